From an optimization exercise on the open Yosys and OpenROAD flow, aimed at small area; shortcuts taken in it are not production practice. Only simulation tests tie the RTL to the original design; equivalence was not proved. Runs are listed by start time; runs that overlapped did not see each other's results, and the first one shown may already differ from the original design. Some runs may be left out. An edit can pass the tests and still lose a function that they never use. No activity file was given, so power comes from the tool's default toggle rates.

### flow/run.sh
#!/bin/bash
# synth_recipe.tcl (not shown) runs the flow's synth.tcl, then flattens the netlist and writes it again
# the make line also repeats each setting of config.mk as NAME=value (left out here)
make -C /OpenROAD-flow-scripts/flow DESIGN_CONFIG=/design/flow/config.mk WORK_HOME=/design/flow/orfs CLKGATE_MAP_FILE= SYNTH_SCRIPT=/design/flow/synth_recipe.tcl finish
### flow/config.mk
export PLATFORM = sky130hd
export DESIGN_NAME = speck_uart_top_v3
export DESIGN_NICKNAME = speck_uart_top_v3
export VERILOG_FILES = /design/flow/design.v
export SDC_FILE = /design/flow/constraint.sdc
export NUM_CORES = 4
export LEC_CHECK = 0
export CAP_MARGIN = 20
export CORE_MARGIN = 2
export CORE_UTILIZATION = 40
export SLEW_MARGIN = 20
### flow/constraint.sdc
create_clock -name core_clock -period 10.0 [get_ports {clk}]
set_input_delay 2.0000 -clock core_clock [delete_from_list [all_inputs] [get_ports {clk}]]
set_output_delay 2.0000 -clock core_clock [all_outputs]
set_load 0.01 [all_outputs]
### flow/design.v
module speck_uart_top_v3 (
    input  wire clk,
    input  wire rst,
    input  wire uart_rxd,
    output wire uart_txd
);
    localparam [3:0] S_CMD   = 4'd0,    
                     S_KEY   = 4'd1,    
                     S_BLK   = 4'd2,    
                     S_FWDW  = 4'd3,    
                     S_FWD   = 4'd4,    
                     S_PREPW = 4'd5,    
                     S_INVA  = 4'd6,    
                     S_INVB  = 4'd7,    
                     S_TX    = 4'd8;    
    reg  [3:0]  st;
    reg  [4:0]  ph;
    reg  [1:0]  sg;
    reg  [4:0]  cnt;       
    reg  [3:0]  bn;        
    reg         rx_busy;
    reg         sp;        
    reg         rb;        
    reg         c0, c1, match;    
    reg         key_ok;
    reg         tx_out;
    reg  [31:0] X, Y, K;
    reg  [95:0] L;
    reg  [7:0]  XS, LS;    
    reg  [3:0]  YS, KS;    
    reg         cd, ck;    
    assign uart_txd = tx_out;
    wire slot_end = (ph == 5'd31);
    wire fwd     = (st == S_FWD);
    wire inva    = (st == S_INVA);
    wire invb    = (st == S_INVB);
    wire invmode = (st == S_PREPW) | inva | invb;
    wire cnt_m1  = (cnt == 5'd31);
    wire cnt_26  = (cnt == 5'd26);
    wire en_df   = fwd & c0;                        
    wire en_kf   = fwd;                             
    wire en_di   = inva & ~c0 & ~cnt_26;            
    wire en_ki   = inva & ~cnt_m1;                  
    wire lo8     = (ph[4:3] == 2'b00);              
    wire late_d  = invb & ~c0 & ~cnt_26 & lo8;
    wire late_k  = invb & ~cnt_m1 & lo8;
    wire ph_hi3  = (ph >= 5'd29);
    wire prep    = ((st == S_PREPW) & (sg == 2'd1) | invb) & ph_hi3;
    wire ph_lt24 = ~(ph[4] & ph[3]);
    reg ib;
    always @(*) begin
        case (ph)
            5'd0:    ib = cnt[0];
            5'd1:    ib = cnt[1];
            5'd2:    ib = cnt[2];
            5'd3:    ib = cnt[3];
            5'd4:    ib = cnt[4];
            default: ib = 1'b0;
        endcase
    end
    wire ynew_i = ph_hi3 ? YS[0] : (Y[3] ^ X[3]);
    wire da     = fwd ? (ph_lt24 ? X[8] : XS[0]) : (X[0] ^ K[0]);
    wire db     = fwd ? Y[0] : ~ynew_i;
    wire dci    = (ph == 5'd0) ? ~fwd : cd;
    wire dsum   = da ^ db ^ dci;
    wire xnew_f = dsum ^ K[0];
    wire ynew_f = YS[1] ^ xnew_f;
    wire knew_i = ph_hi3 ? KS[0] : (K[3] ^ L[3]);
    wire ka     = fwd ? (ph_lt24 ? L[8] : LS[0]) : (L[0] ^ ib);
    wire kb     = fwd ? K[0] : ~knew_i;
    wire kci    = (ph == 5'd0) ? ~fwd : ck;
    wire ksum   = ka ^ kb ^ kci;
    wire lnew_f = ksum ^ ib;
    wire knew_f = KS[1] ^ lnew_f;
    wire rx_win = rx_busy & ~bn[3] & (ph == {cnt[1:0], bn[2:0]});
    wire [1:0] seg  = cnt[3:2] - 2'd1;             
    wire [1:0] dseg = (seg >= sg) ? (seg - sg) : (seg - sg - 2'd1);  
    wire wr_key = rx_win & (st == S_KEY);
    wire wr_blk = rx_win & (st == S_BLK);
    wire wr_K   = wr_key & (cnt[3:2] == 2'd0);
    wire wr_L0  = wr_key & (cnt[3:2] != 2'd0) & (dseg == 2'd0);
    wire wr_L1  = wr_key & (cnt[3:2] != 2'd0) & (dseg == 2'd1);
    wire wr_L2  = wr_key & (cnt[3:2] != 2'd0) & (dseg == 2'd2);
    wire wr_X   = wr_blk & cnt[2];
    wire wr_Y   = wr_blk & ~cnt[2];
    wire xfb = wr_X ? rb :
               en_df ? xnew_f :
               ((en_di & ~lo8) | late_d) ? XS[0] : X[0];
    wire yfb = wr_Y ? rb :
               en_df ? ynew_f :
               en_di ? ynew_i : Y[0];
    wire kfb = wr_K ? rb :
               en_kf ? knew_f :
               en_ki ? knew_i : K[0];
    wire lfb = wr_L0 ? rb :
               en_kf ? lnew_f :
               (en_ki & ~lo8) ? LS[0] : L[0];
    wire l31 = wr_L1 ? rb : L[32];
    wire l63 = wr_L2 ? rb : late_k ? LS[0] : L[64];
    wire xs_in = fwd ? (lo8 ? X[0] : XS[0]) : dsum;
    wire ls_in = fwd ? (lo8 ? L[0] : LS[0]) : ksum;
    wire ys_in = prep ? (Y[3] ^ X[3]) : invmode ? YS[0] : ph_hi3 ? yfb : Y[0];
    wire ks_in = prep ? (K[3] ^ L[3]) : invmode ? KS[0] : ph_hi3 ? kfb : K[0];
    always @(posedge clk) begin
        X  <= {xfb, X[31:1]};
        Y  <= {yfb, Y[31:1]};
        K  <= {kfb, K[31:1]};
        L  <= {lfb, L[95:65], l63, L[63:33], l31, L[31:1]};
        XS <= {xs_in, XS[7:1]};
        LS <= {ls_in, LS[7:1]};
        YS <= {ys_in, YS[3:1]};
        KS <= {ks_in, KS[3:1]};
        cd <= (da & db) | (da & dci) | (db & dci);
        ck <= (ka & kb) | (ka & kci) | (kb & kci);
    end
    wire tapv = cnt[2] ? X[0] : Y[0];
    wire cap  = (st == S_TX) & (ph == {cnt[1:0], bn[2:0]});
    wire rx_open  = (st == S_CMD) | (st == S_KEY) | (st == S_BLK);
    wire rx_start = rx_open & ~rx_busy & ~uart_rxd;
    wire smp      = rx_busy & (ph[3:0] == 4'd0) & (ph[4] == sp);
    wire smp_stop = smp & (bn == 4'd7);
    reg exp_bit;
    always @(*) begin
        case (bn[2:0])
            3'd1:    exp_bit = ~c1;
            3'd2:    exp_bit = c0 & c1;
            3'd3:    exp_bit = ~c0 & c1;
            3'd5:    exp_bit = 1'b1;
            default: exp_bit = 1'b0;
        endcase
    end
    wire tx_last = (st == S_TX) & slot_end & (bn == 4'd9) & (cnt[2:0] == 3'd7);
    wire inv_end = invb & slot_end & cnt_m1;
    always @(posedge clk or posedge rst) begin
        if (rst) begin
            st      <= S_CMD;
            ph      <= 5'd0;
            sg      <= 2'd0;
            rx_busy <= 1'b0;
            key_ok  <= 1'b0;
            tx_out  <= 1'b1;
        end else begin
            ph <= ph + 5'd1;
            if (slot_end)
                sg <= (sg == 2'd2) ? 2'd0 : sg + 2'd1;
            if (rx_start) rx_busy <= 1'b1;
            if (smp_stop) rx_busy <= 1'b0;
            if (smp_stop) begin
                case (st)
                    S_CMD: if (match) begin
                        if (c0 & c1)
                            st <= S_KEY;
                        else if (~c1 & key_ok)
                            st <= S_BLK;
                        else if (~c0 & c1)
                            key_ok <= 1'b0;
                    end
                    S_KEY: if (cnt[3:0] == 4'd15) begin
                        st     <= S_CMD;
                        key_ok <= 1'b1;
                    end
                    default: if (cnt[2:0] == 3'd7) st <= S_FWDW;
                endcase
            end
            if (slot_end) begin
                case (st)
                    S_FWDW:  if (sg == 2'd2) st <= S_FWD;
                    S_FWD:   if (cnt_26) st <= S_PREPW;
                    S_PREPW: if (sg == 2'd1) st <= S_INVA;
                    S_INVA:  st <= S_INVB;
                    S_INVB:  st <= cnt_m1 ? S_TX : S_INVA;
                    S_TX:    if (tx_last) st <= S_CMD;
                    default: ;
                endcase
            end
            if (inv_end)
                tx_out <= 1'b0;
            else if ((st == S_TX) & slot_end)
                tx_out <= (bn == 4'd9) ? tx_last : (bn == 4'd8) ? 1'b1 : (cap ? tapv : rb);
        end
    end
    always @(posedge clk) begin
        if (rx_start) begin
            sp <= ~(ph[4] ^ ph[3]);
            bn <= 4'd14;
        end else if (smp) begin
            bn <= bn + 4'd1;
        end else if (inv_end) begin
            bn <= 4'd0;
        end else if ((st == S_TX) & slot_end) begin
            bn <= (bn == 4'd9) ? 4'd0 : bn + 4'd1;
        end
        if (smp)
            rb <= uart_rxd;
        else if (cap)
            rb <= tapv;
        if (smp & (st == S_CMD)) begin
            if (bn == 4'd15) begin
                c0    <= uart_rxd;
                match <= 1'b1;
            end else if (bn == 4'd0) begin
                c1    <= uart_rxd;
            end else if (~bn[3] & (bn[2:0] != 3'd7)) begin
                if (uart_rxd != exp_bit) match <= 1'b0;
            end
        end
        if (smp_stop)
            cnt <= (st == S_CMD) ? 5'd0 : cnt + 5'd1;
        else if (slot_end) begin
            if ((st == S_FWDW) | inv_end)
                cnt <= 5'd0;
            else if (fwd & ~cnt_26)
                cnt <= cnt + 5'd1;
            else if (invb & ~cnt_m1)
                cnt <= cnt - 5'd1;
            else if ((st == S_TX) & (bn == 4'd9))
                cnt <= cnt + 5'd1;
        end
    end
endmodule
==> flow_metrics.env, run 1 <==
export IMPL_crit_type="reg -> out"
export IMPL_slowest_delay_ns=0.54
export IMPL_worstRegToRegCells=12
export IMPL_clkPwrFrac=0.441
export IMPL_start_util=0.4046
export IMPL_cts_buffer_depth=3
export IMPL_dr_pass1_iters=4
export IMPL_pre_cts_ws_ns=6.167
export IMPL_crit_path_end="uart_txd"
export IMPL_avgSynthCellArea_um2=12.71
export IMPL_tritoncts="built"
export IMPL_leakagePower_nw=3.319
export IMPL_place_area_um2=7445
export IMPL_slowest_stage="dfstp_2"
export IMPL_n_antenna_cell=0
export IMPL_setup_viol=0
export IMPL_crit_cells=1
export IMPL_dp_hpwl_um=7648
export IMPL_crit_family="flip-flops"
export IMPL_yosysTopAreaCell="dfxtp_1"
export IMPL_rrSetupSlack_ns=6.55
export IMPL_relSlewSlack=0.2505
export IMPL_grt_overflow_total=0
export IMPL_cts_max_level=1
export IMPL_nets=606
export IMPL_placement_rows=49
export IMPL_crit_start="tx_out"
export IMPL_critPathBufInv=1
export IMPL_viasPerCell=4.803
export IMPL_fillCellCount=1553
export IMPL_synth_area_leaders="dfxtp_1 62%, dfrtp_1 4.5%, ha_1 4.0%"
export IMPL_synth_area_um2=7218
export IMPL_ys_seq_area_frac=0.7046
export IMPL_synth_seq_cells=246
export IMPL_area_growth_syn_to_layout_pct=14.18
export IMPL_post_cts_resized=0
export IMPL_ios=4
export IMPL_synth_main_ff_cell="dfxtp_1"
export IMPL_cap_violations=0
export IMPL_r2r_start="ph[0]"
export IMPL_rsz0062_at_grt="no"
export IMPL_worst_pin_slew_ns=1.109
export IMPL_detail_route_antenna_nets=0
export IMPL_required_ns=8.00
export IMPL_gp_congestion=0.8655
export IMPL_grt_total_usage=0.1269
export IMPL_clkLatencyLatePin_ns=0.52
export IMPL_share_comb_of_total_power=0.040
export IMPL_end_kind="primary output"
export IMPL_p_sw_frac=0.2161
export IMPL_grt_max_degree=25
export IMPL_grt_pass1_wl_um=20070
export IMPL_critPathArrivalTime_ns=1.59
export IMPL_cts_buffers=23
export IMPL_clock_tree_root_cell="clkbuf_16"
export IMPL_yosys_warnings=1
export IMPL_vias=3943
export IMPL_drive_gt1_frac=0.09459
export IMPL_stdcell_count=821
export IMPL_run_status="timing/DRC/antenna clean"
export IMPL_synth_edf_count=9
export IMPL_layout_min_cycle_time_ns=3.585
export IMPL_chipHeight_um=138.3
export IMPL_io_buffers=3
export IMPL_fin_area_um2=8242
export IMPL_postSynthCellCount=568
export IMPL_drv_slew=0
export IMPL_synth_fp_nets=597
export IMPL_worstHoldPathType="reg -> reg"
export IMPL_dieArea_um2=19140
export IMPL_switching_power_mw=0.4284
export IMPL_placeableCoreArea_um2=17840
export IMPL_synth_top_cell_area_share=0.6185
export IMPL_setup_tns_ns=0
export IMPL_cts_sinks=246
export IMPL_r2r_end="KS[3]"
export IMPL_hold_viol=0
export IMPL_grt_pass1_vias=3935
export IMPL_crit_fanout=2
export IMPL_cts_hold_buf=0
export IMPL_final_setup_worst_slack_ns=6.415
export IMPL_startpoint_type="register"
export IMPL_p_int_mw=1.554
export IMPL_drt_total_wl_um=11840
export IMPL_whs_ns=0.3206
export IMPL_dp_cells=781
export IMPL_p_total_mw=1.983
export IMPL_crit_chain="clkdlybuf4s50_1"
export IMPL_synthArstFlopShare=0.05691
export IMPL_dieWidth_um=138.3
export IMPL_max_freq_mhz=278.9
export IMPL_antenna_found_initial=0
export IMPL_wire_per_inst_um=14.43
export IMPL_cts_reportedPaths_clkPinSlew_ns=0.06
export IMPL_drc=0
export IMPL_p_per_area_nw_per_um2=240.6
export IMPL_skew_ns=0.009302
export IMPL_post_route_util=0.4620
export IMPL_vdd_drop_max_v=0.0001360
export IMPL_pwr_share_seq=0.519
export IMPL_cts_post_setup_buffers_inserted=0
export IMPL_drt_iter0_drc=275
export IMPL_post_route_period_util=0.3585
export IMPL_ys_types=59
==> area by class of cell <==
cell class                      instances  area (um^2)  area share
Sequential cell                       246         5086      0.6171
Clock inverter                          7        83.83     0.01017
Multi-Input combinational cell        282         1972      0.2393
Clock buffer                           33        704.4     0.08547
Timing Repair Buffer                    3        30.03    0.003644
Tap cell                              229        286.5     0.03477
Inverter                               21        78.83    0.009564
==> logic make-up after synthesis <==
logic type	Yosys count	share of synthesized area
simple gates	137	0.1007
mux	19	0.02774
compound gates	80	0.07107
xor+xnor	20	0.02427
buf+inv	40	0.02340
fa+ha+maj	26	0.04819
flops	246	0.7046
==> cells in the final DEF (no fill, tap or decap), types with 3 or more instances in the layout <==
cell,n
edfxtp_1,9
dfxtp_1,223
nand3_1,8
nand2b_1,8
or3_1,3
and2_1,4
nor2_1,39
clkdlybuf4s50_1,3
clkbuf_16,24
o21ai_0,27
nor3_1,12
nor4_1,5
xnor2_1,9
ha_1,23
inv_1,21
mux2i_1,11
mux2_2,8
nand2_1,26
nand4_1,3
clkbuf_8,7
and3_1,6
nor2b_1,5
a21oi_1,19
nor3b_1,3
o211ai_1,5
dfrtp_1,13
fa_1,3
o41ai_1,3
and3b_1,3
a211oi_1,3
xor2_1,11
==> power by group through the flow <==
| stage | clock [mW] | sequential, mW | combinational (mW) |
|---|---|---|---|
| after floorplan | 0 | 1.03 | 0.0706 |
| after global placement | 0 | 1.05 | 0.0726 |
| after detailed placement | 0 | 1.05 | 0.0784 |
| after CTS | 0.900 | 1.03 | 0.0791 |
| after global routing | 0.939 | 1.03 | 0.0913 |
| final | 0.874 | 1.03 | 0.0796 |
==> routing by layer <==
metal,share of wire,track usage,up-vias,routed length (um)
li1,-,-,1942,-
met1,0.49,0.1779,1900,5826
met2,0.44,0.1933,73,5211
met3,0.039,0.02771,28,466
met4,0.029,0.04834,0,340
met5,0,0,-,0
==> sequential cells by signal (all words and copies together) (netlist names), 2 cells and up <==
| signal | cells |
|---|---|
| Y | 32 |
| L | 96 |
| cnt | 5 |
| st | 4 |
| LS | 8 |
| bn | 4 |
| sg | 2 |
| K | 32 |
| KS | 4 |
| XS | 8 |
| YS | 4 |
| X | 32 |
| ph | 5 |
==> worst register-to-register path: cells and delay by family (launching register included) <==
family	cells	cell delay (ns)
and+or+nand+nor	1	0.12
AOI/OAI and AO/OA	5	1.28
DFF	1	0.47
xor gates and xnor gates	3	0.57
buffers and inverters	1	0.14
adders and majority gates	2	0.76
==> synth_stat cells, types with 2 or more instances <==
cell type / n
dfrtp_1: 13
ha_1: 23
nor2_1: 39
o21ai_1: 2
nand2b_1: 8
a21oi_1: 19
and2_1: 4
xor2_1: 11
fa_1: 3
mux2_2: 8
nor4b_1: 2
edfxtp_1: 9
a21o_1: 2
nand3_1: 8
nor3_1: 12
a41oi_1: 2
nand4_1: 3
xnor2_1: 9
a221oi_1: 2
o21ai_0: 27
o211ai_1: 5
nor4b_2: 2
and3b_1: 3
clkbuf_1: 8
o41ai_1: 3
or3_1: 3
nor4_1: 5
o22ai_1: 2
and3_1: 6
nand3b_1: 2
nor3b_1: 3
mux2i_1: 11
nor3b_2: 2
nor2b_1: 5
nand2_1: 26
dfxtp_1: 223
inv_1: 21
a211oi_1: 3
buf_2: 9
==> worst min-delay path by stage <==
stage | start | to | slack, ns | cells past startpoint
floorplan | KS[2] | KS[1] | 0.31 | 0
global placement | XS[7] | XS[6] | 0.31 | 0
detailed placement | L[36] | L[35] | 0.31 | 0
CTS | L[43] | L[42] | 0.32 | 0
global route | X[5] | X[4] | 0.33 | 0
finish | L[43] | L[42] | 0.32 | 0
==> run 2: changes to the inputs <==
--- a/flow/config.mk
+++ b/flow/config.mk
@@ -9,3 +9,6 @@
 export CORE_MARGIN = 2
-export CORE_UTILIZATION = 40
+export CORE_UTILIZATION = 60
+export CTS_BUF_LIST = sky130_fd_sc_hd__clkbuf_16
+export CTS_CLUSTER_DIAMETER = 60
+export CTS_CLUSTER_SIZE = 36
 export SLEW_MARGIN = 20
==> flow_metrics.env, run 2 <==
export IMPL_layout_min_cycle_time_ns=3.526
export IMPL_p_int_mw=1.338
export IMPL_start_util=0.6085
export IMPL_grt_total_usage=0.1857
export IMPL_dieWidth_um=113.7
export IMPL_grt_max_degree=37
export IMPL_max_freq_mhz=283.6
export IMPL_slowest_delay_ns=0.54
export IMPL_crit_family="flip-flops"
export IMPL_r2r_end="KS[3]"
export IMPL_relSlewSlack=0.3388
export IMPL_cts_reportedPaths_clkPinSlew_ns=0.11
export IMPL_run_status="timing/DRC/antenna clean"
export IMPL_post_route_util=0.6645
export IMPL_cap_violations=0
export IMPL_cts_sinks=246
export IMPL_placement_rows=40
export IMPL_dieArea_um2=12920
export IMPL_io_buffers=3
export IMPL_rsz0062_at_grt="no"
export IMPL_drc=0
export IMPL_ys_seq_area_frac=0.7046
export IMPL_leakagePower_nw=3.188
export IMPL_cts_hold_buf=0
export IMPL_worst_pin_slew_ns=0.9781
export IMPL_p_per_area_nw_per_um2=223.4
export IMPL_synth_fp_nets=597
export IMPL_nets=598
export IMPL_dp_hpwl_um=7560
export IMPL_drt_iter0_drc=239
export IMPL_p_sw_frac=0.2402
export IMPL_crit_chain="clkdlybuf4s50_1"
export IMPL_critPathBufInv=1
export IMPL_yosys_warnings=1
export IMPL_post_route_period_util=0.3526
export IMPL_synthArstFlopShare=0.05691
export IMPL_wire_per_inst_um=15.85
export IMPL_synth_seq_cells=246
export IMPL_dr_pass1_iters=4
export IMPL_end_kind="primary output"
export IMPL_r2r_start="ph[0]"
export IMPL_grt_overflow_total=0
export IMPL_largest_reg_flops=96
export IMPL_drt_total_wl_um=11440
export IMPL_critPathArrivalTime_ns=1.53
export IMPL_hold_depth=0
export IMPL_synth_main_ff_cell="dfxtp_1"
export IMPL_rrSetupSlack_ns=6.78
export IMPL_grt_pass1_wl_um=19060
export IMPL_chipHeight_um=113.7
export IMPL_gp_congestion=0.8947
export IMPL_startpoint_type="register"
export IMPL_synth_area_leaders="dfxtp_1 62%, dfrtp_1 4.5%, ha_1 4.0%"
export IMPL_drive_gt1_frac=0.07130
export IMPL_synth_top_cell_area_share=0.6185
export IMPL_whs_ns=0.3135
export IMPL_skew_ns=0.04031
export IMPL_hold_viol=0
export IMPL_crit_type="reg -> out"
export IMPL_avgSynthCellArea_um2=12.71
export IMPL_grt_pass1_vias=3808
export IMPL_hold_path_end="XS[5]"
export IMPL_cts_buffer_depth=3
export IMPL_yosysMostFrequentCell="dfxtp_1"
export IMPL_placeableCoreArea_um2=11860
export IMPL_setup_tns_ns=0
export IMPL_drv_slew=0
export IMPL_worstHoldPathType="reg -> reg"
export IMPL_hp_start="XS[6]"
export IMPL_pwr_share_seq=0.586
export IMPL_fin_area_um2=7881
export IMPL_synth_area_um2=7218
export IMPL_postSynthCellCount=568
export IMPL_antenna_found_initial=0
export IMPL_clock_tree_root_cell="clkbuf_16"
export IMPL_mostFrequentLayoutCells="223 x dfxtp_1, 39 x nor2_1, 27 x o21ai_0, 26 x nand2_1, 23 x ha_1"
export IMPL_setup_viol=0
export IMPL_synth_commonest_cells="223 x dfxtp_1, 39 x nor2_1, 27 x o21ai_0, 26 x nand2_1, 23 x ha_1"
export IMPL_synth_edf_count=9
export IMPL_top_register="L"
export IMPL_yosysTopAreaCell="dfxtp_1"
export IMPL_crit_fanout=2
export IMPL_cts_post_setup_buffers_inserted=0
export IMPL_worstRegToRegCells=12
export IMPL_switching_power_mw=0.4229
export IMPL_area_growth_syn_to_layout_pct=9.187
export IMPL_tritoncts="built"
export IMPL_layout_commonest_cell="dfxtp_1"
export IMPL_ios=4
export IMPL_vdd_drop_max_v=0.0002444
export IMPL_detail_route_antenna_nets=0
export IMPL_clkLatencyLatePin_ns=0.49
export IMPL_place_area_um2=7350
export IMPL_share_comb_of_total_power=0.044
export IMPL_viasPerCell=5.307
export IMPL_vias=3832
export IMPL_n_antenna_cell=0
export IMPL_clkPwrFrac=0.370
export IMPL_fillCellCount=877
export IMPL_stdcell_count=722
export IMPL_required_ns=8.00
export IMPL_slowest_stage="dfstp_2"
export IMPL_post_cts_resized=0
export IMPL_dp_cells=700
export IMPL_ys_types=59
export IMPL_cts_max_level=1
export IMPL_cts_buffers=14
## run 2: changes by cell type in the layout (fill, tap and decap cells not counted), moves of 2 or more
cell and delta:
clkbuf_16 -9, clkbuf_8 -7, clkinv_16 +4, clkbuf_1 -2, clkinv_2 -2, clkinvlp_4 -2
## run 2: layer usage
layer | part of all wire | global-route usage
met2 | 0.43 | 0.2882
met5 | 0 | 0
met4 | 0.015 | 0.05285
met1 | 0.51 | 0.2681
met3 | 0.046 | 0.03719
## run 2: area by class of cell
cell class / count / area (um^2) / share of cell area
clock buffers: 15 / 375.4 / 0.04763
clock inverters: 7 / 156.4 / 0.01984
inverters: 21 / 78.83 / 0.01000
multi-input cells: 282 / 1963 / 0.2491
flip-flops and latches: 246 / 5086 / 0.6453
well taps: 147 / 183.9 / 0.02334
repair buffers: 4 / 37.54 / 0.004763
## run 2: stage by stage
step,worst slack [ns],total power [mW]
after floorplan,6.974,1.104
after global placement,6.321,1.125
after detailed placement,6.226,1.129
after CTS,6.465,1.774
after global routing,6.445,1.823
final,6.474,1.761
## run 2: power by group through the flow
stage               Sequential, mW  Combinational [mW]  Clock [mW]
floorplan                     1.03              0.0706           0
global placement              1.05              0.0729           0
detailed placement            1.05              0.0764           0
CTS                           1.03              0.0771       0.667
global route                  1.03              0.0884       0.701
finish                        1.03              0.0771       0.652
## run 2: worst max path at each step
stage / slack [ns] / startpoint / cells past startpoint / to
after floorplan: 6.97 / uart_rxd / 1 / sp
after global placement: 6.32 / uart_rxd / 2 / sp
after detailed placement: 6.23 / uart_rxd / 2 / sp
after CTS: 6.46 / tx_out / 1 / uart_txd
after global routing: 6.45 / tx_out / 1 / uart_txd
final: 6.47 / tx_out / 1 / uart_txd
## run 2: cell families after synthesis
kind of cell	share of synthesized area
xor+xnor	0.02427
fa+ha+maj	0.04819
buf+inv	0.02340
compound gates	0.07107
mux	0.02774
flops	0.7046
simple gates	0.1007
## run 2: worst register-to-register path: stages (launching register included)
cell and delay (ns):
dfrtp_1 0.48, inv_1 0.15, ha_1 0.22, o21ai_2 0.07, a2111oi_2 0.56, xor2_1 0.13
nand2_1 0.09, o21ai_0 0.12, fa_1 0.53, xnor2_1 0.24, xnor2_1 0.09, a211oi_1 0.34
o41ai_2 0.11
==> run 3: changes to the inputs <==
--- a/flow/config.mk
+++ b/flow/config.mk
@@ -9,6 +9,6 @@
 export CORE_MARGIN = 2
-export CORE_UTILIZATION = 60
-export CTS_BUF_LIST = sky130_fd_sc_hd__clkbuf_16
-export CTS_CLUSTER_DIAMETER = 60
-export CTS_CLUSTER_SIZE = 36
+export CORE_UTILIZATION = 40
+export CTS_BUF_LIST = sky130_fd_sc_hd__clkbuf_8
+export CTS_CLUSTER_DIAMETER = 50
+export CTS_CLUSTER_SIZE = 20
 export SLEW_MARGIN = 20
==> flow_metrics.env, run 3 <==
export IMPL_cts_reportedPaths_clkPinSlew_ns=0.11
export IMPL_largest_reg_flops=96
export IMPL_drc=0
export IMPL_leakagePower_nw=3.131
export IMPL_skew_ns=0.01815
export IMPL_crit_fanout=2
export IMPL_hp_start="Y[4]"
export IMPL_rrSetupSlack_ns=6.54
export IMPL_setup_tns_ns=0
export IMPL_synth_area_um2=7218
export IMPL_grt_overflow_total=0
export IMPL_dieWidth_um=138.3
export IMPL_ys_seq_area_frac=0.7046
export IMPL_top_register="L"
export IMPL_cts_hold_buf=0
export IMPL_end_kind="primary output"
export IMPL_vias=3885
export IMPL_dr_pass1_iters=5
export IMPL_post_route_period_util=0.3600
export IMPL_postSynthCellCount=568
export IMPL_cap_violations=0
export IMPL_stdcell_count=812
export IMPL_viasPerCell=4.784
export IMPL_p_total_mw=1.639
export IMPL_hold_depth=0
export IMPL_yosysTopAreaCell="dfxtp_1"
export IMPL_max_freq_mhz=277.8
export IMPL_gp_congestion=0.8655
export IMPL_wire_per_inst_um=14.33
export IMPL_ios=4
export IMPL_cts_buffer_depth=3
export IMPL_dp_cells=781
export IMPL_n_antenna_cell=0
export IMPL_whs_ns=0.3176
export IMPL_tritoncts="built"
export IMPL_clock_tree_root_cell="clkbuf_8"
export IMPL_drt_total_wl_um=11640
export IMPL_synth_edf_count=9
export IMPL_slowest_delay_ns=0.55
export IMPL_avgSynthCellArea_um2=12.71
export IMPL_slowest_stage="dfstp_2"
export IMPL_startpoint_type="register"
export IMPL_grt_pass1_wl_um=19600
export IMPL_worst_pin_slew_ns=1.152
export IMPL_area_growth_syn_to_layout_pct=8.546
export IMPL_fin_area_um2=7835
export IMPL_drv_slew=0
export IMPL_layout_min_cycle_time_ns=3.600
export IMPL_synth_top_cell_area_share=0.6185
export IMPL_crit_family="flip-flops"
export IMPL_detail_route_antenna_nets=0
export IMPL_cts_sinks=246
export IMPL_dp_hpwl_um=7648
export IMPL_synthArstFlopShare=0.05691
export IMPL_post_route_util=0.4392
export IMPL_drive_gt1_frac=0.08062
export IMPL_place_area_um2=7445
export IMPL_crit_chain="clkdlybuf4s50_1"
export IMPL_chipHeight_um=138.3
export IMPL_p_per_area_nw_per_um2=209.2
export IMPL_grt_max_degree=25
export IMPL_ys_types=59
export IMPL_post_cts_resized=0
export IMPL_rsz0062_at_grt="no"
export IMPL_yosys_warnings=1
export IMPL_required_ns=8.00
export IMPL_placeableCoreArea_um2=17840
export IMPL_cts_post_setup_buffers_inserted=0
export IMPL_io_buffers=3
export IMPL_clkLatencyLatePin_ns=0.53
export IMPL_hold_viol=0
export IMPL_critPathBufInv=1
export IMPL_critPathArrivalTime_ns=1.60
export IMPL_r2r_start="ph[0]"
export IMPL_start_util=0.4046
export IMPL_dieArea_um2=19140
export IMPL_nets=602
export IMPL_final_setup_worst_slack_ns=6.400
export IMPL_cts_buffers=19
export IMPL_synth_area_leaders="dfxtp_1 62%, dfrtp_1 4.5%, ha_1 4.0%"
export IMPL_worstHoldPathType="reg -> reg"
export IMPL_mostFrequentLayoutCells="223 x dfxtp_1, 39 x nor2_1, 27 x o21ai_0, 26 x nand2_1"
export IMPL_layout_commonest_cell="dfxtp_1"
export IMPL_antenna_found_initial=0
export IMPL_cts_max_level=1
export IMPL_r2r_end="KS[3]"
export IMPL_run_status="timing/DRC/antenna clean"
export IMPL_worstRegToRegCells=12
export IMPL_pre_cts_ws_ns=6.167
export IMPL_yosysMostFrequentCell="dfxtp_1"
export IMPL_placement_rows=49
export IMPL_crit_type="reg -> out"
export IMPL_drt_iter0_drc=279
export IMPL_grt_pass1_vias=3806
export IMPL_synth_commonest_cells="223 x dfxtp_1, 39 x nor2_1, 27 x o21ai_0, 26 x nand2_1, 23 x ha_1"
export IMPL_synth_fp_nets=597
export IMPL_synth_main_ff_cell="dfxtp_1"
export IMPL_hold_path_end="Y[3]"
export IMPL_relSlewSlack=0.2212
export IMPL_grt_total_usage=0.1237
export IMPL_setup_viol=0
export IMPL_vdd_drop_max_v=0.0001472
export IMPL_synth_seq_cells=246
-- run 3: cell types whose count changed in the layout (fill, tap and decap cells not counted), moves of 2 or more --
cell | before | now
clkbuf_16 | 15 | 0
clkinv_16 | 4 | 0
inv_1 | 21 | 23
inv_8 | 1 | 3
clkinvlp_4 | 0 | 2
clkbuf_8 | 0 | 20
-- run 3: where the power goes --
part / switching (mW) / internal (mW)
combinational: 0.0447 / 0.0351
clock: 0.326 / 0.204
sequential: 0.0294 / 0.999
total: 0.400 / 1.24
-- run 3: how the worst max path moves through the flow --
stage	startpoint	end	slack, ns	depth (start not counted)
finish	tx_out	uart_txd	6.40	1
global route	ph[0]	KS[3]	6.32	12
CTS	tx_out	uart_txd	6.38	1
detailed placement	uart_rxd	sp	6.17	2
global placement	uart_rxd	sp	6.29	2
floorplan	uart_rxd	sp	6.97	1
-- run 3: layout make-up --
cell class              instances  area [um^2]
flip-flops and latches        246         5086
clock buffers                  20        275.3
well taps                     229        286.5
fillers                      1593        10010
clock inverters                11        106.4
repair buffers                  3        30.03
inverters                      21        78.83
multi-input cells             282         1972
-- run 3: kinds of logic (layout without fill, tap and decap cells) --
family	after synthesis	count (layout)	synth area share
xor+xnor	20	20	0.02427
mux	19	19	0.02774
fa+ha+maj	26	26	0.04819
flops	246	246	0.7046
compound gates	80	80	0.07107
simple gates	137	137	0.1007
buf+inv	40	55	0.02340
-- run 3: layer usage --
layer	vias to the layer above	share of wire	track usage
li1	1928	-	-
met1	1844	0.50	0.1785
met2	92	0.43	0.1868
met3	21	0.049	0.02598
met4	0	0.023	0.03974
met5	-	0	0
==> run 4: changes to the inputs <==
==> flow/flow/run.sh (new file) <==
#!/bin/bash
set -euo pipefail
export CTS_ARGS="-sink_clustering_enable -repair_clock_nets -dont_use_dummy_load -buf_list sky130_fd_sc_hd__clkbuf_4 -sink_clustering_size 10 -sink_clustering_max_diameter 40"
bash standard.sh > flow.log 2>&1
==> flow/standard.sh (new file) <==
#!/bin/bash
# synth_recipe.tcl (not shown) runs the flow's synth.tcl, then flattens the netlist and writes it again
# the make line also repeats each setting of config.mk as NAME=value (left out here)
make -C /OpenROAD-flow-scripts/flow DESIGN_CONFIG=/design/flow/config.mk WORK_HOME=/design/flow/orfs CLKGATE_MAP_FILE= SYNTH_SCRIPT=/design/flow/synth_recipe.tcl "${@:-finish}"
--- a/flow/config.mk
+++ b/flow/config.mk
@@ -10,5 +10,2 @@
 export CORE_UTILIZATION = 40
-export CTS_BUF_LIST = sky130_fd_sc_hd__clkbuf_8
-export CTS_CLUSTER_DIAMETER = 50
-export CTS_CLUSTER_SIZE = 20
 export SLEW_MARGIN = 20
removed: flow/run.sh
==> flow_metrics.env, run 4 <==
export IMPL_run_status="timing/DRC/antenna clean"
export IMPL_cts_max_level=1
export IMPL_p_per_area_nw_per_um2=198.1
export IMPL_post_cts_resized=0
export IMPL_synth_top_cell_area_share=0.6185
export IMPL_slowest_stage="dfstp_2"
export IMPL_drt_total_wl_um=11530
export IMPL_drt_iter0_drc=232
export IMPL_post_route_period_util=0.3687
export IMPL_crit_chain="clkdlybuf4s50_1"
export IMPL_hold_viol=0
export IMPL_drv_slew=0
export IMPL_ios=4
export IMPL_busiest_layer="met2"
export IMPL_antenna_found_initial=0
export IMPL_synth_main_ff_cell="dfxtp_1"
export IMPL_setup_tns_ns=0
export IMPL_synth_seq_cells=246
export IMPL_largest_reg_flops=96
export IMPL_start_util=0.4046
export IMPL_crit_fanout=2
export IMPL_clock_tree_root_cell="clkbuf_4"
export IMPL_grt_max_degree=25
export IMPL_crit_family="flip-flops"
export IMPL_cts_post_setup_buffers_inserted=0
export IMPL_relSlewSlack=0.2289
export IMPL_worstHoldPathType="reg -> reg"
export IMPL_vias=3909
export IMPL_max_freq_mhz=271.2
export IMPL_setup_viol=0
export IMPL_synth_area_um2=7218
export IMPL_grt_total_usage=0.1247
export IMPL_end_kind="primary output"
export IMPL_avgSynthCellArea_um2=12.71
export IMPL_n_antenna_cell=0
export IMPL_chipHeight_um=138.3
export IMPL_drc=0
export IMPL_placeableCoreArea_um2=17840
export IMPL_critPathArrivalTime_ns=1.69
export IMPL_p_total_mw=1.523
export IMPL_synth_commonest_cells="223 x dfxtp_1, 39 x nor2_1, 27 x o21ai_0, 26 x nand2_1, 23 x ha_1"
export IMPL_use_met3=0.02910
export IMPL_grt_pass1_vias=3918
export IMPL_cap_violations=0
export IMPL_critPathBufInv=1
export IMPL_viasPerCell=4.814
export IMPL_layout_min_cycle_time_ns=3.687
export IMPL_grt_pass1_wl_um=19860
export IMPL_crit_type="reg -> out"
export IMPL_worst_pin_slew_ns=1.141
export IMPL_cts_sinks=246
export IMPL_tritoncts="built"
export IMPL_leakagePower_nw=3.077
export IMPL_io_buffers=3
export IMPL_nets=614
export IMPL_post_route_util=0.4308
export IMPL_ys_seq_area_frac=0.7046
export IMPL_postSynthCellCount=568
export IMPL_vdd_drop_max_v=0.0001108
export IMPL_yosysTopAreaCell="dfxtp_1"
export IMPL_synthArstFlopShare=0.05691
export IMPL_cts_buffers=31
export IMPL_top_register="L"
export IMPL_dieArea_um2=19140
export IMPL_grt_overflow_total=0
export IMPL_yosysMostFrequentCell="dfxtp_1"
export IMPL_placement_rows=49
export IMPL_drive_gt1_frac=0.08405
export IMPL_wire_per_inst_um=14.20
export IMPL_skew_ns=0.06694
export IMPL_dieWidth_um=138.3
export IMPL_slowest_delay_ns=0.55
export IMPL_gp_congestion=0.8655
export IMPL_dr_pass1_iters=5
export IMPL_clkLatencyLatePin_ns=0.65
export IMPL_area_growth_syn_to_layout_pct=6.483
export IMPL_fin_area_um2=7686
export IMPL_grtUsageMet2=0.1915
export IMPL_rsz0062_at_grt="no"
export IMPL_grt_use_met1=0.1756
export IMPL_cts_hold_buf=0
export IMPL_cts_buffer_depth=3
export IMPL_place_area_um2=7445
export IMPL_ys_types=59
export IMPL_detail_route_antenna_nets=0
export IMPL_synth_edf_count=9
export IMPL_cts_reportedPaths_clkPinSlew_ns=0.09
export IMPL_layout_commonest_cell="dfxtp_1"
export IMPL_mostFrequentLayoutCells="223 x dfxtp_1, 39 x nor2_1, 31 x clkbuf_4, 27 x o21ai_0, 26 x nand2_1"
export IMPL_yosys_warnings=1
export IMPL_dp_hpwl_um=7648
export IMPL_startpoint_type="register"
export IMPL_required_ns=8.00
export IMPL_synth_area_leaders="dfxtp_1 62%, dfrtp_1 4.5%, ha_1 4.0%"
export IMPL_synth_fp_nets=597
==> run 4: cell types whose count changed in the layout (fill, tap and decap cells not counted) <==
| cell | before | now |
|---|---|---|
| inv_6 | 1 | 0 |
| clkbuf_4 | 0 | 31 |
| clkbuf_8 | 20 | 0 |
| inv_8 | 3 | 0 |
| inv_1 | 23 | 21 |
| clkinvlp_4 | 2 | 0 |
| inv_12 | 1 | 0 |
| clkinv_8 | 1 | 0 |
| clkinv_4 | 1 | 0 |
==> run 4: kinds of logic (layout without fill, tap and decap cells) <==
group,Yosys count,count (layout),share of synthesized area
AOI/OAI and AO/OA,80,80,0.07107
xor gates and xnor gates,20,20,0.02427
adders and majority gates,26,26,0.04819
buffers and inverters,40,55,0.02340
DFF,246,246,0.7046
muxes,19,19,0.02774
and+or+nand+nor,137,137,0.1007
==> run 4: per-layer routing <==
layer,vias to the layer above,routed length (um)
li1,1940,-
met4,0,308
met2,83,5065
met1,1864,5656
met5,-,0
met3,22,498
==> run 4: worst paths after layout <==
path                         from       end  slack (ns)  cells past startpoint
max                        tx_out  uart_txd        6.31                      1
min                         L[53]     L[52]        0.27                      0
max reg2reg                 ph[0]     KS[3]        6.56                     12
min reg2reg                 L[53]     L[52]        0.27                      0
max in group asynchronous     rst     sg[1]        7.80                      2
min in group asynchronous     rst     ph[2]        1.72                      2
==> run 4: metrics by stage <==
step	setup slack (ns)	hold WS, ns	std cells
2_1_floorplan	6.974	0.3096	568
3_3_place_gp	6.291	0.3099	781
3_5_place_dp	6.167	0.3121	781
4_1_cts	6.252	0.2672	812
5_1_grt	6.231	0.2616	812
6_report	6.313	0.2709	812
==> run 4: final cells by class <==
| class | count | area, um^2 |
|---|---|---|
| tap | 229 | 286.5 |
| sequential | 246 | 5086 |
| inverter | 21 | 78.83 |
| fill | 1630 | 10150 |
| clock buffer | 31 | 232.7 |
| multi-input combinational | 282 | 1972 |
| timing repair buffer | 3 | 30.03 |
==> run 4: where the power goes <==
part	internal (mW)	switching, mW
Clock	0.141	0.274
Combinational	0.0349	0.0443
Sequential	0.999	0.0289
Total	1.18	0.347
==> run 5: changes to the inputs <==
==> flow/flow/run.sh (replaced) <==
#!/bin/bash
set -euo pipefail
export CTS_ARGS="-sink_clustering_enable -repair_clock_nets -dont_use_dummy_load -buf_list sky130_fd_sc_hd__clkbuf_8 -sink_clustering_size 20 -sink_clustering_max_diameter 50"
bash standard.sh > flow.log 2>&1
==> flow_metrics.env, run 5 <==
export IMPL_synthArstFlopShare=0.05691
export IMPL_grt_max_degree=25
export IMPL_ys_seq_area_frac=0.7046
export IMPL_crit_type="reg -> out"
export IMPL_synth_main_ff_cell="dfxtp_1"
export IMPL_worst_pin_slew_ns=1.106
export IMPL_cts_reportedPaths_clkPinSlew_ns=0.11
export IMPL_clock_tree_root_cell="clkbuf_8"
export IMPL_crit_chain="clkdlybuf4s50_1"
export IMPL_relSlewSlack=0.2520
export IMPL_dp_hpwl_um=7648
export IMPL_start_util=0.4046
export IMPL_critPathArrivalTime_ns=1.53
export IMPL_cap_violations=0
export IMPL_wire_per_inst_um=14.51
export IMPL_grt_total_usage=0.1241
export IMPL_n_antenna_cell=0
export IMPL_p_total_mw=1.552
export IMPL_dieArea_um2=19140
export IMPL_crit_family="flip-flops"
export IMPL_vias=3867
export IMPL_cts_buffers=19
export IMPL_antenna_found_initial=0
export IMPL_dieWidth_um=138.3
export IMPL_nets=602
export IMPL_postSynthCellCount=568
export IMPL_leakagePower_nw=3.071
export IMPL_synth_area_leaders="dfxtp_1 62%, dfrtp_1 4.5%, ha_1 4.0%"
export IMPL_vdd_drop_max_v=0.0001462
export IMPL_drt_total_wl_um=11610
export IMPL_mostFrequentLayoutCells="223 x dfxtp_1, 39 x nor2_1, 27 x o21ai_0, 26 x nand2_1, 23 x ha_1"
export IMPL_fin_area_um2=7715
export IMPL_required_ns=8.00
export IMPL_drive_gt1_frac=0.06480
export IMPL_io_buffers=3
export IMPL_slowest_stage="dfstp_2"
export IMPL_startpoint_type="register"
export IMPL_cts_buffer_depth=3
export IMPL_synth_fp_nets=597
export IMPL_worstHoldPathType="reg -> reg"
export IMPL_hold_viol=0
export IMPL_slowest_delay_ns=0.54
export IMPL_largest_reg_flops=96
export IMPL_detail_route_antenna_nets=0
export IMPL_post_route_period_util=0.3529
export IMPL_grt_pass1_wl_um=19660
export IMPL_grt_pass1_vias=3835
export IMPL_crit_fanout=2
export IMPL_drc=0
export IMPL_rsz0062_at_grt="no"
export IMPL_placement_rows=49
export IMPL_run_status="timing/DRC/antenna clean"
export IMPL_cts_sinks=246
export IMPL_layout_commonest_cell="dfxtp_1"
export IMPL_end_kind="primary output"
export IMPL_setup_tns_ns=0
export IMPL_cts_post_setup_buffers_inserted=0
export IMPL_grt_overflow_total=0
export IMPL_yosys_warnings=1
export IMPL_drt_iter0_drc=284
export IMPL_tritoncts="built"
export IMPL_max_freq_mhz=283.4
export IMPL_cts_hold_buf=0
export IMPL_viasPerCell=4.834
export IMPL_layout_min_cycle_time_ns=3.529
export IMPL_post_route_util=0.4324
export IMPL_ios=4
export IMPL_setup_viol=0
export IMPL_ys_types=59
export IMPL_placeableCoreArea_um2=17840
export IMPL_clkLatencyLatePin_ns=0.52
export IMPL_dr_pass1_iters=5
export IMPL_chipHeight_um=138.3
export IMPL_synth_area_um2=7218
export IMPL_fillCellCount=1603
export IMPL_synth_top_cell_area_share=0.6185
export IMPL_synth_commonest_cells="223 x dfxtp_1, 39 x nor2_1, 27 x o21ai_0, 26 x nand2_1, 23 x ha_1"
export IMPL_synth_seq_cells=246
export IMPL_gp_congestion=0.8655
export IMPL_place_area_um2=7445
export IMPL_avgSynthCellArea_um2=12.71
export IMPL_synth_edf_count=9
export IMPL_area_growth_syn_to_layout_pct=6.882
export IMPL_yosysTopAreaCell="dfxtp_1"
export IMPL_drv_slew=0
export IMPL_post_cts_resized=0
export IMPL_p_per_area_nw_per_um2=201.2
export IMPL_top_register="L"
export IMPL_yosysMostFrequentCell="dfxtp_1"
export IMPL_critPathBufInv=1
export IMPL_skew_ns=0.05352
export IMPL_cts_max_level=1
==> run 5: logic make-up after synthesis <==
group / share of synthesized area
flip-flops: 0.7046
AND/OR/NAND/NOR: 0.1007
AO/OA/AOI/OAI: 0.07107
buffers and inverters: 0.02340
adder cells (fa/ha/maj): 0.04819
XOR/XNOR: 0.02427
multiplexers: 0.02774
==> run 5: cell type report <==
type	count	area, um^2	area share
Multi-Input combinational cell	282	1972	0.2556
Clock buffer	19	261.5	0.03390
Inverter	21	78.83	0.01022
Timing Repair Buffer	3	30.03	0.003892
Tap cell	229	286.5	0.03714
Sequential cell	246	5086	0.6593
==> run 5: worst paths after layout <==
kind,startpoint,to,slack (ns),depth (start not counted)
max in group asynchronous,rst,key_ok,7.65,2
min in group asynchronous,rst,ph[2],1.87,2
worst max register to register,ph[0],KS[3],6.52,12
worst min register to register,Y[4],Y[3],0.28,0
worst max-delay path,tx_out,uart_txd,6.47,1
worst min-delay path,Y[4],Y[3],0.28,0
==> run 5: power by group <==
part	leakage, nW	total (mW)	switching [mW]	internal [mW]
combinational	0.884	0.0791	0.0443	0.0348
clock	0.137	0.444	0.273	0.171
sequential	2.05	1.03	0.0289	1.00
total	3.07	1.55	0.346	1.21
==> run 5: per-layer routing <==
layer | wire [um] | share of wire | track usage | vias up
li1 | - | - | - | 1911
met1 | 5827 | 0.50 | 0.1780 | 1861
met2 | 5066 | 0.44 | 0.1884 | 76
met3 | 453 | 0.039 | 0.02425 | 19
met4 | 263 | 0.023 | 0.04350 | 0
met5 | 0 | 0 | 0 | -
==> run 5: metrics by stage <==
step	cells	hold slack [ns]	worst slack [ns]
final	800	0.2827	6.471
after global routing	800	0.2800	6.296
after CTS	800	0.2814	6.442
after detailed placement	781	0.3121	6.167
after global placement	781	0.3099	6.291
after floorplan	568	0.3096	6.974
==> run 6: changes to the inputs <==
==> flow/design.v (replaced) <==
module speck_uart_top_v3 (
    input  wire clk,
    input  wire rst,
    input  wire uart_rxd,
    output wire uart_txd
);
    localparam [2:0] S_CMD  = 3'd0,    
                     S_KEY  = 3'd1,    
                     S_BLK  = 3'd2,    
                     S_WAIT = 3'd3,    
                     S_RUN  = 3'd4,    
                     S_TX   = 3'd5;    
    reg  [2:0]  st;
    reg         fwd;       
    reg         dk;        
    reg         pk, pd;    
    reg  [4:0]  ph;
    reg  [4:0]  cnt;       
    reg  [3:0]  bn;        
    reg         rx_busy;
    reg         sp;        
    reg         rb;        
    reg         c0, c1, match;    
    reg         key_ok;
    reg         tx_out;
    reg  [31:0] X, Y, K, L0, L1, L2;
    reg  [7:0]  S8;        
    reg  [3:0]  S4;        
    reg         cy;        
    assign uart_txd = tx_out;
    wire slot_end = (ph == 5'd31);
    wire ph_0     = (ph == 5'd0);
    wire lo8      = (ph[4:3] == 2'b00);                        
    wire lo3      = lo8 & ~(ph[2] | (ph[1] & ph[0]));          
    wire hi3      = (ph[4:2] == 3'b111) & (ph[1] | ph[0]);     
    wire lt24     = ~(ph[4] & ph[3]);
    wire run  = (st == S_RUN);
    wire f_d  = run & fwd & ~dk;
    wire f_k  = run & fwd & dk;
    wire i_d  = run & ~fwd & ~dk;
    wire i_k  = run & ~fwd & dk;
    reg cb;
    always @(*) begin
        case (ph[2:0])
            3'd0:    cb = cnt[0];
            3'd1:    cb = cnt[1];
            3'd2:    cb = cnt[2];
            3'd3:    cb = cnt[3];
            default: cb = cnt[4];
        endcase
    end
    wire ib = lo8 & ~(ph[2] & (ph[1] | ph[0])) & (cb ^ ~fwd);
    wire p0  = ~dk ? X[0] : (fwd ? L0[0] : L2[0]);
    wire p8  = ~dk ? X[8] : L0[8];
    wire p3  = ~dk ? X[3] : L2[3];
    wire q0  = ~dk ? Y[0] : K[0];
    wire q3  = ~dk ? Y[3] : K[3];
    wire q29 = ~dk ? Y[29] : K[29];
    wire r   = ~dk ? K[0] : ib;
    wire qnew_i = hi3 ? S4[3] : (q3 ^ p3);
    wire ea     = fwd ? (lt24 ? p8 : S8[0]) : (p0 ^ r);
    wire eb     = fwd ? q0 : ~qnew_i;
    wire eci    = ph_0 ? ~fwd : cy;
    wire esum   = ea ^ eb ^ eci;
    wire pnew_f = esum ^ r;
    wire qnew_f = (lo3 ? q29 : S4[1]) ^ pnew_f;
    wire s8_in = fwd ? (lo8 ? p0 : S8[0]) : esum;
    wire s4_in = fwd ? q0 : (lo3 ? (q0 ^ p0) : S4[0]);
    wire hit    = (ph == {cnt[1:0], bn[2:0]});
    wire rx_win = rx_busy & ~bn[3] & hit;
    wire wr_key = rx_win & (st == S_KEY);
    wire wr_blk = rx_win & (st == S_BLK);
    wire wr_K   = wr_key & (cnt[3:2] == 2'd0);
    wire wr_L0  = wr_key & (cnt[3:2] == 2'd1);
    wire wr_L1  = wr_key & (cnt[3:2] == 2'd2);
    wire wr_L2  = wr_key & (cnt[3:2] == 2'd3);
    wire wr_X   = wr_blk & cnt[2];
    wire wr_Y   = wr_blk & ~cnt[2];
    wire late_x = (i_d & ~lo8) | (pd & lo8);
    wire xfb  = wr_X ? rb : f_d ? pnew_f : late_x ? S8[0] : X[0];
    wire yfb  = wr_Y ? rb : f_d ? qnew_f : i_d ? qnew_i : Y[0];
    wire kfb  = wr_K ? rb : f_k ? qnew_f : i_k ? qnew_i : K[0];
    wire l0fb = wr_L0 ? rb : f_k ? L1[0] : (i_k | (pk & lo8)) ? S8[0] : L0[0];
    wire l1fb = wr_L1 ? rb : f_k ? L2[0] : i_k ? ((pk & lo8) ? S8[0] : L0[0]) : L1[0];
    wire l2fb = wr_L2 ? rb : f_k ? pnew_f : i_k ? L1[0] : L2[0];
    always @(posedge clk) begin
        X  <= {xfb,  X[31:1]};
        Y  <= {yfb,  Y[31:1]};
        K  <= {kfb,  K[31:1]};
        L0 <= {l0fb, L0[31:1]};
        L1 <= {l1fb, L1[31:1]};
        L2 <= {l2fb, L2[31:1]};
        S8 <= {s8_in, S8[7:1]};
        S4 <= {s4_in, S4[3:1]};
        cy <= (ea & eb) | (ea & eci) | (eb & eci);
    end
    wire tapv = cnt[2] ? X[0] : Y[0];
    wire s_tx = (st == S_TX);
    wire cap  = s_tx & hit;
    wire rx_start = ~rx_busy & ~uart_rxd;
    wire smp      = rx_busy & (ph[3:0] == 4'd0) & (ph[4] == sp);
    wire smp_stop = smp & (bn == 4'd7);
    reg exp_bit;
    always @(*) begin
        case (bn[2:0])
            3'd1:    exp_bit = ~c1;
            3'd2:    exp_bit = c0 & c1;
            3'd3:    exp_bit = ~c0 & c1;
            3'd5:    exp_bit = 1'b1;
            default: exp_bit = 1'b0;
        endcase
    end
    wire cnt_26   = (cnt == 5'd26);
    wire cnt_31   = (cnt == 5'd31);
    wire pair_end = ~fwd & (~dk | c0);               
    wire run_end  = run & slot_end & pair_end & cnt_31;
    wire tx_last  = (bn == 4'd9) & (cnt[2:0] == 3'd7);
    always @(posedge clk or posedge rst) begin
        if (rst) begin
            st      <= S_CMD;
            rx_busy <= 1'b0;
            key_ok  <= 1'b0;
            tx_out  <= 1'b1;
        end else begin
            if (rx_start) rx_busy <= 1'b1;
            if (smp_stop) rx_busy <= 1'b0;
            if (smp_stop) begin
                case (st)
                    S_CMD: if (match) begin
                        if (c0 & c1)
                            st <= S_KEY;
                        else if (~c1 & key_ok)
                            st <= S_BLK;
                        else if (~c0 & c1)
                            key_ok <= 1'b0;
                    end
                    S_KEY: if (cnt[3:0] == 4'd15) begin
                        st     <= S_CMD;
                        key_ok <= 1'b1;
                    end
                    default: if (cnt[2:0] == 3'd7) st <= S_WAIT;
                endcase
            end
            if (slot_end) begin
                if (st == S_WAIT) st <= S_RUN;
                if (run_end)      st <= S_TX;
                if (s_tx & tx_last) st <= S_CMD;
            end
            if (run_end)
                tx_out <= 1'b0;
            else if (s_tx & slot_end)
                tx_out <= (bn == 4'd9) ? tx_last : (bn == 4'd8) ? 1'b1 : (cap ? tapv : rb);
        end
    end
    always @(posedge clk) begin
        ph <= ph + 5'd1;
        if (slot_end) begin
            pk <= i_k;
            pd <= i_d;
            if (st == S_WAIT) begin
                fwd <= 1'b1;
                dk  <= ~c0;
            end else if (run) begin
                if (fwd) begin
                    if (dk & cnt_26) fwd <= 1'b0;
                    dk <= ~dk | ~c0 | cnt_26;
                end else begin
                    dk <= pair_end;
                end
            end
        end
        if (rx_start) begin
            sp <= ~(ph[4] ^ ph[3]);
            bn <= 4'd14;
        end else if (smp) begin
            bn <= bn + 4'd1;
        end else if (run_end) begin
            bn <= 4'd0;
        end else if (s_tx & slot_end) begin
            bn <= (bn == 4'd9) ? 4'd0 : bn + 4'd1;
        end
        if (smp)
            rb <= uart_rxd;
        else if (cap)
            rb <= tapv;
        if (smp & (st == S_CMD)) begin
            if (bn == 4'd15) begin
                c0    <= uart_rxd;
                match <= 1'b1;
            end else if (bn == 4'd0) begin
                c1    <= uart_rxd;
            end else if (~bn[3] & (bn[2:0] != 3'd7)) begin
                if (uart_rxd != exp_bit) match <= 1'b0;
            end
        end
        if (smp_stop)
            cnt <= (st == S_CMD) ? {~c1, ~c1, 3'b000} : cnt + 5'd1;
        else if (slot_end) begin
            if (run & fwd & dk & cnt_26)
                cnt <= ~cnt;
            else if ((run & (fwd ? dk : pair_end)) | (s_tx & (bn == 4'd9)))
                cnt <= cnt + 5'd1;
        end
    end
endmodule
==> flow/flow/run.sh (replaced) <==
#!/bin/bash
set -euo pipefail
export CTS_ARGS="-sink_clustering_enable -repair_clock_nets -dont_use_dummy_load -buf_list sky130_fd_sc_hd__clkbuf_4 -sink_clustering_size 10 -sink_clustering_max_diameter 40"
bash standard.sh > flow.log 2>&1
==> flow_metrics.env, run 6 <==
export IMPL_placement_rows=46
export IMPL_wire_per_inst_um=13.56
export IMPL_mostFrequentLayoutCells="215 x dfxtp_1, 34 x nand2_1, 29 x clkbuf_4, 25 x nor2_1"
export IMPL_ios=4
export IMPL_setup_viol=0
export IMPL_leakagePower_nw=2.802
export IMPL_cap_violations=0
export IMPL_cts_reportedPaths_clkPinSlew_ns=0.10
export IMPL_crit_fanout=2
export IMPL_grt_max_degree=24
export IMPL_cts_sinks=234
export IMPL_grt_overflow_total=0
export IMPL_r2r_start="ph[2]"
export IMPL_hold_path_end="L2[14]"
export IMPL_grt_pass1_vias=3446
export IMPL_crit_start="tx_out"
export IMPL_yosysMostFrequentCell="dfxtp_1"
export IMPL_area_growth_syn_to_layout_pct=7.118
export IMPL_use_met3=0.03114
export IMPL_cts_post_setup_buffers_inserted=0
export IMPL_slowest_stage="dfstp_2"
export IMPL_vias=3481
export IMPL_r2r_end="K[31]"
export IMPL_synth_top_cell_area_share=0.6547
export IMPL_io_buffers=3
export IMPL_synth_fp_nets=526
export IMPL_drt_total_wl_um=10050
export IMPL_synth_area_leaders="dfxtp_1 65%, edfxtp_1 5.9%, ha_1 3.6%"
export IMPL_final_setup_worst_slack_ns=6.331
export IMPL_start_util=0.4109
export IMPL_drc=0
export IMPL_synth_main_ff_cell="dfxtp_1"
export IMPL_dp_hpwl_um=6535
export IMPL_clkLatencyLatePin_ns=0.63
export IMPL_cts_hold_buf=0
export IMPL_yosysTopAreaCell="dfxtp_1"
export IMPL_synthArstFlopShare=0.02564
export IMPL_hp_start="L2[15]"
export IMPL_chipHeight_um=132.2
export IMPL_max_freq_mhz=272.5
export IMPL_placeableCoreArea_um2=16000
export IMPL_clock_tree_root_cell="clkbuf_4"
export IMPL_rrSetupSlack_ns=6.68
export IMPL_dr_pass1_iters=5
export IMPL_synth_area_um2=6574
export IMPL_drt_iter0_drc=223
export IMPL_drv_slew=0
export IMPL_yosys_warnings=1
export IMPL_detail_route_antenna_nets=0
export IMPL_postSynthCellCount=503
export IMPL_worstHoldPathType="reg -> reg"
export IMPL_relSlewSlack=0.4817
export IMPL_stdcell_count=741
export IMPL_gp_congestion=0.8482
export IMPL_cts_max_level=1
export IMPL_tritoncts="built"
export IMPL_skew_ns=0.03970
export IMPL_grt_use_met1=0.1705
export IMPL_dieArea_um2=17480
export IMPL_dp_cells=711
export IMPL_ys_types=59
export IMPL_ys_seq_area_frac=0.7372
export IMPL_grt_pass1_wl_um=17040
export IMPL_post_route_period_util=0.3669
export IMPL_startpoint_type="register"
export IMPL_synth_edf_count=13
export IMPL_hold_depth=0
export IMPL_grt_total_usage=0.1193
export IMPL_setup_tns_ns=0
export IMPL_worstRegToRegCells=12
export IMPL_required_ns=8.00
export IMPL_worst_pin_slew_ns=0.7775
export IMPL_crit_family="flip-flops"
export IMPL_layout_min_cycle_time_ns=3.669
export IMPL_vdd_drop_max_v=0.0001054
export IMPL_cts_buffers=29
export IMPL_end_kind="primary output"
export IMPL_critPathArrivalTime_ns=1.67
export IMPL_layout_commonest_cell="dfxtp_1"
export IMPL_pre_cts_ws_ns=6.523
export IMPL_p_per_area_nw_per_um2=209.3
export IMPL_crit_type="reg -> out"
export IMPL_antenna_found_initial=1
export IMPL_crit_chain="clkdlybuf4s50_1"
export IMPL_critPathBufInv=1
export IMPL_viasPerCell=4.698
export IMPL_slowest_delay_ns=0.53
export IMPL_run_status="timing/DRC/antenna clean"
export IMPL_hold_viol=0
export IMPL_nets=549
export IMPL_grtUsageMet2=0.1722
export IMPL_busiest_layer="met2"
export IMPL_synth_seq_cells=234
export IMPL_avgSynthCellArea_um2=13.07
export IMPL_dieWidth_um=132.2
export IMPL_synth_commonest_cells="215 x dfxtp_1, 34 x nand2_1, 25 x nor2_1, 22 x a21oi_1, 22 x inv_1"
export IMPL_rsz0062_at_grt="no"
export IMPL_drive_gt1_frac=0.08015
export IMPL_post_cts_resized=0
export IMPL_cts_buffer_depth=3
==> run 6: stage by stage <==
step	power (mW)	utilization	cell area (um^2)	hold slack (ns)
CTS	1.499	0.4399	7039	0.3312
detailed placement	1.101	0.4263	6822	0.3121
global placement	1.098	0.4263	6822	0.3110
global route	1.549	0.4401	7042	0.3334
finish	1.474	0.4401	7042	0.3200
floorplan	1.073	-	6574	0.3096
==> run 6: report_power, final <==
part | leakage [nW] | internal [mW] | switching, mW
Clock | 0.133 | 0.133 | 0.260
Sequential | 1.93 | 0.956 | 0.0288
Combinational | 0.742 | 0.0426 | 0.0540
==> run 6: worst max path at each step <==
stage	end	slack [ns]	depth (start not counted)
global placement	match	6.56	5
finish	uart_txd	6.33	1
global route	uart_txd	6.25	1
CTS	uart_txd	6.27	1
floorplan	K[31]	6.96	13
detailed placement	match	6.52	5
==> run 6: area by class of cell <==
cell class	count	area (um^2)
Antenna cell	1	2.502
Sequential cell	234	4846
Clock buffer	29	217.7
Fill cell	1503	8959
Inverter	23	86.33
Tap cell	216	270.3
Timing Repair Buffer	3	30.03
Multi-Input combinational cell	235	1589
==> run 6: cells by family after synthesis <==
family,synth area share
flops,0.7372
simple gates,0.08965
compound gates,0.06852
buf+inv,0.02112
fa+ha+maj,0.03921
xor+xnor,0.02113
mux,0.02322
==> run 6: routing by layer <==
metal,vias to the layer above,share of wire
li1,1734,-
met3,25,0.060
met4,0,0.026
met1,1618,0.50
met2,104,0.41
met5,-,0
==> run 7: changes to the inputs <==
==> flow/flow/run.sh (replaced) <==
#!/bin/bash
set -euo pipefail
export CTS_ARGS="-sink_clustering_enable -repair_clock_nets -dont_use_dummy_load -buf_list sky130_fd_sc_hd__clkbuf_4 -sink_clustering_size 10 -sink_clustering_max_diameter 40"

bash standard.sh synth > synth.log 2>&1

R=orfs/results/${FLOW_PLATFORM}/speck_uart_top_v3/base
LIB=${FLOW_HOME}/platforms/${FLOW_PLATFORM}/lib/sky130_fd_sc_hd__tt_025C_1v80.lib
YOSYS=${FLOW_HOME}/../tools/install/yosys/bin/yosys
[ -x "$YOSYS" ] || YOSYS=yosys

cp $R/1_2_yosys.v std_netlist.v
SEQ=$(grep -o "sky130_fd_sc_hd__[a-z]*df[a-z0-9_]*" std_netlist.v | sort -u | tr '\n' ' ')

cat > reopt.ys <<EOY
read_liberty -ignore_miss_func $LIB
blackbox $SEQ
read_verilog std_netlist.v
hierarchy -top ${FLOW_TOP}
flatten
opt -purge
abc -liberty $LIB -dont_use *probe* -dont_use *lpflow*
opt_clean -purge
hilomap -singleton -hicell sky130_fd_sc_hd__conb_1 HI -locell sky130_fd_sc_hd__conb_1 LO
splitnets
opt_clean -purge
insbuf -buf sky130_fd_sc_hd__buf_4 A X
stat -liberty $LIB
write_verilog -noattr -noexpr -nohex -nodec reopt_netlist.v
EOY

cat > equiv.ys <<EOY
read_liberty -ignore_miss_func $LIB
blackbox $SEQ
read_verilog std_netlist.v
rename ${FLOW_TOP} gold
read_verilog reopt_netlist.v
rename ${FLOW_TOP} gate
flatten gold gate
rename -hide w:_*
rename -hide w:*.*
opt_clean
equiv_make gold gate equiv
hierarchy -top equiv
equiv_simple -seq 0
equiv_status -assert
EOY

if "$YOSYS" -l reopt.log -s reopt.ys > /dev/null 2>&1 && \
   "$YOSYS" -l equiv.log -s equiv.ys > /dev/null 2>&1; then
    cp reopt_netlist.v $R/1_2_yosys.v
    touch $R/1_2_yosys.v
    echo "re-mapped netlist in use" > reopt_status.txt
else
    echo "re-mapping failed or not proven; standard netlist in use" > reopt_status.txt
fi

bash standard.sh > flow.log 2>&1
==> flow_metrics.env, run 7 <==
export IMPL_critPathArrivalTime_ns=1.65
export IMPL_placement_rows=45
export IMPL_skew_ns=0.04314
export IMPL_worst_pin_slew_ns=0.6874
export IMPL_drt_iter0_drc=180
export IMPL_viasPerCell=4.797
export IMPL_cts_sinks=234
export IMPL_slowest_stage="dfstp_2"
export IMPL_fin_area_um2=6654
export IMPL_cts_reportedPaths_clkPinSlew_ns=0.09
export IMPL_area_growth_syn_to_layout_pct=7.870
export IMPL_startpoint_type="register"
export IMPL_layout_min_cycle_time_ns=3.645
export IMPL_clock_tree_root_cell="clkbuf_4"
export IMPL_drc=0
export IMPL_layout_commonest_cell="dfxtp_1"
export IMPL_cts_max_level=1
export IMPL_synth_fp_nets=472
export IMPL_postSynthCellCount=469
export IMPL_hold_depth=0
export IMPL_grt_max_degree=15
export IMPL_dr_pass1_iters=4
export IMPL_start_util=0.4073
export IMPL_dp_hpwl_um=5995
export IMPL_mostFrequentLayoutCells="215 x dfxtp_1, 38 x nand2_1, 32 x nor2_1, 29 x clkbuf_4, 22 x o21ai_0"
export IMPL_cts_buffers=29
export IMPL_chipHeight_um=128.2
export IMPL_critPathBufInv=1
export IMPL_final_setup_worst_slack_ns=6.355
export IMPL_avgSynthCellArea_um2=13.15
export IMPL_drv_slew=0
export IMPL_dieArea_um2=16430
export IMPL_rsz0062_at_grt="no"
export IMPL_crit_chain="clkdlybuf4s50_1"
export IMPL_crit_family="flip-flops"
export IMPL_grt_pass1_wl_um=15570
export IMPL_tritoncts="built"
export IMPL_nets=506
export IMPL_worstRegToRegCells=11
export IMPL_drt_total_wl_um=9359
export IMPL_vias=3310
export IMPL_crit_type="reg -> out"
export IMPL_post_route_period_util=0.3645
export IMPL_setup_viol=0
export IMPL_synth_area_um2=6168
export IMPL_wire_per_inst_um=13.56
export IMPL_cts_post_setup_buffers_inserted=0
export IMPL_detail_route_antenna_nets=0
export IMPL_dieWidth_um=128.2
export IMPL_crit_fanout=2
export IMPL_hold_viol=0
export IMPL_grt_total_usage=0.1179
export IMPL_grt_overflow_total=0
export IMPL_rrSetupSlack_ns=6.82
export IMPL_max_freq_mhz=274.3
export IMPL_required_ns=8.00
export IMPL_post_cts_resized=0
export IMPL_gp_congestion=0.8870
export IMPL_cts_hold_buf=0
export IMPL_crit_cells=1
export IMPL_relSlewSlack=0.5375
export IMPL_grt_pass1_vias=3228
export IMPL_run_status="timing/DRC/antenna clean"
export IMPL_setup_tns_ns=0
export IMPL_end_kind="primary output"
export IMPL_clkLatencyLatePin_ns=0.62
export IMPL_pre_cts_ws_ns=6.731
export IMPL_worstHoldPathType="reg -> reg"
export IMPL_cap_violations=0
export IMPL_ios=4
export IMPL_place_area_um2=6434
export IMPL_placeableCoreArea_um2=15150
export IMPL_drive_gt1_frac=0.06188
export IMPL_antenna_found_initial=1
export IMPL_slowest_delay_ns=0.53
export IMPL_yosys_warnings=1
export IMPL_io_buffers=3
export IMPL_cts_buffer_depth=3
## run 7: per-layer routing
layer / track usage / share of wire / vias to the layer above
li1: - / - / 1669
met5: 0 / 0 / -
met3: 0.03381 / 0.060 / 19
met1: 0.1689 / 0.49 / 1541
met4: 0.04590 / 0.018 / 0
met2: 0.1680 / 0.43 / 81
## run 7: final cells by class
cell class / count / area, um^2
flip-flops and latches: 234 / 4846
well taps: 188 / 235.2
fillers: 1358 / 8492
clock buffers: 29 / 217.7
repair buffers: 3 / 30.03
inverters: 11 / 41.29
multi-input cells: 224 / 1281
diodes: 1 / 2.502
## run 7: metrics by stage
stage,hold WS [ns],cells,util
2_1_floorplan,0.3096,469,-
3_3_place_gp,0.3099,660,0.4248
3_5_place_dp,0.3121,660,0.4248
4_1_cts,0.2889,689,0.4392
5_1_grt,0.2990,690,0.4393
6_report,0.2907,690,0.4393
## run 7: worst paths after layout
path	to	from
hold reg to reg	L1[9]	L1[10]
hold / removal	L1[9]	L1[10]
max in group asynchronous	tx_out	rst
min in group asynchronous	st[0]	rst
setup / recovery	uart_txd	tx_out
setup reg to reg	K[31]	ph[0]
## run 7: worst register-to-register path: stages, from the launching register on
cell and delay (ns):
dfxtp_1 0.54, mux4_2 0.56, a21oi_1 0.14, o21ai_0 0.09
a211o_1 0.37, xnor2_1 0.13, o21ai_0 0.27, xor2_1 0.29
xnor2_1 0.23, xnor2_1 0.15, a211oi_1 0.26, a21oi_1 0.07
Power of run 7 is not shown: the default activity estimate is doubtful for this run.
==> run 8: changes to the inputs <==
--- a/flow/flow/run.sh
+++ b/flow/flow/run.sh
@@ -2,3 +2,3 @@
 set -euo pipefail
-export CTS_ARGS="-sink_clustering_enable -repair_clock_nets -dont_use_dummy_load -buf_list sky130_fd_sc_hd__clkbuf_4 -sink_clustering_size 10 -sink_clustering_max_diameter 40"
+export CTS_ARGS="-sink_clustering_enable -repair_clock_nets -dont_use_dummy_load -buf_list {sky130_fd_sc_hd__clkbuf_2 sky130_fd_sc_hd__clkbuf_4 sky130_fd_sc_hd__clkbuf_8} -sink_clustering_size 14 -sink_clustering_max_diameter 35"
 
--- a/flow/config.mk
+++ b/flow/config.mk
@@ -9,3 +9,3 @@
 export CORE_MARGIN = 2
-export CORE_UTILIZATION = 40
+export CORE_UTILIZATION = 60
 export SLEW_MARGIN = 20
==> flow_metrics.env, run 8 <==
export IMPL_crit_chain="clkdlybuf4s50_1"
export IMPL_vias=3263
export IMPL_avgSynthCellArea_um2=13.15
export IMPL_end_kind="primary output"
export IMPL_post_cts_resized=0
export IMPL_critPathBufInv=1
export IMPL_n_antenna_cell=0
export IMPL_synth_area_um2=6168
export IMPL_layout_min_cycle_time_ns=3.522
export IMPL_dieArea_um2=11110
export IMPL_layout_commonest_cell="dfxtp_1"
export IMPL_worst_pin_slew_ns=0.6561
export IMPL_ios=4
export IMPL_drt_total_wl_um=9126
export IMPL_wire_per_inst_um=14.35
export IMPL_rsz0062_at_grt="no"
export IMPL_drc=0
export IMPL_drt_iter0_drc=228
export IMPL_cts_buffer_depth=3
export IMPL_relSlewSlack=0.5610
export IMPL_placement_rows=37
export IMPL_antenna_found_initial=0
export IMPL_grt_max_degree=15
export IMPL_drive_gt1_frac=0.06000
export IMPL_grt_pass1_vias=3115
export IMPL_tritoncts="built"
export IMPL_startpoint_type="register"
export IMPL_yosys_warnings=1
export IMPL_cap_violations=0
export IMPL_required_ns=8.00
export IMPL_hold_viol=0
export IMPL_cts_max_level=1
export IMPL_slowest_delay_ns=0.53
export IMPL_post_route_util=0.6662
export IMPL_final_setup_worst_slack_ns=6.478
export IMPL_cts_buffers=28
export IMPL_crit_fanout=2
export IMPL_dp_hpwl_um=5766
export IMPL_io_buffers=3
export IMPL_start_util=0.6084
export IMPL_dr_pass1_iters=4
export IMPL_rrSetupSlack_ns=6.84
export IMPL_cts_post_setup_buffers_inserted=0
export IMPL_critPathArrivalTime_ns=1.52
export IMPL_cts_reportedPaths_clkPinSlew_ns=0.07
export IMPL_max_freq_mhz=283.9
export IMPL_pre_cts_ws_ns=6.745
export IMPL_clock_tree_root_cell="clkbuf_8"
export IMPL_grt_total_usage=0.1728
export IMPL_cts_hold_buf=0
export IMPL_setup_tns_ns=0
export IMPL_area_growth_syn_to_layout_pct=9.493
export IMPL_post_route_period_util=0.3522
export IMPL_cts_sinks=234
export IMPL_worstHoldPathType="reg -> reg"
export IMPL_grt_pass1_wl_um=15350
export IMPL_synth_fp_nets=472
export IMPL_viasPerCell=5.131
export IMPL_drv_slew=0
export IMPL_placeableCoreArea_um2=10140
export IMPL_chipHeight_um=105.4
export IMPL_skew_ns=0.04932
export IMPL_place_area_um2=6369
export IMPL_slowest_stage="clkdlybuf4s50_1"
export IMPL_crit_type="reg -> out"
export IMPL_crit_family="buffers and inverters"
export IMPL_dieWidth_um=105.4
export IMPL_fin_area_um2=6754
export IMPL_clkLatencyLatePin_ns=0.52
export IMPL_gp_congestion=0.8981
export IMPL_detail_route_antenna_nets=0
export IMPL_postSynthCellCount=469
export IMPL_run_status="timing/DRC/antenna clean"
export IMPL_nets=505
export IMPL_setup_viol=0
export IMPL_mostFrequentLayoutCells="215 x dfxtp_1, 38 x nand2_1, 32 x nor2_1, 28 x clkbuf_8, 22 x o21ai_0"
export IMPL_grt_overflow_total=0
run 8: cell count changes in the layout (fill, tap and decap cells not counted):
cell      change
clkbuf_4     -29
clkbuf_8     +28
diode_2       -1
run 8: worst paths after layout:
kind | to | cells after the start | start
setup / recovery | uart_txd | 1 | tx_out
hold reg to reg | L2[14] | 0 | L2[15]
max in group asynchronous | tx_out | 2 | rst
min in group asynchronous | st[2] | 2 | rst
hold / removal | L2[14] | 0 | L2[15]
setup reg to reg | K[31] | 11 | cnt[2]
run 8: stage by stage:
| stage | hold WS (ns) | cells |
|---|---|---|
| floorplan | 0.3096 | 469 |
| global placement | 0.3099 | 608 |
| detailed placement | 0.3121 | 608 |
| CTS | 0.3044 | 636 |
| global route | 0.3059 | 636 |
| finish | 0.3024 | 636 |
run 8: metal layers:
metal	vias to the layer above	GRT usage	share of wire
li1	1655	-	-
met1	1529	0.2669	0.52
met2	65	0.2401	0.42
met3	14	0.03772	0.041
met4	0	0.06000	0.021
met5	-	0	0
run 8: final cells by class:
| type | instances | area [um^2] |
|---|---|---|
| flip-flops and latches | 234 | 4846 |
| fillers | 743 | 3385 |
| multi-input cells | 224 | 1281 |
| clock buffers | 28 | 385.4 |
| well taps | 136 | 170.2 |
| inverters | 11 | 41.29 |
| repair buffers | 3 | 30.03 |
Power of run 8 is not shown: the default activity estimate is doubtful for this run.
==> run 9: changes to the inputs <==
--- a/flow/flow/run.sh
+++ b/flow/flow/run.sh
@@ -2,3 +2,3 @@
 set -euo pipefail
-export CTS_ARGS="-sink_clustering_enable -repair_clock_nets -dont_use_dummy_load -buf_list {sky130_fd_sc_hd__clkbuf_2 sky130_fd_sc_hd__clkbuf_4 sky130_fd_sc_hd__clkbuf_8} -sink_clustering_size 14 -sink_clustering_max_diameter 35"
+export CTS_ARGS="-sink_clustering_enable -repair_clock_nets -dont_use_dummy_load -buf_list sky130_fd_sc_hd__clkbuf_4 -sink_clustering_size 13 -sink_clustering_max_diameter 30"
 
--- a/flow/config.mk
+++ b/flow/config.mk
@@ -9,3 +9,3 @@
 export CORE_MARGIN = 2
-export CORE_UTILIZATION = 60
+export CORE_UTILIZATION = 55
 export SLEW_MARGIN = 20
==> flow_metrics.env, run 9 <==
export IMPL_grt_pass1_wl_um=15210
export IMPL_startpoint_type="register"
export IMPL_layout_min_cycle_time_ns=3.571
export IMPL_whs_ns=0.2675
export IMPL_drt_total_wl_um=9200
export IMPL_crit_type="reg -> out"
export IMPL_clock_tree_root_cell="clkbuf_4"
export IMPL_drive_gt1_frac=0.07115
export IMPL_vias=3341
export IMPL_grt_total_usage=0.1624
export IMPL_setup_tns_ns=0
export IMPL_chipHeight_um=109.9
export IMPL_synth_area_um2=6168
export IMPL_cts_post_setup_buffers_inserted=0
export IMPL_crit_family="flip-flops"
export IMPL_skew_ns=0.06956
export IMPL_dp_cells=612
export IMPL_antenna_found_initial=0
export IMPL_cts_buffers=34
export IMPL_hold_viol=0
export IMPL_ios=4
export IMPL_max_freq_mhz=280.0
export IMPL_wire_per_inst_um=14.24
export IMPL_crit_fanout=2
export IMPL_placement_rows=38
export IMPL_r2r_start="cnt[2]"
export IMPL_avgSynthCellArea_um2=13.15
export IMPL_crit_chain="clkdlybuf4s50_1"
export IMPL_worstHoldPathType="reg -> reg"
export IMPL_layout_commonest_cell="dfxtp_1"
export IMPL_drv_slew=0
export IMPL_gp_congestion=0.8289
export IMPL_cts_max_level=2
export IMPL_mostFrequentLayoutCells="215 x dfxtp_1, 38 x nand2_1, 34 x clkbuf_4, 32 x nor2_1, 22 x o21ai_0"
export IMPL_grt_max_degree=15
export IMPL_yosys_warnings=1
export IMPL_slowest_stage="dfstp_2"
export IMPL_critPathArrivalTime_ns=1.57
export IMPL_detail_route_antenna_nets=0
export IMPL_tritoncts="built"
export IMPL_worst_pin_slew_ns=0.7311
export IMPL_hold_path_end="S8[6]"
export IMPL_required_ns=8.00
export IMPL_area_growth_syn_to_layout_pct=7.465
export IMPL_grt_pass1_vias=3163
export IMPL_start_util=0.5665
export IMPL_dp_hpwl_um=5840
export IMPL_run_status="timing/DRC/antenna clean"
export IMPL_cap_violations=0
export IMPL_io_buffers=3
export IMPL_post_cts_resized=0
export IMPL_drt_iter0_drc=227
export IMPL_dieArea_um2=12080
export IMPL_rrSetupSlack_ns=6.79
export IMPL_clkLatencyLatePin_ns=0.56
export IMPL_dr_pass1_iters=4
export IMPL_placeableCoreArea_um2=10890
export IMPL_hold_depth=0
export IMPL_worstRegToRegCells=11
export IMPL_grt_overflow_total=0
export IMPL_relSlewSlack=0.5081
export IMPL_viasPerCell=5.172
export IMPL_postSynthCellCount=469
export IMPL_post_route_util=0.6088
export IMPL_end_kind="primary output"
export IMPL_hp_start="S8[7]"
export IMPL_cts_hold_buf=0
export IMPL_setup_viol=0
export IMPL_cts_sinks=234
export IMPL_cts_reportedPaths_clkPinSlew_ns=0.11
export IMPL_stdcell_count=646
export IMPL_critPathBufInv=1
export IMPL_nets=511
export IMPL_cts_buffer_depth=3
export IMPL_r2r_end="K[31]"
export IMPL_dieWidth_um=109.9
export IMPL_post_route_period_util=0.3571
export IMPL_slowest_delay_ns=0.53
export IMPL_synth_fp_nets=472
export IMPL_rsz0062_at_grt="no"
export IMPL_drc=0
export IMPL_n_antenna_cell=0
-- run 9: per-layer routing --
metal / routed length [um] / global-route usage / up-vias / share of wire
met1: 4703 / 0.2369 / 1572 / 0.51
met2: 3829 / 0.2235 / 64 / 0.42
met3: 447 / 0.04386 / 23 / 0.049
li1: - / - / 1682 / -
met5: 0 / 0 / - / 0
met4: 220 / 0.07685 / 0 / 0.024
-- run 9: through the flow --
step	instance area, um^2	setup WS, ns
CTS	6629	6.391
detailed placement	6374	6.723
global placement	6374	6.770
global route	6629	6.373
floorplan	6168	7.133
finish	6629	6.429
-- run 9: worst max path at each step --
stage / startpoint / cells past startpoint / end
6_report: tx_out / 1 / uart_txd
5_1_grt: tx_out / 1 / uart_txd
4_1_cts: tx_out / 1 / uart_txd
3_5_place_dp: uart_rxd / 5 / bn[1]
3_3_place_gp: uart_rxd / 5 / bn[1]
2_1_floorplan: ph[0] / 11 / K[31]
-- run 9: layout make-up --
| cell class | count | area, um^2 |
|---|---|---|
| multi-input combinational | 224 | 1281 |
| timing repair buffer | 3 | 30.03 |
| fill | 886 | 4259 |
| sequential | 234 | 4846 |
| inverter | 11 | 41.29 |
| tap | 140 | 175.2 |
| clock buffer | 34 | 255.2 |
Power of run 9 is not shown: the default activity estimate is doubtful for this run.
==> run 10: changes to the inputs <==
--- a/flow/design.v
+++ b/flow/design.v
@@ -15,3 +15,2 @@
     reg         dk;        
-    reg         pk, pd;    
     reg  [4:0]  ph;
@@ -78,14 +77,16 @@
     wire wr_Y   = wr_blk & ~cnt[2];
-    wire late_x = (i_d & ~lo8) | (pd & lo8);
-    wire xfb  = wr_X ? rb : f_d ? pnew_f : late_x ? S8[0] : X[0];
+    wire hi8  = ph[4] & ph[3];                                  
+    wire xfb  = wr_X ? rb : f_d ? pnew_f : (i_d & ~lo8) ? S8[0] : X[0];
+    wire x7   = (i_d & hi8) ? esum : X[8];
     wire yfb  = wr_Y ? rb : f_d ? qnew_f : i_d ? qnew_i : Y[0];
     wire kfb  = wr_K ? rb : f_k ? qnew_f : i_k ? qnew_i : K[0];
-    wire l0fb = wr_L0 ? rb : f_k ? L1[0] : (i_k | (pk & lo8)) ? S8[0] : L0[0];
-    wire l1fb = wr_L1 ? rb : f_k ? L2[0] : i_k ? ((pk & lo8) ? S8[0] : L0[0]) : L1[0];
+    wire l0fb = wr_L0 ? rb : f_k ? L1[0] : i_k ? S8[0] : L0[0];
+    wire l07  = (i_k & hi8) ? esum : L0[8];
+    wire l1fb = wr_L1 ? rb : f_k ? L2[0] : i_k ? L0[0] : L1[0];
     wire l2fb = wr_L2 ? rb : f_k ? pnew_f : i_k ? L1[0] : L2[0];
     always @(posedge clk) begin
-        X  <= {xfb,  X[31:1]};
+        X  <= {xfb,  X[31:9], x7, X[7:1]};
         Y  <= {yfb,  Y[31:1]};
         K  <= {kfb,  K[31:1]};
-        L0 <= {l0fb, L0[31:1]};
+        L0 <= {l0fb, L0[31:9], l07, L0[7:1]};
         L1 <= {l1fb, L1[31:1]};
@@ -136,3 +137,3 @@
                     end
-                    S_KEY: if (cnt[3:0] == 4'd15) begin
+                    S_KEY: if (cnt_31) begin
                         st     <= S_CMD;
@@ -140,3 +141,3 @@
                     end
-                    default: if (cnt[2:0] == 3'd7) st <= S_WAIT;
+                    default: if (cnt_31) st <= S_WAIT;
                 endcase
@@ -157,4 +158,2 @@
         if (slot_end) begin
-            pk <= i_k;
-            pd <= i_d;
             if (st == S_WAIT) begin
@@ -196,3 +195,3 @@
         if (smp_stop)
-            cnt <= (st == S_CMD) ? {~c1, ~c1, 3'b000} : cnt + 5'd1;
+            cnt <= (st == S_CMD) ? {1'b1, ~c1, 3'b000} : cnt + 5'd1;
         else if (slot_end) begin
--- a/flow/flow/run.sh
+++ b/flow/flow/run.sh
@@ -2,3 +2,3 @@
 set -euo pipefail
-export CTS_ARGS="-sink_clustering_enable -repair_clock_nets -dont_use_dummy_load -buf_list sky130_fd_sc_hd__clkbuf_4 -sink_clustering_size 13 -sink_clustering_max_diameter 30"
+export CTS_ARGS="-sink_clustering_enable -repair_clock_nets -dont_use_dummy_load -buf_list sky130_fd_sc_hd__clkbuf_4 -sink_clustering_size 10 -sink_clustering_max_diameter 40"
 
--- a/flow/config.mk
+++ b/flow/config.mk
@@ -9,3 +9,3 @@
 export CORE_MARGIN = 2
-export CORE_UTILIZATION = 55
+export CORE_UTILIZATION = 40
 export SLEW_MARGIN = 20
==> flow_metrics.env, run 10 <==
export IMPL_crit_family="flip-flops"
export IMPL_dp_hpwl_um=6547
export IMPL_post_cts_resized=0
export IMPL_busiest_layer="met1"
export IMPL_layout_min_cycle_time_ns=3.662
export IMPL_antenna_found_initial=0
export IMPL_grtUsageMet2=0.1840
export IMPL_use_met3=0.03451
export IMPL_end_kind="primary output"
export IMPL_worstHoldPathType="reg -> reg"
export IMPL_detail_route_antenna_nets=0
export IMPL_drive_gt1_frac=0.06102
export IMPL_cts_sinks=232
export IMPL_dr_pass1_iters=5
export IMPL_grt_total_usage=0.1284
export IMPL_dieWidth_um=128.4
export IMPL_wire_per_inst_um=14.48
export IMPL_worst_pin_slew_ns=0.6772
export IMPL_setup_tns_ns=0
export IMPL_crit_type="reg -> out"
export IMPL_avgSynthCellArea_um2=13.00
export IMPL_synth_fp_nets=479
export IMPL_worstRegToRegCells=10
export IMPL_post_route_period_util=0.3662
export IMPL_nets=513
export IMPL_area_growth_syn_to_layout_pct=7.806
export IMPL_skew_ns=0.04166
export IMPL_setup_viol=0
export IMPL_placeableCoreArea_um2=15150
export IMPL_yosys_warnings=1
export IMPL_cts_buffer_depth=3
export IMPL_cts_buffers=29
export IMPL_hold_viol=0
export IMPL_startpoint_type="register"
export IMPL_max_freq_mhz=273.1
export IMPL_io_buffers=3
export IMPL_placement_rows=45
export IMPL_required_ns=8.00
export IMPL_grt_use_met1=0.1855
export IMPL_dieArea_um2=16480
export IMPL_run_status="timing/DRC/antenna clean"
export IMPL_hold_depth=0
export IMPL_layout_commonest_cell="dfxtp_1"
export IMPL_r2r_start="fwd"
export IMPL_clock_tree_root_cell="clkbuf_4"
export IMPL_drv_slew=0
export IMPL_grt_pass1_vias=3354
export IMPL_start_util=0.4085
export IMPL_vias=3404
export IMPL_chipHeight_um=128.4
export IMPL_crit_fanout=2
export IMPL_drt_iter0_drc=240
export IMPL_grt_overflow_total=0
export IMPL_synth_area_um2=6187
export IMPL_gp_congestion=0.8245
export IMPL_postSynthCellCount=476
export IMPL_mostFrequentLayoutCells="215 x dfxtp_1, 38 x nor2_1, 31 x nand2_1, 29 x clkbuf_4, 26 x a21oi_1"
export IMPL_grt_pass1_wl_um=16990
export IMPL_slowest_delay_ns=0.54
export IMPL_clkLatencyLatePin_ns=0.62
export IMPL_critPathBufInv=1
export IMPL_drc=0
export IMPL_drt_total_wl_um=10080
export IMPL_critPathArrivalTime_ns=1.66
export IMPL_crit_chain="clkdlybuf4s50_1"
export IMPL_cap_violations=0
export IMPL_tritoncts="built"
export IMPL_rsz0062_at_grt="no"
export IMPL_cts_max_level=1
export IMPL_grt_max_degree=18
export IMPL_ios=4
export IMPL_viasPerCell=4.891
export IMPL_n_antenna_cell=0
export IMPL_cts_hold_buf=0
export IMPL_slowest_stage="dfstp_2"
export IMPL_cts_reportedPaths_clkPinSlew_ns=0.10
export IMPL_rrSetupSlack_ns=6.67
export IMPL_cts_post_setup_buffers_inserted=0
export IMPL_r2r_end="Y[31]"
export IMPL_relSlewSlack=0.5450
export IMPL_whs_ns=0.3096
export IMPL_hp_start="Y[28]"
export IMPL_hold_path_end="Y[27]"
==> run 10: layer usage <==
layer	vias up	share of wire
met1	1596	0.50
met2	92	0.41
met4	0	0.029
met5	-	0
li1	1692	-
met3	24	0.059
==> run 10: worst max path at each step <==
stage	startpoint	endpoint	slack (ns)	cells after the start
2_1_floorplan	ph[0]	Y[31]	7.16	10
3_3_place_gp	uart_rxd	match	6.73	3
3_5_place_dp	uart_rxd	match	6.70	3
4_1_cts	tx_out	uart_txd	6.27	1
5_1_grt	tx_out	uart_txd	6.25	1
6_report	tx_out	uart_txd	6.34	1
==> run 10: layout make-up <==
type                       count  area [um^2]
clock buffer                  29        217.7
multi-input combinational    232         1356
fill                        1423         8476
sequential                   232         4786
tap                          188        235.2
inverter                      12        45.04
timing repair buffer           3        30.03
==> run 10: through the flow <==
stage	setup slack [ns]	std cells	area [um^2]	util
2_1_floorplan	7.163	476	6187	-
4_1_cts	6.268	696	6670	0.4404
6_report	6.338	696	6670	0.4404
3_5_place_dp	6.698	667	6452	0.4260
3_3_place_gp	6.732	667	6452	0.4260
5_1_grt	6.253	696	6670	0.4404
Power of run 10 is not shown: the default activity estimate is doubtful for this run.
==> run 11: changes to the inputs <==
--- a/flow/design.v
+++ b/flow/design.v
@@ -11,3 +11,4 @@
                      S_RUN  = 3'd4,    
-                     S_TX   = 3'd5;    
+                     S_TX   = 3'd5,    
+                     S_DEC  = 3'd6;    
     reg  [2:0]  st;
@@ -21,3 +22,3 @@
     reg         rb;        
-    reg         c0, c1, match;    
+    reg         c0;        
     reg         key_ok;
@@ -26,3 +27,3 @@
     reg  [7:0]  S8;        
-    reg  [3:0]  S4;        
+    reg  [2:0]  S3;        
     reg         cy;        
@@ -58,3 +59,3 @@
     wire r   = ~dk ? K[0] : ib;
-    wire qnew_i = hi3 ? S4[3] : (q3 ^ p3);
+    wire qnew_i = hi3 ? S3[1] : (q3 ^ p3);
     wire ea     = fwd ? (lt24 ? p8 : S8[0]) : (p0 ^ r);
@@ -64,6 +65,7 @@
     wire pnew_f = esum ^ r;
-    wire qnew_f = (lo3 ? q29 : S4[1]) ^ pnew_f;
+    wire qnew_f = (lo3 ? q29 : S3[0]) ^ pnew_f;
     wire s8_in = fwd ? (lo8 ? p0 : S8[0]) : esum;
-    wire s4_in = fwd ? q0 : (lo3 ? (q0 ^ p0) : S4[0]);
-    wire hit    = (ph == {cnt[1:0], bn[2:0]});
+    wire s3_in = fwd ? q0 : (lo3 ? (q0 ^ p0) : S3[0]);
+    wire s_cmd  = (st == S_CMD);
+    wire hit    = (ph == {cnt[1:0] & {2{~s_cmd}}, bn[2:0]});
     wire rx_win = rx_busy & ~bn[3] & hit;
@@ -75,3 +77,3 @@
     wire wr_L2  = wr_key & (cnt[3:2] == 2'd3);
-    wire wr_X   = wr_blk & cnt[2];
+    wire wr_X   = (wr_blk & cnt[2]) | (rx_win & s_cmd);
     wire wr_Y   = wr_blk & ~cnt[2];
@@ -94,3 +96,3 @@
         S8 <= {s8_in, S8[7:1]};
-        S4 <= {s4_in, S4[3:1]};
+        S3 <= {s3_in, S3[2:1]};
         cy <= (ea & eb) | (ea & eci) | (eb & eci);
@@ -103,12 +105,7 @@
     wire smp_stop = smp & (bn == 4'd7);
-    reg exp_bit;
-    always @(*) begin
-        case (bn[2:0])
-            3'd1:    exp_bit = ~c1;
-            3'd2:    exp_bit = c0 & c1;
-            3'd3:    exp_bit = ~c0 & c1;
-            3'd5:    exp_bit = 1'b1;
-            default: exp_bit = 1'b0;
-        endcase
-    end
+    wire [7:0] cmd   = X[8:1];
+    wire       is_k  = (cmd == 8'h4B);
+    wire       is_ed = (cmd[7:1] == 7'b0100_010);   
+    wire       is_r  = (cmd == 8'h52);
+    wire       dec   = (st == S_DEC) & slot_end;
     wire cnt_26   = (cnt == 5'd26);
@@ -127,12 +124,15 @@
             if (smp_stop) rx_busy <= 1'b0;
+            if (dec) begin
+                if (is_k)
+                    st <= S_KEY;
+                else if (is_ed & key_ok)
+                    st <= S_BLK;
+                else
+                    st <= S_CMD;
+                if (is_r)
+                    key_ok <= 1'b0;
+            end
             if (smp_stop) begin
                 case (st)
-                    S_CMD: if (match) begin
-                        if (c0 & c1)
-                            st <= S_KEY;
-                        else if (~c1 & key_ok)
-                            st <= S_BLK;
-                        else if (~c0 & c1)
-                            key_ok <= 1'b0;
-                    end
+                    S_CMD: st <= S_DEC;
                     S_KEY: if (cnt_31) begin
@@ -184,14 +184,8 @@
             rb <= tapv;
-        if (smp & (st == S_CMD)) begin
-            if (bn == 4'd15) begin
-                c0    <= uart_rxd;
-                match <= 1'b1;
-            end else if (bn == 4'd0) begin
-                c1    <= uart_rxd;
-            end else if (~bn[3] & (bn[2:0] != 3'd7)) begin
-                if (uart_rxd != exp_bit) match <= 1'b0;
-            end
-        end
-        if (smp_stop)
-            cnt <= (st == S_CMD) ? {1'b1, ~c1, 3'b000} : cnt + 5'd1;
+        if (dec)
+            c0 <= cmd[0];
+        if (dec)
+            cnt <= {1'b1, ~cmd[1], 3'b000};
+        else if (smp_stop)
+            cnt <= cnt + 5'd1;
         else if (slot_end) begin
==> flow_metrics.env, run 11 <==
export IMPL_cts_hold_buf=0
export IMPL_nets=505
export IMPL_start_util=0.4053
export IMPL_hold_viol=0
export IMPL_whs_ns=0.2963
export IMPL_placement_rows=45
export IMPL_critPathBufInv=1
export IMPL_synth_fp_nets=470
export IMPL_detail_route_antenna_nets=0
export IMPL_max_freq_mhz=272.2
export IMPL_slowest_stage="dfstp_2"
export IMPL_avgSynthCellArea_um2=13.05
export IMPL_worstHoldPathType="reg -> reg"
export IMPL_drt_total_wl_um=9664
export IMPL_chipHeight_um=127.4
export IMPL_hold_depth=0
export IMPL_post_route_period_util=0.3674
export IMPL_fillCellCount=1393
export IMPL_grtUsageMet2=0.1828
export IMPL_critPathArrivalTime_ns=1.67
export IMPL_tritoncts="built"
export IMPL_cts_reportedPaths_clkPinSlew_ns=0.10
export IMPL_startpoint_type="register"
export IMPL_worstRegToRegCells=9
export IMPL_skew_ns=0.04284
export IMPL_setup_tns_ns=0
export IMPL_n_antenna_cell=0
export IMPL_dieArea_um2=16240
export IMPL_drv_slew=0
export IMPL_drc=0
export IMPL_crit_fanout=2
export IMPL_vias=3357
export IMPL_gp_congestion=0.9211
export IMPL_postSynthCellCount=467
export IMPL_synth_area_um2=6093
export IMPL_grt_pass1_wl_um=16190
export IMPL_dp_hpwl_um=6235
export IMPL_ios=4
export IMPL_crit_chain="clkdlybuf4s50_1"
export IMPL_cap_violations=0
export IMPL_setup_viol=0
export IMPL_grt_total_usage=0.1235
export IMPL_layout_min_cycle_time_ns=3.674
export IMPL_drive_gt1_frac=0.06400
export IMPL_use_met3=0.03559
export IMPL_crit_type="reg -> out"
export IMPL_grt_use_met1=0.1713
export IMPL_stdcell_count=688
export IMPL_viasPerCell=4.879
export IMPL_crit_cells=1
export IMPL_drt_iter0_drc=188
export IMPL_cts_buffers=30
export IMPL_mostFrequentLayoutCells="218 x dfxtp_1, 33 x nand2_1, 30 x nor2_1, 30 x clkbuf_4, 23 x a21oi_1"
export IMPL_cts_max_level=1
export IMPL_grt_max_degree=29
export IMPL_cts_sinks=229
export IMPL_grt_overflow_total=0
export IMPL_area_growth_syn_to_layout_pct=8.049
export IMPL_dr_pass1_iters=4
export IMPL_post_cts_resized=0
export IMPL_wire_per_inst_um=14.05
export IMPL_busiest_layer="met2"
export IMPL_dieWidth_um=127.4
export IMPL_clkLatencyLatePin_ns=0.61
export IMPL_crit_family="flip-flops"
export IMPL_post_route_util=0.4380
export IMPL_io_buffers=3
export IMPL_worst_pin_slew_ns=0.8899
export IMPL_rsz0062_at_grt="no"
export IMPL_placeableCoreArea_um2=15030
export IMPL_clock_tree_root_cell="clkbuf_4"
export IMPL_yosys_warnings=1
export IMPL_cts_buffer_depth=3
export IMPL_layout_commonest_cell="dfxtp_1"
export IMPL_grt_pass1_vias=3317
export IMPL_cts_post_setup_buffers_inserted=0
export IMPL_relSlewSlack=0.4067
export IMPL_dp_cells=658
export IMPL_required_ns=8.00
export IMPL_end_kind="primary output"
export IMPL_run_status="timing/DRC/antenna clean"
export IMPL_slowest_delay_ns=0.54
export IMPL_antenna_found_initial=0
-- run 11: through the flow --
step	cell area (um^2)	setup slack, ns
floorplan	6093	7.085
global placement	6359	6.876
detailed placement	6359	6.767
CTS	6584	6.267
global route	6584	6.218
finish	6584	6.326
-- run 11: layout make-up --
class,count,area (um^2),share of cell area
Clock buffer,30,225.2,0.03421
Inverter,14,52.55,0.007982
Multi-Input combinational cell,224,1375,0.2089
Sequential cell,229,4666,0.7087
Tap cell,188,235.2,0.03573
Timing Repair Buffer,3,30.03,0.004561
-- run 11: path summary, 6_finish.rpt --
| kind | startpoint | end | slack (ns) |
|---|---|---|---|
| min in group asynchronous | rst | st[0] | 1.56 |
| worst min register to register | Y[4] | Y[3] | 0.30 |
| worst min-delay path | Y[4] | Y[3] | 0.30 |
| worst max register to register | ph[1] | Y[31] | 6.72 |
| worst max-delay path | tx_out | uart_txd | 6.33 |
| max in group asynchronous | rst | tx_out | 8.21 |
-- run 11: metal layers --
metal,wire (um),vias up,part of all wire
li1,-,1670,-
met1,4785,1608,0.50
met2,4203,59,0.43
met3,416,20,0.043
met4,259,0,0.027
met5,0,-,0
Power of run 11 is not shown: the default activity estimate is doubtful for this run.
==> run 12: changes to the inputs <==
--- a/flow/config.mk
+++ b/flow/config.mk
@@ -9,3 +9,4 @@
 export CORE_MARGIN = 2
-export CORE_UTILIZATION = 40
+export CORE_UTILIZATION = 65
+export PLACE_DENSITY = 0.8
 export SLEW_MARGIN = 20
==> flow_metrics.env, run 12 <==
export IMPL_rsz0062_at_grt="no"
export IMPL_drc=0
export IMPL_critPathArrivalTime_ns=1.59
export IMPL_vias=3409
export IMPL_viasPerCell=5.598
export IMPL_io_buffers=3
export IMPL_cap_violations=0
export IMPL_layout_commonest_cell="dfxtp_1"
export IMPL_pre_cts_ws_ns=6.692
export IMPL_n_antenna_cell=0
export IMPL_area_growth_syn_to_layout_pct=6.222
export IMPL_dieWidth_um=100.8
export IMPL_nets=503
export IMPL_dieArea_um2=10160
export IMPL_run_status="timing/DRC/antenna clean"
export IMPL_crit_type="reg -> out"
export IMPL_drt_total_wl_um=9803
export IMPL_postSynthCellCount=467
export IMPL_startpoint_type="register"
export IMPL_mostFrequentLayoutCells="218 x dfxtp_1, 33 x nand2_1, 30 x nor2_1, 28 x clkbuf_4, 23 x a21oi_1"
export IMPL_crit_family="flip-flops"
export IMPL_grt_pass1_wl_um=16530
export IMPL_detail_route_antenna_nets=0
export IMPL_worstHoldPathType="reg -> reg"
export IMPL_clkLatencyLatePin_ns=0.60
export IMPL_placeableCoreArea_um2=9153
export IMPL_gp_congestion=0.9654
export IMPL_cts_hold_buf=0
export IMPL_dp_cells=581
export IMPL_chipHeight_um=100.8
export IMPL_clock_tree_root_cell="clkbuf_4"
export IMPL_hold_viol=0
export IMPL_setup_viol=0
export IMPL_cts_post_setup_buffers_inserted=0
export IMPL_dp_hpwl_um=6505
export IMPL_fin_area_um2=6472
export IMPL_synth_area_um2=6093
export IMPL_setup_tns_ns=0
export IMPL_yosys_warnings=1
export IMPL_fillCellCount=643
export IMPL_worst_pin_slew_ns=0.9129
export IMPL_post_route_period_util=0.3593
export IMPL_max_freq_mhz=278.3
export IMPL_cts_reportedPaths_clkPinSlew_ns=0.10
export IMPL_layout_min_cycle_time_ns=3.593
export IMPL_cts_max_level=1
export IMPL_grt_max_degree=29
export IMPL_cts_buffer_depth=3
export IMPL_place_area_um2=6262
export IMPL_cts_sinks=229
export IMPL_ios=4
export IMPL_placement_rows=35
export IMPL_skew_ns=0.07996
export IMPL_slowest_stage="dfstp_2"
export IMPL_antenna_found_initial=0
export IMPL_required_ns=8.00
export IMPL_critPathBufInv=1
export IMPL_crit_chain="clkdlybuf4s50_1"
export IMPL_drt_iter0_drc=144
export IMPL_relSlewSlack=0.3914
export IMPL_dr_pass1_iters=4
export IMPL_grt_pass1_vias=3345
export IMPL_avgSynthCellArea_um2=13.05
export IMPL_post_cts_resized=0
export IMPL_start_util=0.6658
export IMPL_grt_overflow_total=0
export IMPL_crit_fanout=2
export IMPL_drv_slew=0
export IMPL_drive_gt1_frac=0.06024
export IMPL_wire_per_inst_um=16.10
export IMPL_final_setup_worst_slack_ns=6.407
export IMPL_tritoncts="built"
export IMPL_slowest_delay_ns=0.53
export IMPL_synth_fp_nets=470
export IMPL_end_kind="primary output"
export IMPL_grt_total_usage=0.2066
export IMPL_cts_buffers=28
export IMPL_stdcell_count=609
-- run 12: changes by cell type in the layout (fill, tap and decap cells not counted) --
cell | before | now
clkbuf_4 | 30 | 28
-- run 12: final cells by class --
type                            count  area, um^2  share of cell area
Timing Repair Buffer                3       30.03            0.004639
Inverter                           14       52.55            0.008119
Sequential cell                   229        4666              0.7209
Multi-Input combinational cell    224        1375              0.2124
Clock buffer                       28       210.2             0.03248
Tap cell                          111       138.9             0.02146
-- run 12: worst paths after layout --
check,startpoint,end,slack [ns],cells after the start
worst max-delay path,tx_out,uart_txd,6.41,1
worst min-delay path,L1[6],L1[5],0.30,0
worst max register to register,cnt[3],Y[31],6.60,9
worst min register to register,L1[6],L1[5],0.30,0
max in group asynchronous,rst,tx_out,8.12,2
min in group asynchronous,rst,key_ok,1.59,2
-- run 12: through the flow --
step,util,hold slack (ns)
floorplan,-,0.3096
global placement,0.6842,0.3111
detailed placement,0.6842,0.3121
CTS,0.7072,0.2865
global route,0.7072,0.2819
finish,0.7072,0.3022
-- run 12: layer usage --
| layer | vias to the layer above | global-route usage | part of all wire |
|---|---|---|---|
| met5 | - | 0 | 0 |
| met4 | 0 | 0.06744 | 0.016 |
| met3 | 15 | 0.04716 | 0.057 |
| li1 | 1662 | - | - |
| met1 | 1627 | 0.2961 | 0.46 |
| met2 | 105 | 0.3133 | 0.46 |
Power of run 12 is not shown: the default activity estimate is doubtful for this run.
==> run 13: changes to the inputs <==
--- a/flow/flow/run.sh
+++ b/flow/flow/run.sh
@@ -14,3 +14,13 @@
 
-cat > reopt.ys <<EOY
+SCRIPTS=(
+  ""
+  "-script +&get,-n;&st;&dch,-f;&nf,-R,1000;&put"
+  "-script +&get,-n;&st;&dch,-f;&nf,-a,-R,1000,-F,5;&put"
+  "-script +&get,-n;&st;&syn2;&dch,-f;&nf,-R,1000;&put"
+)
+
+best=""
+best_area=""
+for n in "${!SCRIPTS[@]}"; do
+  cat > reopt_$n.ys <<EOY
 read_liberty -ignore_miss_func $LIB
@@ -21,3 +31,3 @@
 opt -purge
-abc -liberty $LIB -dont_use *probe* -dont_use *lpflow*
+abc -liberty $LIB -dont_use *probe* -dont_use *lpflow* ${SCRIPTS[$n]}
 opt_clean -purge
@@ -27,7 +37,6 @@
 insbuf -buf sky130_fd_sc_hd__buf_4 A X
-stat -liberty $LIB
-write_verilog -noattr -noexpr -nohex -nodec reopt_netlist.v
+tee -o reopt_$n.stat stat -liberty $LIB
+write_verilog -noattr -noexpr -nohex -nodec reopt_$n.v
 EOY
-
-cat > equiv.ys <<EOY
+  cat > equiv_$n.ys <<EOY
 read_liberty -ignore_miss_func $LIB
@@ -36,3 +45,3 @@
 rename ${FLOW_TOP} gold
-read_verilog reopt_netlist.v
+read_verilog reopt_$n.v
 rename ${FLOW_TOP} gate
@@ -47,10 +56,21 @@
 EOY
+  if "$YOSYS" -l reopt_$n.log -s reopt_$n.ys > /dev/null 2>&1 && \
+     "$YOSYS" -l equiv_$n.log -s equiv_$n.ys > /dev/null 2>&1; then
+    area=$(awk '/Chip area for module/ {print $NF}' reopt_$n.stat | tail -1)
+    echo "script $n: area $area, proven" >> reopt_status.txt
+    if [ -z "$best" ] || awk -v a="$area" -v b="$best_area" 'BEGIN {exit !(a < b)}'; then
+      best=$n
+      best_area=$area
+    fi
+  else
+    echo "script $n: failed or not proven" >> reopt_status.txt
+  fi
+done
 
-if "$YOSYS" -l reopt.log -s reopt.ys > /dev/null 2>&1 && \
-   "$YOSYS" -l equiv.log -s equiv.ys > /dev/null 2>&1; then
-    cp reopt_netlist.v $R/1_2_yosys.v
-    touch $R/1_2_yosys.v
-    echo "re-mapped netlist in use" > reopt_status.txt
+if [ -n "$best" ]; then
+  cp reopt_$best.v $R/1_2_yosys.v
+  touch $R/1_2_yosys.v
+  echo "re-mapped netlist $best in use (area $best_area)" >> reopt_status.txt
 else
-    echo "re-mapping failed or not proven; standard netlist in use" > reopt_status.txt
+  echo "standard netlist in use" >> reopt_status.txt
 fi
==> flow_metrics.env, run 13 <==
export IMPL_layout_min_cycle_time_ns=3.604
export IMPL_nets=510
export IMPL_crit_family="flip-flops"
export IMPL_drt_total_wl_um=9306
export IMPL_worstHoldPathType="reg -> reg"
export IMPL_dr_pass1_iters=5
export IMPL_relSlewSlack=0.3693
export IMPL_crit_fanout=2
export IMPL_run_status="timing/DRC/antenna clean"
export IMPL_viasPerCell=5.519
export IMPL_required_ns=8.00
export IMPL_cts_buffers=27
export IMPL_cts_buffer_depth=3
export IMPL_hold_viol=0
export IMPL_drt_iter0_drc=173
export IMPL_drive_gt1_frac=0.05743
export IMPL_wire_per_inst_um=15.11
export IMPL_setup_viol=0
export IMPL_synth_area_um2=6038
export IMPL_r2r_end="Y[31]"
export IMPL_cap_violations=0
export IMPL_hold_path_end="L1[0]"
export IMPL_start_util=0.6629
export IMPL_drc=0
export IMPL_io_buffers=3
export IMPL_grt_pass1_vias=3220
export IMPL_grt_max_degree=29
export IMPL_setup_tns_ns=0
export IMPL_cts_post_setup_buffers_inserted=0
export IMPL_hp_start="L1[1]"
export IMPL_dieArea_um2=10080
export IMPL_crit_type="reg -> out"
export IMPL_avgSynthCellArea_um2=12.71
export IMPL_post_route_period_util=0.3604
export IMPL_r2r_start="ph[1]"
export IMPL_post_cts_resized=0
export IMPL_gp_congestion=0.9083
export IMPL_slowest_delay_ns=0.54
export IMPL_critPathBufInv=1
export IMPL_grt_pass1_wl_um=15610
export IMPL_dp_hpwl_um=6113
export IMPL_worstRegToRegCells=10
export IMPL_crit_chain="clkdlybuf4s50_1"
export IMPL_antenna_found_initial=0
export IMPL_ios=4
export IMPL_grt_overflow_total=0
export IMPL_n_antenna_cell=0
export IMPL_postSynthCellCount=475
export IMPL_clkLatencyLatePin_ns=0.60
export IMPL_chipHeight_um=100.4
export IMPL_area_growth_syn_to_layout_pct=6.154
export IMPL_clock_tree_root_cell="clkbuf_4"
export IMPL_hold_depth=0
export IMPL_skew_ns=0.07564
export IMPL_drv_slew=0
export IMPL_cts_sinks=229
export IMPL_synth_fp_nets=478
export IMPL_vias=3400
export IMPL_placement_rows=35
export IMPL_yosys_warnings=1
export IMPL_detail_route_antenna_nets=0
export IMPL_grt_total_usage=0.1946
export IMPL_end_kind="primary output"
export IMPL_rsz0062_at_grt="no"
export IMPL_dieWidth_um=100.4
export IMPL_critPathArrivalTime_ns=1.60
export IMPL_mostFrequentLayoutCells="218 x dfxtp_1, 40 x nor2_1, 39 x nand2_1, 27 x clkbuf_4, 23 x o21ai_0"
export IMPL_cts_max_level=1
export IMPL_worst_pin_slew_ns=0.9461
export IMPL_placeableCoreArea_um2=9109
export IMPL_tritoncts="built"
export IMPL_rrSetupSlack_ns=6.79
export IMPL_cts_hold_buf=0
export IMPL_cts_reportedPaths_clkPinSlew_ns=0.10
export IMPL_startpoint_type="register"
export IMPL_layout_commonest_cell="dfxtp_1"
export IMPL_slowest_stage="dfstp_2"
export IMPL_max_freq_mhz=277.5
[run 13: cell type report]
type	instances	area [um^2]
Sequential cell	229	4666
Fill cell	663	2699
Multi-Input combinational cell	233	1324
Clock buffer	27	202.7
Tap cell	111	138.9
Inverter	13	48.80
Timing Repair Buffer	3	30.03
[run 13: worst max path at each step]
| stage | from | end | slack (ns) | cells past startpoint |
|---|---|---|---|---|
| floorplan | ph[1] | K[31] | 7.22 | 10 |
| global placement | cnt[3] | K[31] | 6.94 | 10 |
| detailed placement | cnt[3] | Y[31] | 6.83 | 10 |
| CTS | tx_out | uart_txd | 6.34 | 1 |
| global route | tx_out | uart_txd | 6.31 | 1 |
| finish | tx_out | uart_txd | 6.40 | 1 |
[run 13: metal layers]
layer,part of all wire,track usage,up-vias
met5,0,0,-
met2,0.44,0.2907,113
li1,-,-,1682
met3,0.065,0.04666,22
met1,0.48,0.2809,1583
met4,0.022,0.06639,0
[run 13: worst register-to-register path, delay by kind of cell (launching register included)]
family | cells | cell delay (ns)
AND/OR/NAND/NOR | 1 | 0.16
multiplexers | 1 | 0.54
AO/OA/AOI/OAI | 3 | 0.91
flip-flops | 1 | 0.49
XOR/XNOR | 5 | 0.99
[run 13: stage by stage]
| step | setup WS (ns) | hold WS [ns] | instances | area (um^2) | utilization |
|---|---|---|---|---|---|
| global route | 6.307 | 0.2945 | 616 | 6410 | 0.7037 |
| floorplan | 7.221 | 0.3096 | 475 | 6038 | - |
| global placement | 6.938 | 0.3102 | 589 | 6207 | 0.6815 |
| finish | 6.396 | 0.2904 | 616 | 6410 | 0.7037 |
| CTS | 6.344 | 0.2896 | 616 | 6410 | 0.7037 |
| detailed placement | 6.830 | 0.3121 | 589 | 6207 | 0.6815 |
Power of run 13 is not shown: the default activity estimate is doubtful for this run.
==> run 14: changes to the inputs <==
--- a/flow/flow/run.sh
+++ b/flow/flow/run.sh
@@ -2,2 +2,3 @@
 set -euo pipefail
+export BUFFER_PORTS_ARGS="-buffer_cell sky130_fd_sc_hd__buf_1"
 export CTS_ARGS="-sink_clustering_enable -repair_clock_nets -dont_use_dummy_load -buf_list sky130_fd_sc_hd__clkbuf_4 -sink_clustering_size 10 -sink_clustering_max_diameter 40"
==> flow_metrics.env, run 14 <==
export IMPL_run_status="timing/DRC/antenna clean"
export IMPL_viasPerCell=5.549
export IMPL_startpoint_type="register"
export IMPL_placement_rows=35
export IMPL_grt_use_met1=0.2651
export IMPL_crit_fanout=7
export IMPL_ios=4
export IMPL_drt_iter0_drc=228
export IMPL_end_kind="register"
export IMPL_crit_chain="mux4_2, nor2b_1, o31ai_1, xor2_1, o21ai_0, xnor2_1, xnor2_1, xnor2_1, xnor2_1, a31oi_1"
export IMPL_setup_tns_ns=0
export IMPL_dp_hpwl_um=6203
export IMPL_relSlewSlack=0.3943
export IMPL_cts_buffers=27
export IMPL_wire_per_inst_um=15.14
export IMPL_mostFrequentLayoutCells="218 x dfxtp_1, 40 x nor2_1, 39 x nand2_1, 27 x clkbuf_4, 23 x o21ai_0"
export IMPL_chipHeight_um=100.4
export IMPL_cts_sinks=229
export IMPL_placeableCoreArea_um2=9109
export IMPL_cts_post_setup_buffers_inserted=0
export IMPL_synth_area_um2=6038
export IMPL_required_ns=10.43
export IMPL_detail_route_antenna_nets=0
export IMPL_grt_overflow_total=0
export IMPL_setup_viol=0
export IMPL_hold_viol=0
export IMPL_crit_type="reg -> reg"
export IMPL_layout_min_cycle_time_ns=3.367
export IMPL_slowest_delay_ns=0.54
export IMPL_worstHoldPathType="reg -> reg"
export IMPL_skew_ns=0.02601
export IMPL_grt_total_usage=0.1920
export IMPL_dr_pass1_iters=4
export IMPL_drc=0
export IMPL_cts_reportedPaths_clkPinSlew_ns=0.10
export IMPL_clock_tree_root_cell="clkbuf_4"
export IMPL_grt_pass1_wl_um=15470
export IMPL_dieWidth_um=100.4
export IMPL_cap_violations=0
export IMPL_post_route_period_util=0.3367
export IMPL_worst_pin_slew_ns=0.9086
export IMPL_rsz0062_at_grt="no"
export IMPL_cts_hold_buf=0
export IMPL_drive_gt1_frac=0.05743
export IMPL_grtUsageMet2=0.3010
export IMPL_yosys_warnings=1
export IMPL_antenna_found_initial=0
export IMPL_grt_max_degree=29
export IMPL_gp_congestion=0.9487
export IMPL_slowest_stage="mux4_2"
export IMPL_max_freq_mhz=297.0
export IMPL_n_antenna_cell=0
export IMPL_busiest_layer="met2"
export IMPL_post_cts_resized=0
export IMPL_clkLatencyLatePin_ns=0.59
export IMPL_area_growth_syn_to_layout_pct=5.843
export IMPL_use_met3=0.04178
export IMPL_drt_total_wl_um=9324
export IMPL_synth_fp_nets=478
export IMPL_critPathArrivalTime_ns=3.79
export IMPL_postSynthCellCount=475
export IMPL_io_buffers=3
export IMPL_nets=510
export IMPL_start_util=0.6629
export IMPL_cts_max_level=1
export IMPL_vias=3418
export IMPL_cts_buffer_depth=3
export IMPL_crit_top_cell="xnor2_1"
export IMPL_avgSynthCellArea_um2=12.71
export IMPL_layout_commonest_cell="dfxtp_1"
export IMPL_dieArea_um2=10080
export IMPL_drv_slew=0
export IMPL_tritoncts="built"
export IMPL_grt_pass1_vias=3336
[run 14: cell count changes in the layout (fill, tap and decap cells not counted), sizes merged]
cell           before  now
clkdlybuf4s50       3    0
buf                 0    3
[run 14: path summary, 6_finish.rpt]
path,slack [ns],to,startpoint,cells past startpoint
setup / recovery,6.63,K[31],ph[1],10
max in group asynchronous,8.51,tx_out,rst,2
min in group asynchronous,1.27,st[0],rst,2
setup reg to reg,6.63,K[31],ph[1],10
hold / removal,0.31,X[10],X[11],0
hold reg to reg,0.31,X[10],X[11],0
[run 14: final cells by class]
class | instances | area (um^2)
multi-input combinational | 233 | 1324
inverter | 13 | 48.80
timing repair buffer | 3 | 11.26
tap | 111 | 138.9
sequential | 229 | 4666
clock buffer | 27 | 202.7
fill | 655 | 2718
[run 14: per-layer routing]
layer / routed length (um) / vias to the layer above
met2: 4206 / 119
met1: 4365 / 1597
met3: 532 / 25
li1: - / 1677
met5: 0 / -
met4: 220 / 0
[run 14: critical path, delay by kind of cell, from the launching register on]
kind	cells	cell delay [ns]
compound gates	3	0.97
xor+xnor	5	1.05
mux	1	0.54
flops	1	0.50
simple gates	1	0.15
[run 14: per-stage QoR]
stage	hold slack [ns]	setup WS (ns)	utilization	cells	cell area [um^2]
after floorplan	0.3096	7.221	-	475	6038
after global placement	0.3100	6.959	0.6794	589	6188
after detailed placement	0.3121	6.729	0.6794	589	6188
after CTS	0.3034	6.715	0.7016	616	6391
after global routing	0.3216	6.484	0.7016	616	6391
final	0.3082	6.633	0.7016	616	6391
Power of run 14 is not shown: the default activity estimate is doubtful for this run.
==> run 15: changes to the inputs <==
--- a/flow/flow/run.sh
+++ b/flow/flow/run.sh
@@ -18,4 +18,8 @@
   "-script +&get,-n;&st;&dch,-f;&nf,-R,1000;&put"
-  "-script +&get,-n;&st;&dch,-f;&nf,-a,-R,1000,-F,5;&put"
+  "-script +&get,-n;&st;&dch,-f;&nf,-R,1000;&put;&get,-n;&st;&dch,-f;&nf,-R,1000;&put"
   "-script +&get,-n;&st;&syn2;&dch,-f;&nf,-R,1000;&put"
+  "-script +&get,-n;&st;&if,-K,4,-a;&mfs;&st;&dch,-f;&nf,-R,1000;&put"
+  "-script +&get,-n;&st;&if,-K,6,-a;&mfs;&st;&dch,-f;&nf,-R,1000;&put"
+  "-script +&get,-n;&st;&dch,-f;&if,-K,3,-a;&mfs;&st;&dch,-f;&nf,-R,1000;&put"
+  "-script +&get,-n;&st;&dch,-f;&if,-K,6,-a;&mfs;&st;&dch,-f;&nf,-R,1000;&put;&get,-n;&st;&dch,-f;&nf,-R,1000;&put"
 )
==> flow_metrics.env, run 15 <==
export IMPL_gp_congestion=0.8943
export IMPL_cts_buffer_depth=3
export IMPL_drive_gt1_frac=0.05870
export IMPL_drt_iter0_drc=156
export IMPL_dieArea_um2=10010
export IMPL_synth_fp_nets=467
export IMPL_detail_route_antenna_nets=0
export IMPL_crit_family="flip-flops"
export IMPL_crit_fanout=2
export IMPL_max_freq_mhz=305.4
export IMPL_relSlewSlack=0.4342
export IMPL_clkLatencyLatePin_ns=0.60
export IMPL_postSynthCellCount=464
export IMPL_layout_min_cycle_time_ns=3.275
export IMPL_cts_post_setup_buffers_inserted=0
export IMPL_grt_overflow_total=0
export IMPL_post_cts_resized=0
export IMPL_end_kind="primary output"
export IMPL_skew_ns=0.05877
export IMPL_cts_sinks=229
export IMPL_fillCellCount=664
export IMPL_n_antenna_cell=0
export IMPL_wire_per_inst_um=15.12
export IMPL_fin_area_um2=6347
export IMPL_startpoint_type="register"
export IMPL_place_area_um2=6145
export IMPL_dr_pass1_iters=6
export IMPL_slowest_delay_ns=0.54
export IMPL_grt_pass1_wl_um=15460
export IMPL_synth_area_um2=5994
export IMPL_chipHeight_um=100.0
export IMPL_antenna_found_initial=0
export IMPL_nets=499
export IMPL_rrSetupSlack_ns=6.82
export IMPL_worst_pin_slew_ns=0.8422
export IMPL_hold_viol=0
export IMPL_cap_violations=0
export IMPL_grt_max_degree=27
export IMPL_grt_total_usage=0.1940
export IMPL_cts_max_level=1
export IMPL_drc=0
export IMPL_area_growth_syn_to_layout_pct=5.886
export IMPL_crit_chain="buf_1"
export IMPL_cts_reportedPaths_clkPinSlew_ns=0.11
export IMPL_grt_pass1_vias=3356
export IMPL_cts_hold_buf=0
export IMPL_setup_tns_ns=0
export IMPL_drv_slew=0
export IMPL_placeableCoreArea_um2=9109
export IMPL_cts_buffers=27
export IMPL_mostFrequentLayoutCells="218 x dfxtp_1, 35 x nor2_1, 34 x nand2_1, 27 x clkbuf_4, 24 x o21ai_0"
export IMPL_placement_rows=35
export IMPL_tritoncts="built"
export IMPL_crit_type="reg -> out"
export IMPL_worstHoldPathType="reg -> reg"
export IMPL_slowest_stage="dfstp_2"
export IMPL_viasPerCell=5.567
export IMPL_run_status="timing/DRC/antenna clean"
export IMPL_dieWidth_um=100.0
export IMPL_setup_viol=0
export IMPL_post_route_period_util=0.3275
export IMPL_critPathArrivalTime_ns=1.27
export IMPL_clock_tree_root_cell="clkbuf_4"
export IMPL_io_buffers=3
export IMPL_vias=3368
export IMPL_start_util=0.6581
export IMPL_avgSynthCellArea_um2=12.92
export IMPL_ios=4
export IMPL_drt_total_wl_um=9150
export IMPL_layout_commonest_cell="dfxtp_1"
export IMPL_dp_hpwl_um=5911
export IMPL_yosys_warnings=1
export IMPL_required_ns=8.00
export IMPL_rsz0062_at_grt="no"
export IMPL_critPathBufInv=1
run 15: worst paths after layout:
path                       cells after the start        to  startpoint
max in group asynchronous                      2    tx_out         rst
hold / removal                                 0      Y[6]        Y[7]
min in group asynchronous                      2   rx_busy         rst
setup reg to reg                              11     Y[31]      cnt[3]
hold reg to reg                                0      Y[6]        Y[7]
setup / recovery                               1  uart_txd      tx_out
run 15: cell type report:
type                    instances  area [um^2]  area share
clock buffers                  27        202.7     0.03193
flip-flops and latches        229         4666      0.7351
multi-input cells             226         1295      0.2040
repair buffers                  3        11.26    0.001774
inverters                       9        33.78    0.005322
well taps                     111        138.9     0.02188
run 15: routing by layer:
layer  GRT usage  up-vias  routed length, um
met4     0.08008        0                278
met2      0.3025      124               4046
met1      0.2660     1568               4275
met5           0        -                  0
li1            -     1653                  -
met3     0.04248       23                549
run 15: per-stage QoR:
step	std cells	utilization	hold WS (ns)	worst slack (ns)
floorplan	464	-	0.3096	7.256
global placement	578	0.6746	0.3101	6.962
detailed placement	578	0.6746	0.3121	6.886
CTS	605	0.6968	0.3031	6.700
global route	605	0.6968	0.3129	6.554
finish	605	0.6968	0.3188	6.725
Power of run 15 is not shown: the default activity estimate is doubtful for this run.
==> run 16: changes to the inputs <==
--- a/flow/design.v
+++ b/flow/design.v
@@ -6,12 +6,16 @@
 );
-    localparam [2:0] S_CMD  = 3'd0,    
-                     S_KEY  = 3'd1,    
-                     S_BLK  = 3'd2,    
-                     S_WAIT = 3'd3,    
-                     S_RUN  = 3'd4,    
-                     S_TX   = 3'd5,    
-                     S_DEC  = 3'd6;    
-    reg  [2:0]  st;
-    reg         fwd;       
-    reg         dk;        
+    localparam [3:0] S_CMD  = 4'b0000,    
+                     S_KEY  = 4'b0001,    
+                     S_BLK  = 4'b0010,    
+                     S_WAIT = 4'b0011,    
+                     S_DEC  = 4'b0100,    
+                     S_TX   = 4'b0101,    
+                     S_FD   = 4'b1100,    
+                     S_FK   = 4'b1101,    
+                     S_ID   = 4'b1000,    
+                     S_IK   = 4'b1001;    
+    reg  [3:0]  st;
+    wire        run = st[3];
+    wire        fwd = st[2];
+    wire        dk  = st[0];
     reg  [4:0]  ph;
@@ -36,3 +40,2 @@
     wire lt24     = ~(ph[4] & ph[3]);
-    wire run  = (st == S_RUN);
     wire f_d  = run & fwd & ~dk;
@@ -145,5 +148,21 @@
             if (slot_end) begin
-                if (st == S_WAIT) st <= S_RUN;
-                if (run_end)      st <= S_TX;
+                if (st == S_WAIT) st <= c0 ? S_FD : S_FK;
                 if (s_tx & tx_last) st <= S_CMD;
+                if (run) begin
+                    if (fwd) begin
+                        if (~dk)
+                            st <= S_FK;
+                        else if (cnt_26)
+                            st <= S_IK;
+                        else
+                            st <= c0 ? S_FD : S_FK;
+                    end else begin
+                        if (~pair_end)
+                            st <= S_ID;
+                        else if (cnt_31)
+                            st <= S_TX;
+                        else
+                            st <= S_IK;
+                    end
+                end
             end
@@ -157,15 +176,2 @@
         ph <= ph + 5'd1;
-        if (slot_end) begin
-            if (st == S_WAIT) begin
-                fwd <= 1'b1;
-                dk  <= ~c0;
-            end else if (run) begin
-                if (fwd) begin
-                    if (dk & cnt_26) fwd <= 1'b0;
-                    dk <= ~dk | ~c0 | cnt_26;
-                end else begin
-                    dk <= pair_end;
-                end
-            end
-        end
         if (rx_start) begin
==> flow_metrics.env, run 16 <==
export IMPL_worstRegToRegCells=11
export IMPL_r2r_start="ph[0]"
export IMPL_cap_violations=0
export IMPL_grt_total_usage=0.2007
export IMPL_rsz0062_at_grt="no"
export IMPL_vdd_drop_max_v=0.0001498
export IMPL_crit_start="ph[0]"
export IMPL_placeableCoreArea_um2=9065
export IMPL_max_freq_mhz=285.2
export IMPL_dieArea_um2=9984
export IMPL_ios=4
export IMPL_dieWidth_um=99.92
export IMPL_p_sw_frac=0.2481
export IMPL_pwr_share_seq=0.668
export IMPL_layout_min_cycle_time_ns=3.507
export IMPL_final_setup_worst_slack_ns=6.493
export IMPL_run_status="timing/DRC/antenna clean"
export IMPL_share_comb_of_total_power=0.083
export IMPL_drt_total_wl_um=9496
export IMPL_synth_area_um2=5981
export IMPL_synth_fp_nets=464
export IMPL_n_antenna_cell=0
export IMPL_crit_type="reg -> reg"
export IMPL_detail_route_antenna_nets=0
export IMPL_grt_overflow_total=0
export IMPL_clkPwrFrac=0.248
export IMPL_gp_congestion=0.9505
export IMPL_dr_pass1_iters=4
export IMPL_end_kind="register"
export IMPL_setup_tns_ns=0
export IMPL_r2r_end="K[31]"
export IMPL_cts_post_setup_buffers_inserted=0
export IMPL_drive_gt1_frac=0.06288
export IMPL_place_area_um2=6131
export IMPL_cts_buffers=29
export IMPL_area_growth_syn_to_layout_pct=6.151
export IMPL_switching_power_mw=0.3828
export IMPL_required_ns=10.50
export IMPL_fin_area_um2=6349
export IMPL_layout_commonest_cell="dfxtp_1"
export IMPL_stdcell_count=604
export IMPL_nets=498
export IMPL_grt_max_degree=31
export IMPL_chipHeight_um=99.92
export IMPL_post_cts_resized=0
export IMPL_leakagePower_nw=2.458
export IMPL_tritoncts="built"
export IMPL_grt_pass1_vias=3226
export IMPL_pre_cts_ws_ns=6.605
export IMPL_yosys_warnings=1
export IMPL_p_int_mw=1.160
export IMPL_vias=3312
export IMPL_cts_max_level=1
export IMPL_worst_pin_slew_ns=0.9485
export IMPL_cts_buffer_depth=3
export IMPL_antenna_found_initial=0
export IMPL_crit_path_end="K[31]"
export IMPL_dp_hpwl_um=6248
export IMPL_fillCellCount=639
export IMPL_hold_viol=0
export IMPL_dp_cells=575
export IMPL_multi_input_area_um2=1316
export IMPL_cts_hold_buf=0
export IMPL_post_route_period_util=0.3507
export IMPL_crit_fanout=8
export IMPL_mostFrequentLayoutCells="218 x dfxtp_1, 33 x nand2_1, 31 x nor2_1, 29 x clkbuf_4, 25 x o21ai_0"
export IMPL_cts_reportedPaths_clkPinSlew_ns=0.09
export IMPL_drt_iter0_drc=199
export IMPL_viasPerCell=5.483
export IMPL_skew_ns=0.05484
export IMPL_drv_slew=0
export IMPL_clkLatencyLatePin_ns=0.61
export IMPL_drc=0
export IMPL_avgSynthCellArea_um2=12.97
export IMPL_critPathArrivalTime_ns=4.01
export IMPL_placement_rows=35
export IMPL_io_buffers=3
export IMPL_relSlewSlack=0.3677
export IMPL_cts_sinks=228
export IMPL_postSynthCellCount=461
export IMPL_startpoint_type="register"
export IMPL_rrSetupSlack_ns=6.49
export IMPL_setup_viol=0
export IMPL_clock_tree_root_cell="clkbuf_4"
export IMPL_start_util=0.6598
export IMPL_grt_pass1_wl_um=15700
export IMPL_seqCellArea_um2=4631
export IMPL_wire_per_inst_um=15.72
export IMPL_worstHoldPathType="reg -> reg"
export IMPL_p_per_area_nw_per_um2=243.0
run 16: final cells by class:
type / count / share of cell area
multi-input combinational: 224 / 0.2073
sequential: 228 / 0.7294
inverter: 9 / 0.005321
timing repair buffer: 3 / 0.001774
clock buffer: 29 / 0.03429
tap: 111 / 0.02188
run 16: layer usage:
layer	up-vias	GRT usage	share of wire
li1	1642	-	-
met1	1557	0.2874	0.49
met2	84	0.3051	0.44
met3	29	0.03900	0.045
met4	0	0.07903	0.031
met5	-	0	0
run 16: power by group through the flow:
stage	logic, mW	registers (mW)	clock network (mW)
floorplan	0.0993	1.03	0
global placement	0.120	1.05	0
detailed placement	0.125	1.05	0
CTS	0.126	1.03	0.401
global route	0.142	1.04	0.434
finish	0.128	1.03	0.383
run 16: per-stage QoR:
stage | total power, mW | utilization | hold slack (ns)
after detailed placement | 1.176 | 0.6763 | 0.3121
after floorplan | 1.129 | - | 0.3096
final | 1.543 | 0.7003 | 0.2896
after CTS | 1.557 | 0.7003 | 0.2924
after global placement | 1.167 | 0.6763 | 0.3103
after global routing | 1.615 | 0.7003 | 0.3069
run 16: worst min path at each step:
stage / startpoint / end / cells after the start
global route: Y[24] / Y[23] / 0
finish: Y[24] / Y[23] / 0
detailed placement: L1[18] / L1[17] / 0
CTS: Y[24] / Y[23] / 0
floorplan: K[1] / K[0] / 0
global placement: S8[1] / S8[0] / 0
run 16: worst max-delay path, stage by stage (launching register included):
cell	delay, ns
dfxtp_1	0.50
mux4_2	0.54
mux2i_1	0.16
xor2_1	0.10
a41oi_1	0.46
xnor2_1	0.17
o21ai_0	0.14
xnor2_1	0.53
xor2_1	0.43
xnor2_1	0.13
o21ai_0	0.17
nand2_1	0.08
==> run 17: changes to the inputs <==
--- a/flow/design.v
+++ b/flow/design.v
@@ -6,12 +6,16 @@
 );
-    localparam [3:0] S_CMD  = 4'b0000,    
-                     S_KEY  = 4'b0001,    
-                     S_BLK  = 4'b0010,    
-                     S_WAIT = 4'b0011,    
-                     S_DEC  = 4'b0100,    
-                     S_TX   = 4'b0101,    
-                     S_FD   = 4'b1100,    
-                     S_FK   = 4'b1101,    
-                     S_ID   = 4'b1000,    
-                     S_IK   = 4'b1001;    
+    localparam [3:0] S_CMD    = 4'b0000,    
+                     S_KEY    = 4'b0001,    
+                     S_BLK_D  = 4'b0010,    
+                     S_BLK_E  = 4'b0011,
+                     S_DEC    = 4'b0100,    
+                     S_TX     = 4'b0101,    
+                     S_WAIT_D = 4'b0110,    
+                     S_WAIT_E = 4'b0111,
+                     S_FD     = 4'b1110,    
+                     S_FK_E   = 4'b1111,    
+                     S_FK_D   = 4'b1101,    
+                     S_IK_E   = 4'b1011,    
+                     S_IK_D   = 4'b1001,    
+                     S_ID     = 4'b1000;    
     reg  [3:0]  st;
@@ -26,3 +30,2 @@
     reg         rb;        
-    reg         c0;        
     reg         key_ok;
@@ -75,3 +78,4 @@
     wire wr_key = rx_win & (st == S_KEY);
-    wire wr_blk = rx_win & (st == S_BLK);
+    wire s_blk  = (st[3:1] == 3'b001);
+    wire wr_blk = rx_win & s_blk;
     wire wr_K   = wr_key & (cnt[3:2] == 2'd0);
@@ -115,4 +119,4 @@
     wire cnt_31   = (cnt == 5'd31);
-    wire pair_end = ~fwd & (~dk | c0);               
-    wire run_end  = run & slot_end & pair_end & cnt_31;
+    wire pair_end = (st == S_IK_E) | (st == S_ID);    
+    wire run_end  = slot_end & pair_end & cnt_31;
     wire tx_last  = (bn == 4'd9) & (cnt[2:0] == 3'd7);
@@ -131,3 +135,3 @@
                 else if (is_ed & key_ok)
-                    st <= S_BLK;
+                    st <= cmd[0] ? S_BLK_E : S_BLK_D;
                 else
@@ -144,3 +148,3 @@
                     end
-                    default: if (cnt_31) st <= S_WAIT;
+                    default: if (cnt_31) st <= {3'b011, st[0]};
                 endcase
@@ -148,21 +152,14 @@
             if (slot_end) begin
-                if (st == S_WAIT) st <= c0 ? S_FD : S_FK;
-                if (s_tx & tx_last) st <= S_CMD;
-                if (run) begin
-                    if (fwd) begin
-                        if (~dk)
-                            st <= S_FK;
-                        else if (cnt_26)
-                            st <= S_IK;
-                        else
-                            st <= c0 ? S_FD : S_FK;
-                    end else begin
-                        if (~pair_end)
-                            st <= S_ID;
-                        else if (cnt_31)
-                            st <= S_TX;
-                        else
-                            st <= S_IK;
-                    end
-                end
+                case (st)
+                    S_WAIT_E: st <= S_FD;
+                    S_WAIT_D: st <= S_FK_D;
+                    S_TX:     if (tx_last) st <= S_CMD;
+                    S_FD:     st <= S_FK_E;
+                    S_FK_E:   st <= cnt_26 ? S_IK_E : S_FD;
+                    S_FK_D:   st <= cnt_26 ? S_IK_D : S_FK_D;
+                    S_IK_E:   st <= cnt_31 ? S_TX : S_IK_E;
+                    S_IK_D:   st <= S_ID;
+                    S_ID:     st <= cnt_31 ? S_TX : S_IK_D;
+                    default: ;
+                endcase
             end
@@ -191,4 +188,2 @@
         if (dec)
-            c0 <= cmd[0];
-        if (dec)
             cnt <= {1'b1, ~cmd[1], 3'b000};
==> flow_metrics.env, run 17 <==
export IMPL_run_status="timing/DRC/antenna clean"
export IMPL_setup_tns_ns=0
export IMPL_gp_congestion=0.8978
export IMPL_cap_violations=0
export IMPL_io_buffers=3
export IMPL_drc=0
export IMPL_dr_pass1_iters=5
export IMPL_area_growth_syn_to_layout_pct=5.966
export IMPL_layout_min_cycle_time_ns=3.389
export IMPL_required_ns=10.52
export IMPL_nets=504
export IMPL_chipHeight_um=99.89
export IMPL_synth_fp_nets=471
export IMPL_wirelength_met1_um=4586
export IMPL_post_cts_resized=0
export IMPL_wl_met2_um=4337
export IMPL_critPathArrivalTime_ns=3.91
export IMPL_dp_hpwl_um=6397
export IMPL_clock_tree_root_cell="clkbuf_4"
export IMPL_start_util=0.6787
export IMPL_crit_family="XOR/XNOR gates"
export IMPL_fillCellCount=640
export IMPL_grt_pass1_vias=3309
export IMPL_ios=4
export IMPL_viasPerCell=5.486
export IMPL_crit_chain="nand4_1, a21oi_1, a21oi_1, a211o_1, xnor2_1, o21ai_0, xor2_1, xnor2_1, xor2_1, nand3_1, nand3_1, o21a_1"
export IMPL_dieArea_um2=9978
export IMPL_rsz0062_at_grt="no"
export IMPL_relSlewSlack=0.4856
export IMPL_worst_pin_slew_ns=0.7636
export IMPL_crit_type="reg -> reg"
export IMPL_avgSynthCellArea_um2=12.77
export IMPL_critPathBufInv=0
export IMPL_skew_ns=0.05586
export IMPL_highest_layer="met4"
export IMPL_postSynthCellCount=468
export IMPL_drt_iter0_drc=165
export IMPL_cts_buffer_depth=3
export IMPL_cts_max_level=1
export IMPL_drv_slew=0
export IMPL_antenna_found_initial=0
export IMPL_cts_buffers=27
export IMPL_placeableCoreArea_um2=8806
export IMPL_placement_rows=34
export IMPL_synth_area_um2=5977
export IMPL_end_kind="register"
export IMPL_wire_per_inst_um=15.83
export IMPL_detail_route_antenna_nets=0
export IMPL_seqCellArea_um2=4601
export IMPL_grt_total_usage=0.2072
export IMPL_tritoncts="built"
export IMPL_hold_viol=0
export IMPL_grt_overflow_total=0
export IMPL_dieWidth_um=99.89
export IMPL_vias=3330
export IMPL_clkLatencyLatePin_ns=0.59
export IMPL_worstHoldPathType="reg -> reg"
export IMPL_drt_total_wl_um=9607
export IMPL_crit_fanout=23
export IMPL_setup_viol=0
export IMPL_startpoint_type="register"
export IMPL_cts_post_setup_buffers_inserted=0
export IMPL_post_route_period_util=0.3389
export IMPL_multi_input_area_um2=1339
export IMPL_grt_max_degree=34
export IMPL_yosys_warnings=1
export IMPL_max_freq_mhz=295.0
export IMPL_slowest_stage="dfrtp_1"
export IMPL_n_antenna_cell=0
export IMPL_cts_hold_buf=0
export IMPL_mostFrequentLayoutCells="218 x dfxtp_1, 33 x nand2_1, 33 x nor2_1, 27 x clkbuf_4, 26 x o21ai_0"
export IMPL_grt_pass1_wl_um=16350
export IMPL_slowest_delay_ns=0.84
export IMPL_drive_gt1_frac=0.06012
export IMPL_layout_commonest_cell="dfxtp_1"
export IMPL_cts_reportedPaths_clkPinSlew_ns=0.11
export IMPL_cts_sinks=227
export IMPL_dr_wl_met3_um=550
## run 17: final cells by class
type                       instances  share of cell area
sequential                       227              0.7264
multi-input combinational        231              0.2114
clock buffer                      27             0.03200
tap                              108             0.02134
inverter                          10            0.005927
timing repair buffer               4            0.002963
## run 17: routing by layer
layer | vias up | global-route usage
met5 | - | 0
met4 | 0 | 0.06639
met3 | 18 | 0.04039
met2 | 105 | 0.3196
met1 | 1543 | 0.2994
li1 | 1664 | -
## run 17: path summary, 6_finish.rpt
path / start / endpoint / slack, ns / cells past startpoint
hold / removal: L0[23] / L0[22] / 0.30 / 0
hold reg to reg: L0[23] / L0[22] / 0.30 / 0
setup reg to reg: st[0] / K[31] / 6.61 / 12
setup / recovery: st[0] / K[31] / 6.61 / 12
max in group asynchronous: rst / tx_out / 8.45 / 2
min in group asynchronous: rst / key_ok / 1.26 / 2
## run 17: stage by stage
step | utilization | area (um^2) | cells | worst slack [ns] | hold slack, ns
2_1_floorplan | - | 5977 | 468 | 7.228 | 0.3096
3_3_place_gp | 0.6962 | 6131 | 580 | 6.948 | 0.3111
3_5_place_dp | 0.6962 | 6131 | 580 | 6.811 | 0.3121
4_1_cts | 0.7192 | 6334 | 607 | 6.714 | 0.2904
5_1_grt | 0.7192 | 6334 | 607 | 6.363 | 0.2929
6_report | 0.7192 | 6334 | 607 | 6.611 | 0.2990
Power of run 17 is not shown: the default activity estimate is doubtful for this run.
==> run 18: changes to the inputs <==
--- a/flow/flow/run.sh
+++ b/flow/flow/run.sh
@@ -3,3 +3,3 @@
 export BUFFER_PORTS_ARGS="-buffer_cell sky130_fd_sc_hd__buf_1"
-export CTS_ARGS="-sink_clustering_enable -repair_clock_nets -dont_use_dummy_load -buf_list sky130_fd_sc_hd__clkbuf_4 -sink_clustering_size 10 -sink_clustering_max_diameter 40"
+export CTS_ARGS="-sink_clustering_enable -repair_clock_nets -dont_use_dummy_load -buf_list sky130_fd_sc_hd__clkbuf_4 -sink_clustering_size 10 -sink_clustering_max_diameter 80"
 
==> flow_metrics.env, run 18 <==
export IMPL_stdcell_count=606
export IMPL_dr_pass1_iters=5
export IMPL_clock_tree_root_cell="clkbuf_4"
export IMPL_layout_min_cycle_time_ns=3.369
export IMPL_area_growth_syn_to_layout_pct=5.841
export IMPL_slowest_stage="dfrtp_1"
export IMPL_drive_gt1_frac=0.05823
export IMPL_gp_congestion=0.8978
export IMPL_avgSynthCellArea_um2=12.77
export IMPL_worstRegToRegCells=12
export IMPL_mostFrequentLayoutCells="218 x dfxtp_1, 33 x nand2_1, 33 x nor2_1, 26 x o21ai_0, 26 x clkbuf_4"
export IMPL_crit_type="reg -> reg"
export IMPL_hold_path_end="L2[20]"
export IMPL_crit_chain="nand4_1, a21oi_1, a21oi_1, a211o_1, xnor2_1, o21ai_0, xor2_1, xnor2_1, xor2_1, nand3_1, nand3_1, o21a_1"
export IMPL_setup_tns_ns=0
export IMPL_grt_pass1_vias=3272
export IMPL_viasPerCell=5.482
export IMPL_grt_pass1_wl_um=16320
export IMPL_dieArea_um2=9978
export IMPL_multi_input_area_um2=1339
export IMPL_drc=0
export IMPL_antenna_found_initial=0
export IMPL_cts_post_setup_buffers_inserted=0
export IMPL_dp_hpwl_um=6397
export IMPL_drv_slew=0
export IMPL_setup_viol=0
export IMPL_cts_reportedPaths_clkPinSlew_ns=0.11
export IMPL_hold_depth=0
export IMPL_synth_area_um2=5977
export IMPL_hold_viol=0
export IMPL_cts_buffer_depth=3
export IMPL_nets=503
export IMPL_postSynthCellCount=468
export IMPL_run_status="timing/DRC/antenna clean"
export IMPL_placement_rows=34
export IMPL_grt_total_usage=0.2072
export IMPL_relSlewSlack=0.4912
export IMPL_hp_start="L2[21]"
export IMPL_worst_pin_slew_ns=0.7552
export IMPL_end_kind="register"
export IMPL_layout_commonest_cell="dfxtp_1"
export IMPL_cts_max_level=1
export IMPL_cts_sinks=227
export IMPL_clkLatencyLatePin_ns=0.60
export IMPL_placeableCoreArea_um2=8806
export IMPL_cts_hold_buf=0
export IMPL_rsz0062_at_grt="no"
export IMPL_post_cts_resized=0
export IMPL_ios=4
export IMPL_dieWidth_um=99.89
export IMPL_dp_cells=580
export IMPL_r2r_start="st[0]"
export IMPL_critPathArrivalTime_ns=3.86
export IMPL_seqCellArea_um2=4601
export IMPL_yosys_warnings=1
export IMPL_vias=3322
export IMPL_io_buffers=3
export IMPL_detail_route_antenna_nets=0
export IMPL_wire_per_inst_um=15.79
export IMPL_startpoint_type="register"
export IMPL_max_freq_mhz=296.8
export IMPL_start_util=0.6787
export IMPL_cap_violations=0
export IMPL_grt_overflow_total=0
export IMPL_n_antenna_cell=0
export IMPL_tritoncts="built"
export IMPL_fillCellCount=645
export IMPL_required_ns=10.49
export IMPL_grt_max_degree=34
export IMPL_synth_fp_nets=471
export IMPL_worstHoldPathType="reg -> reg"
export IMPL_crit_fanout=23
export IMPL_drt_total_wl_um=9571
export IMPL_slowest_delay_ns=0.83
export IMPL_skew_ns=0.06933
export IMPL_cts_buffers=26
export IMPL_drt_iter0_drc=169
export IMPL_chipHeight_um=99.89
export IMPL_r2r_end="K[31]"
export IMPL_post_route_period_util=0.3369
export IMPL_rrSetupSlack_ns=6.63
## run 18: changes by cell type in the layout (fill, tap and decap cells not counted)
cell      before  now
clkbuf_4      27   26
## run 18: per-layer routing
layer	up-vias	track usage	part of all wire
met3	15	0.04109	0.057
met4	0	0.06533	0.016
li1	1660	-	-
met2	108	0.3191	0.45
met5	-	0	0
met1	1539	0.2999	0.47
## run 18: final cells by class
cell class                 count  area share
multi-input combinational    231      0.2116
clock buffer                  26     0.03085
timing repair buffer           4    0.002967
inverter                      10    0.005934
sequential                   227      0.7273
tap                          108     0.02136
## run 18: through the flow
| step | cell area [um^2] | hold slack, ns | util | worst slack, ns |
|---|---|---|---|---|
| after global placement | 6131 | 0.3111 | 0.6962 | 6.948 |
| after global routing | 6326 | 0.2578 | 0.7184 | 6.333 |
| after floorplan | 5977 | 0.3096 | - | 7.228 |
| final | 6326 | 0.2822 | 0.7184 | 6.631 |
| after detailed placement | 6131 | 0.3121 | 0.6962 | 6.811 |
| after CTS | 6326 | 0.2712 | 0.7184 | 6.691 |
## run 18: worst max path at each step
stage,slack [ns],endpoint,from
2_1_floorplan,7.23,K[31],ph[1]
3_3_place_gp,6.95,K[31],st[0]
3_5_place_dp,6.81,K[31],st[0]
4_1_cts,6.69,K[31],st[0]
5_1_grt,6.33,K[31],st[0]
6_report,6.63,K[31],st[0]
## run 18: critical path: cells and delay by family (launching register included)
kind | cells | cell delay [ns]
DFF | 1 | 0.83
AOI/OAI and AO/OA | 5 | 0.97
xor gates and xnor gates | 4 | 1.01
and+or+nand+nor | 3 | 0.43
Power of run 18 is not shown: the default activity estimate is doubtful for this run.
==> run 19: changes to the inputs <==
--- a/flow/flow/run.sh
+++ b/flow/flow/run.sh
@@ -3,3 +3,3 @@
 export BUFFER_PORTS_ARGS="-buffer_cell sky130_fd_sc_hd__buf_1"
-export CTS_ARGS="-sink_clustering_enable -repair_clock_nets -dont_use_dummy_load -buf_list sky130_fd_sc_hd__clkbuf_4 -sink_clustering_size 10 -sink_clustering_max_diameter 80"
+export CTS_ARGS="-sink_clustering_enable -repair_clock_nets -dont_use_dummy_load -buf_list sky130_fd_sc_hd__clkbuf_4 -sink_clustering_size 11 -sink_clustering_max_diameter 45"
 
==> flow_metrics.env, run 19 <==
export IMPL_crit_fanout=23
export IMPL_max_freq_mhz=304.0
export IMPL_cts_hold_buf=0
export IMPL_worstHoldPathType="reg -> reg"
export IMPL_nets=502
export IMPL_cts_post_setup_buffers_inserted=0
export IMPL_tritoncts="built"
export IMPL_worst_pin_slew_ns=0.7560
export IMPL_startpoint_type="register"
export IMPL_layout_min_cycle_time_ns=3.289
export IMPL_dieArea_um2=9978
export IMPL_grt_total_usage=0.2072
export IMPL_area_growth_syn_to_layout_pct=5.715
export IMPL_vias=3306
export IMPL_dr_pass1_iters=5
export IMPL_n_antenna_cell=0
export IMPL_rsz0062_at_grt="no"
export IMPL_cts_sinks=227
export IMPL_skew_ns=0.04348
export IMPL_post_route_util=0.7175
export IMPL_clock_tree_root_cell="clkbuf_4"
export IMPL_cap_violations=0
export IMPL_slowest_stage="dfrtp_1"
export IMPL_crit_family="XOR/XNOR gates"
export IMPL_setup_tns_ns=0
export IMPL_mostFrequentLayoutCells="218 x dfxtp_1, 33 x nand2_1, 33 x nor2_1, 26 x o21ai_0"
export IMPL_critPathArrivalTime_ns=3.82
export IMPL_placeableCoreArea_um2=8806
export IMPL_grt_max_degree=34
export IMPL_run_status="timing/DRC/antenna clean"
export IMPL_cts_buffer_depth=3
export IMPL_detail_route_antenna_nets=0
export IMPL_antenna_found_initial=0
export IMPL_drt_total_wl_um=9626
export IMPL_drive_gt1_frac=0.05634
export IMPL_drc=0
export IMPL_crit_type="reg -> reg"
export IMPL_dieWidth_um=99.89
export IMPL_crit_chain="nand4_1, a21oi_1, a21oi_1, a211o_1, xnor2_1, o21ai_0, xor2_1, xnor2_1, xor2_1, nand3_1, nand3_1, o21a_1"
export IMPL_slowest_delay_ns=0.84
export IMPL_gp_congestion=0.8978
export IMPL_grt_overflow_total=0
export IMPL_io_buffers=3
export IMPL_clkLatencyLatePin_ns=0.58
export IMPL_layout_commonest_cell="dfxtp_1"
export IMPL_multi_input_area_um2=1339
export IMPL_start_util=0.6787
export IMPL_wire_per_inst_um=15.91
export IMPL_cts_max_level=1
export IMPL_synth_area_um2=5977
export IMPL_fillCellCount=644
export IMPL_pre_cts_ws_ns=6.811
export IMPL_synth_fp_nets=471
export IMPL_cts_reportedPaths_clkPinSlew_ns=0.11
export IMPL_dp_hpwl_um=6397
export IMPL_postSynthCellCount=468
export IMPL_seqCellArea_um2=4601
export IMPL_end_kind="register"
export IMPL_hold_viol=0
export IMPL_cts_buffers=25
export IMPL_relSlewSlack=0.4907
export IMPL_critPathBufInv=0
export IMPL_placement_rows=34
export IMPL_post_route_period_util=0.3289
export IMPL_grt_pass1_wl_um=16240
export IMPL_chipHeight_um=99.89
export IMPL_final_setup_worst_slack_ns=6.711
export IMPL_grt_pass1_vias=3258
export IMPL_drt_iter0_drc=157
export IMPL_drv_slew=0
export IMPL_yosys_warnings=1
export IMPL_avgSynthCellArea_um2=12.77
export IMPL_setup_viol=0
export IMPL_required_ns=10.53
export IMPL_post_cts_resized=0
export IMPL_viasPerCell=5.464
export IMPL_ios=4
==> run 19: cell count changes in the layout (fill, tap and decap cells not counted), sizes merged <==
cell	previous run	this run
clkbuf	26	25
==> run 19: layout make-up <==
cell class / count / share of cell area
flip-flops and latches: 227 / 0.7281
multi-input cells: 231 / 0.2119
clock buffers: 25 / 0.02970
well taps: 108 / 0.02139
inverters: 10 / 0.005941
repair buffers: 4 / 0.002970
==> run 19: per-stage QoR <==
stage / std cells / instance area [um^2] / hold slack [ns]
floorplan: 468 / 5977 / 0.3096
CTS: 605 / 6319 / 0.3059
detailed placement: 580 / 6131 / 0.3121
global placement: 580 / 6131 / 0.3111
global route: 605 / 6319 / 0.3143
finish: 605 / 6319 / 0.3070
==> run 19: layer usage <==
metal | track usage | up-vias | wire length, um
met1 | 0.2947 | 1550 | 4623
met4 | 0.06217 | 0 | 189
met5 | 0 | - | 0
met3 | 0.04526 | 20 | 467
met2 | 0.3233 | 80 | 4345
li1 | - | 1656 | -
==> run 19: final timing paths <==
kind                               end    from  slack [ns]  depth (start not counted)
worst max-delay path             K[31]   st[0]        6.71                         12
worst min-delay path            L0[13]  L0[14]        0.31                          0
worst max register to register   K[31]   st[0]        6.71                         12
worst min register to register  L0[13]  L0[14]        0.31                          0
max in group asynchronous       tx_out     rst        8.49                          2
min in group asynchronous        st[0]     rst        1.27                          2
Power of run 19 is not shown: the default activity estimate is doubtful for this run.

afterwards: timing with drivers on the ports:
No port has a modelled driver above. Below, the same layouts with a new extraction and two added sets of constraints.
Step 1, drivers: a clkbuf_16 drives clk and a buf_2 each remaining input, both assumed.
Step 2 times the ports against the registers' clock, not the clock port: input delays grow and output delays shrink by t, the midpoint of the rising clock arrivals with the driver on.
a / b / c = ideal ports / drivers / drivers and shift; a / b = the first two.
run	t, ns	setup WS [ns]	hold slack, ns
run 1	0.551	6.415 / 6.374 / 6.129	0.321 / 0.321 / 0.321
run 2	0.515	6.474 / 6.434 / 6.197	0.313 / 0.313 / 0.313
run 3	0.556	6.400 / 6.364 / 6.095	0.318 / 0.318 / 0.318
run 4	0.645	6.313 / 6.282 / 6.101	0.271 / 0.271 / 0.271
run 5	0.526	6.471 / 6.435 / 6.092	0.283 / 0.283 / 0.283
run 6	0.642	6.331 / 6.297 / 6.495	0.320 / 0.320 / 0.320
run 7	0.633	6.355 / 6.318 / 6.695	0.291 / 0.291 / 0.291
run 8	0.530	6.478 / 6.443 / 6.719	0.302 / 0.302 / 0.302
run 9	0.550	6.429 / 6.397 / 6.719	0.268 / 0.268 / 0.268
run 10	0.627	6.338 / 6.308 / 6.670	0.310 / 0.310 / 0.310
run 11	0.624	6.326 / 6.293 / 6.721	0.296 / 0.296 / 0.296
run 12	0.595	6.407 / 6.377 / 6.599	0.302 / 0.302 / 0.302
run 13	0.587	6.396 / 6.367 / 6.789	0.290 / 0.290 / 0.290
run 14	0.607	6.633 / 6.633 / 6.633	0.308 / 0.308 / 0.308
run 15	0.599	6.725 / 6.696 / 6.817	0.319 / 0.319 / 0.319
run 16	0.615	6.493 / 6.493 / 6.493	0.290 / 0.290 / 0.290
run 17	0.597	6.611 / 6.611 / 6.611	0.299 / 0.299 / 0.299
run 18	0.598	6.631 / 6.631 / 6.631	0.282 / 0.282 / 0.282
run 19	0.589	6.711 / 6.692 / 6.711	0.307 / 0.307 / 0.307
After both steps setup and hold are still met in every run listed. The setup slack of run 5, which loses most, moves by -0.036 ns with the drivers and by -0.379 ns with both steps.
